This design comes from an exercise in tuning for small area on the open sky130 flow, not from production work.
At most, simulation tests tie the RTL to the original design; equivalence was not proved.
Order is by start time. A run may have started before the one above it ended, and the first run may already hold edits.
Not every run is shown, and edits may drop behaviour that the tests do not exercise.
No functional check of the RTL was part of runs 4 to 6.
The clock cells of runs 8 to 18 come from the design's own scripts or RTL, not from TritonCTS.
The clock input has no modelled driver; a real chip could not lean on it and would need a root buffer or a full tree.
No activity file was given, so power comes from the tool's default toggle rates.

==> flow/design.v <==
module config_passer (
    CLK,
    RSTn,
    Empty,
    Data,
    D7_D0,
    RINC,
    WrEn,
    RegAddr
);
parameter AnalyzeInstruction = 1'b0;
parameter ReceiveData = 1'b1;
input Empty;
input CLK;
input RSTn;
input[7:0] Data;
output[7:0] D7_D0;
output RINC;
output WrEn;
output[2:0] RegAddr;
reg state;
reg NextState; 
reg[7:0] D7_D0;
reg WrReg;
reg[2:0] Count;
reg[2:0] RegAddr;
reg RINC;
reg WrEn;
always @(posedge CLK or negedge RSTn) begin
    if(~RSTn)
        state <= AnalyzeInstruction;
    else
        state <= NextState;
end
always @(*) begin
    case(state)
        AnalyzeInstruction:
            if((~Empty) && (Data[2:0] != 0))
                NextState = ReceiveData;
            else
                NextState = AnalyzeInstruction;
        default:
            if((~Empty) && (Count == 1))
                NextState = AnalyzeInstruction;
            else
                NextState = ReceiveData;
    endcase
end
always @(posedge CLK or negedge RSTn) begin
    if(~RSTn)
        RegAddr <= 3'b0;
    else if((~Empty) && (state == AnalyzeInstruction))
        RegAddr <= Data[5:3];
end
always @(posedge CLK or negedge RSTn) begin
    if(~RSTn)
        WrReg <= 1'b0;
    else if((~Empty) && (state == AnalyzeInstruction))
        WrReg <= Data[7];
end
always @(posedge CLK or negedge RSTn) begin
    if(~RSTn)
        Count <= 3'b0;
    else if(state == AnalyzeInstruction && (~Empty)) begin
        Count <= Data[2:0];
    end
    else if(state == ReceiveData && (~Empty)) begin
        Count <= Count -1;
    end
end
always @(*) begin
    D7_D0 = Data;
    RINC = ~Empty;
    WrEn = (~Empty) & WrReg & state;
end
endmodule
module fifo_top(
    iWRST,
    oFULL,
    iWDAT,
    iWINC,
    iWCLK,
    iRRST,
    oEMPT,
    oRDAT,
    iRINC,
    iRCLK
);
parameter DATAWIDTH = 8;
input iWRST;
output oFULL;
input[DATAWIDTH - 1:0] iWDAT;
input iWINC;
input iWCLK;
input iRRST;
output oEMPT;
output[DATAWIDTH - 1:0] oRDAT;
input iRINC;
input iRCLK;
reg oFULL;
reg oEMPT;
wire[DATAWIDTH -1:0] oRDAT;
reg[DATAWIDTH - 1:0] fifoRegs[15:0];
reg C;
wire En;
reg[3:0] rAddr; 
reg[3:0] wAddr; 
reg[4:0] rPtr2D; 
reg[4:0] rPtr1D;
reg[4:0] wPtr2D; 
reg[4:0] wPtr1D;
reg[4:0] rPtr; 
reg[4:0] wPtr; 
reg[4:0] wbin; 
reg[4:0] wbnext; 
reg[4:0] wgnext; 
reg wAddrMsb;
reg[4:0] rbin; 
reg[4:0] rbnext; 
reg[4:0] rgnext; 
reg rAddrMsb;
assign En = (~oFULL) & iWINC;
assign oRDAT = fifoRegs[rAddr];
integer k;
always @(posedge iWCLK or posedge iWRST) begin
    if(iWRST)
	for(k = 0;k < 16;k = k + 1)begin
		fifoRegs[k] <= 0;
	end
    else if(En)
        fifoRegs[wAddr] <= iWDAT; 
end
always @(posedge iWCLK or posedge iWRST) begin
    if(iWRST)
        {rPtr2D,rPtr1D} <= 0;
    else
        {rPtr2D,rPtr1D} <= {rPtr1D,rPtr};
end
integer i;
always @(*) begin
    for(i = 0;i <= 4;i=i+1)
        wbin[i]=^(wPtr>>i);
end
always @(*) begin
    if(~oFULL)
        wbnext = wbin + iWINC;
    else
        wbnext = wbin;
end
always @(*) begin
    wgnext = (wbnext>>1)^wbnext;
end
always @(posedge iWCLK or posedge iWRST) begin
    if(iWRST)
        wAddrMsb <= 0;
    else
        wAddrMsb <= wgnext[4]^wgnext[3];
end
always @ (*) begin
    wAddr = {wAddrMsb,wPtr[2:0]};
end
always @(posedge iWCLK or posedge iWRST) begin
    if(iWRST)
        oFULL <= 0;
    else
        oFULL <= (wgnext == {~rPtr2D[4:3],rPtr2D[2:0]});
end
always @(posedge iWCLK or posedge iWRST) begin
    if(iWRST)
        wPtr <= 0;
    else
        wPtr <= wgnext;
end
always @(posedge iRCLK or posedge iRRST) begin
    if(iRRST)
        {wPtr2D,wPtr1D} <= 0;
    else
        {wPtr2D,wPtr1D} <= {wPtr1D,wPtr};
end
integer j;
always @(*) begin
    for(j = 0;j <= 4;j=j+1)
        rbin[j]=^(rPtr>>j);
end
always @(*) begin
    if(~oEMPT)
        rbnext = rbin + iRINC;
    else
        rbnext = rbin;
end
always @(*) begin
    rgnext = (rbnext>>1)^rbnext;
end
always @(posedge iRCLK or posedge iRRST) begin
    if(iRRST)
        rAddrMsb <= 0;
    else
        rAddrMsb <= rgnext[4]^rgnext[3];
end
always @ (*) begin
    rAddr = {rAddrMsb,rPtr[2:0]};
end
always @(posedge iRCLK or posedge iRRST) begin
    if(iRRST)
        oEMPT <= 1;
    else
        oEMPT <= (rgnext == wPtr2D);
end
always @(posedge iRCLK or posedge iRRST) begin
    if(iRRST)
        rPtr <= 0;
    else
        rPtr <= rgnext;
end
endmodule
module jtag_top(
    iTms,
    iTck,
    iTdi,
    iTrst,
    oTdo,
    oTdoEnable,
    oWrEn,
    iDesync
);
parameter stateLen = 4;
parameter pTestLogicReset = 4'hF;
parameter pRunTestIdle = 4'hC;
parameter pSelectDRScan = 4'h7;
parameter pCaptureDR = 4'h6;
parameter pShiftDR = 4'h2;
parameter pExit1DR = 4'h1;
parameter pPauseDR = 4'h3;
parameter pExit2DR = 4'h0;
parameter pUpdateDR = 4'h5;
parameter pSelectIRScan = 4'h4;
parameter pCaptureIR = 4'hE;
parameter pShiftIR = 4'hA;
parameter pExit1IR = 4'h9;
parameter pPauseIR = 4'hB;
parameter pExit2IR = 4'h8;
parameter pUpdateIR = 4'hD;
parameter instrLen = 4;
parameter BYPASS = 4'b0001;
parameter IDCODE = 4'b0010;
parameter CONFIG = 4'b0100;
parameter IDCODEVALUE = 32'h149511c3;
parameter SYNCWORD = 8'b11110000;
input iTms;
input iTck;
input iTdi;
input iTrst;
output oTdo;
output oTdoEnable;
output oWrEn;
input iDesync;
reg[stateLen - 1:0] currentState;
reg idcodeSelect;
reg bypassSelect;
reg configSelect;
reg oTdo;
reg oTdoEnable;
reg tdoHold;
reg oWrEn;
wire tmsReset;
reg tmsQ1;
reg tmsQ2;
reg tmsQ3;
reg tmsQ4;
reg[instrLen - 1:0] SIR;
reg[instrLen - 1:0] IR;
reg bypassReg;
reg[31:0] IDC;
reg[7:0] SCF;
reg sync;
reg[3:0] sftCnt;
always @(posedge iTck or negedge iTrst) begin
    if (iTrst == 0) begin
    tmsQ1 <= 1'b0;
    tmsQ2 <= 1'b0;
    tmsQ3 <= 1'b0;
    tmsQ4 <= 1'b0;
    end else begin
    tmsQ1 <= iTms;
    tmsQ2 <= tmsQ1;
    tmsQ3 <= tmsQ2;
    tmsQ4 <= tmsQ3;
    end
end
assign tmsReset = iTms & tmsQ1 & tmsQ2 & tmsQ3 & tmsQ4;
always @(posedge iTck or negedge iTrst) begin
    if (iTrst == 0) begin
        currentState <= pTestLogicReset;
    end
    else begin
        case (currentState)
            pTestLogicReset:
                if(iTms)
                    currentState <= pTestLogicReset;
                else
                    currentState <= pRunTestIdle;
            pRunTestIdle:
                if(iTms)
                    currentState <= pSelectDRScan;
                else
                    currentState <= pRunTestIdle;
            pSelectDRScan:
                if(iTms)
                    currentState <= pSelectIRScan;
                else
                    currentState <= pCaptureDR;
            pCaptureDR:
                if(iTms)
                    currentState <= pExit1DR;
                else
                    currentState <= pShiftDR;
            pShiftDR:
                if(iTms)
                    currentState <= pExit1DR;
                else
                    currentState <= pShiftDR;
            pExit1DR:
                if(iTms)
                    currentState <= pUpdateDR;
                else
                    currentState <= pPauseDR;
            pPauseDR:
                if(iTms)
                    currentState <= pExit2DR;
                else
                    currentState <= pPauseDR;
            pExit2DR:
                if(iTms)
                    currentState <= pUpdateDR;
                else
                    currentState <= pShiftDR;
            pUpdateDR:
                if(iTms)
                    currentState <= pSelectDRScan;
                else
                    currentState <= pRunTestIdle;
            pSelectIRScan:
                if(iTms)
                    currentState <= pTestLogicReset;
                else
                    currentState <= pCaptureIR;
            pCaptureIR:
                if(iTms)
                    currentState <= pExit1IR;
                else
                    currentState <= pShiftIR;
            pShiftIR:
                if(iTms)
                    currentState <= pExit1IR;
                else
                    currentState <= pShiftIR;
            pExit1IR:
                if(iTms)
                    currentState <= pUpdateIR;
                else
                    currentState <= pPauseIR;
            pPauseIR:
                if(iTms)
                    currentState <= pExit2IR;
                else
                    currentState <= pPauseIR;
            pExit2IR:
                if(iTms)
                    currentState <= pUpdateIR;
                else
                    currentState <= pShiftIR;
            pUpdateIR:
                if(iTms)
                    currentState <= pSelectDRScan;
                else
                    currentState <= pRunTestIdle;
        endcase
    end
end
always @(posedge iTck or negedge iTrst) begin
    if(iTrst == 0)
        SIR <= BYPASS;
    else if(currentState == pTestLogicReset)
        SIR <= BYPASS;
    else if(currentState == pShiftIR)
        SIR <= {iTdi,SIR[instrLen - 1:1]};
end
always @(posedge iTck or negedge iTrst) begin
    if(iTrst == 0)
        IR <= BYPASS;
    else if(currentState == pTestLogicReset)
        IR <= BYPASS;
    else if(currentState == pUpdateIR)
        IR <= SIR;
end
always @(posedge iTck or negedge iTrst) begin
    if(iTrst == 0)
        bypassReg <= 1'b0;
    else if(currentState == pCaptureDR && IR == BYPASS)
        bypassReg <= 1'b0;
    else if(currentState == pShiftDR && IR == BYPASS)
        bypassReg <= iTdi;
end
always @(posedge iTck or negedge iTrst) begin
    if(iTrst == 0)
        IDC <= 32'b0;
    else if(currentState == pCaptureDR && IR == IDCODE)
        IDC <= IDCODEVALUE;
    else if(currentState == pShiftDR && IR ==IDCODE)
        IDC <= {iTdi,IDC[31:1]};
end
always @(posedge iTck or negedge iTrst) begin
    if(iTrst == 0)
        SCF <= 8'b0;
    else if(currentState == pTestLogicReset)
        SCF <= 8'b0;
    else if(currentState == pShiftDR && IR == CONFIG)
        SCF <= {iTdi,SCF[7:1]};
end
always @(posedge iTck or negedge iTrst) begin
    if(iTrst == 0)
        sync <= 1'b0;
    else if(currentState == pTestLogicReset)
        sync <= 1'b0;
    else if(SCF == SYNCWORD)
        sync <= 1'b1;
    else if(iDesync == 1'b1)
        sync <= 1'b0;
end
always @(posedge iTck or negedge iTrst) begin
    if(iTrst == 0)
        sftCnt <= 0;
    else if(currentState == pTestLogicReset)
        sftCnt <= 0;
    else if(~sync)
        sftCnt <= 0;
    else if (currentState == pShiftDR && IR == CONFIG && sync) begin
            sftCnt <= sftCnt + 1;
    end
end
always @(*) begin
    if(currentState == pShiftDR && IR == CONFIG && sync && sftCnt == 15)
        oWrEn = 1'b1;
    else
        oWrEn = 1'b0;
end
always @(*) begin
    oTdo = tdoHold;
    if(currentState == pShiftIR)
        oTdo = SIR[0];
    else if(currentState == pShiftDR)
        case (IR)
            BYPASS:oTdo = bypassReg;
            IDCODE:oTdo = IDC[0];
            CONFIG:oTdo = SCF[0];
        endcase
end
always @(posedge iTck or negedge iTrst) begin
    if(iTrst == 0)
        tdoHold <= 1'b0;
    else
        tdoHold <= oTdo;
end
always @(*) begin
    if(currentState == pShiftIR)
        oTdoEnable = 1'b0;
    else if(currentState == pShiftDR)
        oTdoEnable = 1'b0;
    else
        oTdoEnable = 1'b1;
end
always @(IR) begin
    idcodeSelect = 1'b0;
    bypassSelect = 1'b0;
    configSelect = 1'b0;
    case (IR)
        IDCODE:idcodeSelect = 1'b1;
        BYPASS:bypassSelect = 1'b1;
        CONFIG:configSelect = 1'b1;
        default:bypassSelect = 1'b1;
    endcase
end
endmodule
module top(
    iTms,
    iTck,
    iTrst,
    iDesync,
    iTdi,
    oRINC,
    WrEn,
    regAddr,
    D7_D0,
    setDataReg_Latch
);
input iTms;
input iTck;
input iTrst;
input iDesync;
input iTdi;
output oRINC;
output WrEn;
output[2:0] regAddr;
output[7:0] D7_D0;
output[7:0] setDataReg_Latch;
wire iTms;
wire iTck;
wire iTdi;
wire iTrst;
wire oTdo;
wire oTdoEnable;
wire oWrEn;
wire iDesync;
wire oFULL;
reg[7:0] setDataReg;
reg[7:0] setDataReg_Latch;
reg wrEnQ;
wire oEMPT;
wire[7:0] oRDAT;
wire iWINC;
wire[7:0] D7_D0;
wire WrEn; 
wire[2:0] regAddr;
wire oRINC;
jtag_top jtag_top_inst(
    .iTms(iTms),
    .iTck(iTck),
    .iTdi(iTdi),
    .iTrst(iTrst),
    .oTdo(oTdo),
    .oTdoEnable(oTdoEnable),
    .oWrEn(oWrEn),
    .iDesync(iDesync)
);
fifo_top fifo_top_inst(
    .iWRST(~iTrst), 
    .oFULL(oFULL),
    .iWDAT(setDataReg_Latch),
    .iWINC(1'b1),
    .iWCLK(iTck),
    .iRRST(~iTrst),
    .oEMPT(oEMPT),
    .oRDAT(oRDAT),
    .iRINC(oRINC),
    .iRCLK(iTck)
);
config_passer config_passer_inst(
    .CLK(iTck),
    .RSTn(iTrst),
    .Empty(oEMPT),
    .Data(oRDAT),
    .D7_D0(D7_D0),
    .RINC(oRINC),
    .WrEn(WrEn),
    .RegAddr(regAddr)
);
always @(posedge iTck or negedge iTrst) begin
    if(~iTrst)
        setDataReg <= 8'b0;
    else if(~oTdoEnable) begin
        setDataReg <= {oTdo,setDataReg[7:1]};
    end  
end
always @(posedge iTck or negedge iTrst) begin
    if(~iTrst)
        wrEnQ <= 1'b0;
    else
        wrEnQ <= oWrEn;
end
always @(posedge iTck or negedge iTrst) begin
    if(~iTrst)
        setDataReg_Latch <= 8'b0;
    else if(wrEnQ & ~oWrEn)
        setDataReg_Latch <= setDataReg;
end
endmodule
==> flow/run.sh <==
#!/bin/bash
# synth_recipe.tcl (not shown) runs the flow's synth.tcl, then flattens the netlist and writes it again
# the make line also repeats each setting of config.mk as NAME=value (left out here)
make -C /OpenROAD-flow-scripts/flow DESIGN_CONFIG=/design/flow/config.mk WORK_HOME=/design/flow/orfs CLKGATE_MAP_FILE= SYNTH_SCRIPT=/design/flow/synth_recipe.tcl finish
==> flow/config.mk <==
export PLATFORM = sky130hd
export DESIGN_NAME = top
export DESIGN_NICKNAME = top
export VERILOG_FILES = /design/flow/design.v
export SDC_FILE = /design/flow/constraint.sdc
export NUM_CORES = 4
export LEC_CHECK = 0
export CAP_MARGIN = 20
export CORE_MARGIN = 2
export CORE_UTILIZATION = 40
export PLACE_DENSITY = 0.6
export SLEW_MARGIN = 20
==> flow/constraint.sdc <==
create_clock -name core_clock -period 8.0 [get_ports {iTck}]
set_input_delay 1.6000 -clock core_clock [delete_from_list [all_inputs] [get_ports {iTck}]]
set_output_delay 1.6000 -clock core_clock [all_outputs]
set_load 0.01 [all_outputs]
==> run_results.csv, run 1 <==
group,metric,value,unit
global_route,grt_pass1_wl,38800,um
logic_synthesis,ys_top_cells_by_count,"dfrtp_1, mux2_2, nand2_1",
logic_synthesis,ys_top_cells_by_area,"dfrtp_1, mux2_2, nand2_1",
worst_setup_path,r2r_setup_slack,4.93,ns
sta,finalHoldViolCount,0,
worst_setup_path,worstPathCellList,"ha_1, buf_4, a222oi_1, a311oi_1, a21oi_1, a31o_2, inv_1, clkdlybuf4s50_1",
global_route,grt_pass1_vias,6974,
clock_network,clk_pin_slew,0.06,ns
sta,fmax,0.205,GHz
logic_synthesis,ys.flop_type,"dfrtp_1",
sta,setup_viol_count_final,0,
placement,place_inst,1219,
worst_setup_path,slowest_delay,0.52,ns
cells_and_area,drive_gt1_share,23.2,%
power,power.density,237,nW/um^2
logic_synthesis,yosys.cell_types.count,63,
global_route,grt_overflow,0,
worst_setup_path,cp_max_fo,32,
logic_synthesis,synth.most_common_cell,"dfrtp_1",
logic_synthesis,synth_compound_area_share,9.72,%
worst_setup_path,worst_r2r_endpoint,"fifo_top_inst.oEMPT",
floorplan,start_util,40.8,%
placement,place.gp.congestion,0.756,
power,leakage,0.00587,uW
logic_synthesis,syn_inst,906,
routing,drc,0,
floorplan,die_area,28900,sq um
worst_setup_path,critPathCaptureType,"output port",
hold_path,hold_path_class,"register to register",
worst_setup_path,critical_path.endpoint,"D7_D0[1]",
logic_synthesis,synth_top_family_by_area,"multiplexers",
clock_network,post_cts_resized,0,
logic_synthesis,yosys.area_share.simple,9.26,%
global_route,grt_usage,16.9,%
logic_synthesis,ys_seq_elements,246,
worst_setup_path,worstPathRequired,6.40,ns
clock_network,cts_made_buffers,28,
floorplan,die_h,170,um
worst_setup_path,r2r_cells,10,
logic_synthesis,yosys.area.top_type,"dfrtp_1",
worst_setup_path,cp-start-kind,"register",
logic_synthesis,synth_xor_area_share,2.85,%
logic_synthesis,netlist_area,11000,sq um
status,status,"no timing/DRC/antenna violations",
logic_synthesis,netlist.area_leader.share,54.3,%
logic_synthesis,postSynth.asyncResetShare,100,%
run,drv_cap,0,
sta,period_minus_slack,4.87,ns
placement,io_buffer_count,25,
logic_synthesis,avgSynthCellArea,12.2,sq um
routing,num_vias,6848,
floorplan,ios,26,
cells_and_area,antenna_cells,0,
clock_network,h-tree-depth,1,
clock_network,clockRootBuffer,"clkbuf_16",
cells_and_area,syn2layout_area_growth,13.7,%
clock_network,clockBufferDepth,3,
floorplan,core_area,27000,sq um
sta,rsz0062_at_grt,"false",
global_route,antenna_found_initial,0,
sta,finalCritPeriodShare,60.9,%
routing,drt_first_pass_iters,5,
cells_and_area,final_nets,928,
floorplan,die_x,170,um
worst_setup_path,reg2reg_from,"fifo_top_inst.rPtr[2]",
cells_and_area,final_core_util,46.4,%
worst_setup_path,crit_start,"fifo_top_inst.rPtr[1]",
sta,relSlewSlack,40.8,%
placement,dpl.hpwl,14600,um
clock_network,clk_latency,0.55,ns
cells_and_area,fin_cells,1272,
routing,routed_wl,23500,um
routing,first_iter_violations,426,
power,ir_drop,0.147,mV
sta,fin_setup_tns,0,ns
clock_network,cts_setup_buffers,0,
logic_synthesis,ys_seq_area_share,56.0,%
routing,wl_per_cell,18.5,um
routing,postRouteAntennaNets,0,
floorplan,rows,60,
clock_network,cts.sinks,246,
global_route,grt_max_degree,155,
clock_network,cts_tree,"built",
worst_setup_path,critical_path.slowest_cell,"clkdlybuf4s50_1",
routing,vias_per_cell,5.38,
logic_synthesis,synth-adder-area-share,1.59,%
worst_setup_path,crit_type,"register to output port",
sta,slew_violations,0,
sta,tightest_slew,0.887,ns
logic_synthesis,synth_edf_count,0,
logic_synthesis,synth.area.mux_share,17.5,%
logic_synthesis,syn-num-nets,925,
clock_network,hold_buffers,0,
worst_setup_path,arrival,3.27,ns
logic_synthesis,ys_warn_count,5,
sta,clock_skew,0.0262,ns
-- area by class of cell --
cell class / count / area, sq um
timing repair buffer: 34 / 348
inverter: 21 / 78.8
fill: 2431 / 14400
clock buffer: 37 / 785
sequential: 246 / 6160
clock inverter: 15 / 195
tap: 341 / 427
multi-input combinational: 578 / 4510
-- flip-flops by register name (all words and copies together) (netlist names), 8 cells and up --
name	flops
setDataReg_Latch	8
jtag_top_inst.SCF	8
fifo_top_inst.fifoRegs	128
jtag_top_inst.IDC	32
setDataReg	8
-- worst min-delay path by stage --
stage,start,end,slack [ns],cells past startpoint
2_1_floorplan,fifo_top_inst.rPtr1D[0],fifo_top_inst.rPtr2D[0],0.33,0
3_3_place_gp,fifo_top_inst.rPtr1D[3],fifo_top_inst.rPtr2D[3],0.33,0
3_5_place_dp,fifo_top_inst.wPtr1D[2],fifo_top_inst.wPtr2D[2],0.33,0
4_1_cts,fifo_top_inst.rPtr1D[2],fifo_top_inst.rPtr2D[2],0.34,0
5_1_grt,fifo_top_inst.wPtr1D[2],fifo_top_inst.wPtr2D[2],0.35,0
6_report,fifo_top_inst.rPtr1D[2],fifo_top_inst.rPtr2D[2],0.34,0
-- kinds of logic (layout without fill, tap and decap cells) --
family	after synthesis	after routing
buf+inv	82	107
flops	246	246
xor+xnor	29	29
fa+ha+maj	14	14
mux	171	171
compound gates	155	155
simple gates	209	209
-- critical path: cells and delay by family (launching register included) --
kind,cells,cell delay (ns)
AOI/OAI and AO/OA,4,1.07
adders and majority gates,1,0.22
buffers and inverters,3,0.94
DFF,1,0.50
-- placed cells by master (no fill, tap or decap), types with 5 or more instances in the layout --
cell type / count
mux2i_1: 18
nand2_1: 75
nand2b_1: 22
buf_4: 7
nor2_1: 46
a22oi_1: 20
clkbuf_8: 5
a222oi_1: 10
mux2_1: 8
a22o_1: 13
a221oi_1: 9
clkbuf_16: 28
clkinv_2: 7
a21oi_1: 20
mux2_2: 142
and2_1: 9
o21ai_0: 48
dfrtp_1: 239
and3_1: 14
dfstp_2: 7
xor2_1: 11
inv_1: 20
clkdlybuf4s50_1: 24
nand3_1: 15
xnor2_1: 14
ha_1: 14
-- layer usage --
metal,track usage [%],wire length [um],up-vias
li1,-,-,3240
met1,23.2,11000,3455
met2,28.1,11100,113
met3,2.84,845,40
met4,4.61,549,0
met5,0,0,-
-- power by group --
part / switching (uW) / internal [uW] / total [uW]
Sequential: 93.5 / 1330 / 1420
Clock: 507 / 820 / 1330
Combinational: 110 / 105 / 215
Total: 710 / 2260 / 2970
-- stage by stage --
stage               total power [uW]  worst slack, ns  hold WS [ns]  cell area, sq um
finish                          2970             3.13         0.340             12500
global route                    3110             3.04         0.350             12500
CTS                             3010             3.18         0.342             12500
detailed placement              1670             3.77         0.335             11500
global placement                1660             3.89         0.335             11500
floorplan                       1590             4.56         0.331             11000
==> run 2: changes to the inputs <==
==> flow/design.v (replaced) <==
module config_passer (
    CLK,
    RSTn,
    Empty,
    Data,
    D7_D0,
    RINC,
    WrEn,
    RegAddr
);
parameter AnalyzeInstruction = 1'b0;
parameter ReceiveData = 1'b1;
input Empty;
input CLK;
input RSTn;
input[7:0] Data;
output[7:0] D7_D0;
output RINC;
output WrEn;
output[2:0] RegAddr;
reg state;
reg NextState; 
reg WrReg;
reg[2:0] Count;
reg[2:0] RegAddr;
always @(posedge CLK or negedge RSTn) begin
    if(~RSTn)
        state <= AnalyzeInstruction;
    else
        state <= NextState;
end
always @(*) begin
    case(state)
        AnalyzeInstruction:
            if((~Empty) && (Data[2:0] != 0))
                NextState = ReceiveData;
            else
                NextState = AnalyzeInstruction;
        default:
            if((~Empty) && (Count == 1))
                NextState = AnalyzeInstruction;
            else
                NextState = ReceiveData;
    endcase
end
always @(posedge CLK or negedge RSTn) begin
    if(~RSTn)
        RegAddr <= 3'b0;
    else if((~Empty) && (state == AnalyzeInstruction))
        RegAddr <= Data[5:3];
end
always @(posedge CLK) begin
    if((~Empty) && (state == AnalyzeInstruction))
        WrReg <= Data[7];
end
always @(posedge CLK) begin
    if(state == AnalyzeInstruction && (~Empty))
        Count <= Data[2:0];
    else if(state == ReceiveData && (~Empty))
        Count <= Count - 3'd1;
end
assign D7_D0 = Data;
assign RINC = ~Empty;
assign WrEn = (~Empty) & WrReg & state;
endmodule
module fifo_top(
    input        iClk,
    input        iRstn,
    input  [7:0] iWDAT,
    input        iChg,       
    output       oEMPT,
    output [7:0] oRDAT
);
reg [2:0] t;
wire inc = ~t[2] | t[1] | t[0] | iChg;
always @(posedge iClk or negedge iRstn) begin
    if (!iRstn)
        t <= 3'd0;
    else
        t <= {t[2] | (t[1] & t[0]), t[1:0] + {1'b0, inc}};
end
reg [7:0] rdat;
always @(posedge iClk) begin
    if (!(t[2] & (t[1] | t[0])))
        rdat <= iWDAT;
end
assign oEMPT = ~t[2];
assign oRDAT = rdat;
endmodule
module jtag_top(
    input  iTck,
    input  iTrst,
    input  iTms,
    input  iTdi,
    input  iDesync,
    input  tdoHold,      
    output oTdo,         
    output oShift,       
    output oWrEn
);
localparam pTestLogicReset = 4'hF;
localparam pRunTestIdle    = 4'hC;
localparam pSelectDRScan   = 4'h7;
localparam pCaptureDR      = 4'h6;
localparam pShiftDR        = 4'h2;
localparam pExit1DR        = 4'h1;
localparam pPauseDR        = 4'h3;
localparam pExit2DR        = 4'h0;
localparam pUpdateDR       = 4'h5;
localparam pSelectIRScan   = 4'h4;
localparam pCaptureIR      = 4'hE;
localparam pShiftIR        = 4'hA;
localparam pExit1IR        = 4'h9;
localparam pPauseIR        = 4'hB;
localparam pExit2IR        = 4'h8;
localparam pUpdateIR       = 4'hD;
localparam IR_BYPASS = 2'd0;
localparam IR_IDCODE = 2'd1;
localparam IR_CONFIG = 2'd2;
localparam IR_NONE   = 2'd3;
reg [3:0] stN;                       
wire [3:0] st = ~stN;
reg [3:0] nxt;
always @(*) begin
    case (st)
        pTestLogicReset: nxt = iTms ? pTestLogicReset : pRunTestIdle;
        pRunTestIdle:    nxt = iTms ? pSelectDRScan   : pRunTestIdle;
        pSelectDRScan:   nxt = iTms ? pSelectIRScan   : pCaptureDR;
        pCaptureDR:      nxt = iTms ? pExit1DR        : pShiftDR;
        pShiftDR:        nxt = iTms ? pExit1DR        : pShiftDR;
        pExit1DR:        nxt = iTms ? pUpdateDR       : pPauseDR;
        pPauseDR:        nxt = iTms ? pExit2DR        : pPauseDR;
        pExit2DR:        nxt = iTms ? pUpdateDR       : pShiftDR;
        pUpdateDR:       nxt = iTms ? pSelectDRScan   : pRunTestIdle;
        pSelectIRScan:   nxt = iTms ? pTestLogicReset : pCaptureIR;
        pCaptureIR:      nxt = iTms ? pExit1IR        : pShiftIR;
        pShiftIR:        nxt = iTms ? pExit1IR        : pShiftIR;
        pExit1IR:        nxt = iTms ? pUpdateIR       : pPauseIR;
        pPauseIR:        nxt = iTms ? pExit2IR        : pPauseIR;
        pExit2IR:        nxt = iTms ? pUpdateIR       : pShiftIR;
        default:         nxt = iTms ? pSelectDRScan   : pRunTestIdle;  
    endcase
end
always @(posedge iTck or negedge iTrst) begin
    if (!iTrst)
        stN <= 4'h0;
    else
        stN <= ~nxt;
end
wire tlr   = (st == pTestLogicReset);
wire capdr = (st == pCaptureDR);
wire shdr  = (st == pShiftDR);
wire shir  = (st == pShiftIR);
wire updir = (st == pUpdateIR);
reg [3:0] SIR;
reg [1:0] IR;
always @(posedge iTck) begin
    if (tlr)
        SIR <= 4'b0001;
    else if (shir)
        SIR <= {iTdi, SIR[3:1]};
end
always @(posedge iTck) begin
    if (tlr)
        IR <= IR_BYPASS;
    else if (updir)
        case (SIR)
            4'b0001: IR <= IR_BYPASS;
            4'b0010: IR <= IR_IDCODE;
            4'b0100: IR <= IR_CONFIG;
            default: IR <= IR_NONE;
        endcase
end
wire cfg = (IR == IR_CONFIG);
reg [31:0] IDC;
always @(posedge iTck) begin
    if (capdr)
        IDC <= 32'h149511c3;
    else if (shdr)
        IDC <= {iTdi, IDC[31:1]};
end
reg [7:0] SCF;
always @(posedge iTck) begin
    if (tlr)
        SCF <= 8'b0;
    else if (shdr && cfg)
        SCF <= {iTdi, SCF[7:1]};
end
reg sync;
always @(posedge iTck) begin
    if (tlr)
        sync <= 1'b0;
    else if (SCF == 8'hF0)
        sync <= 1'b1;
    else if (iDesync)
        sync <= 1'b0;
end
reg [3:0] sftCnt;
always @(posedge iTck) begin
    if (tlr || !sync)
        sftCnt <= 4'd0;
    else if (shdr && cfg)
        sftCnt <= sftCnt + 4'd1;
end
assign oWrEn = shdr & cfg & sync & (&sftCnt);
reg drTdo;
always @(*) begin
    case (IR)
        IR_BYPASS: drTdo = IDC[31];
        IR_IDCODE: drTdo = IDC[0];
        IR_CONFIG: drTdo = SCF[0];
        default:   drTdo = tdoHold;
    endcase
end
assign oTdo   = shir ? SIR[0] : drTdo;
assign oShift = shir | shdr;
endmodule
module top(
    iTms,
    iTck,
    iTrst,
    iDesync,
    iTdi,
    oRINC,
    WrEn,
    regAddr,
    D7_D0,
    setDataReg_Latch
);
input iTms;
input iTck;
input iTrst;
input iDesync;
input iTdi;
output oRINC;
output WrEn;
output[2:0] regAddr;
output[7:0] D7_D0;
output[7:0] setDataReg_Latch;
wire oTdo;
wire oShift;
wire oWrEn;
wire oEMPT;
wire[7:0] oRDAT;
reg[7:0] setDataReg;
reg[7:0] setDataReg_Latch;
reg wrEnQ;
jtag_top jtag_top_inst(
    .iTck(iTck),
    .iTrst(iTrst),
    .iTms(iTms),
    .iTdi(iTdi),
    .iDesync(iDesync),
    .tdoHold(setDataReg[7]),
    .oTdo(oTdo),
    .oShift(oShift),
    .oWrEn(oWrEn)
);
fifo_top fifo_top_inst(
    .iClk(iTck),
    .iRstn(iTrst),
    .iWDAT(setDataReg_Latch),
    .iChg(wrEnQ),
    .oEMPT(oEMPT),
    .oRDAT(oRDAT)
);
config_passer config_passer_inst(
    .CLK(iTck),
    .RSTn(iTrst),
    .Empty(oEMPT),
    .Data(oRDAT),
    .D7_D0(D7_D0),
    .RINC(oRINC),
    .WrEn(WrEn),
    .RegAddr(regAddr)
);
always @(posedge iTck) begin
    if (oShift)
        setDataReg <= {oTdo, setDataReg[7:1]};
end
always @(posedge iTck or negedge iTrst) begin
    if(~iTrst)
        wrEnQ <= 1'b0;
    else
        wrEnQ <= oWrEn;
end
always @(posedge iTck or negedge iTrst) begin
    if(~iTrst)
        setDataReg_Latch <= 8'b0;
    else if(wrEnQ)
        setDataReg_Latch <= setDataReg;
end
endmodule
==> run 2 against run 1 <==
  * Core utilization increased by 0.35 points
  * Still clean
  * Critical endpoint is now WrEn
  * Clock power decreased by 77%
  * Critical path type unchanged
  * Fmax increased by 50%
  * Cell area decreased by 68%
  * Hold slack improved by 0.11 ns
==> run_results.csv, run 2 <==
group,metric,value,unit
power,power,1240,uW
logic_synthesis,ys.flop_type,"dfxtp_1",
clock_network,clockBufferDepth,2,
logic_synthesis,postSynth.asyncResetShare,22.0,%
logic_synthesis,yosys.cell_types.count,40,
floorplan,ios,26,
run,drv_cap,0,
cells_and_area,multi_input_area,1260,sq um
global_route,grt_pass1_wl,10200,um
floorplan,die_area,9570,sq um
placement,place.gp.congestion,0.739,
worst_setup_path,reg2reg_from,"jtag_top_inst.IR[0]",
logic_synthesis,netlist.area_leader.share,29.0,%
clock_network,clk_pin_slew,0.10,ns
cells_and_area,drive_gt1_share,8.87,%
clock_network,clk_latency,0.37,ns
floorplan,core_area,8640,sq um
sta,clock_skew,0.0142,ns
cells_and_area,final_core_util,46.8,%
power,power.density,308,nW/um^2
sta,slew_violations,0,
placement,io_buffer_count,25,
clock_network,cts.sinks,91,
logic_synthesis,avgSynthCellArea,10.1,sq um
placement,place_area,3820,sq um
global_route,grt_max_degree,43,
sta,rsz0062_at_grt,"false",
cells_and_area,seq_area,2120,sq um
cells_and_area,stdcell_area,4040,sq um
sta,setup_viol_count_final,0,
cells_and_area,top_register,"jtag_top_inst.IDC",
worst_setup_path,cp-start-kind,"register",
worst_setup_path,critPathCaptureType,"output port",
logic_synthesis,ys_top_cells_by_area,"dfxtp_1, edfxtp_1, dfrtp_1",
clock_network,cts_made_buffers,9,
sta,finalHoldViolCount,0,
clock_network,cts_tree,"built",
worst_setup_path,crit_start,"fifo_top_inst.t[2]",
sta,finalCritPeriodShare,40.5,%
status,status,"no timing/DRC/antenna violations",
routing,num_vias,2424,
cells_and_area,final_nets,380,
placement,dpl.hpwl,3810,um
clock_network,cts_setup_buffers,0,
worst_setup_path,arrival,1.64,ns
logic_synthesis,synth_edf_count,20,
logic_synthesis,yosys.area.top_type,"dfxtp_1",
routing,wl_per_cell,12.6,um
logic_synthesis,ys_seq_area_share,60.3,%
global_route,grt_overflow,0,
sta,relSlewSlack,35.8,%
sta,fmax,0.309,GHz
clock_network,hold_buffers,0,
floorplan,die_x,97.8,um
logic_synthesis,netlist_area,3520,sq um
cells_and_area,final_cell_mix,"nand2_1, dfxtp_1, a21oi_1, clkdlybuf4s50_1, nand3_1",
floorplan,die_h,97.8,um
worst_setup_path,cp_max_fo,10,
routing,vias_per_cell,5.05,
logic_synthesis,ys_warn_count,4,
cells_and_area,largest_reg_flops,32,
hold_path,hp-start,"jtag_top_inst.IDC[18]",
cells_and_area,syn2layout_area_growth,14.8,%
floorplan,rows,34,
routing,first_iter_violations,127,
logic_synthesis,ys_seq_elements,91,
sta,tightest_slew,0.961,ns
cells_and_area,fillers,820,
global_route,grt_usage,13.3,%
power,ir_drop,0.184,mV
clock_network,clockRootBuffer,"clkbuf_8",
placement,dpl_worst_slack,5.17,ns
cells_and_area,final_common_cell,"nand2_1",
routing,routed_wl,6040,um
cells_and_area,antenna_cells,0,
sta,worst_slack,4.76,ns
logic_synthesis,syn-num-nets,363,
floorplan,start_util,40.8,%
clock_network,h-tree-depth,3,
sta,fin_setup_tns,0,ns
worst_setup_path,worstPathRequired,6.40,ns
logic_synthesis,synth.most_common_cell,"nand2_1",
clock_network,post_cts_resized,0,
routing,drt_first_pass_iters,4,
worst_setup_path,crit_type,"register to output port",
logic_synthesis,syn_inst,350,
routing,postRouteAntennaNets,0,
routing,drc,0,
hold_path,hold_path_class,"register to register",
global_route,antenna_found_initial,0,
global_route,grt_pass1_vias,2160,
sta,period_minus_slack,3.24,ns
power,leakage,0.00163,uW
logic_synthesis,ys_top_cells_by_count,"nand2_1, dfxtp_1, a21oi_1",
==> run 2: area by class of cell <==
type                    instances  share of cell area [%]
clock inverters                 7                    1.58
multi-input cells             227                    31.3
flip-flops and latches         91                    52.5
clock buffers                   9                    3.07
well taps                     108                    3.35
repair buffers                 28                    7.25
inverters                      10                   0.929
==> run 2: worst paths after layout <==
path                                            end  slack (ns)  depth (start not counted)
setup / recovery                               WrEn        4.76                          2
hold / removal                jtag_top_inst.IDC[17]        0.45                          2
setup reg to reg            jtag_top_inst.sftCnt[3]        6.16                          5
hold reg to reg               jtag_top_inst.IDC[17]        0.45                          2
max in group asynchronous       setDataReg_Latch[0]        5.65                          1
min in group asynchronous  config_passer_inst.state        1.75                          1
==> run 2: power breakdown <==
group / total, uW / switching [uW] / internal [uW]
clock: 300 / 178 / 122
combinational: 260 / 144 / 116
sequential: 682 / 89.2 / 593
total: 1240 / 411 / 831
==> run 2: kinds of logic (layout without fill, tap and decap cells) <==
kind of cell | Yosys count | after routing | share of synthesized area, %
buf+inv | 32 | 54 | 3.80
flops | 91 | 91 | 60.3
xor+xnor | 3 | 3 | 0.747
compound gates | 58 | 58 | 8.96
simple gates | 143 | 143 | 18.7
mux | 15 | 15 | 4.66
fa+ha+maj | 8 | 8 | 2.84
==> run 2: per-stage QoR <==
step           hold slack (ns)  instances
6_report                 0.448        480
5_1_grt                  0.464        480
3_3_place_gp             0.431        463
3_5_place_dp             0.433        463
2_1_floorplan            0.420        350
4_1_cts                  0.455        479
==> run 2: critical path, stage by stage (launching register included) <==
cell             delay (ns)
dfrtp_1                0.54
and3_1                 0.20
clkdlybuf4s50_1        0.53
==> run 2: per-layer routing <==
layer / GRT usage, % / share of wire [%] / vias up
li1: - / - / 1229
met1: 17.5 / 50 / 1141
met2: 20.4 / 44 / 44
met3: 4.08 / 3.8 / 10
met4: 5.45 / 1.9 / 0
met5: 0 / 0 / -
==> run 3: changes to the inputs <==
==> flow/config.mk (replaced) <==
export PLATFORM = sky130hd
export DESIGN_NAME = top
export DESIGN_NICKNAME = top
export VERILOG_FILES = /design/flow/design.v
export SDC_FILE = /design/flow/constraint.sdc
export NUM_CORES = 4
export LEC_CHECK = 0
export ABC_AREA = 1
export CAP_MARGIN = 20
export CORE_MARGIN = 2
export CORE_UTILIZATION = 70
export CTS_CLUSTER_DIAMETER = 100
export CTS_CLUSTER_SIZE = 30
export GPL_TIMING_DRIVEN = 0
export PLACE_DENSITY = 0.8
export SLEW_MARGIN = 20
==> run 3 against run 2 <==
  * Still clean on timing, DRC and antenna
  * First-iteration DRC count grew 56%
  * Sequential cell count is the same
  * Die area shrank 40%
  * Core utilization grew 35 points
  * Combinational power grew 45%
  * Largest cell class unchanged
  * Highest routed layer unchanged
==> run_results.csv, run 3 <==
group,metric,value,unit
clock_network,cts_made_buffers,9,
worst_setup_path,cpLargestDelayFamily,"buffers and inverters",
cells_and_area,seq_area,2120,sq um
worst_setup_path,cp_max_fo,5,
logic_synthesis,ys_top_cells_by_count,"nand2_1, nor2_1, dfxtp_1",
sta,finalHoldViolCount,0,
clock_network,post_cts_resized,0,
run,drv_cap,0,
global_route,antenna_found_initial,0,
placement,place.gp.congestion,0.787,
global_route,grt_usage,25.7,%
worst_setup_path,r2r_cells,5,
sta,rsz0062_at_grt,"false",
logic_synthesis,synth.most_common_cell,"nand2_1",
global_route,grt_overflow,0,
worst_setup_path,cp-start-kind,"register",
clock_network,hold_buffers,0,
floorplan,ios,26,
cells_and_area,antenna_cells,0,
logic_synthesis,syn-num-nets,415,
clock_network,h-tree-depth,3,
sta,setup_viol_count_final,0,
floorplan,die_h,75.7,um
worst_setup_path,path_buf_inv,1,
cells_and_area,fillers,331,
power,ir_drop,0.282,mV
clock_network,clockRootBuffer,"clkbuf_8",
routing,drc,0,
sta,slew_violations,0,
logic_synthesis,avgSynthCellArea,8.95,sq um
global_route,grt_pass1_wl,10900,um
logic_synthesis,ys_warn_count,4,
hold_path,hp-start,"setDataReg[5]",
clock_network,cts_tree,"built",
clock_network,clk_latency,0.35,ns
worst_setup_path,arrival,1.47,ns
cells_and_area,final_core_util,82.1,%
cells_and_area,drive_gt1_share,10.2,%
worst_setup_path,critPathCaptureType,"output port",
floorplan,die_x,75.7,um
worst_setup_path,worst_r2r_endpoint,"setDataReg[7]",
worst_setup_path,reg2reg_from,"jtag_top_inst.stN[2]",
placement,io_buffer_count,25,
cells_and_area,final_common_cell,"nand2_1",
sta,relSlewSlack,37.9,%
cells_and_area,top_register,"jtag_top_inst.IDC",
clock_network,cts_setup_buffers,0,
placement,dpl.hpwl,4680,um
worst_setup_path,worstPathCellList,"and3_1, clkdlybuf4s50_1",
logic_synthesis,netlist_area,3600,sq um
worst_setup_path,r2r_setup_slack,6.39,ns
routing,drt_first_pass_iters,6,
routing,routed_wl,6850,um
logic_synthesis,ys_seq_elements,91,
logic_synthesis,ys_top_cells_by_area,"dfxtp_1, edfxtp_1, dfrtp_1",
cells_and_area,largest_reg_flops,32,
logic_synthesis,synth_edf_count,20,
hold_path,min_to,"setDataReg[4]",
logic_synthesis,yosys.area.top_type,"dfxtp_1",
worst_setup_path,worstPathRequired,6.40,ns
global_route,grt_pass1_vias,2459,
floorplan,die_area,5730,sq um
sta,tightest_slew,0.928,ns
cells_and_area,syn2layout_area_growth,15.1,%
power,leakage,0.00191,uW
logic_synthesis,yosys.cell_types.count,31,
sta,period_minus_slack,3.07,ns
sta,clock_skew,0.00876,ns
floorplan,core_area,5040,sq um
routing,first_iter_violations,198,
logic_synthesis,postSynth.asyncResetShare,22.0,%
logic_synthesis,netlist.area_leader.share,28.4,%
clock_network,clk_pin_slew,0.09,ns
clock_network,clockBufferDepth,2,
power,power.density,337,nW/um^2
logic_synthesis,ys.flop_type,"dfxtp_1",
worst_setup_path,critical_path.slowest_cell,"clkdlybuf4s50_1",
sta,fin_setup_tns,0,ns
routing,vias_per_cell,5.28,
clock_network,cts.sinks,91,
logic_synthesis,syn_inst,402,
routing,num_vias,2710,
sta,finalCritPeriodShare,38.4,%
cells_and_area,multi_input_area,1280,sq um
logic_synthesis,ys_seq_area_share,59.0,%
status,status,"no timing/DRC/antenna violations",
worst_setup_path,crit_type,"register to output port",
sta,fmax,0.325,GHz
floorplan,start_util,71.3,%
routing,postRouteAntennaNets,0,
hold_path,hold_depth,0,
global_route,grt_max_degree,21,
worst_setup_path,crit_start,"fifo_top_inst.t[2]",
routing,wl_per_cell,13.3,um
floorplan,rows,26,
cells_and_area,final_nets,451,
cells_and_area,final_cell_mix,"nand2_1, nor2_1, dfxtp_1, o21ai_0, inv_1",
worst_setup_path,slowest_delay,0.52,ns
hold_path,hold_path_class,"register to register",
[run 3: stage by stage]
stage	power, uW	instance area, sq um	hold slack (ns)	cells	worst slack, ns
4_1_cts	1400	4140	0.449	513	4.91
3_3_place_gp	1050	3930	0.427	497	5.27
5_1_grt	1490	4140	0.468	513	4.84
6_report	1390	4140	0.445	513	4.93
3_5_place_dp	1080	3930	0.429	497	5.23
2_1_floorplan	985	3600	0.420	402	5.78
[run 3: layout make-up]
type	count	area share (%)
flip-flops and latches	91	51.3
multi-input cells	266	31.0
repair buffers	25	6.05
clock buffers	12	4.26
inverters	30	2.75
well taps	70	2.12
plain buffers	15	1.87
clock inverters	4	0.695
[run 3: cell families (layout without fill, tap and decap cells)]
family          after synthesis  after routing  share of synthesized area [%]
mux                           8              8                           2.51
flops                        91             91                           59.0
buf+inv                      45             86                           5.32
xor+xnor                      2              2                          0.487
simple gates                192            192                           21.9
fa+ha+maj                     8              8                           2.78
compound gates               56             56                           8.04
[run 3: where the power goes]
part | internal, uW | switching, uW | leakage (uW)
Sequential | 618 | 90.5 | 0.000912
Combinational | 138 | 239 | 0.000894
Clock | 150 | 158 | 0.000108
[run 3: metal layers]
layer | wire length [um] | track usage (%) | up-vias
met5 | 0 | 0 | -
met4 | 123 | 11.9 | 0
met3 | 238 | 4.37 | 12
met2 | 3450 | 44.2 | 63
met1 | 3040 | 31.8 | 1270
li1 | - | - | 1365
[run 3: worst max path at each step]
stage,endpoint,slack [ns],cells past startpoint
final,WrEn,4.93,2
after global routing,WrEn,4.84,2
after CTS,WrEn,4.91,2
after detailed placement,jtag_top_inst.stN[0],5.23,1
after global placement,fifo_top_inst.t[2],5.27,1
after floorplan,WrEn,5.78,1
==> run 4: changes to the inputs <==
--- a/flow/design.v
+++ b/flow/design.v
@@ -173,11 +173,10 @@
 end
 wire cfg = (IR == IR_CONFIG);
 reg [31:0] IDC;
-always @(posedge iTck) begin
-    if (capdr)
-        IDC <= 32'h149511c3;
-    else if (shdr)
-        IDC <= {iTdi, IDC[31:1]};
+wire idcHold = ~(capdr | shdr);
+always @(posedge iTck) begin
+    IDC <= ({32{shdr}} & {iTdi, IDC[31:1]}) | ({32{idcHold}} & IDC) |
+           ({32{capdr}} & 32'h149511c3);
 end
 reg [7:0] SCF;
 always @(posedge iTck) begin
==> flow/flow/run.sh (new file) <==
#!/bin/bash
# Own layout flow: the standard flow with port buffers of the smallest buffer
# cell and a smaller clock tree without dummy loads.
export BUFFER_PORTS_ARGS="-buffer_cell sky130_fd_sc_hd__buf_1"
export CTS_ARGS="-sink_clustering_enable -repair_clock_nets -dont_use_dummy_load -sink_clustering_size 50 -sink_clustering_max_diameter 200 -buf_list sky130_fd_sc_hd__clkbuf_16"
bash standard.sh > standard.log 2>&1
==> flow/standard.sh (new file) <==
#!/bin/bash
# synth_recipe.tcl (not shown) runs the flow's synth.tcl, then flattens the netlist and writes it again
# the make line also repeats each setting of config.mk as NAME=value (left out here)
make -C /OpenROAD-flow-scripts/flow DESIGN_CONFIG=/design/flow/config.mk WORK_HOME=/design/flow/orfs CLKGATE_MAP_FILE= SYNTH_SCRIPT=/design/flow/synth_recipe.tcl "${@:-finish}"
==> flow/config.mk (replaced) <==
export PLATFORM = sky130hd
export DESIGN_NAME = top
export DESIGN_NICKNAME = top
export VERILOG_FILES = /design/flow/design.v
export SDC_FILE = /design/flow/constraint.sdc
export NUM_CORES = 4
export LEC_CHECK = 0
export CAP_MARGIN = 20
export CORE_MARGIN = 2
export CORE_UTILIZATION = 75
export PLACE_DENSITY = 0.8
export SLEW_MARGIN = 20
removed: flow/run.sh
==> run 4 against run 3 <==
  * Still clean on timing, DRC and antenna
  * Register-to-register slack got worse by 0.68 ns
  * Wire length decreased by 10%
  * Sequential share of layout area increased by 4.5 points
  * Largest cell class unchanged
  * Synthesized area decreased by 2.9%
  * Non-clock buffer count decreased by 14
  * Hold slack improved by 0.0051 ns
  * Power decreased by 9.3%
  * Critical path type unchanged
  * Clock skew increased by 0.0076 ns
  * Global-route usage increased by 0.51 points
==> run_results.csv, run 4 <==
group,metric,value,unit
power,leakage,0.00157,uW
cells_and_area,antenna_cells,0,
routing,wl_met3,300,um
worst_setup_path,worstPathCellList,"and3_1, buf_1",
sta,setup_viol_count_final,0,
routing,num_vias,2393,
global_route,grt_max_degree,65,
clock_network,clk_pin_slew,0.06,ns
power,seqPwrFrac,54.0,%
cells_and_area,syn2layout_area_growth,8.95,%
sta,finalHoldViolCount,0,
logic_synthesis,syn_inst,342,
clock_network,post_cts_resized,0,
placement,place.gp.congestion,0.801,
logic_synthesis,yosys.area.top_type,"dfxtp_1",
sta,fin_setup_tns,0,ns
cells_and_area,final_nets,373,
worst_setup_path,worstPathRequired,6.40,ns
global_route,grt_pass1_vias,2315,
routing,wl_per_cell,15.0,um
cells_and_area,seq_area,2120,sq um
logic_synthesis,netlist_area,3490,sq um
hold_path,hp-start,"setDataReg[6]",
logic_synthesis,postSynth.asyncResetShare,22.0,%
floorplan,start_util,79.1,%
routing,vias_per_cell,5.84,
run,drv_cap,0,
logic_synthesis,ys.flop_type,"dfxtp_1",
status,status,"no timing/DRC/antenna violations",
power,p_int,877,uW
logic_synthesis,ys_warn_count,4,
worst_setup_path,path_buf_inv,1,
routing,top_layer,"met4",
worst_setup_path,arrival,1.17,ns
sta,clock_skew,0.0163,ns
global_route,grt_overflow,0,
hold_path,hold_depth,0,
routing,wl_met2,3080,um
logic_synthesis,avgSynthCellArea,10.2,sq um
hold_path,min_to,"setDataReg[5]",
routing,postRouteAntennaNets,0,
worst_setup_path,slowest_delay,0.51,ns
sta,fmax,0.360,GHz
global_route,grt_pass1_wl,10400,um
floorplan,core_area,4410,sq um
placement,dpl.hpwl,3860,um
sta,relSlewSlack,31.9,%
hold_path,hold_path_class,"register to register",
floorplan,die_x,72.3,um
worst_setup_path,worst_r2r_endpoint,"jtag_top_inst.SCF[6]",
clock_network,clockRootBuffer,"clkbuf_16",
placement,dpl_worst_slack,5.47,ns
cells_and_area,top_register,"jtag_top_inst.IDC",
floorplan,die_h,72.3,um
logic_synthesis,ys_top_cells_by_area,"dfxtp_1, edfxtp_1, dfrtp_1",
clock_network,h-tree-depth,3,
clock_network,cts_setup_buffers,0,
floorplan,ios,26,
sta,finalCritPeriodShare,34.7,%
logic_synthesis,ys_seq_area_share,60.7,%
cells_and_area,largest_reg_flops,32,
power,swShare,30.7,%
floorplan,rows,24,
cells_and_area,drive_gt1_share,8.10,%
worst_setup_path,cp.depth,2,
logic_synthesis,yosys.cell_types.count,46,
worst_setup_path,critical_path.slowest_cell,"dfrtp_1",
cells_and_area,final_common_cell,"nand2_1",
global_route,antenna_found_initial,0,
worst_setup_path,critPathCaptureType,"output port",
routing,met1Wirelength,2670,um
global_route,grt_usage,26.2,%
clock_network,clockBufferDepth,2,
sta,worst_slack,5.23,ns
cells_and_area,final_cell_mix,"nand2_1, dfxtp_1, o21ai_0, nor2_1, buf_1",
floorplan,die_area,5220,sq um
routing,first_iter_violations,139,
power,power.density,332,nW/um^2
worst_setup_path,r2r_setup_slack,5.71,ns
clock_network,cts_tree,"built",
sta,tightest_slew,1.02,ns
logic_synthesis,synth.most_common_cell,"nand2_1",
worst_setup_path,cp_max_fo,10,
cells_and_area,fillers,226,
clock_network,cts.sinks,91,
sta,rsz0062_at_grt,"false",
sta,slew_violations,0,
routing,drt_first_pass_iters,5,
clock_network,clk_latency,0.33,ns
routing,drc,0,
worst_setup_path,cpLargestDelayFamily,"flip-flops",
logic_synthesis,synth_edf_count,20,
clock_network,cts_made_buffers,9,
worst_setup_path,r2r_cells,4,
cells_and_area,multi_input_area,1250,sq um
worst_setup_path,crit_type,"register to output port",
power,switching_power,388,uW
sta,period_minus_slack,2.77,ns
logic_synthesis,ys_seq_elements,91,
placement,io_buffer_count,25,
worst_setup_path,cp-start-kind,"register",
logic_synthesis,syn-num-nets,355,
power,combinationalPowerShare,19.0,%
clock_network,hold_buffers,0,
cells_and_area,final_core_util,86.2,%
worst_setup_path,reg2reg_from,"jtag_top_inst.stN[2]",
routing,routed_wl,6160,um
logic_synthesis,ys_top_cells_by_count,"nand2_1, dfxtp_1, o21ai_0",
power,ir_drop,0.230,mV
logic_synthesis,netlist.area_leader.share,29.2,%
power,clock_power_share,27.0,%
==> run 4: cell types whose count changed in the layout (fill, tap and decap cells not counted), moves of 6 or more <==
cell             before  now
mux2i_1               0    6
nor2_1               59   24
nand2_1              99   69
clkbuf_16             1    9
buf_2                11    0
clkbuf_8             11    0
o21ai_0              31   43
a21oi_1              19   13
buf_1                 0   24
clkdlybuf4s50_1      25    0
nand3_1              21    5
inv_1                27   10
==> run 4: worst max path at each step <==
stage / startpoint / to / slack [ns]
5_1_grt: fifo_top_inst.t[2] / WrEn / 5.16
6_report: fifo_top_inst.t[2] / WrEn / 5.23
3_3_place_gp: iTrst / jtag_top_inst.stN[2] / 5.52
3_5_place_dp: iTrst / jtag_top_inst.stN[1] / 5.47
4_1_cts: fifo_top_inst.t[2] / WrEn / 5.22
2_1_floorplan: fifo_top_inst.t[2] / WrEn / 5.72
==> run 4: logic make-up after synthesis <==
| kind of cell | synth area share (%) |
|---|---|
| AO/OA/AOI/OAI | 11.1 |
| buffers and inverters | 3.47 |
| adder cells (fa/ha/maj) | 2.87 |
| AND/OR/NAND/NOR | 15.8 |
| XOR/XNOR | 0.752 |
| multiplexers | 5.27 |
| flip-flops | 60.7 |
==> run 4: power by group through the flow <==
stage,sequential (uW),clock [uW],combinational (uW)
after floorplan,634,0,236
after detailed placement,687,0,238
final,683,341,241
after CTS,680,345,244
after global placement,683,0,223
after global routing,698,361,285
==> run 4: final cells by class <==
cell class / count / area share, %
multi-input cells: 221 / 32.8
inverters: 11 / 1.08
well taps: 52 / 1.71
clock buffers: 9 / 5.92
repair buffers: 26 / 2.70
flip-flops and latches: 91 / 55.8
==> run 4: through the flow <==
stage | total power [uW] | hold WS (ns) | instances | cell area [sq um]
2_1_floorplan | 870 | 0.420 | 342 | 3490
3_3_place_gp | 906 | 0.430 | 401 | 3580
3_5_place_dp | 925 | 0.441 | 401 | 3580
4_1_cts | 1270 | 0.449 | 410 | 3800
5_1_grt | 1340 | 0.467 | 410 | 3810
6_report | 1260 | 0.450 | 410 | 3810
==> run 4: metal layers <==
layer,up-vias,track usage [%]
li1,1204,-
met1,1118,32.9
met2,60,44.0
met3,11,6.39
met4,0,10.3
met5,-,0
==> run 4: worst reg2reg max path: stages (launching register included) <==
cell and delay [ns]:
dfrtp_1 1.02, nand3b_4 0.34, inv_2 0.29, nand2_1 0.30
mux2i_1 0.20
==> run 5: changes to the inputs <==
==> flow/flow/run.sh (replaced) <==
#!/bin/bash
# Own layout flow: the standard flow with port buffers of the smallest buffer
# cell and a smaller clock tree without dummy loads.
export BUFFER_PORTS_ARGS="-buffer_cell sky130_fd_sc_hd__buf_1"
export CTS_ARGS="-sink_clustering_enable -repair_clock_nets -dont_use_dummy_load -sink_clustering_size 30 -sink_clustering_max_diameter 150 -buf_list sky130_fd_sc_hd__clkbuf_8"
bash standard.sh > standard.log 2>&1
--- a/flow/config.mk
+++ b/flow/config.mk
@@ -8,5 +8,6 @@
 export CAP_MARGIN = 20
 export CORE_MARGIN = 2
 export CORE_UTILIZATION = 75
+export GPL_TIMING_DRIVEN = 0
 export PLACE_DENSITY = 0.8
 export SLEW_MARGIN = 20
==> run 5 against run 4 <==
  * Sequential cell count did not move
  * Via count rose by 5.0%
  * Power fell by 6.5%
  * Critical path depth did not move
  * Wire length rose by 5.9%
  * Cell area fell by 0.76%
  * Sequential share of layout area rose by 0.42 points
  * Critical endpoint unchanged
  * Clock skew rose by 0.0084 ns
  * Register-to-register slack improved by 0.73 ns
  * Clock power fell by 31%
  * Largest power group unchanged
  * Synthesized area did not move
==> run_results.csv, run 5 <==
group,metric,value,unit
sta,fin_setup_tns,0,ns
clock_network,post_cts_resized,0,
sta,relSlewSlack,56.4,%
global_route,antenna_found_initial,0,
logic_synthesis,syn-num-nets,355,
cells_and_area,final_nets,391,
floorplan,start_util,79.1,%
cells_and_area,multi_input_area,1250,sq um
sta,period_minus_slack,2.80,ns
clock_network,cts.sinks,91,
routing,wl_per_cell,15.2,um
power,seqPwrFrac,54.4,%
worst_setup_path,cp_max_fo,8,
floorplan,core_area,4410,sq um
clock_network,hold_buffers,0,
sta,finalCritPeriodShare,35.0,%
clock_network,clk_pin_slew,0.09,ns
clock_network,h-tree-depth,3,
worst_setup_path,cp-start-kind,"register",
placement,dpl.hpwl,4540,um
logic_synthesis,synth_edf_count,20,
cells_and_area,fin_cells,428,
logic_synthesis,synth_top_family_by_area,"simple AND/OR/NAND/NOR gates",
logic_synthesis,avgSynthCellArea,10.2,sq um
cells_and_area,drive_gt1_share,8.78,%
placement,place.gp.congestion,0.753,
floorplan,die_h,72.3,um
global_route,grt_use_met3,5.56,%
logic_synthesis,synth.area.mux_share,5.27,%
clock_network,clockRootBuffer,"clkbuf_8",
routing,drc,0,
sta,slew_violations,0,
routing,first_iter_violations,267,
power,swShare,32.9,%
clock_network,cts_tree,"built",
worst_setup_path,arrival,1.20,ns
hold_path,hold_path_class,"register to register",
cells_and_area,largest_reg_flops,32,
sta,rsz0062_at_grt,"false",
global_route,grt_max_degree,21,
logic_synthesis,ys_top_cells_by_area,"dfxtp_1, edfxtp_1, dfrtp_1",
logic_synthesis,ys_seq_area_share,60.7,%
cells_and_area,final_cell_mix,"nand2_1, dfxtp_1, o21ai_0, buf_1, nor2_1",
sta,setup_viol_count_final,0,
logic_synthesis,ys_seq_elements,91,
cells_and_area,antenna_cells,0,
power,power.density,313,nW/um^2
logic_synthesis,synth.most_common_cell,"nand2_1",
logic_synthesis,ys_top_cells_by_count,"nand2_1, dfxtp_1, o21ai_0",
global_route,grt_busiest_layer,"met2",
cells_and_area,final_common_cell,"nand2_1",
sta,holdWs,0.443,ns
logic_synthesis,netlist_area,3490,sq um
clock_network,clockBufferDepth,2,
routing,routed_wl,6520,um
worst_setup_path,critPathCaptureType,"output port",
cells_and_area,seq_area,2120,sq um
sta,clock_skew,0.0247,ns
power,combinationalPowerShare,25.7,%
clock_network,cts_setup_buffers,0,
worst_setup_path,crit_type,"register to output port",
logic_synthesis,ys_warn_count,4,
worst_setup_path,worstPathRequired,6.40,ns
run,drv_cap,0,
power,p_int,793,uW
floorplan,rows,24,
routing,vias_per_cell,5.87,
logic_synthesis,netlist.area_leader.share,29.2,%
global_route,grt_pass1_wl,11200,um
placement,io_buffer_count,25,
logic_synthesis,synth_compound_area_share,11.1,%
global_route,grt_usage,28.7,%
logic_synthesis,synth_xor_area_share,0.752,%
logic_synthesis,yosys.area_share.simple,15.8,%
routing,drt_first_pass_iters,4,
sta,finalHoldViolCount,0,
logic_synthesis,ys.flop_type,"dfxtp_1",
cells_and_area,fillers,251,
routing,postRouteAntennaNets,0,
logic_synthesis,syn_inst,342,
clock_network,clk_latency,0.36,ns
sta,fmax,0.357,GHz
cells_and_area,top_register,"jtag_top_inst.IDC",
logic_synthesis,synth-adder-area-share,2.87,%
power,ir_drop,0.226,mV
floorplan,ios,26,
global_route,grt_pass1_vias,2349,
status,status,"no timing/DRC/antenna violations",
logic_synthesis,yosys.area.top_type,"dfxtp_1",
global_route,grt_util_met1,38.0,%
global_route,met2_usage,46.8,%
logic_synthesis,postSynth.asyncResetShare,22.0,%
power,leakage,0.00156,uW
global_route,grt_overflow,0,
power,clock_power_share,19.9,%
routing,num_vias,2512,
clock_network,cts_made_buffers,9,
logic_synthesis,yosys.cell_types.count,46,
placement,place_inst,419,
sta,tightest_slew,0.648,ns
floorplan,die_area,5220,sq um
floorplan,die_x,72.3,um
cells_and_area,syn2layout_area_growth,8.13,%
power,switching_power,389,uW
run 5: per-stage QoR:
stage | area, sq um | util (%) | worst slack, ns | total power (uW)
final | 3780 | 85.6 | 5.20 | 1180
after global placement | 3650 | 82.7 | 5.47 | 932
after floorplan | 3490 | - | 5.72 | 870
after detailed placement | 3650 | 82.7 | 5.43 | 952
after CTS | 3780 | 85.5 | 5.20 | 1180
after global routing | 3780 | 85.6 | 5.11 | 1260
run 5: cell families after synthesis:
group                      after synthesis
adders and majority gates                8
muxes                                   17
xor gates and xnor gates                 3
buffers and inverters                   30
DFF                                     91
and+or+nand+nor                        122
AOI/OAI and AO/OA                       71
run 5: layer usage:
metal / vias up / share of wire, %
li1: 1228 / -
met1: 1217 / 43
met2: 58 / 50
met3: 9 / 4.5
met4: 0 / 1.5
met5: - / 0
run 5: area by class of cell:
| class | instances | share of cell area [%] |
|---|---|---|
| flip-flops and latches | 91 | 56.2 |
| inverters | 11 | 1.09 |
| multi-input cells | 221 | 33.1 |
| repair buffers | 25 | 2.52 |
| clock buffers | 9 | 3.28 |
| plain buffers | 19 | 2.12 |
| well taps | 52 | 1.72 |
run 5: power groups by stage:
stage               Clock (uW)  Combinational (uW)  Sequential, uW
finish                     235                 304             643
global route               256                 352             656
CTS                        239                 304             642
detailed placement           0                 301             651
global placement             0                 287             645
floorplan                    0                 236             634
run 5: path summary, 6_finish.rpt:
check / slack [ns] / to / start / depth (start not counted)
worst max-delay path: 5.20 / WrEn / fifo_top_inst.t[2] / 2
worst min-delay path: 0.44 / jtag_top_inst.IDC[21] / jtag_top_inst.IDC[22] / 2
worst max register to register: 6.44 / jtag_top_inst.SCF[0] / jtag_top_inst.stN[1] / 5
worst min register to register: 0.44 / jtag_top_inst.IDC[21] / jtag_top_inst.IDC[22] / 2
max in group asynchronous: 6.43 / jtag_top_inst.stN[3] / iTrst / 1
min in group asynchronous: 1.20 / config_passer_inst.RegAddr[1] / iTrst / 1
run 5: critical path, stage by stage, from the launching register on:
cell and delay (ns):
dfrtp_1 0.51, and3_1 0.20, buf_1 0.14
==> run 6: changes to the inputs <==
--- a/flow/design.v
+++ b/flow/design.v
@@ -1,67 +1,38 @@
 module config_passer (
-    CLK,
-    RSTn,
-    Empty,
-    Data,
-    D7_D0,
-    RINC,
-    WrEn,
-    RegAddr
-);
-parameter AnalyzeInstruction = 1'b0;
-parameter ReceiveData = 1'b1;
-input Empty;
-input CLK;
-input RSTn;
-input[7:0] Data;
-output[7:0] D7_D0;
-output RINC;
-output WrEn;
-output[2:0] RegAddr;
-reg state;
-reg NextState; 
+    input        CLK,
+    input        RSTn,
+    input        Empty,
+    input  [7:0] Data,
+    output [7:0] D7_D0,
+    output       RINC,
+    output       WrEn,
+    output [2:0] RegAddr
+);
+reg [2:0] Count;
+reg [2:0] RegAddr;
 reg WrReg;
-reg[2:0] Count;
-reg[2:0] RegAddr;
+wire analyze = (Count == 3'd0);
 always @(posedge CLK or negedge RSTn) begin
-    if(~RSTn)
-        state <= AnalyzeInstruction;
-    else
-        state <= NextState;
-end
-always @(*) begin
-    case(state)
-        AnalyzeInstruction:
-            if((~Empty) && (Data[2:0] != 0))
-                NextState = ReceiveData;
-            else
-                NextState = AnalyzeInstruction;
-        default:
-            if((~Empty) && (Count == 1))
-                NextState = AnalyzeInstruction;
-            else
-                NextState = ReceiveData;
-    endcase
+    if (~RSTn)
+        Count <= 3'd0;
+    else if (!analyze)
+        Count <= Count - 3'd1;
+    else if (!Empty)
+        Count <= Data[2:0];
 end
 always @(posedge CLK or negedge RSTn) begin
-    if(~RSTn)
+    if (~RSTn)
         RegAddr <= 3'b0;
-    else if((~Empty) && (state == AnalyzeInstruction))
+    else if (analyze && !Empty)
         RegAddr <= Data[5:3];
 end
 always @(posedge CLK) begin
-    if((~Empty) && (state == AnalyzeInstruction))
+    if (analyze)
         WrReg <= Data[7];
 end
-always @(posedge CLK) begin
-    if(state == AnalyzeInstruction && (~Empty))
-        Count <= Data[2:0];
-    else if(state == ReceiveData && (~Empty))
-        Count <= Count - 3'd1;
-end
 assign D7_D0 = Data;
-assign RINC = ~Empty;
-assign WrEn = (~Empty) & WrReg & state;
+assign RINC  = ~Empty;
+assign WrEn  = WrReg & ~analyze;
 endmodule
 module fifo_top(
     input        iClk,
@@ -154,11 +125,11 @@
 wire updir = (st == pUpdateIR);
 reg [3:0] SIR;
 reg [1:0] IR;
-always @(posedge iTck) begin
-    if (tlr)
-        SIR <= 4'b0001;
-    else if (shir)
-        SIR <= {iTdi, SIR[3:1]};
+wire sirShift = shir;                   
+wire sirHold  = ~(shir | tlr);
+always @(posedge iTck) begin
+    SIR <= ({4{sirShift}} & {iTdi, SIR[3:1]}) | ({4{sirHold}} & SIR) |
+           {3'b000, tlr};
 end
 always @(posedge iTck) begin
     if (tlr)
@@ -179,11 +150,10 @@
            ({32{capdr}} & 32'h149511c3);
 end
 reg [7:0] SCF;
-always @(posedge iTck) begin
-    if (tlr)
-        SCF <= 8'b0;
-    else if (shdr && cfg)
-        SCF <= {iTdi, SCF[7:1]};
+wire scfShift = shdr & cfg;             
+wire scfHold  = ~(scfShift | tlr);
+always @(posedge iTck) begin
+    SCF <= ({8{scfShift}} & {iTdi, SCF[7:1]}) | ({8{scfHold}} & SCF);
 end
 reg sync;
 always @(posedge iTck) begin
==> flow/flow/run.sh (replaced) <==
#!/bin/bash
# Own layout flow: the standard ORFS flow (standard.sh) with
#  - an area-oriented ABC script for the combinational logic (abc_area.script
#    here replaces ORFS's; registers are mapped exactly as in the standard
#    synthesis, before ABC runs),
#  - port buffers of the smallest buffer cell,
#  - clock tree synthesis without dummy loads.
# Each tool's output goes to the ORFS logs; make's output to standard.log.
set -e
HERE=$(pwd)
rm -rf "$HERE/scripts"
cp -r "$FLOW_HOME/scripts" "$HERE/scripts"
cp "$HERE/flow/abc_area.script" "$HERE/scripts/abc_area.script"
export SCRIPTS_DIR="$HERE/scripts"
export BUFFER_PORTS_ARGS="-buffer_cell sky130_fd_sc_hd__buf_1"
export CTS_ARGS="-sink_clustering_enable -repair_clock_nets -dont_use_dummy_load"
bash standard.sh > standard.log 2>&1
==> flow/flow/abc_area.script (new file) <==
strash
balance
rewrite
refactor
balance
rewrite
rewrite -z
balance
refactor -z
rewrite -z
balance
dch -f
amap
topo
--- a/flow/config.mk
+++ b/flow/config.mk
@@ -5,6 +5,7 @@
 export SDC_FILE = /design/flow/constraint.sdc
 export NUM_CORES = 4
 export LEC_CHECK = 0
+export ABC_AREA = 1
 export CAP_MARGIN = 20
 export CORE_MARGIN = 2
 export CORE_UTILIZATION = 75
==> run 6 against run 5 <==
  * Hold slack about the same
  * Global-route usage decreased by 3.4 points
  * Register-to-register slack got worse by 1.3 ns
  * Clock-buffer cell count unchanged
  * Highest routed layer unchanged
  * Critical path type unchanged
  * Largest power group unchanged
  * Cell count decreased by 15%
  * Non-clock buffer count decreased by 18
  * Die area decreased by 8.6%
==> run_results.csv, run 6 <==
group,metric,value,unit
routing,num_vias,2160,
logic_synthesis,postSynth.asyncResetShare,24.4,%
logic_synthesis,synth.most_common_cell,"clkinv_1",
power,leakage,0.00137,uW
worst_setup_path,r2r_setup_slack,5.13,ns
sta,relSlewSlack,57.1,%
logic_synthesis,ys_top_cells_by_count,"clkinv_1, dfxtp_1, o22ai_1",
status,status,"no timing/DRC/antenna violations",
floorplan,die_h,69.1,um
hold_path,hold_path_class,"register to register",
sta,clock_skew,0.0254,ns
worst_setup_path,crit_type,"register to output port",
logic_synthesis,yosys.area.top_type,"dfxtp_1",
worst_setup_path,cp-start-kind,"register",
routing,drc,0,
placement,place.gp.congestion,0.806,
routing,drt_first_pass_iters,4,
worst_setup_path,cp_max_fo,5,
clock_network,clk_latency,0.36,ns
cells_and_area,fillers,219,
sta,rsz0062_at_grt,"false",
logic_synthesis,yosys.cell_types.count,28,
logic_synthesis,synth_edf_count,17,
global_route,antenna_found_initial,0,
sta,finalHoldViolCount,0,
worst_setup_path,crit_top_cell,"clkinv_1",
clock_network,cts_made_buffers,9,
run,drv_cap,0,
cells_and_area,final_common_cell,"clkinv_1",
clock_network,clockBufferDepth,2,
power,power.density,330,nW/um^2
global_route,grt_util_met1,29.8,%
floorplan,die_x,69.1,um
clock_network,cts_tree,"built",
clock_network,cts_setup_buffers,0,
floorplan,ios,26,
logic_synthesis,ys.flop_type,"dfxtp_1",
global_route,grt_busiest_layer,"met2",
cells_and_area,syn2layout_area_growth,9.58,%
worst_setup_path,arrival,1.65,ns
logic_synthesis,ys_warn_count,4,
power,ir_drop,0.256,mV
worst_setup_path,critPathCaptureType,"output port",
global_route,grt_use_met3,6.58,%
global_route,grt_usage,25.3,%
logic_synthesis,avgSynthCellArea,11.3,sq um
routing,first_iter_violations,106,
cells_and_area,largest_reg_flops,32,
placement,place_area,3350,sq um
cells_and_area,final_core_util,86.3,%
global_route,grt_max_degree,34,
clock_network,cts.sinks,90,
worst_setup_path,slowest_delay,0.39,ns
placement,dpl.hpwl,3790,um
sta,finalCritPeriodShare,40.6,%
sta,tightest_slew,0.642,ns
cells_and_area,stdcell_area,3480,sq um
sta,slew_violations,0,
floorplan,rows,23,
floorplan,start_util,78.8,%
logic_synthesis,ys_top_cells_by_area,"dfxtp_1, dfrtp_1, edfxtp_1",
sta,fmax,0.308,GHz
clock_network,hold_buffers,0,
clock_network,h-tree-depth,3,
logic_synthesis,syn-num-nets,293,
clock_network,post_cts_resized,0,
clock_network,clockRootBuffer,"clkbuf_8",
floorplan,core_area,4030,sq um
cells_and_area,drive_gt1_share,4.13,%
logic_synthesis,ys_seq_elements,90,
routing,vias_per_cell,5.92,
sta,setup_viol_count_final,0,
global_route,grt_pass1_wl,9570,um
worst_setup_path,critical_path.slowest_cell,"dfrtp_1",
cells_and_area,antenna_cells,0,
sta,fin_setup_tns,0,ns
cells_and_area,top_register,"jtag_top_inst.IDC",
logic_synthesis,syn_inst,280,
routing,postRouteAntennaNets,0,
routing,wl_per_cell,15.1,um
worst_setup_path,worstPathCellList,"clkinv_1, ha_1, nand2_1, clkinv_1, nor2b_1, buf_1",
routing,routed_wl,5500,um
global_route,grt_overflow,0,
floorplan,die_area,4770,sq um
worst_setup_path,worstPathRequired,6.40,ns
placement,io_buffer_count,25,
global_route,grt_pass1_vias,2215,
clock_network,clk_pin_slew,0.08,ns
sta,holdWs,0.444,ns
global_route,met2_usage,42.0,%
logic_synthesis,netlist.area_leader.share,32.2,%
logic_synthesis,netlist_area,3170,sq um
cells_and_area,final_cell_mix,"clkinv_1, dfxtp_1, o22ai_1, buf_1, dfrtp_1",
cells_and_area,final_nets,330,
logic_synthesis,ys_seq_area_share,65.6,%
sta,period_minus_slack,3.25,ns
run 6: changes by cell type after synthesis, sizes merged, moves of 6 or more:
| cell | before | now |
|---|---|---|
| inv | 11 | 0 |
| a22o | 0 | 8 |
| mux2i | 6 | 0 |
| a21oi | 14 | 4 |
| o22a | 0 | 15 |
| nand2 | 70 | 7 |
| nor2 | 24 | 12 |
| o22ai | 3 | 32 |
| mux2 | 11 | 0 |
| clkbuf | 13 | 0 |
| buf | 6 | 0 |
| o21ai | 45 | 7 |
| clkinv | 0 | 64 |
run 6: kinds of logic after synthesis:
| logic type | Yosys count | share of synthesized area [%] |
|---|---|---|
| flip-flops | 90 | 65.6 |
| AO/OA/AOI/OAI | 79 | 17.8 |
| buffers and inverters | 64 | 7.57 |
| AND/OR/NAND/NOR | 39 | 5.91 |
| adder cells (fa/ha/maj) | 8 | 3.15 |
run 6: critical path, delay by kind of cell (launching register included):
family                     cells  cell delay, ns
adders and majority gates      1            0.22
and+or+nand+nor                2            0.27
buffers and inverters          3            0.42
DFF                            1            0.39
run 6: worst paths after layout:
kind	from	to	depth (start not counted)
max	config_passer_inst.Count[0]	WrEn	6
min	setDataReg[7]	setDataReg[6]	0
max reg2reg	jtag_top_inst.stN[0]	jtag_top_inst.SCF[0]	7
min reg2reg	setDataReg[7]	setDataReg[6]	0
max in group asynchronous	iTrst	setDataReg_Latch[0]	1
min in group asynchronous	iTrst	fifo_top_inst.t[0]	1
run 6: final cells by class:
type	count	area, sq um	share of cell area, %
Clock buffer	9	124	3.56
Timing Repair Buffer	26	110	3.17
Multi-Input combinational cell	126	860	24.7
Tap cell	50	62.6	1.80
Sequential cell	90	2080	59.9
Inverter	64	240	6.91
run 6: power breakdown:
part | switching [uW] | internal, uW | leakage, uW
clock network | 128 | 101 | 0.0000647
registers | 64.7 | 582 | 0.000899
logic | 158 | 116 | 0.000407
total | 350 | 798 | 0.00137
run 6: metal layers:
layer  up-vias  share of wire [%]
met5         -                  0
met4         0                3.2
met3        17                4.0
met2        49                 50
met1      1034                 43
li1       1060                  -
run 6: per-stage QoR:
step	setup slack (ns)	instances	power, uW
after CTS	4.69	365	1150
after detailed placement	4.71	356	919
after global placement	4.83	355	892
after floorplan	5.34	280	848
final	4.75	365	1150
after global routing	4.62	365	1210
==> run 7: changes to the inputs <==
--- a/flow/design.v
+++ b/flow/design.v
@@ -6,10 +6,9 @@
     output [7:0] D7_D0,
     output       RINC,
     output       WrEn,
-    output [2:0] RegAddr
+    output reg [2:0] RegAddr
 );
 reg [2:0] Count;
-reg [2:0] RegAddr;
 reg WrReg;
 wire analyze = (Count == 3'd0);
 always @(posedge CLK or negedge RSTn) begin
@@ -122,38 +121,37 @@
 wire capdr = (st == pCaptureDR);
 wire shdr  = (st == pShiftDR);
 wire shir  = (st == pShiftIR);
-wire updir = (st == pUpdateIR);
-reg [3:0] SIR;
-reg [1:0] IR;
+reg [3:0] SIRn;                         
+wire [3:0] SIR = ~SIRn;
 wire sirShift = shir;                   
 wire sirHold  = ~(shir | tlr);
 always @(posedge iTck) begin
-    SIR <= ({4{sirShift}} & {iTdi, SIR[3:1]}) | ({4{sirHold}} & SIR) |
-           {3'b000, tlr};
-end
-always @(posedge iTck) begin
-    if (tlr)
-        IR <= IR_BYPASS;
-    else if (updir)
-        case (SIR)
-            4'b0001: IR <= IR_BYPASS;
-            4'b0010: IR <= IR_IDCODE;
-            4'b0100: IR <= IR_CONFIG;
-            default: IR <= IR_NONE;
-        endcase
+    SIRn <= ~(({4{sirShift}} & {iTdi, SIR[3:1]}) | ({4{sirHold}} & SIR) |
+              {3'b000, tlr});
+end
+reg [1:0] IR;
+always @(*) begin
+    case (SIR)
+        4'b0001: IR = IR_BYPASS;
+        4'b0010: IR = IR_IDCODE;
+        4'b0100: IR = IR_CONFIG;
+        default: IR = IR_NONE;
+    endcase
 end
 wire cfg = (IR == IR_CONFIG);
-reg [31:0] IDC;
+reg [31:0] IDCn;
+wire [31:0] IDC = ~IDCn;
 wire idcHold = ~(capdr | shdr);
 always @(posedge iTck) begin
-    IDC <= ({32{shdr}} & {iTdi, IDC[31:1]}) | ({32{idcHold}} & IDC) |
-           ({32{capdr}} & 32'h149511c3);
-end
-reg [7:0] SCF;
+    IDCn <= ~(({32{shdr}} & {iTdi, IDC[31:1]}) | ({32{idcHold}} & IDC) |
+              ({32{capdr}} & 32'h149511c3));
+end
+reg [7:0] SCFn;                         
+wire [7:0] SCF = ~SCFn;
 wire scfShift = shdr & cfg;             
 wire scfHold  = ~(scfShift | tlr);
 always @(posedge iTck) begin
-    SCF <= ({8{scfShift}} & {iTdi, SCF[7:1]}) | ({8{scfHold}} & SCF);
+    SCFn <= ~(({8{scfShift}} & {iTdi, SCF[7:1]}) | ({8{scfHold}} & SCF));
 end
 reg sync;
 always @(posedge iTck) begin
==> run 7 against run 6 <==
  * Still clean on timing, DRC and antenna
  * Synthesized area fell by 1.8%
  * Cell count fell by 1.4%
  * Combinational power fell by 19%
  * Power fell by 5.4%
  * Register-to-register slack got worse by 0.55 ns
  * Sequential cell count fell by 2
  * Sequential share of layout area fell by 0.098 points
  * Clock skew fell by 0.0048 ns
  * First-iteration DRC count rose by 53%
  * Critical endpoint is now jtag_top_inst.SCFn[7]
  * Largest cell class unchanged
  * Largest power group unchanged
==> run_results.csv, run 7 <==
group,metric,value,unit
floorplan,die_x,68.5,um
cells_and_area,final_nets,325,
worst_setup_path,worstPathRequired,8.26,ns
logic_synthesis,netlist.area_leader.share,31.5,%
logic_synthesis,yosys.cell_types.count,25,
logic_synthesis,synth_top_family_by_area,"compound AO/OA/AOI/OAI gates",
global_route,grt_pass1_wl,9290,um
logic_synthesis,yosys.area.top_type,"dfxtp_1",
cells_and_area,fin_cells,360,
status,status,"no timing/DRC/antenna violations",
logic_synthesis,avgSynthCellArea,11.3,sq um
hold_path,hold_path_class,"register to register",
logic_synthesis,postSynth.asyncResetShare,25.0,%
power,ir_drop,0.250,mV
placement,dpl_worst_slack,4.67,ns
floorplan,rows,23,
clock_network,clockRootBuffer,"clkbuf_8",
sta,finalCritPeriodShare,42.7,%
floorplan,die_area,4690,sq um
routing,drt_first_pass_iters,4,
logic_synthesis,synth_compound_area_share,16.0,%
sta,setup_viol_count_final,0,
clock_network,cts_setup_buffers,0,
logic_synthesis,synth_xor_area_share,0,%
worst_setup_path,critPathCaptureType,"register",
logic_synthesis,ys_warn_count,4,
sta,fin_setup_tns,0,ns
routing,first_iter_violations,162,
logic_synthesis,synth-adder-area-share,3.21,%
power,leakage,0.00133,uW
routing,routed_wl,6060,um
routing,num_vias,2199,
sta,relSlewSlack,42.7,%
clock_network,cts_tree,"built",
clock_network,clk_latency,0.34,ns
worst_setup_path,arrival,3.68,ns
global_route,grt_overflow,0,
sta,fmax,0.293,GHz
floorplan,start_util,77.9,%
clock_network,cts.sinks,88,
cells_and_area,drive_gt1_share,3.87,%
routing,wl_per_cell,16.8,um
clock_network,clk_pin_slew,0.07,ns
worst_setup_path,cp_max_fo,32,
routing,postRouteAntennaNets,0,
clock_network,cts_made_buffers,9,
worst_setup_path,cp-start-kind,"register",
placement,place.gp.congestion,0.850,
sta,worst_slack,4.58,ns
sta,slew_violations,0,
sta,rsz0062_at_grt,"false",
floorplan,die_h,68.5,um
placement,dpl.hpwl,3970,um
hold_path,hold_depth,2,
sta,tightest_slew,0.854,ns
cells_and_area,top_register,"jtag_top_inst.IDCn",
clock_network,h-tree-depth,3,
floorplan,ios,26,
sta,period_minus_slack,3.42,ns
clock_network,post_cts_resized,0,
power,power.density,318,nW/um^2
global_route,grt_max_degree,33,
clock_network,hold_buffers,0,
logic_synthesis,ys_top_cells_by_count,"dfxtp_1, nor2_1, clkinv_1",
cells_and_area,syn2layout_area_growth,9.59,%
sta,holdWs,0.444,ns
sta,clock_skew,0.0205,ns
worst_setup_path,r2r_cells,8,
global_route,grt_pass1_vias,2009,
floorplan,core_area,4000,sq um
power,power,1090,uW
logic_synthesis,ys_seq_elements,88,
placement,place_inst,351,
sta,finalHoldViolCount,0,
logic_synthesis,synth_edf_count,17,
logic_synthesis,ys_seq_area_share,65.5,%
logic_synthesis,syn_inst,275,
worst_setup_path,crit_type,"register to register",
logic_synthesis,yosys.area_share.simple,11.6,%
global_route,grt_usage,28.6,%
cells_and_area,antenna_cells,0,
logic_synthesis,syn-num-nets,288,
logic_synthesis,synth.area.mux_share,0,%
logic_synthesis,ys_top_cells_by_area,"dfxtp_1, dfrtp_1, edfxtp_1",
cells_and_area,final_cell_mix,"dfxtp_1, nor2_1, clkinv_1, o22a_1, buf_1",
logic_synthesis,ys.flop_type,"dfxtp_1",
routing,vias_per_cell,6.11,
clock_network,clockBufferDepth,2,
cells_and_area,largest_reg_flops,32,
run,drv_cap,0,
placement,io_buffer_count,25,
cells_and_area,final_common_cell,"dfxtp_1",
routing,drc,0,
global_route,antenna_found_initial,0,
logic_synthesis,netlist_area,3120,sq um
[run 7: final cells by class]
type	count	area, sq um
sequential	88	2040
multi-input combinational	156	962
fill	218	583
clock buffer	9	124
inverter	31	116
timing repair buffer	26	110
tap	50	62.6
[run 7: worst paths after layout]
path / from / slack (ns) / end
max: jtag_top_inst.stN[2] / 4.58 / jtag_top_inst.SCFn[7]
min: jtag_top_inst.SCFn[2] / 0.44 / jtag_top_inst.SCFn[1]
max reg2reg: jtag_top_inst.stN[2] / 4.58 / jtag_top_inst.SCFn[7]
min reg2reg: jtag_top_inst.SCFn[2] / 0.44 / jtag_top_inst.SCFn[1]
max in group asynchronous: iTrst / 6.42 / wrEnQ
min in group asynchronous: iTrst / 1.22 / config_passer_inst.RegAddr[1]
[run 7: cells by family after synthesis]
| logic type | Yosys count |
|---|---|
| flops | 88 |
| simple gates | 83 |
| compound gates | 65 |
| buf+inv | 31 |
| fa+ha+maj | 8 |
[run 7: per-stage QoR]
step / area [sq um] / utilization (%)
floorplan: 3120 / -
global placement: 3270 / 81.9
detailed placement: 3290 / 82.3
CTS: 3420 / 85.4
global route: 3420 / 85.4
finish: 3420 / 85.4
[run 7: routing by layer]
metal,track usage [%],up-vias,wire length [um]
met4,15.5,0,163
li1,-,1054,-
met3,5.76,17,252
met1,31.8,1062,2420
met2,50.7,66,3220
met5,0,-,0
[run 7: critical path: stages, from the launching register on]
cell and delay (ns):
dfrtp_1 0.44, clkinv_1 0.19, nor3_1 0.35, clkinv_1 0.77
nor2_1 0.75, clkinv_1 0.36, nand2_1 0.31, nor2_1 0.06
a21oi_1 0.11
[run 7: power by group]
part / internal (uW) / switching (uW) / total [uW]
sequential: 567 / 68.6 / 636
combinational: 92.1 / 130 / 222
clock: 101 / 127 / 228
==> run 8: changes to the inputs <==
==> flow/flow/run.sh (replaced) <==
#!/bin/bash
# Own layout flow: the standard ORFS flow (standard.sh) with
#  - an area-oriented ABC script for the combinational logic (abc_area.script
#    here replaces ORFS's; registers are mapped exactly as in the standard
#    synthesis, before ABC runs),
#  - port buffers of the smallest buffer cell,
#  - a small two-level clock tree built by manual_cts.tcl in place of
#    TritonCTS: the clock port drives one root buffer, which drives a few leaf
#    buffers, each at the centre of a cluster of flip-flops.
# Each tool's output goes to the ORFS logs; make's output to standard.log.
set -e
HERE=$(pwd)
rm -rf "$HERE/scripts"
cp -r "$FLOW_HOME/scripts" "$HERE/scripts"
cp "$HERE/flow/abc_area.script" "$HERE/scripts/abc_area.script"
sed -i 's|^log_cmd clock_tree_synthesis {\*}\$cts_args|source $::env(MANUAL_CTS_TCL)|' "$HERE/scripts/cts.tcl"
grep -q MANUAL_CTS_TCL "$HERE/scripts/cts.tcl"
export SCRIPTS_DIR="$HERE/scripts"
export MANUAL_CTS_TCL="$HERE/flow/manual_cts.tcl"
export MANUAL_CTS_K=${MANUAL_CTS_K:-6}
export MANUAL_CTS_LEAF=${MANUAL_CTS_LEAF:-sky130_fd_sc_hd__clkbuf_8}
export MANUAL_CTS_ROOT=${MANUAL_CTS_ROOT:-sky130_fd_sc_hd__clkbuf_4}
export BUFFER_PORTS_ARGS="-buffer_cell sky130_fd_sc_hd__buf_1"
bash standard.sh > standard.log 2>&1
==> flow/flow/manual_cts.tcl (new file) <==
# Manual two-level clock tree: the clock port drives one root buffer, which
# drives K leaf buffers, each placed at the centroid of a k-means cluster of
# flip-flop clock pins. Env: CTS_K, CTS_LEAF, CTS_ROOT.
proc manual_cts {clkname K leafcell rootcell} {
  set block [ord::get_db_block]
  set db [ord::get_db]
  set clknet [$block findNet $clkname]
  set sinks {}
  foreach it [$clknet getITerms] {
    set bb [[$it getInst] getBBox]
    lappend sinks [list $it [expr ([$bb xMin]+[$bb xMax])/2] [expr ([$bb yMin]+[$bb yMax])/2]]
  }
  set n [llength $sinks]
  # k-means, initial centres spread over the sorted-by-x list
  set sorted [lsort -integer -index 1 $sinks]
  set cx {}; set cy {}
  for {set k 0} {$k < $K} {incr k} {
    set s [lindex $sorted [expr int(($k + 0.5) * $n / $K)]]
    lappend cx [lindex $s 1]; lappend cy [lindex $s 2]
  }
  for {set iter 0} {$iter < 50} {incr iter} {
    set assign {}
    foreach s $sinks {
      set best 0; set bd 1e30
      for {set k 0} {$k < $K} {incr k} {
        set d [expr abs([lindex $s 1]-[lindex $cx $k]) + abs([lindex $s 2]-[lindex $cy $k])]
        if {$d < $bd} {set bd $d; set best $k}
      }
      lappend assign $best
    }
    set nx {}; set ny {}
    for {set k 0} {$k < $K} {incr k} {
      set sx 0.0; set sy 0.0; set c 0
      foreach s $sinks a $assign { if {$a == $k} { set sx [expr $sx+[lindex $s 1]]; set sy [expr $sy+[lindex $s 2]]; incr c } }
      if {$c > 0} { lappend nx [expr int($sx/$c)]; lappend ny [expr int($sy/$c)] } else { lappend nx [lindex $cx $k]; lappend ny [lindex $cy $k] }
    }
    set cx $nx; set cy $ny
  }
  set rootm [$db findMaster $rootcell]
  set leafm [$db findMaster $leafcell]
  set root [odb::dbInst_create $block $rootm clkbuf_root]
  set rootnet [odb::dbNet_create $block clknet_root]
  $rootnet setSigType CLOCK
  [$root findITerm A] connect $clknet
  [$root findITerm X] connect $rootnet
  set rx 0; set ry 0
  for {set k 0} {$k < $K} {incr k} {
    set leaf [odb::dbInst_create $block $leafm clkbuf_leaf_$k]
    set net [odb::dbNet_create $block clknet_leaf_$k]
    $net setSigType CLOCK
    [$leaf findITerm A] connect $rootnet
    [$leaf findITerm X] connect $net
    foreach s $sinks a $assign {
      if {$a == $k} { set it [lindex $s 0]; $it disconnect; $it connect $net }
    }
    $leaf setLocation [lindex $cx $k] [lindex $cy $k]
    $leaf setPlacementStatus PLACED
    set rx [expr $rx + [lindex $cx $k]]; set ry [expr $ry + [lindex $cy $k]]
  }
  $root setLocation [expr $rx / $K] [expr $ry / $K]
  $root setPlacementStatus PLACED
}

manual_cts iTck $::env(MANUAL_CTS_K) $::env(MANUAL_CTS_LEAF) $::env(MANUAL_CTS_ROOT)
==> run 8 against run 7 <==
  * Clock power fell by 14%
  * Wire length fell by 7.8%
  * Combinational power fell by 2%
  * First-iteration DRC count fell by 19%
  * Die area did not move
  * Sequential cell count did not move
  * Core utilization fell by 0.84 points
  * Worst setup slack improved by 0.042 ns
  * Via count fell by 2.5%
  * Critical path depth fell by 3
  * Critical path type is now register to output port
  * Largest power group unchanged
==> run_results.csv, run 8 <==
group,metric,value,unit
status,status,"no timing/DRC/antenna violations",
sta,setup_viol_count_final,0,
global_route,grt_usage,24.3,%
routing,wl_per_cell,15.6,um
worst_setup_path,crit_top_cell,"nor2b_1",
logic_synthesis,netlist_area,3120,sq um
floorplan,die_h,68.5,um
cells_and_area,final_nets,323,
floorplan,rows,23,
placement,dpl_worst_slack,4.67,ns
logic_synthesis,netlist.area_leader.share,31.5,%
global_route,grt_max_degree,33,
logic_synthesis,syn_inst,275,
logic_synthesis,yosys.cell_types.count,25,
logic_synthesis,postSynth.asyncResetShare,25.0,%
logic_synthesis,ys.flop_type,"dfxtp_1",
floorplan,core_area,4000,sq um
worst_setup_path,worstPathRequired,6.40,ns
sta,slew_violations,0,
cells_and_area,syn2layout_area_growth,8.51,%
placement,place_inst,351,
floorplan,die_area,4690,sq um
power,power.density,309,nW/um^2
clock_network,hold_buffers,0,
sta,period_minus_slack,3.37,ns
run,drv_cap,0,
cells_and_area,largest_reg_flops,32,
sta,worst_slack,4.63,ns
cells_and_area,stdcell_area,3380,sq um
logic_synthesis,ys_seq_area_share,65.5,%
floorplan,die_x,68.5,um
logic_synthesis,synth_top_family_by_area,"compound AO/OA/AOI/OAI gates",
cells_and_area,multi_input_area,962,sq um
power,ir_drop,0.259,mV
power,leakage,0.00131,uW
routing,num_vias,2144,
placement,place.gp.congestion,0.850,
logic_synthesis,yosys.area.top_type,"dfxtp_1",
worst_setup_path,worstPathCellList,"clkinv_1, ha_1, nor2b_1, nor2b_1, buf_1",
routing,first_iter_violations,132,
hold_path,hold_path_class,"register to register",
routing,drt_first_pass_iters,4,
logic_synthesis,ys_seq_elements,88,
worst_setup_path,critPathCaptureType,"output port",
clock_network,clk_latency,0.42,ns
cells_and_area,top_register,"jtag_top_inst.IDCn",
placement,io_buffer_count,25,
sta,rsz0062_at_grt,"false",
logic_synthesis,avgSynthCellArea,11.3,sq um
logic_synthesis,ys_top_cells_by_area,"dfxtp_1, dfrtp_1, edfxtp_1",
sta,relSlewSlack,41.9,%
routing,drc,0,
floorplan,start_util,77.9,%
global_route,grt_pass1_wl,8670,um
routing,vias_per_cell,5.99,
worst_setup_path,crit_type,"register to output port",
cells_and_area,final_common_cell,"dfxtp_1",
worst_setup_path,critical_path.slowest_cell,"nor2b_1",
placement,dpl.hpwl,3970,um
worst_setup_path,cp-start-kind,"register",
logic_synthesis,synth_compound_area_share,16.0,%
logic_synthesis,syn-num-nets,288,
logic_synthesis,ys_warn_count,4,
sta,tightest_slew,0.869,ns
clock_network,post_cts_resized,0,
clock_network,cts_setup_buffers,0,
clock_network,clk_pin_slew,0.11,ns
logic_synthesis,synth_xor_area_share,0,%
sta,finalHoldViolCount,0,
sta,finalCritPeriodShare,42.2,%
cells_and_area,seq_area,2040,sq um
global_route,antenna_found_initial,0,
logic_synthesis,synth.area.mux_share,0,%
cells_and_area,fin_cells,358,
routing,postRouteAntennaNets,0,
sta,clock_skew,0.0428,ns
routing,routed_wl,5590,um
cells_and_area,drive_gt1_share,3.25,%
logic_synthesis,synth_edf_count,17,
sta,fmax,0.296,GHz
worst_setup_path,cp_max_fo,6,
logic_synthesis,synth-adder-area-share,3.21,%
logic_synthesis,yosys.area_share.simple,11.6,%
global_route,grt_pass1_vias,1971,
cells_and_area,final_cell_mix,"dfxtp_1, nor2_1, clkinv_1, o22a_1, buf_1",
cells_and_area,fillers,229,
placement,place_area,3290,sq um
cells_and_area,antenna_cells,0,
global_route,grt_overflow,0,
floorplan,ios,26,
sta,fin_setup_tns,0,ns
logic_synthesis,ys_top_cells_by_count,"dfxtp_1, nor2_1, clkinv_1",
worst_setup_path,slowest_delay,0.42,ns
worst_setup_path,arrival,1.77,ns
[run 8: cell counts after synthesis]
No cell type changed its count.
[run 8: power breakdown]
part / switching, uW / leakage [uW] / internal [uW]
clock: 122 / 0.0000477 / 73.0
sequential: 66.0 / 0.000883 / 567
combinational: 126 / 0.000378 / 92.0
[run 8: cell families after synthesis]
logic type	Yosys count
AO/OA/AOI/OAI	65
adder cells (fa/ha/maj)	8
buffers and inverters	31
flip-flops	88
AND/OR/NAND/NOR	83
[run 8: worst paths after layout]
kind,from,endpoint,slack [ns],cells past startpoint
max reg2reg,jtag_top_inst.stN[2],jtag_top_inst.SCFn[7],4.64,8
min in group asynchronous,iTrst,config_passer_inst.RegAddr[0],1.12,1
min,setDataReg[7],setDataReg[6],0.41,0
min reg2reg,setDataReg[7],setDataReg[6],0.41,0
max,config_passer_inst.Count[0],WrEn,4.63,5
max in group asynchronous,iTrst,config_passer_inst.RegAddr[2],6.49,1
[run 8: through the flow]
stage	power (uW)	hold WS, ns	util (%)
final	1050	0.413	84.6
after global routing	1110	0.429	84.6
after CTS	1010	0.438	84.6
after detailed placement	858	0.437	82.3
after global placement	830	0.437	81.9
after floorplan	793	0.425	-
[run 8: final cells by class]
type / count / area share [%]
plain buffers: 7 / 2.66
inverters: 31 / 3.44
multi-input cells: 156 / 28.4
flip-flops and latches: 88 / 60.4
well taps: 50 / 1.85
repair buffers: 26 / 3.25
[run 8: critical path, delay by kind of cell (launching register included)]
family / cells / cell delay, ns
and+or+nand+nor: 2 / 0.52
adders and majority gates: 1 / 0.21
DFF: 1 / 0.39
buffers and inverters: 2 / 0.24
[run 8: routing by layer]
metal / global-route usage [%] / routed length (um) / vias to the layer above
met2: 46.0 / 2930 / 49
met3: 2.47 / 218 / 15
met5: 0 / 0 / -
met1: 29.1 / 2290 / 1031
li1: - / - / 1049
met4: 6.50 / 155 / 0
==> run 9: changes to the inputs <==
--- a/flow/flow/run.sh
+++ b/flow/flow/run.sh
@@ -6,7 +6,7 @@
 #  - port buffers of the smallest buffer cell,
 #  - a small two-level clock tree built by manual_cts.tcl in place of
 #    TritonCTS: the clock port drives one root buffer, which drives a few leaf
-#    buffers, each at the centre of a cluster of flip-flops.
+#    buffers, each driving an equal share of the flip-flops.
 # Each tool's output goes to the ORFS logs; make's output to standard.log.
 set -e
 HERE=$(pwd)
@@ -17,8 +17,8 @@
 grep -q MANUAL_CTS_TCL "$HERE/scripts/cts.tcl"
 export SCRIPTS_DIR="$HERE/scripts"
 export MANUAL_CTS_TCL="$HERE/flow/manual_cts.tcl"
-export MANUAL_CTS_K=${MANUAL_CTS_K:-6}
-export MANUAL_CTS_LEAF=${MANUAL_CTS_LEAF:-sky130_fd_sc_hd__clkbuf_8}
-export MANUAL_CTS_ROOT=${MANUAL_CTS_ROOT:-sky130_fd_sc_hd__clkbuf_4}
+export MANUAL_CTS_K=${MANUAL_CTS_K:-8}
+export MANUAL_CTS_LEAF=${MANUAL_CTS_LEAF:-sky130_fd_sc_hd__buf_4}
+export MANUAL_CTS_ROOT=${MANUAL_CTS_ROOT:-sky130_fd_sc_hd__buf_2}
 export BUFFER_PORTS_ARGS="-buffer_cell sky130_fd_sc_hd__buf_1"
 bash standard.sh > standard.log 2>&1
==> flow/flow/manual_cts.tcl (replaced) <==
# Manual two-level clock tree. The clock port drives one root buffer, which
# drives K leaf buffers. The flip-flops are split into K groups of nearly equal
# size by recursive bisection along the longer side of each group's bounding
# box; each leaf buffer drives one group and is placed at the group's centre.
proc cts_split {sinks K} {
  if {$K <= 1} { return [list $sinks] }
  set xs {}; set ys {}
  foreach s $sinks { lappend xs [lindex $s 1]; lappend ys [lindex $s 2] }
  set xs [lsort -integer $xs]; set ys [lsort -integer $ys]
  set w [expr [lindex $xs end] - [lindex $xs 0]]
  set h [expr [lindex $ys end] - [lindex $ys 0]]
  set idx [expr {$w >= $h ? 1 : 2}]
  set sorted [lsort -integer -index $idx $sinks]
  set k1 [expr $K / 2]
  set n [llength $sorted]
  set n1 [expr int(round(double($n) * $k1 / $K))]
  set a [lrange $sorted 0 [expr $n1 - 1]]
  set b [lrange $sorted $n1 end]
  return [concat [cts_split $a $k1] [cts_split $b [expr $K - $k1]]]
}

proc manual_cts {clkname K leafcell rootcell} {
  set block [ord::get_db_block]
  set db [ord::get_db]
  set clknet [$block findNet $clkname]
  set sinks {}
  foreach it [$clknet getITerms] {
    set bb [[$it getInst] getBBox]
    lappend sinks [list $it [expr ([$bb xMin]+[$bb xMax])/2] [expr ([$bb yMin]+[$bb yMax])/2]]
  }
  set groups [cts_split $sinks $K]
  set rootm [$db findMaster $rootcell]
  set leafm [$db findMaster $leafcell]
  set root [odb::dbInst_create $block $rootm clkbuf_root]
  set rootnet [odb::dbNet_create $block clknet_root]
  $rootnet setSigType CLOCK
  [$root findITerm A] connect $clknet
  [$root findITerm X] connect $rootnet
  set rx 0; set ry 0; set k 0
  foreach g $groups {
    set leaf [odb::dbInst_create $block $leafm clkbuf_leaf_$k]
    set net [odb::dbNet_create $block clknet_leaf_$k]
    $net setSigType CLOCK
    [$leaf findITerm A] connect $rootnet
    [$leaf findITerm X] connect $net
    set sx 0; set sy 0
    foreach s $g {
      set it [lindex $s 0]; $it disconnect; $it connect $net
      incr sx [lindex $s 1]; incr sy [lindex $s 2]
    }
    set cx [expr $sx / [llength $g]]; set cy [expr $sy / [llength $g]]
    $leaf setLocation $cx $cy
    $leaf setPlacementStatus PLACED
    incr rx $cx; incr ry $cy; incr k
  }
  $root setLocation [expr $rx / $k] [expr $ry / $k]
  $root setPlacementStatus PLACED
}

manual_cts iTck $::env(MANUAL_CTS_K) $::env(MANUAL_CTS_LEAF) $::env(MANUAL_CTS_ROOT)
==> run 9 against run 8 <==
  * Still clean
  * Sequential share of layout area increased by 0.45 points
  * Synthesized area unchanged
  * Power decreased by 2.1%
  * Hold slack improved by 0.044 ns
  * Combinational power about the same
  * Clock power decreased by 11%
  * Fmax decreased by 0.67%
  * Wire length decreased by 0.18%
  * Cell area decreased by 0.74%
  * Via count about the same
  * Register-to-register slack about the same
  * Clock skew decreased by 0.037 ns
  * Critical path type unchanged
  * Largest cell class unchanged
  * Largest power group unchanged
==> run_results.csv, run 9 <==
group,metric,value,unit
worst_setup_path,arrival,1.80,ns
global_route,grt_pass1_vias,1984,
status,status,"no timing/DRC/antenna violations",
sta,tightest_slew,0.918,ns
logic_synthesis,avgSynthCellArea,11.3,sq um
cells_and_area,final_nets,325,
placement,place.gp.congestion,0.850,
sta,clock_skew,0.00602,ns
sta,slew_violations,0,
worst_setup_path,crit_type,"register to output port",
floorplan,die_x,68.5,um
routing,first_iter_violations,119,
worst_setup_path,cp-start-kind,"register",
routing,postRouteAntennaNets,0,
logic_synthesis,synth_top_family_by_area,"compound AO/OA/AOI/OAI gates",
sta,fmax,0.294,GHz
logic_synthesis,syn_inst,275,
floorplan,start_util,77.9,%
clock_network,cts_setup_buffers,0,
sta,period_minus_slack,3.40,ns
clock_network,clk_latency,0.43,ns
floorplan,die_h,68.5,um
global_route,grt_pass1_wl,8700,um
routing,drc,0,
logic_synthesis,synth-adder-area-share,3.21,%
sta,fin_setup_tns,0,ns
routing,wl_per_cell,15.5,um
routing,drt_first_pass_iters,4,
floorplan,ios,26,
logic_synthesis,yosys.area.top_type,"dfxtp_1",
logic_synthesis,ys_seq_elements,88,
logic_synthesis,synth_edf_count,17,
global_route,antenna_found_initial,0,
logic_synthesis,ys_warn_count,4,
power,power.density,305,nW/um^2
sta,holdWs,0.456,ns
logic_synthesis,synth_compound_area_share,16.0,%
power,ir_drop,0.275,mV
cells_and_area,final_core_util,84.0,%
logic_synthesis,yosys.area_share.simple,11.6,%
sta,setup_viol_count_final,0,
worst_setup_path,worstPathRequired,6.40,ns
logic_synthesis,ys_seq_area_share,65.5,%
cells_and_area,final_cell_mix,"dfxtp_1, nor2_1, clkinv_1, o22a_1, buf_1",
clock_network,hold_buffers,0,
worst_setup_path,cp_max_fo,6,
logic_synthesis,postSynth.asyncResetShare,25.0,%
run,drv_cap,0,
logic_synthesis,syn-num-nets,288,
global_route,grt_overflow,0,
cells_and_area,drive_gt1_share,3.87,%
sta,finalHoldViolCount,0,
logic_synthesis,ys_top_cells_by_count,"dfxtp_1, nor2_1, clkinv_1",
sta,relSlewSlack,38.6,%
sta,finalCritPeriodShare,42.5,%
floorplan,rows,23,
clock_network,clk_pin_slew,0.10,ns
global_route,grt_max_degree,33,
cells_and_area,antenna_cells,0,
cells_and_area,largest_reg_flops,32,
power,leakage,0.00130,uW
cells_and_area,final_common_cell,"dfxtp_1",
logic_synthesis,yosys.cell_types.count,25,
floorplan,core_area,4000,sq um
routing,routed_wl,5580,um
placement,io_buffer_count,25,
global_route,grt_usage,24.4,%
cells_and_area,syn2layout_area_growth,7.70,%
logic_synthesis,ys_top_cells_by_area,"dfxtp_1, dfrtp_1, edfxtp_1",
worst_setup_path,critPathCaptureType,"output port",
sta,rsz0062_at_grt,"false",
cells_and_area,top_register,"jtag_top_inst.IDCn",
logic_synthesis,netlist_area,3120,sq um
logic_synthesis,netlist.area_leader.share,31.5,%
logic_synthesis,synth.area.mux_share,0,%
routing,num_vias,2146,
logic_synthesis,synth_xor_area_share,0,%
hold_path,hold_path_class,"register to register",
floorplan,die_area,4690,sq um
clock_network,post_cts_resized,0,
logic_synthesis,ys.flop_type,"dfxtp_1",
routing,vias_per_cell,5.96,
placement,dpl.hpwl,3970,um
[run 9: cell counts after synthesis]
No cell type changed its count.
[run 9: per-layer routing]
metal  GRT usage (%)  routed length, um  vias up  part of all wire, %
li1                -                  -     1052                    -
met1            29.5               2340     1020                   42
met2            45.1               2850       60                   51
met3            2.80                239       14                  4.3
met4            7.50                146        0                  2.6
met5               0                  0        -                    0
[run 9: path summary, 6_finish.rpt]
kind | depth (start not counted) | slack, ns | from | end
max in group asynchronous | 1 | 6.54 | iTrst | wrEnQ
worst max-delay path | 5 | 4.60 | config_passer_inst.Count[0] | WrEn
worst min register to register | 0 | 0.46 | setDataReg[7] | setDataReg[6]
worst min-delay path | 0 | 0.46 | setDataReg[7] | setDataReg[6]
worst max register to register | 8 | 4.63 | jtag_top_inst.stN[2] | jtag_top_inst.SCFn[7]
min in group asynchronous | 1 | 1.12 | iTrst | fifo_top_inst.t[2]
[run 9: kinds of logic (layout without fill, tap and decap cells)]
logic type	Yosys count	count (layout)
flip-flops	88	88
AND/OR/NAND/NOR	83	83
AO/OA/AOI/OAI	65	65
buffers and inverters	31	66
adder cells (fa/ha/maj)	8	8
[run 9: layout make-up]
type	count	area [sq um]
Inverter	31	116
Sequential cell	88	2040
Buffer	9	65.1
Tap cell	50	62.6
Multi-Input combinational cell	156	962
Timing Repair Buffer	26	110
Fill cell	236	642
[run 9: critical path: stages, from the launching register on]
cell	delay (ns)
dfrtp_1	0.38
clkinv_1	0.09
ha_1	0.22
nor2b_1	0.43
nor2b_1	0.10
buf_1	0.15
[run 9: stage by stage]
step / power (uW) / setup WS, ns / instances / cell area, sq um
floorplan: 793 / 5.38 / 275 / 3120
global placement: 830 / 4.74 / 350 / 3270
detailed placement: 858 / 4.67 / 351 / 3290
CTS: 990 / 4.69 / 360 / 3360
global route: 1090 / 4.30 / 360 / 3360
finish: 1020 / 4.60 / 360 / 3360
[run 9: power by group]
| part | switching, uW | internal [uW] |
|---|---|---|
| combinational | 125 | 92.0 |
| sequential | 65.7 | 567 |
| clock | 120 | 53.9 |
| total | 311 | 713 |
==> run 10: changes to the inputs <==
--- a/flow/config.mk
+++ b/flow/config.mk
@@ -6,9 +6,9 @@
 export NUM_CORES = 4
 export LEC_CHECK = 0
 export ABC_AREA = 1
-export CAP_MARGIN = 20
+export CAP_MARGIN = 0
 export CORE_MARGIN = 2
 export CORE_UTILIZATION = 75
 export GPL_TIMING_DRIVEN = 0
 export PLACE_DENSITY = 0.8
-export SLEW_MARGIN = 20
+export SLEW_MARGIN = 0
==> run 10 against run 9 <==
  * Worst setup slack better by 0.031 ns
  * Critical path depth unchanged
  * Clock skew up 0.0038 ns
  * Largest cell class unchanged
  * Power about the same
  * Sequential power about the same
  * Clock power about the same
  * Wire length up 0.86%
  * Fmax up 0.93%
  * Critical path type unchanged
  * Still clean on timing, DRC and antenna
  * Via count up 0.28%
  * Die area unchanged
  * Cell count up 0.28%
  * Highest routed layer unchanged
==> run_results.csv, run 10 <==
group,metric,value,unit
status,status,"no timing/DRC/antenna violations",
worst_setup_path,critical_path.slowest_cell,"nor2b_1",
clock_network,post_cts_resized,0,
routing,wl_per_cell,15.6,um
routing,routed_wl,5630,um
worst_setup_path,cp.depth,5,
floorplan,die_area,4690,sq um
hold_path,hold_depth,0,
cells_and_area,antenna_cells,0,
sta,fin_setup_tns,0,ns
power,swShare,30.4,%
logic_synthesis,ys.flop_type,"dfxtp_1",
routing,drt_first_pass_iters,4,
global_route,grt_usage,24.0,%
placement,place.gp.congestion,0.850,
sta,rsz0062_at_grt,"false",
routing,drc,0,
power,switching_power,311,uW
sta,setup_viol_count_final,0,
worst_setup_path,critPathCaptureType,"output port",
worst_setup_path,slowest_delay,0.41,ns
worst_setup_path,arrival,1.77,ns
worst_setup_path,crit_type,"register to output port",
placement,dpl_worst_slack,4.70,ns
global_route,grt_max_degree,33,
cells_and_area,syn2layout_area_growth,8.03,%
sta,tightest_slew,0.868,ns
worst_setup_path,r2r_cells,8,
hold_path,hold_path_class,"register to register",
floorplan,ios,26,
logic_synthesis,ys_seq_elements,88,
worst_setup_path,r2r_setup_slack,4.65,ns
sta,relSlewSlack,41.9,%
cells_and_area,final_cell_mix,"dfxtp_1, nor2_1, clkinv_1, o22a_1, buf_1",
logic_synthesis,yosys.cell_types.count,25,
routing,first_iter_violations,108,
logic_synthesis,netlist_area,3120,sq um
cells_and_area,final_common_cell,"dfxtp_1",
logic_synthesis,postSynth.asyncResetShare,25.0,%
run,drv_cap,0,
sta,fmax,0.297,GHz
logic_synthesis,syn-num-nets,288,
routing,num_vias,2152,
sta,slew_violations,0,
logic_synthesis,netlist.area_leader.share,31.5,%
routing,vias_per_cell,5.96,
hold_path,min_to,"config_passer_inst.WrReg",
clock_network,clk_latency,0.43,ns
power,clock_power_share,16.9,%
hold_path,hp-start,"fifo_top_inst.rdat[7]",
floorplan,die_x,68.5,um
worst_setup_path,cp_max_fo,6,
logic_synthesis,yosys.area.top_type,"dfxtp_1",
logic_synthesis,syn_inst,275,
placement,io_buffer_count,25,
cells_and_area,final_nets,326,
power,power.density,304,nW/um^2
worst_setup_path,cpLargestDelayFamily,"simple AND/OR/NAND/NOR gates",
cells_and_area,top_register,"jtag_top_inst.IDCn",
placement,dpl.hpwl,4010,um
global_route,grt_overflow,0,
floorplan,die_h,68.5,um
clock_network,hold_buffers,0,
logic_synthesis,avgSynthCellArea,11.3,sq um
cells_and_area,final_core_util,84.2,%
logic_synthesis,ys_seq_area_share,65.5,%
logic_synthesis,ys_top_cells_by_count,"dfxtp_1, nor2_1, clkinv_1",
power,ir_drop,0.267,mV
worst_setup_path,path_buf_inv,2,
worst_setup_path,crit_top_cell,"nor2b_1",
logic_synthesis,synth_edf_count,17,
power,combinationalPowerShare,21.3,%
sta,finalHoldViolCount,0,
sta,clock_skew,0.00984,ns
global_route,grt_pass1_vias,1973,
power,leakage,0.00131,uW
sta,worst_slack,4.63,ns
clock_network,clk_pin_slew,0.10,ns
worst_setup_path,worstPathCellList,"clkinv_1, ha_1, nor2b_1, nor2b_1, buf_1",
worst_setup_path,worstPathRequired,6.40,ns
floorplan,rows,23,
cells_and_area,largest_reg_flops,32,
worst_setup_path,cp-start-kind,"register",
power,seqPwrFrac,61.8,%
floorplan,start_util,77.9,%
logic_synthesis,ys_top_cells_by_area,"dfxtp_1, dfrtp_1, edfxtp_1",
routing,postRouteAntennaNets,0,
clock_network,cts_setup_buffers,0,
sta,period_minus_slack,3.37,ns
worst_setup_path,reg2reg_from,"jtag_top_inst.stN[2]",
power,p_int,713,uW
sta,finalCritPeriodShare,42.1,%
worst_setup_path,worst_r2r_endpoint,"jtag_top_inst.SCFn[7]",
logic_synthesis,ys_warn_count,4,
cells_and_area,drive_gt1_share,3.86,%
global_route,grt_pass1_wl,8560,um
global_route,antenna_found_initial,0,
floorplan,core_area,4000,sq um
run 10: cells by family after synthesis:
group                      after synthesis  synth area share (%)
adders and majority gates                8                  3.21
and+or+nand+nor                         83                  11.6
buffers and inverters                   31                  3.73
DFF                                     88                  65.5
AOI/OAI and AO/OA                       65                  16.0
run 10: routing by layer:
layer	routed length [um]	track usage (%)	part of all wire, %	vias up
met3	175	1.97	3.1	17
met1	2390	28.9	43	1026
li1	-	-	-	1061
met2	2870	44.5	51	48
met5	0	0	0	-
met4	188	8.75	3.3	0
run 10: per-stage QoR:
step	std cells	power (uW)	hold slack, ns	area (sq um)
finish	361	1020	0.456	3370
global route	361	1090	0.466	3370
CTS	360	990	0.438	3360
detailed placement	351	858	0.437	3290
global placement	350	830	0.437	3270
floorplan	275	793	0.425	3120
run 10: worst max path at each step:
stage                            end  slack (ns)                        start
4_1_cts        jtag_top_inst.SCFn[7]        4.69         jtag_top_inst.stN[2]
5_1_grt        jtag_top_inst.SCFn[1]        4.30         jtag_top_inst.stN[2]
3_5_place_dp   jtag_top_inst.SCFn[7]        4.70         jtag_top_inst.stN[2]
3_3_place_gp   jtag_top_inst.IDCn[8]        4.74         jtag_top_inst.stN[3]
2_1_floorplan                   WrEn        5.38  config_passer_inst.Count[0]
6_report                        WrEn        4.63  config_passer_inst.Count[0]
run 10: area by class of cell:
type / count / area (sq um)
buffer: 9 / 65.1
fill: 225 / 632
inverter: 31 / 116
multi-input combinational: 156 / 962
sequential: 88 / 2040
tap: 50 / 62.6
timing repair buffer: 27 / 120
run 10: power groups by stage:
| stage | combinational (uW) | sequential, uW | clock (uW) |
|---|---|---|---|
| after floorplan | 172 | 621 | 0 |
| after global placement | 197 | 633 | 0 |
| after detailed placement | 218 | 640 | 0 |
| after CTS | 218 | 642 | 130 |
| after global routing | 250 | 645 | 195 |
| final | 218 | 633 | 173 |
==> run 11: changes to the inputs <==
==> flow/flow/abc_area.script (replaced) <==
strash
&get -n
&deepsyn -T 30
&put
dch -f
amap
topo
--- a/flow/config.mk
+++ b/flow/config.mk
@@ -6,9 +6,9 @@
 export NUM_CORES = 4
 export LEC_CHECK = 0
 export ABC_AREA = 1
-export CAP_MARGIN = 0
+export CAP_MARGIN = 20
 export CORE_MARGIN = 2
 export CORE_UTILIZATION = 75
 export GPL_TIMING_DRIVEN = 0
 export PLACE_DENSITY = 0.8
-export SLEW_MARGIN = 0
+export SLEW_MARGIN = 20
==> run 11 against run 10 <==
  * Cell area fell by 1.9%
  * Die area fell by 1.4%
  * Clock power barely moved
  * Cell count fell by 3.0%
  * Critical path type is now register to register
  * Highest routed layer unchanged
  * Clock skew fell by 0.0021 ns
  * Synthesized cell count fell by 3.6%
==> run_results.csv, run 11 <==
group,metric,value,unit
status,status,"no timing/DRC/antenna violations",
logic_synthesis,ys_top_cells_by_count,"dfxtp_1, clkinv_1, nor2_1",
placement,io_buffer_count,25,
logic_synthesis,ys_seq_area_share,66.5,%
placement,place_area,3240,sq um
floorplan,ios,26,
floorplan,start_util,77.3,%
logic_synthesis,syn_inst,265,
power,ir_drop,0.256,mV
logic_synthesis,ys_seq_elements,88,
logic_synthesis,synth_edf_count,17,
worst_setup_path,cp_max_fo,32,
logic_synthesis,yosys.cell_types.count,29,
logic_synthesis,avgSynthCellArea,11.6,sq um
logic_synthesis,netlist.area_leader.share,31.9,%
cells_and_area,multi_input_area,897,sq um
floorplan,core_area,3970,sq um
sta,finalCritPeriodShare,47.0,%
sta,fin_setup_tns,0,ns
sta,clock_skew,0.00770,ns
worst_setup_path,cp-start-kind,"register",
sta,setup_viol_count_final,0,
cells_and_area,seq_area,2040,sq um
logic_synthesis,syn-num-nets,278,
cells_and_area,drive_gt1_share,3.67,%
sta,rsz0062_at_grt,"false",
routing,wl_per_cell,15.0,um
clock_network,hold_buffers,0,
cells_and_area,largest_reg_flops,32,
floorplan,die_area,4620,sq um
global_route,antenna_found_initial,0,
worst_setup_path,worstPathRequired,8.37,ns
routing,postRouteAntennaNets,0,
global_route,met2_usage,44.3,%
cells_and_area,antenna_cells,0,
run,drv_cap,0,
routing,num_vias,2020,
global_route,grt_use_met3,1.97,%
logic_synthesis,ys_top_cells_by_area,"dfxtp_1, dfrtp_1, edfxtp_1",
logic_synthesis,ys_warn_count,4,
power,leakage,0.00132,uW
logic_synthesis,synth.most_common_cell,"dfxtp_1",
placement,place.gp.congestion,0.817,
floorplan,rows,23,
global_route,grt_busiest_layer,"met2",
sta,relSlewSlack,36.2,%
clock_network,post_cts_resized,0,
sta,period_minus_slack,3.76,ns
cells_and_area,top_register,"jtag_top_inst.IDCn",
power,power.density,290,nW/um^2
routing,first_iter_violations,110,
global_route,grt_pass1_vias,1926,
logic_synthesis,ys.flop_type,"dfxtp_1",
sta,worst_slack,4.24,ns
placement,dpl_worst_slack,4.27,ns
worst_setup_path,arrival,4.13,ns
global_route,grt_max_degree,33,
clock_network,clk_pin_slew,0.10,ns
worst_setup_path,critPathCaptureType,"register",
cells_and_area,final_cell_mix,"dfxtp_1, clkinv_1, nor2_1, buf_1, dfrtp_1",
global_route,grt_util_met1,30.8,%
cells_and_area,syn2layout_area_growth,7.62,%
floorplan,die_x,68.0,um
sta,finalHoldViolCount,0,
clock_network,clk_latency,0.42,ns
routing,routed_wl,5250,um
global_route,grt_usage,23.9,%
routing,drt_first_pass_iters,4,
global_route,grt_overflow,0,
hold_path,hold_path_class,"register to register",
logic_synthesis,postSynth.asyncResetShare,25.0,%
cells_and_area,final_core_util,83.2,%
logic_synthesis,yosys.area.top_type,"dfxtp_1",
cells_and_area,stdcell_area,3300,sq um
global_route,grt_pass1_wl,8500,um
sta,fmax,0.266,GHz
floorplan,die_h,68.0,um
worst_setup_path,r2r_setup_slack,4.24,ns
routing,vias_per_cell,5.77,
routing,drc,0,
cells_and_area,final_common_cell,"dfxtp_1",
sta,tightest_slew,0.955,ns
sta,slew_violations,0,
cells_and_area,fillers,234,
clock_network,cts_setup_buffers,0,
logic_synthesis,netlist_area,3070,sq um
placement,dpl.hpwl,3840,um
worst_setup_path,crit_type,"register to register",
cells_and_area,final_nets,315,
run 11: path summary, 6_finish.rpt:
path | from | end | cells after the start
max in group asynchronous | iTrst | setDataReg_Latch[4] | 1
worst max register to register | jtag_top_inst.stN[1] | jtag_top_inst.SCFn[6] | 9
min in group asynchronous | iTrst | config_passer_inst.Count[2] | 1
worst min-delay path | jtag_top_inst.IDCn[21] | jtag_top_inst.IDCn[21] | 2
worst min register to register | jtag_top_inst.IDCn[21] | jtag_top_inst.IDCn[21] | 2
worst max-delay path | jtag_top_inst.stN[1] | jtag_top_inst.SCFn[6] | 9
run 11: per-layer routing:
| metal | up-vias | share of wire (%) |
|---|---|---|
| li1 | 1020 | - |
| met1 | 946 | 44 |
| met2 | 42 | 51 |
| met3 | 12 | 3.7 |
| met4 | 0 | 1.8 |
| met5 | - | 0 |
run 11: cells by family after synthesis:
family	after synthesis	share of synthesized area (%)
compound gates	80	18.2
fa+ha+maj	8	3.26
buf+inv	35	4.28
flops	88	66.5
simple gates	54	7.78
run 11: through the flow:
step / power [uW] / hold slack [ns] / std cells
floorplan: 741 / 0.415 / 265
global placement: 775 / 0.421 / 340
detailed placement: 797 / 0.428 / 341
CTS: 928 / 0.429 / 350
global route: 1020 / 0.477 / 350
finish: 957 / 0.439 / 350
run 11: cell type report:
type | count | share of cell area, %
tap | 50 | 1.89
timing repair buffer | 26 | 3.22
sequential | 88 | 61.8
multi-input combinational | 142 | 27.1
buffer | 9 | 1.97
inverter | 35 | 3.98
run 11: report_power, final:
group | total, uW | internal (uW) | leakage (uW) | switching [uW]
Sequential | 606 | 552 | 0.000882 | 53.4
Combinational | 179 | 71.7 | 0.000393 | 108
Clock | 172 | 54.0 | 0.0000424 | 118
Total | 957 | 678 | 0.00132 | 279
run 11: worst max-delay path, stage by stage (launching register included):
cell and delay (ns):
dfrtp_1 0.46, clkinv_1 0.12, nand2_1 0.12, nor2_1 0.55, buf_6 0.23, nand2_1 0.55
nor2_1 0.64, clkinv_1 0.38, o21ai_0 0.42, o22a_1 0.23
==> run 12: changes to the inputs <==
--- a/flow/flow/run.sh
+++ b/flow/flow/run.sh
@@ -3,6 +3,8 @@
 #  - an area-oriented ABC script for the combinational logic (abc_area.script
 #    here replaces ORFS's; registers are mapped exactly as in the standard
 #    synthesis, before ABC runs),
+#  - no separate mapping of adders to half/full adder cells (ADDER_MAP_FILE
+#    empty), so that ABC maps the small counters together with their logic,
 #  - port buffers of the smallest buffer cell,
 #  - a small two-level clock tree built by manual_cts.tcl in place of
 #    TritonCTS: the clock port drives one root buffer, which drives a few leaf
@@ -16,6 +18,7 @@
 sed -i 's|^log_cmd clock_tree_synthesis {\*}\$cts_args|source $::env(MANUAL_CTS_TCL)|' "$HERE/scripts/cts.tcl"
 grep -q MANUAL_CTS_TCL "$HERE/scripts/cts.tcl"
 export SCRIPTS_DIR="$HERE/scripts"
+export ADDER_MAP_FILE=
 export MANUAL_CTS_TCL="$HERE/flow/manual_cts.tcl"
 export MANUAL_CTS_K=${MANUAL_CTS_K:-8}
 export MANUAL_CTS_LEAF=${MANUAL_CTS_LEAF:-sky130_fd_sc_hd__buf_4}
==> run 12 against run 11 <==
  * Still clean on timing, DRC and antenna
  * Hold slack improved by 0.026 ns
  * Clock power about the same
  * Sequential power grew 3%
  * Combinational power grew 13%
  * Critical endpoint is now WrEn
  * Highest routed layer unchanged
==> run_results.csv, run 12 <==
group,metric,value,unit
worst_setup_path,crit_type,"register to output port",
logic_synthesis,yosys.area.top_type,"dfxtp_1",
clock_network,clk_latency,0.43,ns
global_route,grt_overflow,0,
run,drv_cap,0,
power,seqPwrFrac,62.3,%
cells_and_area,final_common_cell,"dfxtp_1",
logic_synthesis,syn_inst,242,
sta,period_minus_slack,3.12,ns
floorplan,die_h,66.7,um
routing,postRouteAntennaNets,0,
logic_synthesis,yosys.cell_types.count,28,
logic_synthesis,postSynth.asyncResetShare,25.0,%
floorplan,start_util,79.2,%
sta,slew_violations,0,
sta,setup_viol_count_final,0,
logic_synthesis,ys_top_cells_by_area,"dfxtp_1, dfrtp_1, edfxtp_1",
routing,routed_wl,4880,um
sta,holdWs,0.465,ns
logic_synthesis,synth.most_common_cell,"dfxtp_1",
sta,relSlewSlack,34.6,%
floorplan,rows,22,
sta,tightest_slew,0.979,ns
cells_and_area,final_cell_mix,"dfxtp_1, o22a_1, clkinv_1, buf_1, dfrtp_1",
global_route,antenna_found_initial,0,
global_route,grt_max_degree,35,
global_route,grt_pass1_wl,8140,um
routing,first_iter_violations,88,
clock_network,cts_setup_buffers,0,
routing,met1Wirelength,2130,um
cells_and_area,final_nets,283,
logic_synthesis,ys_seq_elements,88,
placement,place_area,3110,sq um
sta,finalCritPeriodShare,39.0,%
logic_synthesis,synth_edf_count,17,
sta,rsz0062_at_grt,"false",
placement,place.gp.congestion,0.830,
sta,finalHoldViolCount,0,
routing,wl_met3,224,um
clock_network,hold_buffers,0,
power,p_int,704,uW
power,power.density,315,nW/um^2
logic_synthesis,ys.flop_type,"dfxtp_1",
cells_and_area,drive_gt1_share,3.99,%
cells_and_area,fin_cells,324,
sta,clock_skew,0.00817,ns
cells_and_area,stdcell_area,3170,sq um
worst_setup_path,worstPathRequired,6.40,ns
clock_network,post_cts_resized,0,
sta,fin_setup_tns,0,ns
placement,place_inst,315,
global_route,grt_usage,23.3,%
power,power,1000,uW
sta,fmax,0.321,GHz
logic_synthesis,ys_seq_area_share,69.4,%
routing,drt_first_pass_iters,4,
routing,wl_per_cell,15.1,um
placement,dpl.hpwl,3480,um
power,leakage,0.00122,uW
logic_synthesis,syn-num-nets,247,
logic_synthesis,ys_top_cells_by_count,"dfxtp_1, o22a_1, clkinv_1",
routing,num_vias,1901,
power,combinationalPowerShare,20.3,%
floorplan,ios,26,
placement,io_buffer_count,25,
floorplan,die_area,4440,sq um
routing,wl_met2,2440,um
cells_and_area,antenna_cells,0,
floorplan,die_x,66.7,um
power,swShare,29.6,%
clock_network,clk_pin_slew,0.09,ns
routing,vias_per_cell,5.87,
logic_synthesis,netlist_area,2940,sq um
worst_setup_path,critPathCaptureType,"output port",
worst_setup_path,arrival,1.52,ns
worst_setup_path,cp-start-kind,"register",
hold_path,hold_path_class,"register to register",
logic_synthesis,ys_warn_count,4,
cells_and_area,syn2layout_area_growth,7.73,%
global_route,grt_pass1_vias,1867,
cells_and_area,top_register,"jtag_top_inst.IDCn",
floorplan,core_area,3720,sq um
cells_and_area,largest_reg_flops,32,
routing,top_layer,"met4",
logic_synthesis,avgSynthCellArea,12.2,sq um
power,switching_power,296,uW
status,status,"no timing/DRC/antenna violations",
power,clock_power_share,17.4,%
routing,drc,0,
worst_setup_path,cp_max_fo,4,
logic_synthesis,netlist.area_leader.share,33.3,%
power,ir_drop,0.225,mV
-- run 12: cell type report --
cell class,instances,area (sq um)
buffer,9,65.1
multi-input combinational,119,778
timing repair buffer,25,95.1
fill,195,544
tap,48,60.1
sequential,88,2040
inverter,35,131
-- run 12: final timing paths --
path                                                  start                 endpoint  slack, ns  cells past startpoint
min in group asynchronous                             iTrst     jtag_top_inst.stN[1]       1.12                      1
worst max-delay path            config_passer_inst.Count[0]                     WrEn       4.88                      4
max in group asynchronous                             iTrst      setDataReg_Latch[5]       6.54                      1
worst min-delay path                          setDataReg[6]            setDataReg[5]       0.46                      0
worst min register to register                setDataReg[6]            setDataReg[5]       0.46                      0
worst max register to register         jtag_top_inst.stN[0]  jtag_top_inst.sftCnt[3]       4.91                     12
-- run 12: cells by family (layout without fill, tap and decap cells) --
| kind of cell | count (synthesis) | in the layout | share of synthesized area [%] |
|---|---|---|---|
| AO/OA/AOI/OAI | 76 | 76 | 19.2 |
| flip-flops | 88 | 88 | 69.4 |
| AND/OR/NAND/NOR | 43 | 43 | 6.97 |
| buffers and inverters | 35 | 69 | 4.46 |
-- run 12: layer usage --
layer,vias up,GRT usage [%]
li1,958,-
met1,886,28.4
met2,45,43.9
met3,12,3.04
met4,0,5.10
met5,-,0
-- run 12: through the flow --
stage | util [%] | setup WS, ns
finish | 85.4 | 4.88
global route | 85.4 | 4.57
CTS | 85.4 | 4.93
detailed placement | 83.6 | 4.89
global placement | 83.4 | 4.15
floorplan | - | 4.96
-- run 12: critical path, cell delays in order, from the launching register on --
cell	delay [ns]
dfrtp_1	0.40
or2_0	0.25
nor2_1	0.24
nor2b_1	0.07
buf_1	0.13
-- run 12: power groups by stage --
stage,clock network [uW],logic [uW],registers [uW]
finish,174,203,623
global route,196,229,635
CTS,130,205,633
detailed placement,0,204,631
global placement,0,186,625
floorplan,0,161,614
==> run 13: changes to the inputs <==
--- a/flow/design.v
+++ b/flow/design.v
@@ -164,7 +164,7 @@
 end
 reg [3:0] sftCnt;
 always @(posedge iTck) begin
-    if (tlr || !sync)
+    if (!sync)
         sftCnt <= 4'd0;
     else if (shdr && cfg)
         sftCnt <= sftCnt + 4'd1;
--- a/flow/flow/run.sh
+++ b/flow/flow/run.sh
@@ -20,7 +20,7 @@
 export SCRIPTS_DIR="$HERE/scripts"
 export ADDER_MAP_FILE=
 export MANUAL_CTS_TCL="$HERE/flow/manual_cts.tcl"
-export MANUAL_CTS_K=${MANUAL_CTS_K:-8}
+export MANUAL_CTS_K=${MANUAL_CTS_K:-7}
 export MANUAL_CTS_LEAF=${MANUAL_CTS_LEAF:-sky130_fd_sc_hd__buf_4}
 export MANUAL_CTS_ROOT=${MANUAL_CTS_ROOT:-sky130_fd_sc_hd__buf_2}
 export BUFFER_PORTS_ARGS="-buffer_cell sky130_fd_sc_hd__buf_1"
==> run 13 against run 12 <==
  * Clock skew grew 0.0073 ns
  * Synthesized cell count decreased by 2.1%
  * Cell area is essentially flat
  * Via count fell by 2.2%
  * Die area shrank 0.12%
  * Register-to-register slack gained 0.06 ns
  * Combinational power fell by 2%
  * Sequential power fell by 1%
  * Clock power decreased by 5%
  * Sequential cell count did not move
  * Cell count down 1.5%
  * Hold slack improved by 0.0014 ns
  * Critical path type unchanged
  * Largest power group unchanged
==> run_results.csv, run 13 <==
group,metric,value,unit
placement,dpl.hpwl,3500,um
routing,drc,0,
routing,first_iter_violations,61,
worst_setup_path,worst_r2r_endpoint,"jtag_top_inst.sftCnt[3]",
logic_synthesis,synth.most_common_cell,"dfxtp_1",
logic_synthesis,postSynth.asyncResetShare,25.0,%
clock_network,clk_latency,0.42,ns
floorplan,die_h,66.6,um
worst_setup_path,slowest_delay,0.41,ns
logic_synthesis,ys_top_cells_by_area,"dfxtp_1, dfrtp_1, edfxtp_1",
placement,dpl_worst_slack,5.06,ns
global_route,grt_pass1_wl,7910,um
logic_synthesis,ys_seq_elements,88,
floorplan,die_area,4440,sq um
cells_and_area,final_cell_mix,"dfxtp_1, o22a_1, clkinv_1, buf_1, dfrtp_1",
sta,fmax,0.312,GHz
routing,drt_first_pass_iters,4,
clock_network,clk_pin_slew,0.12,ns
global_route,grt_pass1_vias,1786,
global_route,grt_max_degree,33,
routing,num_vias,1859,
power,power.density,309,nW/um^2
worst_setup_path,critical_path.slowest_cell,"dfrtp_1",
cells_and_area,antenna_cells,0,
logic_synthesis,yosys.area.top_type,"dfxtp_1",
global_route,grt_overflow,0,
sta,relSlewSlack,32.6,%
worst_setup_path,worstPathRequired,6.40,ns
worst_setup_path,crit_type,"register to output port",
sta,finalCritPeriodShare,40.0,%
logic_synthesis,ys_warn_count,4,
power,ir_drop,0.277,mV
cells_and_area,top_register,"jtag_top_inst.IDCn",
clock_network,hold_buffers,0,
placement,place.gp.congestion,0.821,
placement,place_inst,311,
worst_setup_path,r2r_cells,12,
run,drv_cap,0,
worst_setup_path,r2r_setup_slack,4.97,ns
hold_path,hold_depth,2,
worst_setup_path,critPathCaptureType,"output port",
cells_and_area,final_core_util,85.3,%
global_route,antenna_found_initial,0,
sta,period_minus_slack,3.20,ns
worst_setup_path,reg2reg_from,"jtag_top_inst.stN[0]",
worst_setup_path,path_buf_inv,1,
routing,postRouteAntennaNets,0,
logic_synthesis,synth_edf_count,17,
hold_path,hold_path_class,"register to register",
worst_setup_path,arrival,1.60,ns
sta,slew_violations,0,
worst_setup_path,cpLargestDelayFamily,"simple AND/OR/NAND/NOR gates",
cells_and_area,fin_cells,319,
floorplan,start_util,79.1,%
cells_and_area,drive_gt1_share,4.06,%
worst_setup_path,worstPathCellList,"or2_0, nor2_1, nor2b_1, buf_1",
hold_path,hp-start,"jtag_top_inst.IDCn[24]",
logic_synthesis,ys_seq_area_share,69.4,%
clock_network,post_cts_resized,0,
floorplan,core_area,3720,sq um
sta,rsz0062_at_grt,"false",
sta,tightest_slew,1.01,ns
cells_and_area,syn2layout_area_growth,7.83,%
sta,clock_skew,0.0155,ns
routing,wl_per_cell,15.0,um
routing,routed_wl,4780,um
floorplan,ios,26,
status,status,"no timing/DRC/antenna violations",
logic_synthesis,syn-num-nets,242,
power,leakage,0.00122,uW
worst_setup_path,cp_max_fo,4,
sta,setup_viol_count_final,0,
logic_synthesis,ys_top_cells_by_count,"dfxtp_1, o22a_1, clkinv_1",
logic_synthesis,ys.flop_type,"dfxtp_1",
cells_and_area,final_nets,278,
floorplan,rows,22,
sta,finalHoldViolCount,0,
logic_synthesis,avgSynthCellArea,12.4,sq um
sta,fin_setup_tns,0,ns
logic_synthesis,netlist.area_leader.share,33.4,%
logic_synthesis,syn_inst,237,
sta,worst_slack,4.80,ns
cells_and_area,largest_reg_flops,32,
worst_setup_path,cp-start-kind,"register",
cells_and_area,final_common_cell,"dfxtp_1",
routing,vias_per_cell,5.83,
floorplan,die_x,66.6,um
logic_synthesis,netlist_area,2940,sq um
clock_network,cts_setup_buffers,0,
placement,io_buffer_count,25,
hold_path,min_to,"jtag_top_inst.IDCn[23]",
global_route,grt_usage,22.7,%
logic_synthesis,yosys.cell_types.count,27,
run 13: cell types whose count changed after synthesis, sizes merged:
cell	delta
nor2	-4
o22a	+4
a21oi	-2
a211oi	-1
a311oi	+1
nand2	-1
nor2b	+1
nor3	-1
o211ai	+1
o21ai	-1
o32ai	-1
or3	-1
run 13: layout make-up:
| cell class | instances | area [sq um] |
|---|---|---|
| timing repair buffer | 26 | 110 |
| multi-input combinational | 114 | 769 |
| fill | 214 | 546 |
| tap | 48 | 60.1 |
| buffer | 8 | 57.6 |
| inverter | 35 | 131 |
| sequential | 88 | 2040 |
run 13: worst max path at each step:
stage,start,to,slack (ns),depth (start not counted)
floorplan,jtag_top_inst.stN[0],jtag_top_inst.IDCn[10],4.97,5
global placement,jtag_top_inst.stN[0],jtag_top_inst.IDCn[9],4.18,5
detailed placement,jtag_top_inst.stN[0],jtag_top_inst.sftCnt[3],5.06,12
CTS,jtag_top_inst.stN[0],jtag_top_inst.sftCnt[3],5.05,12
global route,config_passer_inst.Count[0],WrEn,4.67,4
finish,config_passer_inst.Count[0],WrEn,4.80,4
run 13: worst register-to-register path, delay by kind of cell, from the launching register on:
kind / cells / cell delay [ns]
buffers and inverters: 2 / 0.38
and+or+nand+nor: 8 / 1.92
AOI/OAI and AO/OA: 2 / 0.24
DFF: 1 / 0.41
run 13: cells by family after synthesis:
| logic type | count (synthesis) | share of synthesized area, % |
|---|---|---|
| AOI/OAI and AO/OA | 77 | 19.9 |
| and+or+nand+nor | 37 | 6.17 |
| buffers and inverters | 35 | 4.47 |
| DFF | 88 | 69.4 |
run 13: routing by layer:
layer	GRT usage, %	vias up	part of all wire (%)
met4	5.10	0	2.5
met2	41.4	34	48
met1	29.2	871	45
li1	-	942	-
met5	0	-	0
met3	2.53	12	3.9
run 13: metrics by stage:
step                      hold WS, ns  instance area [sq um]  power, uW
after global routing            0.491                   3170       1040
after detailed placement        0.452                   3110        825
after global placement          0.426                   3090        802
after floorplan                 0.414                   2940        767
after CTS                       0.454                   3170        950
final                           0.466                   3170        981
run 13: report_power, final:
group | switching [uW] | total, uW | internal, uW
sequential | 57.5 | 617 | 560
combinational | 110 | 199 | 89.2
clock | 117 | 165 | 48.0
==> run 14: changes to the inputs <==
--- a/flow/flow/run.sh
+++ b/flow/flow/run.sh
@@ -19,6 +19,8 @@
 grep -q MANUAL_CTS_TCL "$HERE/scripts/cts.tcl"
 export SCRIPTS_DIR="$HERE/scripts"
 export ADDER_MAP_FILE=
+# large buffers are not needed at this size; repair uses small ones
+export DONT_USE_CELLS="sky130_fd_sc_hd__buf_6 sky130_fd_sc_hd__buf_8 sky130_fd_sc_hd__buf_12 sky130_fd_sc_hd__buf_16"
 export MANUAL_CTS_TCL="$HERE/flow/manual_cts.tcl"
 export MANUAL_CTS_K=${MANUAL_CTS_K:-7}
 export MANUAL_CTS_LEAF=${MANUAL_CTS_LEAF:-sky130_fd_sc_hd__buf_4}
==> run 14 against run 13 <==
  * Wire length stayed put
  * Sequential cell count stayed put
  * Cell area stayed put
  * Critical endpoint unchanged
  * Largest power group unchanged
==> run_results.csv, run 14 <==
group,metric,value,unit
status,status,"no timing/DRC/antenna violations",
cells_and_area,final_common_cell,"dfxtp_1",
worst_setup_path,worstPathCellList,"or2_0, nor2_1, nor2b_1, buf_1",
logic_synthesis,ys_warn_count,4,
global_route,grt_usage,22.7,%
logic_synthesis,netlist.area_leader.share,33.4,%
routing,drc,0,
sta,worst_slack,4.80,ns
power,power.density,309,nW/um^2
cells_and_area,drive_gt1_share,4.06,%
routing,wl_met2,2310,um
global_route,grt_overflow,0,
cells_and_area,antenna_cells,0,
sta,clock_skew,0.0155,ns
sta,finalCritPeriodShare,40.0,%
floorplan,die_area,4440,sq um
logic_synthesis,avgSynthCellArea,12.4,sq um
cells_and_area,final_core_util,85.3,%
logic_synthesis,syn-num-nets,242,
global_route,grt_pass1_wl,7910,um
sta,period_minus_slack,3.20,ns
placement,dpl.hpwl,3500,um
floorplan,die_h,66.6,um
worst_setup_path,arrival,1.60,ns
clock_network,hold_buffers,0,
global_route,grt_max_degree,33,
clock_network,clk_latency,0.42,ns
cells_and_area,largest_reg_flops,32,
power,ir_drop,0.277,mV
worst_setup_path,crit_type,"register to output port",
clock_network,post_cts_resized,0,
placement,place.gp.congestion,0.821,
cells_and_area,top_register,"jtag_top_inst.IDCn",
sta,fmax,0.312,GHz
routing,postRouteAntennaNets,0,
sta,relSlewSlack,32.6,%
logic_synthesis,ys_seq_area_share,69.4,%
routing,top_layer,"met4",
worst_setup_path,slowest_delay,0.41,ns
worst_setup_path,cp_max_fo,4,
routing,vias_per_cell,5.83,
worst_setup_path,cp-start-kind,"register",
placement,dpl_worst_slack,5.06,ns
routing,routed_wl,4780,um
worst_setup_path,critical_path.slowest_cell,"dfrtp_1",
logic_synthesis,synth_edf_count,17,
routing,wl_per_cell,15.0,um
cells_and_area,fin_cells,319,
sta,finalHoldViolCount,0,
logic_synthesis,ys.flop_type,"dfxtp_1",
routing,wl_met3,186,um
logic_synthesis,yosys.cell_types.count,27,
global_route,grt_pass1_vias,1786,
logic_synthesis,ys_top_cells_by_area,"dfxtp_1, dfrtp_1, edfxtp_1",
floorplan,ios,26,
sta,rsz0062_at_grt,"false",
cells_and_area,syn2layout_area_growth,7.83,%
sta,slew_violations,0,
sta,fin_setup_tns,0,ns
routing,num_vias,1859,
logic_synthesis,syn_inst,237,
placement,place_inst,311,
logic_synthesis,ys_seq_elements,88,
sta,tightest_slew,1.01,ns
floorplan,core_area,3720,sq um
logic_synthesis,yosys.area.top_type,"dfxtp_1",
sta,setup_viol_count_final,0,
routing,drt_first_pass_iters,4,
cells_and_area,final_nets,278,
worst_setup_path,critPathCaptureType,"output port",
logic_synthesis,netlist_area,2940,sq um
power,power,981,uW
logic_synthesis,ys_top_cells_by_count,"dfxtp_1, o22a_1, clkinv_1",
hold_path,hold_path_class,"register to register",
floorplan,start_util,79.1,%
floorplan,die_x,66.6,um
placement,io_buffer_count,25,
run,drv_cap,0,
worst_setup_path,worstPathRequired,6.40,ns
routing,met1Wirelength,2160,um
routing,first_iter_violations,61,
logic_synthesis,synth.most_common_cell,"dfxtp_1",
floorplan,rows,22,
cells_and_area,final_cell_mix,"dfxtp_1, o22a_1, clkinv_1, buf_1, dfrtp_1",
power,leakage,0.00122,uW
global_route,antenna_found_initial,0,
clock_network,cts_setup_buffers,0,
logic_synthesis,postSynth.asyncResetShare,25.0,%
clock_network,clk_pin_slew,0.12,ns
run 14: layout make-up:
class,instances,area (sq um)
well taps,48,60.1
flip-flops and latches,88,2040
multi-input cells,114,769
inverters,35,131
plain buffers,8,57.6
fillers,214,546
repair buffers,26,110
run 14: power by group:
part / leakage (uW) / internal [uW] / switching [uW]
registers: 0.000884 / 560 / 57.5
logic: 0.000297 / 89.2 / 110
clock network: 0.0000376 / 48.0 / 117
total: 0.00122 / 697 / 284
run 14: critical path: cells and delay by family, from the launching register on:
kind	cells	cell delay (ns)
buffers and inverters	1	0.14
flip-flops	1	0.41
AND/OR/NAND/NOR	3	0.63
run 14: per-layer routing:
metal	global-route usage, %	vias up
met2	41.4	34
li1	-	942
met5	0	-
met3	2.53	12
met4	5.10	0
met1	29.2	871
run 14: final timing paths:
check | from | endpoint | slack [ns] | cells after the start
max in group asynchronous | iTrst | setDataReg_Latch[7] | 6.55 | 1
hold / removal | jtag_top_inst.IDCn[24] | jtag_top_inst.IDCn[23] | 0.47 | 2
hold reg to reg | jtag_top_inst.IDCn[24] | jtag_top_inst.IDCn[23] | 0.47 | 2
setup reg to reg | jtag_top_inst.stN[0] | jtag_top_inst.sftCnt[3] | 4.97 | 12
setup / recovery | config_passer_inst.Count[0] | WrEn | 4.80 | 4
min in group asynchronous | iTrst | config_passer_inst.RegAddr[2] | 1.12 | 1
run 14: cells by family after synthesis:
family	Yosys count	share of synthesized area (%)
AOI/OAI and AO/OA	77	19.9
DFF	88	69.4
and+or+nand+nor	37	6.17
buffers and inverters	35	4.47
run 14: stage by stage:
step           hold slack (ns)  cell area (sq um)
4_1_cts                  0.454               3170
2_1_floorplan            0.414               2940
3_3_place_gp             0.426               3090
3_5_place_dp             0.452               3110
6_report                 0.466               3170
5_1_grt                  0.491               3170
==> run 15: changes to the inputs <==
--- a/flow/flow/run.sh
+++ b/flow/flow/run.sh
@@ -6,6 +6,7 @@
 #  - no separate mapping of adders to half/full adder cells (ADDER_MAP_FILE
 #    empty), so that ABC maps the small counters together with their logic,
 #  - port buffers of the smallest buffer cell,
+#  - repair_design free to size a driver up to another footprint,
 #  - a small two-level clock tree built by manual_cts.tcl in place of
 #    TritonCTS: the clock port drives one root buffer, which drives a few leaf
 #    buffers, each driving an equal share of the flip-flops.
@@ -17,10 +18,11 @@
 cp "$HERE/flow/abc_area.script" "$HERE/scripts/abc_area.script"
 sed -i 's|^log_cmd clock_tree_synthesis {\*}\$cts_args|source $::env(MANUAL_CTS_TCL)|' "$HERE/scripts/cts.tcl"
 grep -q MANUAL_CTS_TCL "$HERE/scripts/cts.tcl"
+# let repair_design fix a slow net by sizing its driver up, not only by adding
+# a buffer (the platform restricts sizing to cells of the same footprint)
+sed -i '/^proc repair_design_helper/,/^}/ s/^  append_env_var additional_args MATCH_CELL_FOOTPRINT.*$//' "$HERE/scripts/util.tcl"
 export SCRIPTS_DIR="$HERE/scripts"
 export ADDER_MAP_FILE=
-# large buffers are not needed at this size; repair uses small ones
-export DONT_USE_CELLS="sky130_fd_sc_hd__buf_6 sky130_fd_sc_hd__buf_8 sky130_fd_sc_hd__buf_12 sky130_fd_sc_hd__buf_16"
 export MANUAL_CTS_TCL="$HERE/flow/manual_cts.tcl"
 export MANUAL_CTS_K=${MANUAL_CTS_K:-7}
 export MANUAL_CTS_LEAF=${MANUAL_CTS_LEAF:-sky130_fd_sc_hd__buf_4}
==> run 15 against run 14 <==
  * Still clean on timing, DRC and antenna
  * Cell area is the same
  * Synthesized cell count is the same
  * First-iteration DRC count is the same
  * Critical path depth is the same
  * Wire length is essentially flat
  * Core utilization is the same
  * Sequential share of layout area is the same
  * Cell count is the same
  * Die area is the same
  * Fmax is the same
  * Combinational power is essentially flat
  * Clock power is essentially flat
  * Largest power group unchanged
  * Highest routed layer unchanged
==> run_results.csv, run 15 <==
group,metric,value,unit
status,status,"no timing/DRC/antenna violations",
logic_synthesis,avgSynthCellArea,12.4,sq um
power,p_int,697,uW
sta,tightest_slew,1.01,ns
power,ir_drop,0.277,mV
global_route,antenna_found_initial,0,
sta,period_minus_slack,3.20,ns
floorplan,die_x,66.6,um
routing,drc,0,
floorplan,core_area,3720,sq um
floorplan,rows,22,
logic_synthesis,ys_warn_count,4,
placement,dpl.hpwl,3500,um
sta,rsz0062_at_grt,"false",
logic_synthesis,netlist.area_leader.share,33.4,%
logic_synthesis,yosys.cell_types.count,27,
logic_synthesis,syn-num-nets,242,
worst_setup_path,cp_max_fo,4,
logic_synthesis,ys_top_cells_by_area,"dfxtp_1, dfrtp_1, edfxtp_1",
power,leakage,0.00122,uW
routing,drt_first_pass_iters,4,
cells_and_area,fillers,214,
logic_synthesis,synth.most_common_cell,"dfxtp_1",
worst_setup_path,worst_r2r_endpoint,"jtag_top_inst.sftCnt[3]",
cells_and_area,final_cell_mix,"dfxtp_1, o22a_1, clkinv_1, buf_1, dfrtp_1",
power,combinationalPowerShare,20.3,%
global_route,grt_max_degree,33,
sta,finalCritPeriodShare,40.0,%
hold_path,hold_path_class,"register to register",
logic_synthesis,synth_edf_count,17,
cells_and_area,top_register,"jtag_top_inst.IDCn",
global_route,grt_usage,22.7,%
worst_setup_path,slowest_delay,0.41,ns
run,drv_cap,0,
routing,vias_per_cell,5.83,
placement,dpl_worst_slack,5.06,ns
logic_synthesis,postSynth.asyncResetShare,25.0,%
sta,finalHoldViolCount,0,
cells_and_area,largest_reg_flops,32,
floorplan,start_util,79.1,%
power,switching_power,284,uW
clock_network,hold_buffers,0,
logic_synthesis,ys_top_cells_by_count,"dfxtp_1, o22a_1, clkinv_1",
routing,first_iter_violations,61,
sta,setup_viol_count_final,0,
global_route,grt_pass1_vias,1786,
logic_synthesis,ys.flop_type,"dfxtp_1",
worst_setup_path,r2r_cells,12,
placement,place_area,3110,sq um
power,seqPwrFrac,62.9,%
placement,io_buffer_count,25,
worst_setup_path,worstPathCellList,"or2_0, nor2_1, nor2b_1, buf_1",
cells_and_area,final_nets,278,
logic_synthesis,ys_seq_area_share,69.4,%
clock_network,post_cts_resized,0,
clock_network,clk_latency,0.42,ns
worst_setup_path,worstPathRequired,6.40,ns
clock_network,clk_pin_slew,0.12,ns
worst_setup_path,cp-start-kind,"register",
power,swShare,29.0,%
sta,holdWs,0.466,ns
routing,num_vias,1859,
cells_and_area,syn2layout_area_growth,7.83,%
clock_network,cts_setup_buffers,0,
hold_path,hp-start,"jtag_top_inst.IDCn[24]",
floorplan,die_h,66.6,um
hold_path,min_to,"jtag_top_inst.IDCn[23]",
worst_setup_path,critical_path.slowest_cell,"dfrtp_1",
sta,relSlewSlack,32.6,%
cells_and_area,final_common_cell,"dfxtp_1",
worst_setup_path,arrival,1.60,ns
logic_synthesis,syn_inst,237,
sta,clock_skew,0.0155,ns
floorplan,die_area,4440,sq um
logic_synthesis,ys_seq_elements,88,
cells_and_area,stdcell_area,3170,sq um
worst_setup_path,critPathCaptureType,"output port",
worst_setup_path,r2r_setup_slack,4.97,ns
routing,wl_per_cell,15.0,um
logic_synthesis,yosys.area.top_type,"dfxtp_1",
sta,slew_violations,0,
routing,postRouteAntennaNets,0,
routing,routed_wl,4780,um
logic_synthesis,netlist_area,2940,sq um
cells_and_area,antenna_cells,0,
sta,fin_setup_tns,0,ns
placement,place.gp.congestion,0.821,
global_route,grt_overflow,0,
power,clock_power_share,16.8,%
hold_path,hold_depth,2,
worst_setup_path,reg2reg_from,"jtag_top_inst.stN[0]",
cells_and_area,drive_gt1_share,4.06,%
sta,fmax,0.312,GHz
cells_and_area,final_core_util,85.3,%
power,power.density,309,nW/um^2
worst_setup_path,crit_type,"register to output port",
sta,worst_slack,4.80,ns
floorplan,ios,26,
global_route,grt_pass1_wl,7910,um
## run 15: cell counts after synthesis
Identical to the previous run, type by type.
## run 15: cell families after synthesis
family,Yosys count,share of synthesized area [%]
compound gates,77,19.9
buf+inv,35,4.47
flops,88,69.4
simple gates,37,6.17
## run 15: stage by stage
| stage | std cells | total power, uW |
|---|---|---|
| 5_1_grt | 319 | 1040 |
| 3_5_place_dp | 311 | 825 |
| 3_3_place_gp | 310 | 802 |
| 6_report | 319 | 981 |
| 2_1_floorplan | 237 | 767 |
| 4_1_cts | 319 | 950 |
## run 15: routing by layer
metal | wire length [um] | track usage [%] | part of all wire (%) | vias to the layer above
met2 | 2310 | 41.4 | 48 | 34
met3 | 186 | 2.53 | 3.9 | 12
met1 | 2160 | 29.2 | 45 | 871
met5 | 0 | 0 | 0 | -
li1 | - | - | - | 942
met4 | 119 | 5.10 | 2.5 | 0
## run 15: final cells by class
class                      count  area (sq um)  share of cell area, %
sequential                    88          2040                   64.4
multi-input combinational    114           769                   24.3
inverter                      35           131                   4.14
timing repair buffer          26           110                   3.47
tap                           48          60.1                   1.89
buffer                         8          57.6                   1.82
## run 15: worst max path at each step
stage                              end  cells past startpoint  slack (ns)                        start
3_5_place_dp   jtag_top_inst.sftCnt[3]                     12        5.06         jtag_top_inst.stN[0]
4_1_cts        jtag_top_inst.sftCnt[3]                     12        5.05         jtag_top_inst.stN[0]
3_3_place_gp     jtag_top_inst.IDCn[9]                      5        4.18         jtag_top_inst.stN[0]
5_1_grt                           WrEn                      4        4.67  config_passer_inst.Count[0]
6_report                          WrEn                      4        4.80  config_passer_inst.Count[0]
2_1_floorplan   jtag_top_inst.IDCn[10]                      5        4.97         jtag_top_inst.stN[0]
## run 15: critical path: cells and delay by family, from the launching register on
| kind | cells | cell delay (ns) |
|---|---|---|
| buffers and inverters | 1 | 0.14 |
| DFF | 1 | 0.41 |
| and+or+nand+nor | 3 | 0.63 |
## run 15: power by group through the flow
stage,clock network [uW],logic [uW],registers (uW)
after floorplan,0,156,611
after global placement,0,180,622
after detailed placement,0,198,627
after CTS,123,199,628
after global routing,187,223,631
final,165,199,617
==> run 16: changes to the inputs <==
==> flow/flow/run.sh (replaced) <==
#!/bin/bash
# Own layout flow: the standard ORFS flow (standard.sh) with
#  - an area-oriented ABC script for the combinational logic (abc_area.script
#    here replaces ORFS's; registers are mapped exactly as in the standard
#    synthesis, before ABC runs),
#  - no separate mapping of adders to half/full adder cells (ADDER_MAP_FILE
#    empty), so that ABC maps the small counters together with their logic,
#  - port buffers of the smallest buffer cell,
#  - a small two-level clock tree built by manual_cts.tcl in place of
#    TritonCTS: the clock port drives one root buffer, which drives a few leaf
#    buffers, each driving an equal share of the flip-flops.
# Each tool's output goes to the ORFS logs; make's output to standard.log.
set -e
HERE=$(pwd)
rm -rf "$HERE/scripts"
cp -r "$FLOW_HOME/scripts" "$HERE/scripts"
cp "$HERE/flow/abc_area.script" "$HERE/scripts/abc_area.script"
sed -i 's|^log_cmd clock_tree_synthesis {\*}\$cts_args|source $::env(MANUAL_CTS_TCL)|' "$HERE/scripts/cts.tcl"
grep -q MANUAL_CTS_TCL "$HERE/scripts/cts.tcl"
export SCRIPTS_DIR="$HERE/scripts"
export ADDER_MAP_FILE=
export MANUAL_CTS_TCL="$HERE/flow/manual_cts.tcl"
export MANUAL_CTS_K=${MANUAL_CTS_K:-8}
export MANUAL_CTS_LEAF=${MANUAL_CTS_LEAF:-sky130_fd_sc_hd__buf_4}
export MANUAL_CTS_ROOT=${MANUAL_CTS_ROOT:-sky130_fd_sc_hd__buf_2}
export BUFFER_PORTS_ARGS="-buffer_cell sky130_fd_sc_hd__buf_1"
bash standard.sh > standard.log 2>&1
==> run 16 against run 15 <==
  * Power is 1.4% higher
  * Largest power group unchanged
  * Critical path depth unchanged
  * Critical path type unchanged
  * Via count rose by 1.1%
  * Sequential share of layout area decreased by 0.15 points
  * Sequential power barely moved
  * Cell count increased by 0.31%
  * Core utilization up 0.20 points
  * Wire length up 5.2%
  * First-iteration DRC count up 18%
==> run_results.csv, run 16 <==
group,metric,value,unit
status,status,"no timing/DRC/antenna violations",
routing,wl_per_cell,15.7,um
sta,finalCritPeriodShare,40.3,%
global_route,grt_usage,23.8,%
sta,fin_setup_tns,0,ns
global_route,grt_overflow,0,
logic_synthesis,ys_seq_area_share,69.4,%
placement,place.gp.congestion,0.821,
power,ir_drop,0.264,mV
power,combinationalPowerShare,20.1,%
sta,period_minus_slack,3.23,ns
floorplan,start_util,79.1,%
placement,dpl.hpwl,3500,um
floorplan,ios,26,
worst_setup_path,cp-start-kind,"register",
global_route,grt_max_degree,33,
placement,place_inst,311,
cells_and_area,top_register,"jtag_top_inst.IDCn",
worst_setup_path,cp_max_fo,4,
cells_and_area,drive_gt1_share,4.41,%
sta,slew_violations,0,
logic_synthesis,ys_top_cells_by_count,"dfxtp_1, o22a_1, clkinv_1",
worst_setup_path,worstPathRequired,6.40,ns
cells_and_area,antenna_cells,0,
power,switching_power,291,uW
power,clock_power_share,17.7,%
routing,routed_wl,5020,um
cells_and_area,largest_reg_flops,32,
cells_and_area,final_cell_mix,"dfxtp_1, o22a_1, clkinv_1, buf_1, dfrtp_1",
floorplan,die_area,4440,sq um
routing,drc,0,
cells_and_area,final_core_util,85.5,%
floorplan,core_area,3720,sq um
global_route,antenna_found_initial,0,
clock_network,hold_buffers,0,
logic_synthesis,postSynth.asyncResetShare,25.0,%
sta,clock_skew,0.0100,ns
logic_synthesis,avgSynthCellArea,12.4,sq um
worst_setup_path,cpLargestDelayFamily,"simple AND/OR/NAND/NOR gates",
worst_setup_path,critical_path.slowest_cell,"dfrtp_1",
cells_and_area,fillers,204,
global_route,grt_pass1_vias,1841,
logic_synthesis,ys_warn_count,4,
logic_synthesis,syn_inst,237,
logic_synthesis,ys_seq_elements,88,
routing,drt_first_pass_iters,4,
sta,rsz0062_at_grt,"false",
worst_setup_path,slowest_delay,0.41,ns
cells_and_area,final_common_cell,"dfxtp_1",
logic_synthesis,ys.flop_type,"dfxtp_1",
worst_setup_path,path_buf_inv,1,
floorplan,rows,22,
worst_setup_path,critPathCaptureType,"output port",
logic_synthesis,netlist.area_leader.share,33.4,%
cells_and_area,final_nets,279,
power,swShare,29.3,%
worst_setup_path,worstPathCellList,"or2_0, nor2_1, nor2b_1, buf_1",
power,power,994,uW
run,drv_cap,0,
logic_synthesis,ys_top_cells_by_area,"dfxtp_1, dfrtp_1, edfxtp_1",
clock_network,post_cts_resized,0,
worst_setup_path,crit_type,"register to output port",
logic_synthesis,yosys.cell_types.count,27,
power,seqPwrFrac,62.2,%
sta,setup_viol_count_final,0,
global_route,grt_pass1_wl,8200,um
placement,place_area,3110,sq um
cells_and_area,fin_cells,320,
sta,tightest_slew,1.01,ns
clock_network,clk_pin_slew,0.10,ns
floorplan,die_x,66.6,um
sta,fmax,0.310,GHz
sta,relSlewSlack,32.2,%
clock_network,cts_setup_buffers,0,
logic_synthesis,synth_edf_count,17,
power,p_int,703,uW
routing,postRouteAntennaNets,0,
power,power.density,313,nW/um^2
logic_synthesis,netlist_area,2940,sq um
clock_network,clk_latency,0.45,ns
logic_synthesis,synth.most_common_cell,"dfxtp_1",
floorplan,die_h,66.6,um
worst_setup_path,arrival,1.63,ns
placement,io_buffer_count,25,
power,leakage,0.00122,uW
cells_and_area,syn2layout_area_growth,8.09,%
sta,finalHoldViolCount,0,
logic_synthesis,yosys.area.top_type,"dfxtp_1",
hold_path,hold_path_class,"register to register",
routing,first_iter_violations,72,
cells_and_area,stdcell_area,3180,sq um
logic_synthesis,syn-num-nets,242,
routing,num_vias,1879,
routing,vias_per_cell,5.87,
[run 16: cell counts after synthesis]
Identical to the previous run, type by type.
[run 16: tightest hold or removal path, cell delays in order (launching register included)]
cell and delay (ns):
dfxtp_1 0.32, clkinv_1 0.04, o22ai_1 0.06
[run 16: layout make-up]
class / count / area (sq um) / share of cell area (%)
sequential: 88 / 2040 / 64.3
inverter: 35 / 131 / 4.13
tap: 48 / 60.1 / 1.89
timing repair buffer: 26 / 110 / 3.46
buffer: 9 / 65.1 / 2.05
multi-input combinational: 114 / 769 / 24.2
[run 16: logic make-up (layout without fill, tap and decap cells)]
kind of cell,Yosys count,count (layout),share of synthesized area [%]
AO/OA/AOI/OAI,77,77,19.9
AND/OR/NAND/NOR,37,37,6.17
flip-flops,88,88,69.4
buffers and inverters,35,70,4.47
[run 16: metrics by stage]
stage | hold WS, ns | worst slack [ns]
3_3_place_gp | 0.426 | 4.18
3_5_place_dp | 0.452 | 5.06
2_1_floorplan | 0.414 | 4.97
5_1_grt | 0.489 | 4.67
4_1_cts | 0.454 | 5.05
6_report | 0.465 | 4.77
[run 16: routing by layer]
metal	GRT usage, %	vias to the layer above	part of all wire (%)
li1	-	939	-
met1	29.4	892	44
met4	5.61	0	2.4
met2	44.5	35	50
met3	2.87	13	3.7
met5	0	-	0
[run 16: final timing paths]
check,from,endpoint,slack (ns),cells past startpoint
max in group asynchronous,iTrst,setDataReg_Latch[7],6.57,1
worst min register to register,jtag_top_inst.IDCn[26],jtag_top_inst.IDCn[26],0.47,2
worst max register to register,jtag_top_inst.stN[0],jtag_top_inst.sftCnt[3],4.95,12
worst max-delay path,config_passer_inst.Count[0],WrEn,4.77,4
min in group asynchronous,iTrst,config_passer_inst.RegAddr[0],1.10,1
worst min-delay path,jtag_top_inst.IDCn[26],jtag_top_inst.IDCn[26],0.47,2
[run 16: power groups by stage]
stage / Clock [uW] / Sequential [uW] / Combinational, uW
6_report: 176 / 619 / 200
5_1_grt: 196 / 632 / 224
4_1_cts: 130 / 629 / 200
3_5_place_dp: 0 / 627 / 198
3_3_place_gp: 0 / 622 / 180
2_1_floorplan: 0 / 611 / 156
==> run 17: changes to the inputs <==
==> flow/flow/abc_area.script (replaced) <==
strash
&get -n
&deepsyn -T 30
&dch -f
&nf -R 1000
&put
topo
==> run 17 against run 16 <==
  * Cell count is 6.9% lower
  * Critical path depth stayed put
  * Core utilization shrank 0.48 points
  * Die area is 0.85% lower
  * Critical path type unchanged
  * Largest cell class unchanged
  * Combinational power shrank 7%
==> run_results.csv, run 17 <==
group,metric,value,unit
cells_and_area,final_common_cell,"dfxtp_1",
logic_synthesis,ys_top_cells_by_area,"dfxtp_1, dfrtp_1, edfxtp_1",
sta,slew_violations,0,
global_route,antenna_found_initial,0,
placement,place.gp.congestion,0.749,
routing,postRouteAntennaNets,0,
floorplan,core_area,3690,sq um
worst_setup_path,worstPathCellList,"or2_0, nor2_1, nor2b_1, buf_1",
sta,clock_skew,0.00909,ns
routing,wl_per_cell,16.9,um
logic_synthesis,ys_seq_area_share,70.1,%
routing,num_vias,1862,
global_route,grt_pass1_wl,8510,um
status,status,"no timing/DRC/antenna violations",
sta,period_minus_slack,3.18,ns
placement,place_inst,289,
logic_synthesis,yosys.area.top_type,"dfxtp_1",
worst_setup_path,cp_max_fo,5,
sta,rsz0062_at_grt,"false",
clock_network,post_cts_resized,0,
global_route,grt_pass1_vias,1871,
hold_path,hold_path_class,"register to register",
cells_and_area,syn2layout_area_growth,7.64,%
cells_and_area,fin_cells,298,
clock_network,clk_pin_slew,0.10,ns
sta,setup_viol_count_final,0,
worst_setup_path,worstPathRequired,6.40,ns
clock_network,clk_latency,0.42,ns
floorplan,ios,26,
worst_setup_path,critical_path.slowest_cell,"dfrtp_1",
power,leakage,0.00129,uW
routing,vias_per_cell,6.25,
floorplan,rows,22,
logic_synthesis,postSynth.asyncResetShare,25.0,%
sta,finalHoldViolCount,0,
run,drv_cap,0,
floorplan,die_x,66.3,um
routing,drc,0,
clock_network,cts_setup_buffers,0,
worst_setup_path,slowest_delay,0.39,ns
logic_synthesis,avgSynthCellArea,13.5,sq um
logic_synthesis,netlist_area,2910,sq um
logic_synthesis,ys_warn_count,4,
sta,finalCritPeriodShare,39.8,%
floorplan,die_area,4400,sq um
cells_and_area,top_register,"jtag_top_inst.IDCn",
floorplan,start_util,79.0,%
routing,first_iter_violations,144,
cells_and_area,antenna_cells,0,
routing,drt_first_pass_iters,4,
sta,relSlewSlack,42.2,%
logic_synthesis,yosys.cell_types.count,29,
power,power,985,uW
clock_network,hold_buffers,0,
logic_synthesis,synth_edf_count,17,
power,ir_drop,0.209,mV
logic_synthesis,ys.flop_type,"dfxtp_1",
cells_and_area,final_nets,257,
logic_synthesis,ys_top_cells_by_count,"dfxtp_1, o22a_1, dfrtp_1",
power,power.density,314,nW/um^2
placement,io_buffer_count,25,
logic_synthesis,syn-num-nets,221,
cells_and_area,final_cell_mix,"dfxtp_1, o22a_1, buf_1, dfrtp_1, edfxtp_1",
worst_setup_path,critPathCaptureType,"output port",
global_route,grt_max_degree,23,
placement,dpl.hpwl,3560,um
cells_and_area,drive_gt1_share,4.40,%
logic_synthesis,ys_seq_elements,88,
sta,fmax,0.314,GHz
worst_setup_path,arrival,1.58,ns
sta,fin_setup_tns,0,ns
routing,routed_wl,5050,um
sta,tightest_slew,0.866,ns
logic_synthesis,netlist.area_leader.share,33.7,%
floorplan,die_h,66.3,um
global_route,grt_usage,24.7,%
logic_synthesis,syn_inst,216,
cells_and_area,largest_reg_flops,32,
global_route,grt_overflow,0,
logic_synthesis,synth.most_common_cell,"dfxtp_1",
worst_setup_path,crit_type,"register to output port",
worst_setup_path,cp-start-kind,"register",
## run 17: layout make-up
class / count / area [sq um]
sequential: 88 / 2040
inverter: 6 / 22.5
timing repair buffer: 25 / 95.1
tap: 48 / 60.1
fill: 189 / 552
multi-input combinational: 122 / 852
buffer: 9 / 65.1
## run 17: stage by stage
step | worst slack, ns | hold slack (ns) | util [%] | instance area (sq um)
6_report | 4.82 | 0.452 | 85.0 | 3140
5_1_grt | 4.68 | 0.477 | 85.0 | 3140
4_1_cts | 5.26 | 0.435 | 85.0 | 3140
3_5_place_dp | 5.27 | 0.442 | 83.2 | 3070
3_3_place_gp | 5.33 | 0.425 | 83.2 | 3070
2_1_floorplan | 5.48 | 0.414 | - | 2910
## run 17: worst paths after layout
check | start | to | slack (ns) | cells past startpoint
setup / recovery | config_passer_inst.Count[1] | WrEn | 4.82 | 4
hold / removal | setDataReg[2] | setDataReg[1] | 0.45 | 0
setup reg to reg | jtag_top_inst.stN[0] | jtag_top_inst.sftCnt[3] | 5.56 | 9
hold reg to reg | setDataReg[2] | setDataReg[1] | 0.45 | 0
max in group asynchronous | iTrst | setDataReg_Latch[7] | 6.49 | 1
min in group asynchronous | iTrst | wrEnQ | 1.15 | 1
## run 17: kinds of logic after synthesis
family,share of synthesized area [%]
AOI/OAI and AO/OA,17.1
xor gates and xnor gates,0.301
buffers and inverters,0.773
DFF,70.1
muxes,4.59
and+or+nand+nor,7.17
## run 17: per-layer routing
layer,vias up,GRT usage [%],wire (um)
met5,-,0,0
met4,0,4.08,65
met3,8,2.56,243
met2,60,44.0,2540
met1,912,33.4,2200
li1,882,-,-
## run 17: critical path, delay by kind of cell (launching register included)
family | cells | cell delay, ns
and+or+nand+nor | 3 | 0.65
DFF | 1 | 0.39
buffers and inverters | 1 | 0.13
## run 17: power breakdown
part | internal (uW) | switching, uW | total [uW] | leakage [uW]
clock | 54.1 | 119 | 173 | 0.0000424
combinational | 91.0 | 95.9 | 187 | 0.000359
sequential | 556 | 69.0 | 625 | 0.000884
==> run 18: changes to the inputs <==
--- a/flow/flow/run.sh
+++ b/flow/flow/run.sh
@@ -20,7 +20,7 @@
 export SCRIPTS_DIR="$HERE/scripts"
 export ADDER_MAP_FILE=
 export MANUAL_CTS_TCL="$HERE/flow/manual_cts.tcl"
-export MANUAL_CTS_K=${MANUAL_CTS_K:-8}
+export MANUAL_CTS_K=${MANUAL_CTS_K:-7}
 export MANUAL_CTS_LEAF=${MANUAL_CTS_LEAF:-sky130_fd_sc_hd__buf_4}
 export MANUAL_CTS_ROOT=${MANUAL_CTS_ROOT:-sky130_fd_sc_hd__buf_2}
 export BUFFER_PORTS_ARGS="-buffer_cell sky130_fd_sc_hd__buf_1"
==> run 18 against run 17 <==
  * Cell count fell by 0.34%
  * Worst setup slack worse by 0.022 ns
  * Largest cell class unchanged
  * Sequential power is essentially flat
  * Highest routed layer unchanged
==> run_results.csv, run 18 <==
group,metric,value,unit
floorplan,start_util,79.0,%
logic_synthesis,ys_warn_count,4,
sta,period_minus_slack,3.21,ns
cells_and_area,largest_reg_flops,32,
hold_path,hold_path_class,"register to register",
status,status,"no timing/DRC/antenna violations",
placement,place.gp.congestion,0.749,
clock_network,hold_buffers,0,
cells_and_area,final_cell_mix,"dfxtp_1, o22a_1, buf_1, dfrtp_1, edfxtp_1",
power,power.density,312,nW/um^2
worst_setup_path,r2r_cells,9,
floorplan,die_h,66.3,um
floorplan,core_area,3690,sq um
logic_synthesis,syn_inst,216,
worst_setup_path,critPathCaptureType,"output port",
hold_path,min_to,"jtag_top_inst.sftCnt[3]",
routing,routed_wl,5000,um
cells_and_area,fillers,183,
power,power,975,uW
hold_path,hp-start,"jtag_top_inst.sftCnt[3]",
placement,place_inst,289,
logic_synthesis,netlist.area_leader.share,33.7,%
clock_network,clk_pin_slew,0.11,ns
global_route,antenna_found_initial,0,
logic_synthesis,yosys.cell_types.count,29,
cells_and_area,fin_cells,297,
worst_setup_path,worstPathRequired,6.40,ns
worst_setup_path,crit_type,"register to output port",
logic_synthesis,ys_top_cells_by_area,"dfxtp_1, dfrtp_1, edfxtp_1",
floorplan,die_area,4400,sq um
routing,num_vias,1862,
run,drv_cap,0,
global_route,grt_pass1_vias,1876,
power,ir_drop,0.210,mV
sta,clock_skew,0.0124,ns
sta,finalCritPeriodShare,40.1,%
cells_and_area,final_common_cell,"dfxtp_1",
clock_network,post_cts_resized,0,
floorplan,die_x,66.3,um
placement,io_buffer_count,25,
logic_synthesis,netlist_area,2910,sq um
floorplan,ios,26,
routing,postRouteAntennaNets,0,
logic_synthesis,ys_seq_area_share,70.1,%
global_route,grt_usage,24.4,%
power,leakage,0.00128,uW
sta,tightest_slew,0.840,ns
hold_path,hold_depth,1,
clock_network,cts_setup_buffers,0,
logic_synthesis,ys_seq_elements,88,
floorplan,rows,22,
sta,fmax,0.312,GHz
routing,drt_first_pass_iters,4,
routing,vias_per_cell,6.27,
logic_synthesis,synth.most_common_cell,"dfxtp_1",
logic_synthesis,syn-num-nets,221,
sta,fin_setup_tns,0,ns
worst_setup_path,cp-start-kind,"register",
worst_setup_path,arrival,1.61,ns
routing,wl_per_cell,16.8,um
cells_and_area,top_register,"jtag_top_inst.IDCn",
placement,dpl.hpwl,3560,um
logic_synthesis,postSynth.asyncResetShare,25.0,%
clock_network,clk_latency,0.44,ns
cells_and_area,antenna_cells,0,
global_route,grt_pass1_wl,8430,um
routing,first_iter_violations,125,
sta,setup_viol_count_final,0,
worst_setup_path,reg2reg_from,"jtag_top_inst.stN[0]",
routing,drc,0,
worst_setup_path,cp_max_fo,5,
worst_setup_path,r2r_setup_slack,5.55,ns
cells_and_area,syn2layout_area_growth,7.39,%
sta,rsz0062_at_grt,"false",
cells_and_area,final_nets,256,
sta,slew_violations,0,
logic_synthesis,avgSynthCellArea,13.5,sq um
worst_setup_path,worst_r2r_endpoint,"jtag_top_inst.sftCnt[3]",
sta,holdWs,0.457,ns
cells_and_area,final_core_util,84.8,%
sta,finalHoldViolCount,0,
logic_synthesis,yosys.area.top_type,"dfxtp_1",
global_route,grt_max_degree,23,
logic_synthesis,synth_edf_count,17,
sta,relSlewSlack,44.0,%
cells_and_area,drive_gt1_share,4.02,%
global_route,grt_overflow,0,
logic_synthesis,ys_top_cells_by_count,"dfxtp_1, o22a_1, dfrtp_1",
logic_synthesis,ys.flop_type,"dfxtp_1",
run 18: how the worst max path moves through the flow:
stage,start,endpoint,cells past startpoint
final,config_passer_inst.Count[1],WrEn,4
after global routing,config_passer_inst.Count[1],WrEn,4
after CTS,config_passer_inst.Count[1],WrEn,4
after detailed placement,config_passer_inst.Count[1],WrEn,4
after global placement,config_passer_inst.Count[1],WrEn,4
after floorplan,config_passer_inst.Count[1],WrEn,3
run 18: kinds of logic (layout without fill, tap and decap cells):
| logic type | Yosys count | after routing | share of synthesized area (%) |
|---|---|---|---|
| and+or+nand+nor | 43 | 43 | 7.17 |
| DFF | 88 | 88 | 70.1 |
| xor gates and xnor gates | 1 | 1 | 0.301 |
| AOI/OAI and AO/OA | 66 | 66 | 17.1 |
| buffers and inverters | 6 | 39 | 0.773 |
| muxes | 12 | 12 | 4.59 |
run 18: routing by layer:
metal / global-route usage (%) / part of all wire [%]
met1: 32.8 / 42
met2: 43.3 / 51
met3: 1.87 / 4.1
met4: 5.61 / 2.0
met5: 0 / 0
run 18: area by class of cell:
cell class / instances / area (sq um) / share of cell area, %
Sequential cell: 88 / 2040 / 65.3
Multi-Input combinational cell: 122 / 852 / 27.2
Timing Repair Buffer: 25 / 95.1 / 3.04
Tap cell: 48 / 60.1 / 1.92
Buffer: 8 / 57.6 / 1.84
Inverter: 6 / 22.5 / 0.720
run 18: stage by stage:
stage	worst slack, ns	area (sq um)
floorplan	5.48	2910
global placement	5.33	3070
detailed placement	5.27	3070
CTS	5.26	3130
global route	4.68	3130
finish	4.79	3130
run 18: power breakdown:
part | switching, uW | internal, uW
Sequential | 67.5 | 556
Combinational | 94.4 | 91.0
Clock | 119 | 47.9
Total | 281 | 694
run 18: critical path: stages, from the launching register on:
cell     delay, ns
dfrtp_1       0.39
or2_0         0.27
nor2_1        0.29
nor2b_1       0.08
buf_1         0.13

## separate check: timing with driven ports
The results above use ideal ports. As a check the final layouts listed here were re-extracted and re-timed, cells and wires unchanged. Step 1 (the two cells are an assumption about what drives the block):
set clk [get_ports {iTck}]
set_driving_cell -lib_cell sky130_fd_sc_hd__clkbuf_16 $clk
set_driving_cell -lib_cell sky130_fd_sc_hd__buf_2 [delete_from_list [all_inputs] $clk]
Step 2 adds t to the input delays and takes it off the output delays; t is the mean of the earliest and latest rising clock arrival at the registers after step 1. Input paths then give back, and output paths get back, about the clock's delay inside the block. Three values: no drivers, after step 1, after step 2; two values: the first two.
| run | shift t [ns] | setup WS [ns] | worst hold slack (ns) | worst setup path at the end | pins driven straight from the clock port |
|---|---|---|---|---|---|
| run 1 | 0.578 | 3.128 / 3.084 / 3.662 | 0.340 / 0.340 / 0.340 | register to output | 1 |
| run 2 | 0.394 | 4.759 / 4.726 / 5.120 | 0.448 / 0.448 / 0.448 | register to output | 1 |
| run 3 | 0.371 | 4.926 / 4.898 / 5.133 | 0.445 / 0.445 / 0.445 | input to register | 1 |
| run 4 | 0.353 | 5.226 / 5.195 / 5.548 | 0.450 / 0.450 / 0.450 | register to output | 1 |
| run 5 | 0.374 | 5.202 / 5.174 / 5.549 | 0.443 / 0.443 / 0.443 | register to output | 1 |
| run 6 | 0.373 | 4.749 / 4.720 / 5.093 | 0.444 / 0.444 / 0.444 | register to output | 1 |
| run 7 | 0.356 | 4.584 / 4.584 / 4.584 | 0.444 / 0.444 / 0.444 | register to register | 1 |
| run 8 | 0.424 | 4.626 / 4.602 / 4.644 | 0.413 / 0.413 / 0.413 | register to register | 1 |
| run 9 | 0.452 | 4.603 / 4.580 / 4.632 | 0.456 / 0.456 / 0.456 | register to register | 1 |
| run 10 | 0.453 | 4.635 / 4.608 / 4.646 | 0.456 / 0.456 / 0.456 | register to register | 1 |
| run 11 | 0.443 | 4.240 / 4.240 / 4.240 | 0.439 / 0.439 / 0.439 | register to register | 1 |
| run 12 | 0.451 | 4.883 / 4.861 / 4.913 | 0.465 / 0.465 / 0.465 | register to register | 1 |
| run 13 | 0.435 | 4.797 / 4.771 / 4.968 | 0.466 / 0.466 / 0.466 | register to register | 1 |
| run 14 | 0.435 | 4.797 / 4.771 / 4.968 | 0.466 / 0.466 / 0.466 | register to register | 1 |
| run 15 | 0.435 | 4.797 / 4.771 / 4.968 | 0.466 / 0.466 / 0.466 | register to register | 1 |
| run 16 | 0.467 | 4.774 / 4.747 / 4.946 | 0.465 / 0.465 / 0.465 | register to register | 1 |
| run 17 | 0.438 | 4.817 / 4.792 / 5.230 | 0.452 / 0.452 / 0.452 | register to output | 1 |
| run 18 | 0.462 | 4.795 / 4.769 / 5.230 | 0.457 / 0.457 / 0.457 | register to output | 1 |
After both steps setup and hold are still met in every run listed.
